Context: an optimization exercise on an open-source flow, tuned for small area. The choices shown serve that exercise and are no tape-out recipe.
At most, simulation tests tie the RTL to the original design; equivalence was not proved.
Runs are listed by start time; runs that overlapped did not see each other's results, and the first one shown may already differ from the original design.
Not every run is shown, and edits may drop behaviour that the tests do not exercise.
For run 17, only the layout was checked, not whether the RTL still works.
In runs 6 to 18 the design's own scripts or RTL, not TritonCTS, make the clock network.
The clock port is modelled as an ideal driver, which makes a skipped or thinned clock tree look cheaper than it is; a real chip needs a root buffer or a tree.
Power and IR drop assume default switching activity.

==> design.v <==
module rand_gen(clk, rst, srand, init_srand, randi);
input clk;
input rst;
input [15:0]srand;
input init_srand;
output reg [15:0]randi;
always @(posedge clk or negedge rst)
begin
	if(rst == 1'b0)
		randi <= 16'd0;
	else
		if(init_srand == 1'b0)
			randi <= srand;
		else
			randi <= {randi[13] ^ randi[0], randi[14] ^ randi[15], randi[13:8], (randi[7] ^ randi[2] ^ randi[1]), randi[5:0], randi[6] ^ randi[7]};
end
endmodule
module seven_segment (
input [3:0]i,
output reg [6:0]o
);
always @(*)
begin
   o[0] = !((!i[2] & !i[0]) | (i[3]& !i[1] & !i[0]) | (i[3] & !i[2] & !i[1]) | (!i[3] & i[2] & i[0]) | (i[2] & i[1]) | (!i[3] & i[1]));
	o[1] = !((!i[2] & !i[0]) | (!i[3] & !i[2]) | (!i[3] & !i[1] & !i[0]) | (i[3] & !i[1] & i[0]) | (!i[3] & i[1] & i[0]));
	o[2] = !((!i[3] & !i[1]) | (!i[3] & i[0]) | (!i[3] & i[2] ) | (!i[1] & i[0]) | (i[3] & !i[2]));
	o[3] = !((!i[3] & !i[2] & !i[0] & !i[1]) | (!i[3] & !i[2] & i[1]) | (i[2] & i[1] & !i[0]) | ( i[2] & !i[1] & i[0]) | (i[3] & !i[2] & i[0]) | (i[3] & !i[1]));
	o[4] = !((!i[2] & !i[0]) | (i[1] & !i[0]) | (!i[1] & i[2] & i[3]) | (i[1] & i[0] & i[3]));
	o[5] = !((!i[1] & !i[0]) | (i[3] & !i[2]) | (!i[1] & !i[3] & i[2]) | (i[3] & i[2] & i[1]) | (i[2] & i[1] & !i[0]));
	o[6] = !((i[1] & !i[0]) | (i[3] & !i[2]) | (!i[1] & !i[3] & i[2]) | (i[0] & i[3] & i[2]) | (!i[3] & !i[2] & i[1]));
end
endmodule
module seven_segment_negative(i,ou);
input i;
output reg [6:0]ou;  
always @(*)
begin
if (i) begin
ou[6] = 0;
ou[5] = 1;
ou[4] = 1;
ou[3] = 1;
ou[2] = 1;
ou[1] = 1;
ou[0] = 1;
end
else begin
ou[6] = 1;
ou[5] = 0;
ou[4] = 0;
ou[3] = 0;
ou[2] = 0;
ou[1] = 0;
ou[0] = 0;
end
end
endmodule
module three_decimal_vals_w_neg (
input [7:0]val,
output [6:0]seg7_neg_sign,
output [6:0]seg7_lsb,
output [6:0]seg7_mmb,
output [6:0]seg7_msb
);
reg [3:0] result_hun_digit;
reg [3:0] result_one_digit;
reg [3:0] result_ten_digit;
reg result_is_negative;
reg [6:0]twos_comp;
always @(*)
begin
result_is_negative = 1'b0;
twos_comp = 1'b0;
	if(val[7] == 1'b1) begin
	result_is_negative = 1'b1;
	if(val[0] == 1'b1) begin
		twos_comp[0] = val[0];
		twos_comp[1] = !val[1];
		twos_comp[2] = !val[2];
		twos_comp[3] = !val[3];
		twos_comp[4] = !val[4];
		twos_comp[5] = !val[5];
		twos_comp[6] = !val[6];
		end
	else if(val[1] == 1'b1) begin
		twos_comp[0] = val[0];
		twos_comp[1] = val[1];
		twos_comp[2] = !val[2];
		twos_comp[3] = !val[3];
		twos_comp[4] = !val[4];
		twos_comp[5] = !val[5];
		twos_comp[6] = !val[6];
		end
	else if(val[2] == 1'b1) begin
		twos_comp[0] = val[0];
		twos_comp[1] = val[1];
		twos_comp[2] = val[2];
		twos_comp[3] = !val[3];
		twos_comp[4] = !val[4];
		twos_comp[5] = !val[5];
		twos_comp[6] = !val[6];
		end
	else if(val[3] == 1'b1) begin
		twos_comp[0] = val[0];
		twos_comp[1] = val[1];
		twos_comp[2] = val[2];
		twos_comp[3] = val[3];
		twos_comp[4] = !val[4];
		twos_comp[5] = !val[5];
		twos_comp[6] = !val[6];
		end
	else if(val[4] == 1'b1) begin
		twos_comp[0] = val[0];
		twos_comp[1] = val[1];
		twos_comp[2] = val[2];
		twos_comp[3] = val[3];
		twos_comp[4] = val[4];
		twos_comp[5] = !val[5];
		twos_comp[6] = !val[6];
		end
	else if(val[5] == 1'b1) begin
		twos_comp[0] = val[0];
		twos_comp[1] = val[1];
		twos_comp[2] = val[2];
		twos_comp[3] = val[3];
		twos_comp[4] = val[4];
		twos_comp[5] = val[5];
		twos_comp[6] = !val[6];
	end
	end
	if(val[7] == 1'b0) begin
	result_one_digit = val % 10;
	result_ten_digit = (val / 10) % 10;
	result_hun_digit = val / 100;
	result_is_negative = 0;
	end
	else begin
	result_one_digit = twos_comp % 10;
	result_ten_digit = (twos_comp / 10) % 10;
	result_hun_digit = twos_comp / 100;
	end
end
seven_segment msb(result_ten_digit, seg7_msb);
seven_segment lsb(result_one_digit, seg7_lsb);
seven_segment mmb(result_hun_digit, seg7_mmb);
seven_segment_negative neg(result_is_negative, seg7_neg_sign);
endmodule
module time_to_hit(clk, rst, en, done);
input clk;
input rst;
input en;
output reg done;
parameter one_second = 26'd50000000;
reg [25:0]counter;
always @ (posedge clk or negedge rst)
	begin 
	if (rst == 1'b0)
	begin
		counter <= 26'd0;
		done <= 1'b0;
	end
	else
		if (en == 1'b1)
			if (counter <= one_second)
			begin
				done <= 1'b0;
				counter <= counter +1'b1;
			end
			else
			begin
				done <= 1'b1;
				counter <= 26'd0;
			end
	end
endmodule
module delay(clk, rst, en, done);
input clk;
input rst;
input en;
output reg done;
parameter one_second = 26'd50000000;
reg [25:0]counter;
always @ (posedge clk or negedge rst)
	begin 
	if (rst == 1'b0)
	begin
		counter <= 26'd0;
		done <= 1'b0;
	end
	else
		if (en == 1'b1)
			if (counter <= one_second)
			begin
				done <= 1'b0;
				counter <= counter +1'b1;
			end
			else
			begin
				done <= 1'b1;
				counter <= 26'd0;
			end
	end
endmodule
module guitar(
input clk,
input rst,
input start,
input [3:0]buttons,
output [6:0]seg7_neg_sign,
output [6:0]seg7_dig0,
output [6:0]seg7_dig1,
output [6:0]seg7_dig2,
output [6:0]num_to_hit,
output reg led
);
reg [2:0]S;
reg [2:0]NS;
wire [15:0]randwire;
reg [6:0]song_dur;
reg [7:0]notes_played;
reg [15:0]random;
reg [3:0]hit_num;
reg [3:0]button_hold;
reg [7:0]score;
reg en;
reg en2;
wire deldone;
wire deldone2;
reg del_hold;
reg del_hold2;
reg randhelp;
parameter START = 3'd0,
			 CHECK = 3'd1,
			 NOTE = 3'd2,
			 DELAY = 3'd3,
			 DONE = 3'd4;
rand_gen myrand(clk, rst, 16'd62969, randhelp, randwire);
seven_segment numout(hit_num, num_to_hit);
three_decimal_vals_w_neg mynum(score, seg7_neg_sign, seg7_dig0, seg7_dig2, seg7_dig1);
time_to_hit #(.one_second(26'd500)) my(clk, rst, en, deldone);			 
delay #(.one_second(26'd500)) mydelay(clk, rst, en2, deldone2);			
always @(posedge clk or negedge rst)
begin
	if (rst == 1'b0)
	begin
		S <= START;
	end
	else
	begin
		S <= NS;
	end
end
always @(*) 
begin
	case (S)
		START:
		begin
		if (start == 1'b1)
						NS = CHECK;
				 else
						NS = START;
		end
		CHECK:
		begin
		if (notes_played <= song_dur)
						NS = NOTE;
	   else
						NS = DONE;
		end
		NOTE: 
		begin
		if (del_hold == 1'b1)
					NS = DELAY;
				 else 
					NS = NOTE;
		end
		DELAY: 
		begin
		if (del_hold2 == 1'b1)
					NS = CHECK;
				 else 
					NS = DELAY;
		end
		DONE: NS = DONE;
		default NS = START;
	endcase
end
always @(posedge clk or negedge rst)
begin
	if(rst == 1'b0)
	begin
		notes_played <= 8'd0;
		hit_num <= 4'd0;
		random <= 16'd0;
		en <= 1'b0;
		en2 <= 1'b0;
		button_hold <= 4'd0;
		song_dur <= 7'd127;
		led <= 1'b0;
		score <= 8'd0;
		randhelp <= 1'b0;
		del_hold <= 1'b0;
		del_hold2 <= 1'b0;
	end
	else
	begin
		case (S)
			CHECK:
			begin
				hit_num <= random % 4;
				notes_played <= notes_played + 1'b1;
				song_dur <= 7'd127;
				random <= randwire;
				randhelp <= 1'b1;
				del_hold <= 1'b0;
				del_hold2 <= 1'b0;
				en <= 1'b0;
				en2 <= 1'b0;
				button_hold[0] <= 1'b0;
				button_hold[1] <= 1'b0;
				button_hold[2] <= 1'b0;
				button_hold[3] <= 1'b0;
			end
			NOTE:
			begin
			 	en <= 1'b1;
				del_hold <= deldone;
				button_hold[0] <= !buttons[0];
				button_hold[1] <= !buttons[1];
				button_hold[2] <= !buttons[2];
				button_hold[3] <= !buttons[3];
				if (hit_num == 4'd0)
					if (button_hold[0] == 1'b1)
					begin
						score <= score + 2'd2;
						del_hold <= 1;
					end
				    else if (button_hold[1] == 1'b1)
						begin
						score <= score - 2'd2;
						del_hold <= 1;
					end
					else if (button_hold[2] == 1'b1)
						begin
						score <= score - 2'd2;
						del_hold <= 1;
					end
					else if (button_hold[3] == 1'b1)
						begin
						score <= score - 2'd2;
						del_hold <= 1;
					end
				if (hit_num == 4'd1)
					if (button_hold[1] == 1'b1)
						begin
						score <= score + 2'd2;
						del_hold <= 1;
					end
					else if (button_hold[0] == 1'b1)
						begin
						score <= score - 2'd2;
						del_hold <= 1;
					end
					else if (button_hold[2] == 1'b1)
						begin
						score <= score - 2'd2;
						del_hold <= 1;
					end
					else if (button_hold[3] == 1'b1)
						begin
						score <= score - 2'd2;
						del_hold <= 1;
					end
				if (hit_num == 4'd2)
					if (button_hold[2] == 1'b1)
						begin
						score <= score + 2'd2;
						del_hold <= 1;
					end
					else if (button_hold[1] == 1'b1)
						begin
						score <= score - 2'd2;
						del_hold <= 1;
					end
					else if (button_hold[0] == 1'b1)
						begin
						score <= score - 2'd2;
						del_hold <= 1;
					end
					else if (button_hold[3] == 1'b1)
						begin
						score <= score - 2'd2;
						del_hold <= 1;
					end
				if (hit_num == 4'd3)
					if (button_hold[3] == 1'b1)
						begin
						score <= score + 2'd2;
						del_hold <= 1;
					end
					else if (button_hold[1] == 1'b1)
						begin
						score <= score - 2'd2;
						del_hold <= 1;
					 end
					else if (button_hold[2] == 1'b1)
						begin
						score <= score - 2'd2;
						del_hold <= 1;
					 end
					else if (button_hold[0] == 1'b1)
						begin
						score <= score - 2'd2;
						del_hold <= 1;
					 end
			end
			DELAY: 
			begin
			en2 <= 1'b1;
			del_hold2 <= deldone2;
			end
			DONE: led <= 1'b1;
		endcase
	end
end
endmodule
==> run.sh <==
#!/bin/bash
# synth_recipe.tcl (not shown) runs the flow's synth.tcl, then flattens the netlist and writes it again
# the make line also repeats each setting of config.mk as NAME=value (left out here)
make -C /OpenROAD-flow-scripts/flow DESIGN_CONFIG=/design/flow/config.mk WORK_HOME=/design/flow/orfs CLKGATE_MAP_FILE= SYNTH_SCRIPT=/design/flow/synth_recipe.tcl finish
==> config.mk <==
export PLATFORM = sky130hd
export DESIGN_NAME = guitar
export DESIGN_NICKNAME = guitar
export VERILOG_FILES = /design/flow/design.v
export SDC_FILE = /design/flow/constraint.sdc
export NUM_CORES = 4
export LEC_CHECK = 0
export CAP_MARGIN = 20
export CORE_MARGIN = 2
export CORE_UTILIZATION = 40
export SLEW_MARGIN = 20
==> constraint.sdc <==
create_clock -name core_clock -period 10.0 [get_ports {clk}]
set_input_delay 2.0000 -clock core_clock [delete_from_list [all_inputs] [get_ports {clk}]]
set_output_delay 2.0000 -clock core_clock [all_outputs]
set_load 0.01 [all_outputs]
==> run_results.csv, run 1 <==
group,metric,value,unit
status,status,"no timing/DRC/antenna violations",
min_path,hp-class,"reg2reg",
cts,cts_root_buf,"clkbuf_16",
routing,initialDrtViolationCount,543,
global_routing,antenna_found_initial,0,
yosys,synth_seq_cells,94,
yosys,synth_edf_count,0,
cts,cts_resized,0,
worst_setup_path,crit_buf_inv,4,
global_routing,grt_max_degree,55,
timing,min_period,8060,ps
die,die_w,132,um
timing,hold_viol,0,
die,coreArea,16000,sq um
yosys,ys.flop_type,"dfrtp_1",
timing,finalCritPeriodShare,80.6,%
worst_setup_path,crit_chain,"inv_1 > ha_1 > and4bb_1 > a311o_1 > a21oi_1 > inv_1 > ha_1 > nor2b_1 > o31ai_4 > a2111oi_0 > o32a_1 > nand2_4 > inv_2 > ha_1 > nor2b_1 > and2_1 > a21o_1 > a311o_1 > clkdlybuf4s50_1",
worst_setup_path,path_class,"reg2out",
layout,num-fill-cells,1570,
worst_setup_path,cpMaxStageDelayCell,"dfrtp_1",
global_routing,grt_overflow,0,
cts,tritoncts,"yes",
timing,max_slew_margin,37.0,%
yosys,synth.avg_cell_area,8.25,sq um
global_routing,grt_usage,17.7,%
routing,avgRoutedWirePerCell,15.3,um
worst_setup_path,cp.required,8000,ps
layout,diodes,0,
layout,drive_above_1_share,7.44,%
cts,post-cts-setup-buffers,0,
worst_setup_path,max_stage_delay,660,ps
worst_setup_path,cpMostUsedCell,"ha_1",
placed_design,finalWeightedCongestion,0.898,
yosys,synthCells,798,
cts,cts.clk_slew.worst_paths,70,ps
cts,cts-htree-levels,3,
die,initial_core_util,41.1,%
timing,max_freq,124,MHz
global_routing,busiest_layer,"met2",
cts,clock-sinks,94,
layout,nets,825,
yosys,yosysWarnings,7,
global_routing,gr-usage-met1,25.2,%
global_routing,grt_pass1_vias,5488,
layout,final_common_cell,"nor2_1",
die,dieArea,17500,sq um
routing,dr.pass1.iters,5,
cts,clock_latency,340,ps
timing,fin_setup_tns,0,ps
global_routing,use_met3,2.35,%
layout,area_growth,10.7,%
cts,cts_made_buffers,9,
timing,grt_setup_unrepaired,"false",
cts,cts-hold-fix-buffers,0,
routing,vias,5869,
yosys,seq_area_frac_synth,35.7,%
routing,wirelength,15.7,mm
worst_setup_path,start_kind,"register",
job,cap_violations,0,
routing,drc,0,
global_routing,grt_first_pass_wirelength,26.5,mm
timing,finalClockSkew,7.22,ps
yosys,synth.distinct_cells,87,
yosys,synthArstFlopShare,100,%
die,io_pins,43,
timing,slew_viol_final,0,
worst_setup_path,arrival,6060,ps
worst_setup_path,crit_fanout,16,
timing,setup_violations,0,
yosys,syn_area,6580,sq um
die,placementRows,46,
worst_setup_path,cp_top_family,"compound AO/OA/AOI/OAI gates",
placed_design,portBuffers,38,
global_routing,gr-usage-met2,28.6,%
die,die_h,132,um
routing,ant_nets,0,
cts,clk_path_buf_depth,2,
routing,vias_per_cell,5.74,
worst_setup_path,crit_path_end_kind,"primary output",
layout,layout_common_cells,"nor2_1 (105), dfrtp_1 (94), nand2_1 (75)",
placed_design,dp.final_hpwl,11.2,mm
timing,tightest_slew,919,ps
## cells in the mapped netlist, drive strengths merged, types with 5 or more instances
| master | count | area share (%) |
|---|---|---|
| nor2 | 107 | 6.2 |
| dfrtp | 94 | 36 |
| nand2 | 76 | 4.4 |
| a21oi | 53 | 4.1 |
| o21ai | 51 | 4.1 |
| inv | 31 | 1.8 |
| nand3 | 30 | 2.5 |
| buf | 28 | 3.0 |
| clkbuf | 24 | 1.4 |
| nor3 | 24 | 1.8 |
| xnor2 | 23 | 3.1 |
| ha | 17 | 3.2 |
| nand2b | 17 | 1.6 |
| xor2 | 17 | 2.3 |
| nor4 | 16 | 1.7 |
| a31oi | 14 | 1.4 |
| and3 | 13 | 1.2 |
| nand4 | 12 | 1.1 |
| nor2b | 12 | 1.1 |
| a22oi | 11 | 1.3 |
| o31ai | 9 | 1.3 |
| and2 | 8 | 0.80 |
| o211ai | 8 | 0.91 |
| mux2 | 7 | 1.3 |
| a211oi | 6 | 0.76 |
| a221oi | 6 | 0.89 |
| mux2i | 6 | 0.91 |
| or2 | 6 | 0.65 |
| o22ai | 5 | 0.48 |
| or3 | 5 | 0.55 |
## state kept, by name, summed over array words and instances, names as in the netlist, 2 cells and up
name and flops:
myrand.randi 8, random 2, button_hold 4, S 3
score 7, hit_num 2, notes_played 8, my.counter 26
mydelay.counter 26
## worst paths after layout
check                                                  endpoint  slack (ps)                 startpoint  cells past startpoint
max in group asynchronous           notes_played[0]$_DFFE_PN0N_        7280                        rst                      2
worst min register to register        myrand.randi[5]$_DFF_PN0_         440  myrand.randi[4]$_DFF_PN0_                      1
min in group asynchronous       mydelay.counter[15]$_DFFE_PN0P_        1620                        rst                      1
worst max-delay path                               seg7_dig1[0]        1940       score[3]$_DFFE_PN0P_                     19
worst min-delay path                  myrand.randi[5]$_DFF_PN0_         440  myrand.randi[4]$_DFF_PN0_                      1
worst max register to register             score[6]$_DFFE_PN0P_        6980       score[3]$_DFFE_PN0P_                     10
## routing by layer
metal	up-vias	part of all wire, %
li1	2862	-
met1	2818	48
met2	174	46
met3	15	4.6
met4	0	1.4
met5	-	0
## worst reg2reg max path, stage by stage (launching register included)
cell      delay (ps)
dfrtp_1          660
inv_1            210
ha_1             220
a21boi_0         440
nand2_1          160
xor2_1           190
a222oi_1         390
a22oi_1          110
o21ai_0          200
a32oi_1           90
o31ai_1          250
## metrics by stage
stage / setup slack [ps] / utilization (%) / std cells / hold slack, ps / instance area (sq um)
CTS: 1990 / 45.6 / 1022 / 447 / 7290
detailed placement: 2410 / 43.6 / 1006 / 425 / 6980
finish: 1940 / 45.6 / 1022 / 444 / 7290
global route: 1450 / 45.6 / 1022 / 448 / 7290
floorplan: 3440 / - / 800 / 408 / 6590
global placement: 2600 / 43.6 / 1006 / 424 / 6980
## logic make-up (layout without fill, tap and decap cells)
family,Yosys count,in the layout,share of synthesized area [%]
compound gates,213,213,22.2
simple gates,335,335,24.9
buf+inv,83,89,6.16
xor+xnor,40,40,5.32
fa+ha+maj,18,18,3.40
mux,13,13,2.17
other cells,2,4,0.114
flops,94,94,35.7
## area by class of cell
cell class / instances / area, sq um / share of cell area (%)
multi-input cells: 623 / 3830 / 52.6
flip-flops and latches: 94 / 2350 / 32.3
repair buffers: 42 / 408 / 5.60
well taps: 216 / 270 / 3.71
clock buffers: 9 / 225 / 3.09
inverters: 31 / 116 / 1.60
clock inverters: 7 / 82.6 / 1.13
Power of run 1 is not shown: default switching activity piles up to over one toggle a cycle in this logic, so the estimate is an artifact.
==> run 2, diff against run 1 <==
==> design.v (replaced) <==
module rand_gen(clk, rst, load, r);
input clk;
input rst;
input load;
output reg [6:0] r;
always @(posedge clk or negedge rst)
begin
	if (rst == 1'b0)
		r <= 7'd0;
	else if (load)
		r <= 7'b0101101;
	else
		r <= {r[4] ^ r[0], r[6:1]};
end
endmodule
module seven_segment (
input [3:0]i,
output reg [6:0]o
);
always @(*)
begin
	case (i)
	4'd0: o = 7'h40;
	4'd1: o = 7'h79;
	4'd2: o = 7'h24;
	4'd3: o = 7'h30;
	4'd4: o = 7'h19;
	4'd5: o = 7'h12;
	4'd6: o = 7'h02;
	4'd7: o = 7'h78;
	4'd8: o = 7'h00;
	4'd9: o = 7'h10;
	default: o = 7'bx;
	endcase
end
endmodule
module seven_segment_negative(i,ou);
input i;
output [6:0]ou;
assign ou = i ? 7'b0111111 : 7'b1000000;
endmodule
module three_decimal_vals_w_neg (
input [6:0]s,
output [6:0]seg7_neg_sign,
output [6:0]seg7_ones,
output [6:0]seg7_tens,
output [6:0]seg7_huns
);
wire neg = s[6];
wire [6:0] ns = -s;
wire [5:0] q = neg ? ((s[4:0] == 5'd0) ? 6'd0 : ns[5:0]) : s[5:0];
wire [7:0] m = {1'b0, q, 1'b0};
wire [3:0] one = m % 10;
wire [3:0] ten = (m / 10) % 10;
wire [3:0] hun = m / 100;
seven_segment lsb(one, seg7_ones);
seven_segment msb(ten, seg7_tens);
seven_segment mmb(hun, seg7_huns);
seven_segment_negative sg(neg, seg7_neg_sign);
endmodule
module time_to_hit(clk, rst, en, done);
input clk;
input rst;
input en;
output done;
reg [8:0] counter;
wire [9:0] inc = counter + en;
assign done = &counter;
always @(posedge clk or negedge rst)
begin
	if (rst == 1'b0)
		counter <= 9'd9;
	else
		counter <= inc[8:0] | {5'd0, inc[9], 1'b0, inc[9], 1'b0};
end
endmodule
module delay(clk, rst, en, done);
input clk;
input rst;
input en;
output done;
reg [8:0] counter;
wire [9:0] inc = counter + en;
assign done = inc[9];
always @(posedge clk or negedge rst)
begin
	if (rst == 1'b0)
		counter <= 9'd7;
	else
		counter <= inc[8:0] | {5'd0, inc[9], 1'b0, inc[9], 1'b0};
end
endmodule
module guitar(
input clk,
input rst,
input start,
input [3:0]buttons,
output [6:0]seg7_neg_sign,
output [6:0]seg7_dig0,
output [6:0]seg7_dig1,
output [6:0]seg7_dig2,
output [6:0]num_to_hit,
output reg led
);
localparam START  = 3'd0,
           CHECK1 = 3'd1,    
           CHECK  = 3'd3,
           NOTE1  = 3'd2,
           NOTE   = 3'd6,
           NOTEX  = 3'd7,
           DELAY  = 3'd5,
           DONE   = 3'd4;
reg  [2:0] S;
reg  [2:0] NS;
reg  [6:0] notes;        
reg  [1:0] random;       
reg  [1:0] hit_num;      
reg        bp;           
reg        bc;           
reg  [6:0] score;        
wire [6:0] y;            
wire       win_done;     
wire       del_end;      
wire is_check = (S == CHECK1) || (S == CHECK);
wire note01   = (S == NOTE1) || (S == NOTE);
wire win_en   = (S == NOTE) || (S == NOTEX) || (S == DELAY) || (S == CHECK);
wire last     = &notes;
rand_gen myrand(clk, rst, (S == START) || (S == CHECK1), y);
time_to_hit my(clk, rst, win_en, win_done);
delay mydelay(clk, rst, S == DELAY, del_end);
seven_segment numout({2'b00, hit_num}, num_to_hit);
three_decimal_vals_w_neg mynum(score, seg7_neg_sign, seg7_dig0, seg7_dig1, seg7_dig2);
always @(*)
begin
	case (S)
	START:  NS = start ? CHECK1 : START;
	CHECK1: NS = NOTE1;
	CHECK:  NS = last ? DONE : NOTE1;
	NOTE1,
	NOTE:   NS = (bp | win_done) ? NOTEX : NOTE;
	NOTEX:  NS = DELAY;
	DELAY:  NS = del_end ? CHECK : DELAY;
	default: NS = DONE;
	endcase
end
always @(posedge clk or negedge rst)
begin
	if (rst == 1'b0)
	begin
		S <= START;
		notes <= 7'd0;
		random <= 2'd0;
		hit_num <= 2'd0;
		bp <= 1'b0;
		bc <= 1'b0;
		score <= 7'd0;
		led <= 1'b0;
	end
	else
	begin
		S <= NS;
		if (S == CHECK)
			notes <= notes + 1'b1;
		if (is_check)
		begin
			hit_num <= random;
			random <= ~{y[0], y[1]};
		end
		bp <= note01 & ~&buttons;
		bc <= ~buttons[hit_num];
		if (bp)
			score <= bc ? score + 1'b1 : score - 1'b1;
		if (S == DONE)
			led <= 1'b1;
	end
end
endmodule
==> run_results.csv, run 2 <==
group,metric,value,unit
status,status,"no timing/DRC/antenna violations",
yosys,synth_area_leaders,"dfrtp_1 (28%), ha_1 (8.4%), xnor2_1 (5.0%)",
job,cap_violations,0,
cts,clk_path_buf_depth,2,
yosys,yosysMostFrequentCell,"dfrtp_1",
worst_setup_path,crit_path_end_kind,"primary output",
routing,wl_met1,3.95,mm
routing,dr.pass1.iters,5,
timing,finalCritPeriodShare,91.1,%
layout,num-fill-cells,892,
placed_design,place_inst,565,
timing,max_freq,110,MHz
min_path,min_to,"myrand.r[5]$_DFF_PN0_",
global_routing,grt_pass1_vias,2877,
worst_setup_path,reg2reg_slack,7770,ps
layout,fin_area,4270,sq um
yosys,synth.distinct_cells,76,
layout,drive_above_1_share,10.6,%
routing,drc,0,
min_path,hold_depth,1,
layout,final_cells,573,
yosys,synth_seq_cells,49,
timing,min_period,9110,ps
global_routing,grt_max_degree,50,
routing,ant_nets,0,
global_routing,grt_usage,15.8,%
routing,avgRoutedWirePerCell,13.6,um
worst_setup_path,cp.required,8000,ps
layout,layout_common_cells,"dfrtp_1 (44), clkdlybuf4s50_1 (37), nand2_1 (35)",
cts,clock-sinks,49,
yosys,ys.flop_type,"dfrtp_1",
worst_setup_path,cpMaxStageDelayCell,"dfrtp_1",
global_routing,grt_overflow,0,
timing,finalClockSkew,6.69,ps
timing,setup_violations,0,
timing,grt_setup_unrepaired,"false",
yosys,synth_area_leader_cell,"dfrtp_1",
layout,diodes,0,
cts,cts_made_buffers,5,
cts,tritoncts,"yes",
yosys,seq_area_frac_synth,31.8,%
global_routing,antenna_found_initial,0,
yosys,synth_edf_count,0,
cts,post-cts-setup-buffers,0,
routing,topRoutingLayerUsed,"met4",
layout,final_common_cell,"dfrtp_1",
worst_setup_path,crit_fanout,12,
routing,initialDrtViolationCount,195,
yosys,synth.avg_cell_area,9.03,sq um
timing,fin_ws,894,ps
yosys,synthCells,429,
timing,hold_viol,0,
cts,clock_latency,300,ps
placed_design,portBuffers,38,
worst_setup_path,worstReg2RegEnd,"score[6]$_DFFE_PN0P_",
worst_setup_path,arrival,7110,ps
routing,wirelength,7.80,mm
layout,nets,477,
worst_setup_path,r2r_start,"score[2]$_DFFE_PN0P_",
yosys,yosysWarnings,5,
worst_setup_path,start_kind,"register",
placed_design,pre_cts_slack,1230,ps
routing,vias_per_cell,5.29,
placed_design,dp.final_hpwl,5.85,mm
layout,top_regs,"my.counter: 9 flops, mydelay.counter: 9 flops",
placed_design,finalWeightedCongestion,0.941,
cts,cts_root_buf,"clkbuf_8",
placed_design,placed_area,4190,sq um
die,die_h,102,um
timing,slew_viol_final,0,
worst_setup_path,path_class,"reg2out",
yosys,synthArstFlopShare,100,%
cts,cts.clk_slew.worst_paths,80,ps
die,die_w,102,um
min_path,hp-class,"reg2reg",
yosys,syn_area,3870,sq um
routing,dr_wl_met3,253,um
die,coreArea,9330,sq um
cts,cts_resized,0,
global_routing,grt_first_pass_wirelength,13.4,mm
die,dieArea,10500,sq um
timing,max_slew_margin,47.3,%
worst_setup_path,max_stage_delay,590,ps
routing,vias,3032,
layout,area_growth,10.2,%
cts,cts-htree-levels,2,
cts,cts-hold-fix-buffers,0,
die,placementRows,35,
yosys,synth_commonest_cells,"dfrtp_1 (44), nand2_1 (35), nor2_1 (33)",
die,io_pins,43,
timing,fin_setup_tns,0,ps
worst_setup_path,r2r_cells,8,
min_path,min_from,"myrand.r[6]$_DFF_PN0_",
timing,tightest_slew,791,ps
yosys,synth_top_area_share,28.4,%
worst_setup_path,cpMostUsedCell,"ha_1",
routing,wl_met2,3.43,mm
die,initial_core_util,41.5,%
==> run 2: cell types whose count changed in the layout (fill, tap and decap cells not counted), moves of 11 or more <==
| cell | previous run | this run |
|---|---|---|
| a21oi_1 | 52 | 19 |
| nor3_1 | 24 | 9 |
| dfrtp_1 | 94 | 44 |
| nand2b_1 | 17 | 6 |
| nor4_1 | 14 | 2 |
| inv_1 | 28 | 16 |
| nand2_1 | 75 | 35 |
| nor2_1 | 105 | 33 |
| o21ai_0 | 46 | 14 |
==> run 2: worst max path at each step <==
stage	end	slack, ps	cells past startpoint	startpoint
after global placement	seg7_dig1[3]	1420	26	score[0]$_DFFE_PN0P_
after global routing	seg7_dig1[3]	270	26	score[0]$_DFFE_PN0P_
final	seg7_dig1[3]	890	26	score[0]$_DFFE_PN0P_
after floorplan	seg7_dig1[3]	2390	29	score[1]$_DFFE_PN0P_
after detailed placement	seg7_dig1[3]	1230	26	score[0]$_DFFE_PN0P_
after CTS	seg7_dig1[3]	900	26	score[0]$_DFFE_PN0P_
==> run 2: final cells by class <==
type	instances	area, sq um	share of cell area, %
sequential	49	1230	28.9
multi-input combinational	328	2330	54.7
timing repair buffer	38	378	8.85
clock buffer	8	80.1	1.88
tap	129	161	3.78
inverter	21	83.8	1.96
==> run 2: cell families after synthesis <==
| logic type | share of synthesized area, % |
|---|---|
| AND/OR/NAND/NOR | 21.5 |
| AO/OA/AOI/OAI | 18.1 |
| buffers and inverters | 8.14 |
| flip-flops | 31.8 |
| XOR/XNOR | 7.01 |
| adder cells (fa/ha/maj) | 8.91 |
| multiplexers | 4.36 |
| other | 0.194 |
==> run 2: per-layer routing <==
metal | global-route usage (%) | up-vias
li1 | - | 1538
met1 | 22.5 | 1426
met2 | 24.3 | 53
met3 | 2.60 | 15
met4 | 5.33 | 0
met5 | 0 | -
==> run 2: stage by stage <==
| step | hold WS, ps | util (%) |
|---|---|---|
| finish | 447 | 45.8 |
| global route | 481 | 45.8 |
| CTS | 451 | 45.7 |
| detailed placement | 421 | 44.9 |
| global placement | 418 | 44.9 |
| floorplan | 413 | - |
==> run 2: critical path: cells and delay by family (launching register included) <==
kind | cells | cell delay, ps
buf+inv | 5 | 1060
compound gates | 10 | 2260
flops | 1 | 590
simple gates | 6 | 1530
fa+ha+maj | 5 | 1410
Power of run 2 is not shown: the default activity estimate is doubtful for this run.
==> run 3, diff against run 2 <==
==> design.v (replaced) <==
module rand_gen(clk, load, r);
input clk;
input load;
output reg [6:0] r;
always @(posedge clk)
begin
	if (load)
		r <= 7'b0101101;
	else
		r <= {r[4] ^ r[0], r[6:1]};
end
endmodule
module seven_segment (
input [3:0]i,
output reg [6:0]o
);
always @(*)
begin
	case (i)
	4'd0: o = 7'h40;
	4'd1: o = 7'h79;
	4'd2: o = 7'h24;
	4'd3: o = 7'h30;
	4'd4: o = 7'h19;
	4'd5: o = 7'h12;
	4'd6: o = 7'h02;
	4'd7: o = 7'h78;
	4'd8: o = 7'h00;
	4'd9: o = 7'h10;
	default: o = 7'bx;
	endcase
end
endmodule
module seven_segment_negative(i,ou);
input i;
output [6:0]ou;
assign ou = i ? 7'b0111111 : 7'b1000000;
endmodule
module three_decimal_vals_w_neg (
input clk,
input rst,
input en,         
input hit,        
output [6:0]seg7_neg_sign,
output [6:0]seg7_ones,
output [6:0]seg7_tens,
output [6:0]seg7_huns
);
reg neg;
reg [3:0] t;
reg [2:0] o;
wire z   = (t == 4'd0) && (o == 3'd0);
wire q1  = (t == 4'd0) && (o == 3'd1);
wire q63 = (t == 4'd12) && (o == 3'd3);
wire q64 = (t == 4'd12) && (o == 3'd4);
wire up  = z | ((hit ^ neg) & ~(neg & q64));
always @(posedge clk or negedge rst)
begin
	if (!rst)
	begin
		neg <= 1'b0;
		t <= 4'd0;
		o <= 3'd0;
	end
	else if (en)
	begin
		neg <= neg ? ~((q1 & hit) | (q64 & ~hit)) : ((z & ~hit) | (q63 & hit));
		if (up)
		begin
			if (o == 3'd4)
			begin
				o <= 3'd0;
				t <= t + 1'b1;
			end
			else
				o <= o + 1'b1;
		end
		else
		begin
			if (o == 3'd0)
			begin
				o <= 3'd4;
				t <= t - 1'b1;
			end
			else
				o <= o - 1'b1;
		end
	end
end
wire quirk = neg & (((t == 4'd6) && (o == 3'd2)) | q64);
wire [2:0] od = quirk ? 3'd0 : o;
wire [3:0] td = quirk ? 4'd0 : ((t >= 4'd10) ? t - 4'd10 : t);
wire h = ~quirk & (t >= 4'd10);
seven_segment lsb({od, 1'b0}, seg7_ones);
seven_segment msb(td, seg7_tens);
seven_segment mmb({3'd0, h}, seg7_huns);
seven_segment_negative sg(neg, seg7_neg_sign);
endmodule
module time_to_hit(clk, rst, en, done);
input clk;
input rst;
input en;
output done;
reg [8:0] counter;
wire [9:0] inc = counter + en;
assign done = &counter;
always @(posedge clk or negedge rst)
begin
	if (rst == 1'b0)
		counter <= 9'd9;
	else
		counter <= inc[8:0] | {5'd0, inc[9], 1'b0, inc[9], 1'b0};
end
endmodule
module delay(clk, load, first, done);
input clk;
input load;
input first;
output done;
reg [8:0] x;
assign done = (x[8:7] == 2'b10) && (x[5:0] == 6'b100100);
always @(posedge clk)
begin
	if (load)
		x <= {4'b0010, ~first, 4'b1011};
	else
		x <= {x[7:0], x[8] ^ x[4]};
end
endmodule
module guitar(
input clk,
input rst,
input start,
input [3:0]buttons,
output [6:0]seg7_neg_sign,
output [6:0]seg7_dig0,
output [6:0]seg7_dig1,
output [6:0]seg7_dig2,
output [6:0]num_to_hit,
output reg led
);
localparam START  = 3'd0,
           CHECK1 = 3'd1,    
           CHECK  = 3'd3,
           NOTE1  = 3'd2,
           NOTE   = 3'd6,
           NOTEX  = 3'd7,
           DELAY  = 3'd5,
           DONE   = 3'd4;
reg  [2:0] S;
reg  [2:0] NS;
reg  [6:0] notes;        
reg  [1:0] random;       
reg  [1:0] hit_num;      
reg        bp;           
reg        bc;           
wire [6:0] y;            
wire       win_done;     
wire       del_end;      
wire is_check = (S == CHECK1) || (S == CHECK);
wire note01   = (S == NOTE1) || (S == NOTE);
wire win_en   = (S == NOTE) || (S == NOTEX) || (S == DELAY) || (S == CHECK);
wire last     = &notes;
rand_gen myrand(clk, (S == START) || (S == CHECK1), y);
time_to_hit my(clk, rst, win_en, win_done);
delay mydelay(clk, S == NOTEX, notes == 7'd0, del_end);
seven_segment numout({2'b00, hit_num}, num_to_hit);
three_decimal_vals_w_neg mynum(clk, rst, bp, bc, seg7_neg_sign, seg7_dig0, seg7_dig1, seg7_dig2);
always @(*)
begin
	case (S)
	START:  NS = start ? CHECK1 : START;
	CHECK1: NS = NOTE1;
	CHECK:  NS = last ? DONE : NOTE1;
	NOTE1,
	NOTE:   NS = (bp | win_done) ? NOTEX : NOTE;
	NOTEX:  NS = DELAY;
	DELAY:  NS = del_end ? CHECK : DELAY;
	default: NS = DONE;
	endcase
end
always @(posedge clk)
begin
	if (is_check)
		random <= ~{y[0], y[1]};
	bc <= ~buttons[hit_num];
end
always @(posedge clk or negedge rst)
begin
	if (rst == 1'b0)
	begin
		S <= START;
		notes <= 7'd0;
		hit_num <= 2'd0;
		bp <= 1'b0;
		led <= 1'b0;
	end
	else
	begin
		S <= NS;
		if (S == CHECK)
			notes <= notes + 1'b1;
		if (is_check)
			hit_num <= random & {2{S == CHECK}};
		bp <= note01 & ~&buttons;
		if (S == DONE)
			led <= 1'b1;
	end
end
endmodule
==> run_results.csv, run 3 <==
group,metric,value,unit
yosys,synth.distinct_cells,58,
yosys,ys.flop_type,"dfrtp_1",
worst_setup_path,crit_path_end_kind,"primary output",
timing,max_slew_margin,52.2,%
min_path,hp-class,"reg2reg",
timing,hold_viol,0,
yosys,yosysWarnings,6,
yosys,synthCells,297,
yosys,syn_area,2840,sq um
layout,top_regs,"my.counter: 9 flops, mydelay.x: 9 flops",
timing,slew_viol_final,0,
worst_setup_path,cpMaxStageDelayCell,"clkdlybuf4s50_1",
cts,cts_resized,0,
worst_setup_path,path_class,"reg2out",
yosys,synthArstFlopShare,62.0,%
cts,cts-htree-levels,2,
pwr,clock_power_share,12.7,%
layout,diodes,0,
yosys,yosysMostFrequentCell,"dfrtp_1",
yosys,synth.avg_cell_area,9.55,sq um
global_routing,grt_overflow,0,
die,io_pins,43,
die,die_w,88.2,um
cts,cts_made_buffers,5,
cts,post-cts-setup-buffers,0,
job,cap_violations,0,
yosys,synth-simple-area-share,19.8,%
routing,ant_nets,0,
yosys,synth_area_leader_cell,"dfrtp_1",
timing,finalClockSkew,9.48,ps
worst_setup_path,crit_chain,"inv_1 > ha_1 > or3b_4 > nor3_1 > o21ai_0 > nand2_1 > inv_1 > ha_1 > a32oi_1 > a31oi_1 > clkdlybuf4s50_1",
die,placementRows,30,
routing,drc,0,
cts,cts.clk_slew.worst_paths,100,ps
pwr,sw_frac_of_total,38.8,%
yosys,synth_xor_area_share,5.56,%
layout,num-fill-cells,686,
layout,layout_common_cells,"clkdlybuf4s50_1 (38), dfrtp_1 (29), nor2_1 (25)",
cts,clock_latency,300,ps
placed_design,finalWeightedCongestion,0.787,
layout,area_growth,14.4,%
global_routing,antenna_found_initial,0,
yosys,synth_edf_count,2,
routing,vias,2050,
placed_design,dp.final_hpwl,3.68,mm
global_routing,grt_usage,13.8,%
pwr,intPower,575,uW
yosys,seq_area_frac_synth,41.5,%
routing,dr.pass1.iters,6,
global_routing,grt_first_pass_wirelength,8.63,mm
cts,tritoncts,"yes",
global_routing,grt_max_degree,32,
pwr,leakagePower,0.00139,uW
layout,nets,339,
die,coreArea,6830,sq um
timing,grt_setup_unrepaired,"false",
routing,vias_per_cell,4.99,
status,status,"no timing/DRC/antenna violations",
routing,avgRoutedWirePerCell,12.4,um
yosys,synthMuxAreaShare,4.19,%
timing,setup_violations,0,
layout,fin_util,47.5,%
layout,drive_above_1_share,8.57,%
worst_setup_path,cp.required,8000,ps
die,initial_core_util,41.5,%
pwr,peakVddDrop,0.143,mV
worst_setup_path,crit_fanout,10,
pwr,powerDensity,289,nW/um^2
pwr,p_comb_share,48.2,%
worst_setup_path,arrival,3660,ps
cts,cts-hold-fix-buffers,0,
yosys,synth_compound_area_share,11.3,%
routing,initialDrtViolationCount,74,
timing,fin_setup_tns,0,ps
global_routing,use_met3,2.71,%
die,dieArea,7780,sq um
global_routing,grt_pass1_vias,1865,
routing,wirelength,5.09,mm
global_routing,busiest_layer,"met2",
placed_design,portBuffers,38,
timing,fin_hold_ws,425,ps
pwr,power.switching,364,uW
global_routing,gr-usage-met2,23.0,%
global_routing,gr-usage-met1,18.4,%
yosys,synth_top_area_share,25.6,%
cts,clock-sinks,50,
yosys,synth_top_family_by_area,"simple AND/OR/NAND/NOR gates",
timing,min_period,5660,ps
timing,max_freq,177,MHz
worst_setup_path,max_stage_delay,500,ps
cts,clk_path_buf_depth,2,
timing,finalCritPeriodShare,56.6,%
cts,cts_root_buf,"clkbuf_8",
pwr,power_frac_seq,39.1,%
yosys,synth_area_leaders,"dfrtp_1 (26%), dfxtp_1 (12%), ha_1 (7.9%)",
yosys,synth_commonest_cells,"dfrtp_1 (29), nor2_1 (25), nand2_1 (20)",
timing,tightest_slew,699,ps
yosys,synth_seq_cells,50,
worst_setup_path,start_kind,"register",
layout,final_common_cell,"clkdlybuf4s50_1",
yosys,synthAdderAreaFrac,7.94,%
die,die_h,88.2,um
## run 3: cell types whose count changed after synthesis, sizes merged, moves of 8 or more
cell and delta:
a21oi -9, dfrtp -15, dfxtp +17, ha -8, nand2 -15, nand3 -17
nor2 -9, nor3 -8, xnor2 -9
## run 3: power groups by stage
stage / clock network, uW / logic [uW] / registers (uW)
final: 119 / 453 / 367
after global routing: 129 / 510 / 379
after CTS: 125 / 459 / 366
after detailed placement: 0 / 457 / 369
after global placement: 0 / 450 / 368
after floorplan: 0 / 363 / 324
## run 3: worst paths after layout
kind	startpoint	endpoint	slack [ps]	depth (start not counted)
min reg2reg	myrand.r[6]$_SDFF_PP0_	myrand.r[5]$_SDFF_PP1_	430	1
max	mynum.o[0]$_DFFE_PN0P_	seg7_dig1[6]	4340	11
max in group asynchronous	rst	my.counter[3]$_DFF_PN1_	7590	2
min in group asynchronous	rst	led$_DFFE_PN0N_	2070	2
min	myrand.r[6]$_SDFF_PP0_	myrand.r[5]$_SDFF_PP1_	430	1
max reg2reg	mynum.o[0]$_DFFE_PN0P_	mynum.t[2]$_DFFE_PN0P_	6990	10
## run 3: cells by family (layout without fill, tap and decap cells)
group / Yosys count / count (layout)
AOI/OAI and AO/OA: 45 / 45
xor gates and xnor gates: 18 / 18
adders and majority gates: 18 / 18
buffers and inverters: 49 / 65
DFF: 50 / 50
muxes: 10 / 10
other: 2 / 4
and+or+nand+nor: 105 / 105
## run 3: layout make-up
| cell class | count | area [sq um] | area share [%] |
|---|---|---|---|
| tap | 96 | 120 | 3.70 |
| sequential | 50 | 1180 | 36.3 |
| timing repair buffer | 39 | 388 | 11.9 |
| clock buffer | 5 | 68.8 | 2.12 |
| clock inverter | 3 | 25.0 | 0.771 |
| inverter | 18 | 67.6 | 2.08 |
| multi-input combinational | 200 | 1400 | 43.1 |
## run 3: layer usage
layer / part of all wire [%] / routed length [um]
met4: 1.2 / 59
met2: 47 / 2410
met3: 4.2 / 212
met5: 0 / 0
met1: 47 / 2400
## run 3: critical path: cells and delay by family (launching register included)
kind / cells / cell delay (ps)
fa+ha+maj: 2 / 600
simple gates: 3 / 1000
compound gates: 3 / 530
flops: 1 / 450
buf+inv: 3 / 780
## run 3: per-stage QoR
stage	cell area [sq um]	std cells	total power [uW]	setup slack [ps]
after floorplan	2850	299	688	5590
after global placement	3150	403	818	4800
after detailed placement	3150	403	826	4680
after CTS	3250	411	950	4330
after global routing	3250	411	1020	4170
final	3250	411	939	4340
==> run 4, diff against run 3 <==
==> flow/run.sh (new file) <==
#!/bin/bash
# Own layout flow: the standard synthesis, then its combinational logic re-mapped
# for area (registers and their names untouched), then the standard layout steps
# with the port buffers made of the smallest buffer cell.
set -euo pipefail
W=$(pwd)
R=$W/orfs/results/$FLOW_PLATFORM/guitar/base
LIB=$FLOW_HOME/platforms/$FLOW_PLATFORM/lib/sky130_fd_sc_hd__tt_025C_1v80.lib
YOSYS=$(command -v yosys || echo "$FLOW_HOME/../tools/install/yosys/bin/yosys")

bash standard.sh synth > "$W/flow_synth.log" 2>&1
cp "$R/1_2_yosys.v" "$W/standard_synth.v"

REOPT_LIB=$LIB REOPT_IN=$W/standard_synth.v REOPT_OUT=$W/reopt.v REOPT_ABC=$W/flow/area.abc \
  "$YOSYS" -c "$W/flow/reopt.tcl" > "$W/flow_reopt.log" 2>&1

cp "$W/reopt.v" "$R/1_2_yosys.v"
rm -f "$R/1_synth.odb" "$R/1_synth.sdc"
touch "$R/1_2_yosys.v"

BUFFER_PORTS_ARGS="-buffer_cell sky130_fd_sc_hd__buf_1" bash standard.sh finish > "$W/flow_layout.log" 2>&1
==> flow/area.abc (new file) <==
strash
&get -n
&deepsyn -T 10
&put
strash
&get -n
&dch -f
&nf -R 1000
&put
==> flow/reopt.tcl (new file) <==
# Re-map the combinational logic of the standard synthesis for area. Registers
# (cell type and instance name) and tie cells are kept as they are.
set lib $::env(REOPT_LIB)
set in  $::env(REOPT_IN)
set out $::env(REOPT_OUT)
set abc $::env(REOPT_ABC)
yosys read_liberty -ignore_miss_func $lib
yosys read_verilog $in
yosys hierarchy -top $::env(FLOW_TOP)
yosys setattr -mod -set keep_hierarchy 1 sky130_fd_sc_hd__df* sky130_fd_sc_hd__edf* sky130_fd_sc_hd__conb*
yosys flatten
yosys rename -hide w:*.* 
yosys opt_clean -purge
yosys tee -o $out.before.stat stat
yosys abc -liberty $lib -dont_use *lpflow* -dont_use *probe* -dont_use *_ha_* -dont_use *_fa_* -script $abc
yosys opt_clean -purge
yosys splitnets
yosys opt_clean -purge
yosys hilomap -singleton -hicell sky130_fd_sc_hd__conb_1 HI -locell sky130_fd_sc_hd__conb_1 LO
yosys insbuf -buf sky130_fd_sc_hd__buf_4 A X
yosys tee -o $out.stat stat -liberty $lib
yosys blackbox sky130_fd_sc_hd__*
yosys hierarchy -top $::env(FLOW_TOP)
yosys write_verilog -noattr -noexpr -nohex -nodec $out
==> standard.sh (new file) <==
#!/bin/bash
# synth_recipe.tcl (not shown) runs the flow's synth.tcl, then flattens the netlist and writes it again
# the make line also repeats each setting of config.mk as NAME=value (left out here)
make -C /OpenROAD-flow-scripts/flow DESIGN_CONFIG=/design/flow/config.mk WORK_HOME=/design/flow/orfs CLKGATE_MAP_FILE= SYNTH_SCRIPT=/design/flow/synth_recipe.tcl "${@:-finish}"
removed: run.sh
==> run_results.csv, run 4 <==
group,metric,value,unit
status,status,"no timing/DRC/antenna violations",
pwr,power.switching,238,uW
pwr,sw_frac_of_total,36.8,%
yosys,synthCells,225,
timing,max_slew_margin,34.2,%
worst_setup_path,path_class,"reg2out",
global_routing,grt_overflow,0,
yosys,synth.avg_cell_area,9.95,sq um
timing,min_period,3960,ps
global_routing,antenna_found_initial,0,
job,cap_violations,0,
placed_design,portBuffers,38,
yosys,syn_area,2240,sq um
timing,fin_ws,6040,ps
die,die_h,78.8,um
timing,finalCritPeriodShare,39.6,%
worst_setup_path,crit_chain,"nor2b_1 > o221ai_1 > nand2_1 > o21ai_0 > nor2b_1 > buf_1",
pwr,leakagePower,0.000994,uW
global_routing,grt_usage,13.1,%
cts,clock_latency,290,ps
die,die_w,78.8,um
worst_setup_path,cp_top_family,"compound AO/OA/AOI/OAI gates",
die,io_pins,43,
worst_setup_path,max_stage_delay,480,ps
worst_setup_path,cp.required,8000,ps
die,coreArea,5470,sq um
routing,drc,0,
placed_design,pre_cts_slack,6370,ps
pwr,intPower,409,uW
yosys,yosysWarnings,6,
layout,layout_common_cells,"buf_1 (37), dfrtp_1 (29), nand2_1 (20)",
worst_setup_path,arrival,1960,ps
pwr,clock_power_share,17.0,%
global_routing,grt_max_degree,32,
worst_setup_path,cpMaxStageDelayCell,"dfrtp_1",
die,placementRows,27,
worst_setup_path,cpMostUsedCell,"nor2b_1",
cts,clock-sinks,50,
cts,cts-htree-levels,2,
pwr,peakVddDrop,0.164,mV
routing,initialDrtViolationCount,82,
routing,dr.pass1.iters,4,
routing,avgRoutedWirePerCell,11.6,um
worst_setup_path,crit_buf_inv,1,
worst_setup_path,crit_path_end_kind,"primary output",
cts,cts_resized,0,
cts,clk_path_buf_depth,2,
cts,cts.clk_slew.worst_paths,90,ps
timing,fin_hold_ws,428,ps
global_routing,grt_pass1_vias,1467,
global_routing,grt_first_pass_wirelength,6.50,mm
cts,tritoncts,"yes",
routing,ant_nets,0,
timing,fin_setup_tns,0,ps
timing,slew_viol_final,0,
timing,grt_setup_unrepaired,"false",
cts,cts_root_buf,"clkbuf_8",
layout,final_common_cell,"buf_1",
routing,vias_per_cell,4.84,
cts,cts-hold-fix-buffers,0,
die,dieArea,6210,sq um
layout,area_growth,8.55,%
routing,vias,1584,
layout,nets,261,
cts,post-cts-setup-buffers,0,
worst_setup_path,crit_fanout,10,
timing,max_freq,252,MHz
die,initial_core_util,40.9,%
layout,fin_util,44.4,%
timing,finalClockSkew,7.66,ps
pwr,p_comb_share,30.4,%
placed_design,finalWeightedCongestion,0.855,
placed_design,dp.final_hpwl,2.81,mm
timing,setup_violations,0,
layout,diodes,0,
timing,tightest_slew,978,ps
pwr,power_frac_seq,52.6,%
routing,wirelength,3.80,mm
layout,drive_above_1_share,4.31,%
layout,num-fill-cells,563,
layout,top_regs,"my.counter: 9 flops, mydelay.x: 9 flops",
cts,cts_made_buffers,5,
timing,hold_viol,0,
pwr,powerDensity,266,nW/um^2
worst_setup_path,start_kind,"register",
min_path,hp-class,"reg2reg",
-- run 4: cell type report --
| cell class | count | area (sq um) | share of cell area [%] |
|---|---|---|---|
| flip-flops and latches | 50 | 1180 | 48.5 |
| clock inverters | 3 | 16.3 | 0.669 |
| clock buffers | 5 | 68.8 | 2.83 |
| repair buffers | 38 | 144 | 5.92 |
| well taps | 72 | 90.1 | 3.71 |
| inverters | 13 | 48.8 | 2.01 |
| multi-input cells | 146 | 885 | 36.4 |
-- run 4: final timing paths --
check,cells after the start,end,slack [ps],startpoint
max reg2reg,10,mynum.t[3]$_DFFE_PN0P_,7520,mynum.t[0]$_DFFE_PN0P_
min reg2reg,1,myrand.r[2]$_SDFF_PP1_,430,myrand.r[3]$_SDFF_PP1_
max,6,seg7_dig1[2],6040,mynum.t[1]$_DFFE_PN0P_
max in group asynchronous,1,mynum.t[3]$_DFFE_PN0P_,7760,rst
min,1,myrand.r[2]$_SDFF_PP1_,430,myrand.r[3]$_SDFF_PP1_
min in group asynchronous,1,S[0]$_DFF_PN0_,1760,rst
-- run 4: power by group through the flow --
| stage | registers [uW] | logic (uW) | clock network (uW) |
|---|---|---|---|
| 2_1_floorplan | 328 | 169 | 0 |
| 3_3_place_gp | 345 | 195 | 0 |
| 3_5_place_dp | 345 | 198 | 0 |
| 4_1_cts | 341 | 200 | 115 |
| 5_1_grt | 352 | 224 | 123 |
| 6_report | 341 | 196 | 110 |
-- run 4: per-stage QoR --
| stage | cells | area [sq um] | total power (uW) |
|---|---|---|---|
| 5_1_grt | 327 | 2430 | 699 |
| 6_report | 327 | 2430 | 647 |
| 4_1_cts | 327 | 2430 | 657 |
| 3_3_place_gp | 319 | 2350 | 540 |
| 3_5_place_dp | 319 | 2350 | 543 |
| 2_1_floorplan | 227 | 2250 | 498 |
-- run 4: metal layers --
metal  wire [um]  track usage, %  vias up
li1            -               -      801
met1        1910            17.7      731
met2        1680            21.1       48
met3         169            3.75        4
met4          36            3.10        0
met5           0               0        -
-- run 4: worst register-to-register path: stages (launching register included) --
cell,delay [ps]
dfrtp_1,490
nand2b_1,220
nor3_1,140
o221ai_1,220
o21ai_0,370
and2_0,270
nand2_1,150
nor3_1,150
a31oi_1,90
nor2_1,150
xor2_1,150
==> run 5, diff against run 4 <==
--- a/design.v
+++ b/design.v
@@ -137,7 +137,7 @@
 output [6:0]seg7_dig1,
 output [6:0]seg7_dig2,
 output [6:0]num_to_hit,
-output reg led
+output led
 );
 localparam START  = 3'd0,
            CHECK1 = 3'd1,    
@@ -161,6 +161,7 @@
 wire note01   = (S == NOTE1) || (S == NOTE);
 wire win_en   = (S == NOTE) || (S == NOTEX) || (S == DELAY) || (S == CHECK);
 wire last     = &notes;
+assign led = (S == DONE) & notes[0];
 rand_gen myrand(clk, (S == START) || (S == CHECK1), y);
 time_to_hit my(clk, rst, win_en, win_done);
 delay mydelay(clk, S == NOTEX, notes == 7'd0, del_end);
@@ -193,18 +194,17 @@
 		notes <= 7'd0;
 		hit_num <= 2'd0;
 		bp <= 1'b0;
-		led <= 1'b0;
 	end
 	else
 	begin
 		S <= NS;
 		if (S == CHECK)
 			notes <= notes + 1'b1;
+		else if (S == DONE)
+			notes[0] <= 1'b1;
 		if (is_check)
 			hit_num <= random & {2{S == CHECK}};
 		bp <= note01 & ~&buttons;
-		if (S == DONE)
-			led <= 1'b1;
-	end
-end
-endmodule
+	end
+end
+endmodule
--- a/flow/run.sh
+++ b/flow/run.sh
@@ -18,4 +18,6 @@
 rm -f "$R/1_synth.odb" "$R/1_synth.sdc"
 touch "$R/1_2_yosys.v"
 
-BUFFER_PORTS_ARGS="-buffer_cell sky130_fd_sc_hd__buf_1" bash standard.sh finish > "$W/flow_layout.log" 2>&1
+BUFFER_PORTS_ARGS="-buffer_cell sky130_fd_sc_hd__buf_1" \
+  CTS_ARGS="-sink_clustering_enable -repair_clock_nets -dont_use_dummy_load -buf_list sky130_fd_sc_hd__clkbuf_16 -root_buf sky130_fd_sc_hd__clkbuf_16 -sink_clustering_size 64 -sink_clustering_max_diameter 400" \
+  bash standard.sh finish > "$W/flow_layout.log" 2>&1
==> flow/area.abc (replaced) <==
strash
&get -n
&deepsyn -J 200 -S 1 -T 120
&put
strash
&get -n
&dch -f
&nf -R 1000
&put
==> run_results.csv, run 5 <==
group,metric,value,unit
pwr,power.switching,340,uW
cts,cts_resized,0,
routing,drc,0,
status,status,"no timing/DRC/antenna violations",
placed_design,dp.final_hpwl,2.79,mm
global_routing,grt_first_pass_wirelength,6.48,mm
global_routing,busiest_layer,"met2",
cts,tritoncts,"yes",
pwr,intPower,518,uW
cts,cts-hold-fix-buffers,0,
timing,slew_viol_final,0,
pwr,leakagePower,0.00101,uW
global_routing,gr-usage-met2,19.3,%
timing,min_period,4130,ps
routing,wirelength,3.85,mm
timing,max_slew_margin,49.5,%
routing,ant_nets,0,
timing,max_freq,242,MHz
worst_setup_path,reg2reg_slack,7010,ps
pwr,clock_power_share,17.7,%
worst_setup_path,max_stage_delay,440,ps
global_routing,grt_max_degree,31,
routing,vias_per_cell,4.85,
timing,fin_setup_tns,0,ps
timing,tightest_slew,758,ps
cts,cts-htree-levels,2,
layout,top_regs,"my.counter: 9 flops, mydelay.x: 9 flops",
global_routing,grt_usage,13.5,%
pwr,p_comb_share,38.7,%
cts,clock_latency,290,ps
die,dieArea,6190,sq um
global_routing,gr-usage-met1,18.7,%
cts,cts_root_buf,"clkbuf_16",
job,cap_violations,0,
yosys,yosysWarnings,6,
pwr,power_frac_seq,43.6,%
yosys,synth.avg_cell_area,9.78,sq um
placed_design,portBuffers,38,
global_routing,grt_pass1_vias,1398,
pwr,powerDensity,348,nW/um^2
layout,diodes,0,
timing,finalCritPeriodShare,41.3,%
worst_setup_path,cpMostUsedCell,"o21ai_0",
die,initial_core_util,41.0,%
routing,initialDrtViolationCount,65,
timing,hold_viol,0,
worst_setup_path,cpMaxStageDelayCell,"dfrtp_1",
worst_setup_path,crit_chain,"nand2b_1 > nor3_1 > o21ai_0 > nand2_1 > o21ai_0 > nor2b_1 > buf_1",
die,coreArea,5440,sq um
worst_setup_path,arrival,2130,ps
timing,finalClockSkew,19.3,ps
routing,vias,1585,
layout,nets,264,
worst_setup_path,crit_fanout,7,
timing,setup_violations,0,
placed_design,finalWeightedCongestion,0.835,
pwr,peakVddDrop,0.123,mV
yosys,syn_area,2230,sq um
routing,dr.pass1.iters,4,
cts,post-cts-setup-buffers,0,
worst_setup_path,start_kind,"register",
global_routing,grt_overflow,0,
worst_setup_path,cp.required,8000,ps
die,placementRows,27,
worst_setup_path,path_class,"reg2out",
cts,cts_made_buffers,5,
global_routing,use_met3,4.02,%
layout,layout_common_cells,"buf_1 (37), dfrtp_1 (28), nand2_1 (21)",
cts,clk_path_buf_depth,2,
min_path,hp-class,"reg2reg",
pwr,sw_frac_of_total,39.6,%
cts,clock-sinks,49,
layout,drive_above_1_share,3.53,%
timing,fin_ws,5870,ps
global_routing,antenna_found_initial,0,
die,die_h,78.7,um
die,io_pins,43,
timing,grt_setup_unrepaired,"false",
layout,area_growth,10.4,%
layout,final_common_cell,"buf_1",
yosys,synthCells,228,
die,die_w,78.7,um
cts,cts.clk_slew.worst_paths,70,ps
placed_design,pre_cts_slack,6170,ps
routing,avgRoutedWirePerCell,11.8,um
worst_setup_path,crit_path_end_kind,"primary output",
[run 5: worst max-delay path, delay by kind of cell (launching register included)]
kind | cells | cell delay, ps
flops | 1 | 440
compound gates | 2 | 630
simple gates | 4 | 630
buf+inv | 1 | 150
[run 5: layer usage]
metal / up-vias / part of all wire (%)
met5: - / 0
met4: 0 / 1.8
met3: 6 / 6.2
met2: 43 / 40
met1: 730 / 52
li1: 806 / -
[run 5: layout make-up]
class / count / area (sq um)
Multi-Input combinational cell: 153 / 911
Tap cell: 72 / 90.1
Timing Repair Buffer: 38 / 144
Fill cell: 546 / 2980
Clock buffer: 5 / 125
Sequential cell: 49 / 1150
Inverter: 10 / 37.5
[run 5: worst paths after layout]
kind | startpoint | end | cells after the start
min in group asynchronous | rst | S[1]$_DFF_PN0_ | 1
max | mynum.t[1]$_DFFE_PN0P_ | seg7_dig1[2] | 7
min | myrand.r[3]$_SDFF_PP1_ | myrand.r[2]$_SDFF_PP1_ | 1
max in group asynchronous | rst | my.counter[1]$_DFF_PN0_ | 1
max reg2reg | mynum.t[1]$_DFFE_PN0P_ | mynum.t[3]$_DFFE_PN0P_ | 13
min reg2reg | myrand.r[3]$_SDFF_PP1_ | myrand.r[2]$_SDFF_PP1_ | 1
[run 5: stage by stage]
stage	hold slack [ps]	power (uW)	instance area [sq um]	util [%]	std cells
floorplan	394	636	2240	-	230
global placement	396	705	2340	42.9	322
detailed placement	403	711	2340	42.9	322
CTS	421	868	2460	45.2	327
global route	454	932	2460	45.2	327
finish	418	857	2460	45.2	327
[run 5: power by group through the flow]
stage	clock (uW)	combinational, uW	sequential, uW
2_1_floorplan	0	280	356
3_3_place_gp	0	329	377
3_5_place_dp	0	333	378
4_1_cts	157	336	375
5_1_grt	164	377	391
6_report	151	332	374
==> run 6, diff against run 5 <==
==> flow/run.sh (replaced) <==
#!/bin/bash
# Own layout flow: the standard synthesis, then its combinational logic re-mapped
# for area (registers and their names untouched), then the standard layout steps
# with the port buffers made of the smallest buffer cell and a one-buffer clock net.
set -euo pipefail
W=$(pwd)
R=$W/orfs/results/$FLOW_PLATFORM/guitar/base
LIB=$FLOW_HOME/platforms/$FLOW_PLATFORM/lib/sky130_fd_sc_hd__tt_025C_1v80.lib
YOSYS=$(command -v yosys || echo "$FLOW_HOME/../tools/install/yosys/bin/yosys")

bash standard.sh synth > "$W/flow_synth.log" 2>&1
cp "$R/1_2_yosys.v" "$W/standard_synth.v"

REOPT_LIB=$LIB REOPT_IN=$W/standard_synth.v REOPT_OUT=$W/reopt.v REOPT_ABC=$W/flow/area.abc \
  "$YOSYS" -c "$W/flow/reopt.tcl" > "$W/flow_reopt.log" 2>&1

cp "$W/reopt.v" "$R/1_2_yosys.v"
rm -f "$R/1_synth.odb" "$R/1_synth.sdc"
touch "$R/1_2_yosys.v"

export BUFFER_PORTS_ARGS="-buffer_cell sky130_fd_sc_hd__buf_1"
bash standard.sh place > "$W/flow_place.log" 2>&1

# clock distribution: one buffer (see clock.tcl) instead of the clock tree step
PLATFORM_DIR=$FLOW_HOME/platforms/$FLOW_PLATFORM CLK_BUF_CELL=sky130_fd_sc_hd__clkbuf_8 CLK_BUF_COUNT=3 \
  FLOW_CLOCK_PORT=clk CLK_IN_ODB=$R/3_place.odb CLK_IN_SDC=$R/3_place.sdc \
  CLK_OUT_ODB=$R/4_1_cts.odb CLK_OUT_SDC=$W/clock.sdc \
  openroad -no_init -exit "$W/flow/clock.tcl" > "$W/flow_clock.log" 2>&1
cp "$R/4_1_cts.odb" "$R/4_cts.odb"
cp "$W/clock.sdc" "$R/4_cts.sdc"

bash standard.sh finish > "$W/flow_layout.log" 2>&1
==> flow/clock.tcl (new file) <==
# Clock distribution in place of ORFS's clock tree step: CLK_BUF_COUNT clock
# buffers driven straight from the clock port, each at the centre of the group
# of registers it drives (groups by k-means on position). Every register sees
# one buffer of the same type between the port and its clock pin.
set platform $::env(PLATFORM_DIR)
read_lef $platform/lef/sky130_fd_sc_hd.tlef
read_lef $platform/lef/sky130_fd_sc_hd_merged.lef
read_liberty $platform/lib/sky130_fd_sc_hd__tt_025C_1v80.lib
read_db $::env(CLK_IN_ODB)
read_sdc $::env(CLK_IN_SDC)
source $platform/setRC.tcl

set db [ord::get_db]
set block [ord::get_db_block]
set master [$db findMaster $::env(CLK_BUF_CELL)]
set clk [$block findNet $::env(FLOW_CLOCK_PORT)]
$clk setSigType CLOCK
set nbuf $::env(CLK_BUF_COUNT)

# register clock pins and their positions
set pins {}
foreach it [$clk getITerms] {
  set box [[$it getInst] getBBox]
  lappend pins [list $it [expr {([$box xMin] + [$box xMax]) / 2}] [expr {([$box yMin] + [$box yMax]) / 2}]]
}
set pins [lsort -integer -index 1 $pins]

# k-means on the pin positions, seeded from the pins sorted by x
set k 0
set centres {}
for {set k 0} {$k < $nbuf} {incr k} {
  set p [lindex $pins [expr {int(($k + 0.5) * [llength $pins] / $nbuf)}]]
  lappend centres [list [lindex $p 1] [lindex $p 2]]
}
for {set iter 0} {$iter < 50} {incr iter} {
  set assign {}
  foreach p $pins {
    set best 0
    set bd 1e30
    for {set k 0} {$k < $nbuf} {incr k} {
      set c [lindex $centres $k]
      set d [expr {abs([lindex $p 1] - [lindex $c 0]) + abs([lindex $p 2] - [lindex $c 1])}]
      if {$d < $bd} { set bd $d; set best $k }
    }
    lappend assign $best
  }
  set newc {}
  for {set k 0} {$k < $nbuf} {incr k} {
    set sx 0.0; set sy 0.0; set n 0
    foreach p $pins a $assign {
      if {$a == $k} { set sx [expr {$sx + [lindex $p 1]}]; set sy [expr {$sy + [lindex $p 2]}]; incr n }
    }
    if {$n > 0} { lappend newc [list [expr {$sx / $n}] [expr {$sy / $n}]] } else { lappend newc [lindex $centres $k] }
  }
  set centres $newc
}

for {set k 0} {$k < $nbuf} {incr k} {
  set leaf [odb::dbNet_create $block clknet_${k}_clk]
  $leaf setSigType CLOCK
  set buf [odb::dbInst_create $block $master clkbuf_${k}_clk]
  set n 0
  foreach p $pins a $assign {
    if {$a == $k} {
      set it [lindex $p 0]
      $it disconnect
      $it connect $leaf
      incr n
    }
  }
  puts "clock buffer $k drives $n pins"
  [$buf findITerm A] connect $clk
  [$buf findITerm X] connect $leaf
  set c [lindex $centres $k]
  $buf setLocation [expr {int([lindex $c 0])}] [expr {int([lindex $c 1])}]
  $buf setPlacementStatus PLACED
}

detailed_placement
check_placement -verbose
set_propagated_clock [all_clocks]
estimate_parasitics -placement
report_clock_skew
report_checks -path_delay min -format full_clock_expanded
report_check_types -max_slew -max_capacitance -max_fanout -violators
write_db $::env(CLK_OUT_ODB)
write_sdc -no_timestamp $::env(CLK_OUT_SDC)
==> run_results.csv, run 6 <==
group,metric,value,unit
global_routing,grt_usage,12.1,%
die,dieArea,6190,sq um
routing,avgRoutedWirePerCell,11.6,um
timing,fin_setup_tns,0,ps
worst_setup_path,r2r_start,"mynum.t[1]$_DFFE_PN0P_",
pwr,leakagePower,0.000974,uW
yosys,syn_area,2230,sq um
timing,hold_viol,0,
die,die_h,78.7,um
worst_setup_path,r2r_cells,13,
yosys,synthCells,228,
layout,nets,262,
die,placementRows,27,
layout,diodes,0,
job,cap_violations,0,
yosys,synth.avg_cell_area,9.78,sq um
layout,drive_above_1_share,2.77,%
die,coreArea,5440,sq um
global_routing,antenna_found_initial,0,
min_path,hp-class,"reg2reg",
pwr,peakVddDrop,0.134,mV
timing,finalClockSkew,31.6,ps
layout,final_common_cell,"buf_1",
die,initial_core_util,41.0,%
layout,layout_common_cells,"buf_1 (37), dfrtp_1 (28), nand2_1 (21)",
timing,finalCritPeriodShare,40.3,%
layout,top_regs,"my.counter: 9 flops, mydelay.x: 9 flops",
global_routing,grt_pass1_vias,1362,
routing,dr.pass1.iters,4,
timing,tightest_slew,767,ps
global_routing,grt_first_pass_wirelength,6.35,mm
timing,setup_violations,0,
die,io_pins,43,
routing,vias,1579,
placed_design,dp.final_hpwl,2.79,mm
layout,num-fill-cells,548,
routing,ant_nets,0,
min_path,min_from,"myrand.r[3]$_SDFF_PP1_",
cts,clock_latency,170,ps
worst_setup_path,startpoint,"mynum.t[1]$_DFFE_PN0P_",
routing,drc,0,
global_routing,grt_max_degree,31,
layout,area_growth,6.62,%
timing,max_freq,248,MHz
worst_setup_path,crit_fanout,7,
worst_setup_path,start_kind,"register",
die,die_w,78.7,um
worst_setup_path,path_class,"reg2out",
routing,vias_per_cell,4.86,
placed_design,finalWeightedCongestion,0.835,
worst_setup_path,arrival,2030,ps
min_path,hold_depth,1,
status,status,"no timing/DRC/antenna violations",
timing,min_period,4030,ps
worst_setup_path,crit_path_end_kind,"primary output",
routing,initialDrtViolationCount,42,
timing,max_slew_margin,48.8,%
timing,slew_viol_final,0,
pwr,powerDensity,329,nW/um^2
placed_design,portBuffers,38,
layout,fin_area,2380,sq um
global_routing,grt_overflow,0,
worst_setup_path,cp.required,8000,ps
routing,wirelength,3.77,mm
placed_design,placed_area,2340,sq um
timing,grt_setup_unrepaired,"false",
yosys,yosysWarnings,6,
cts,cts.clk_slew.worst_paths,120,ps
-- run 6: final cells by class --
| class | count | area, sq um | share of cell area [%] |
|---|---|---|---|
| Buffer | 3 | 41.3 | 1.74 |
| Inverter | 10 | 37.5 | 1.58 |
| Multi-Input combinational cell | 153 | 911 | 38.3 |
| Sequential cell | 49 | 1150 | 48.5 |
| Tap cell | 72 | 90.1 | 3.79 |
| Timing Repair Buffer | 38 | 144 | 6.05 |
-- run 6: power by group --
group,switching (uW),internal (uW)
Clock,48.5,27.9
Combinational,193,139
Sequential,83.3,290
-- run 6: layer usage --
metal / track usage [%] / up-vias / part of all wire (%)
li1: - / 797 / -
met1: 18.3 / 735 / 52
met2: 19.1 / 44 / 40
met3: 1.38 / 3 / 6.6
met4: 1.40 / 0 / 1.3
met5: 0 / - / 0
-- run 6: path summary, 6_finish.rpt --
| path | endpoint | slack [ps] |
|---|---|---|
| min in group asynchronous | S[2]$_DFF_PN0_ | 1880 |
| max in group asynchronous | mynum.neg$_DFFE_PN0P_ | 7600 |
| setup / recovery | seg7_dig1[2] | 5970 |
| setup reg to reg | mynum.t[3]$_DFFE_PN0P_ | 7000 |
| hold reg to reg | myrand.r[2]$_SDFF_PP1_ | 430 |
| hold / removal | myrand.r[2]$_SDFF_PP1_ | 430 |
-- run 6: worst max-delay path: stages (launching register included) --
cell,delay [ps]
dfrtp_1,460
nand2b_1,260
nor3_1,80
o21ai_0,400
nand2_1,130
o21ai_0,230
nor2b_1,160
buf_1,150
-- run 6: stage by stage --
stage                     cells  setup slack (ps)  hold WS [ps]  total power [uW]  util (%)
after floorplan             230              6310           394               636         -
after global placement      322              6290           396               705      42.9
after detailed placement    322              6170           403               711      42.9
after global routing        325              5760           463               853      43.7
final                       325              5970           431               781      43.7
==> run 7, diff against run 6 <==
--- a/flow/clock.tcl
+++ b/flow/clock.tcl
@@ -1,6 +1,6 @@
 # Clock distribution in place of ORFS's clock tree step: CLK_BUF_COUNT clock
 # buffers driven straight from the clock port, each at the centre of the group
-# of registers it drives (groups by k-means on position). Every register sees
+# of registers it drives (groups of equal size by k-means on position). Every register sees
 # one buffer of the same type between the port and its clock pin.
 set platform $::env(PLATFORM_DIR)
 read_lef $platform/lef/sky130_fd_sc_hd.tlef
@@ -32,17 +32,26 @@
   set p [lindex $pins [expr {int(($k + 0.5) * [llength $pins] / $nbuf)}]]
   lappend centres [list [lindex $p 1] [lindex $p 2]]
 }
+# balanced k-means: every buffer drives at most ceil(pins / buffers) pins
+set cap [expr {([llength $pins] + $nbuf - 1) / $nbuf}]
 for {set iter 0} {$iter < 50} {incr iter} {
-  set assign {}
+  set pairs {}
+  set i 0
   foreach p $pins {
-    set best 0
-    set bd 1e30
     for {set k 0} {$k < $nbuf} {incr k} {
       set c [lindex $centres $k]
-      set d [expr {abs([lindex $p 1] - [lindex $c 0]) + abs([lindex $p 2] - [lindex $c 1])}]
-      if {$d < $bd} { set bd $d; set best $k }
+      lappend pairs [list [expr {abs([lindex $p 1] - [lindex $c 0]) + abs([lindex $p 2] - [lindex $c 1])}] $i $k]
     }
-    lappend assign $best
+    incr i
+  }
+  set pairs [lsort -real -index 0 $pairs]
+  set assign [lrepeat [llength $pins] -1]
+  set load [lrepeat $nbuf 0]
+  foreach pr $pairs {
+    lassign $pr d i k
+    if {[lindex $assign $i] >= 0 || [lindex $load $k] >= $cap} { continue }
+    lset assign $i $k
+    lset load $k [expr {[lindex $load $k] + 1}]
   }
   set newc {}
   for {set k 0} {$k < $nbuf} {incr k} {
==> run_results.csv, run 7 <==
group,metric,value,unit
min_path,hp-class,"reg2reg",
yosys,synth.avg_cell_area,9.78,sq um
global_routing,grt_first_pass_wirelength,6.45,mm
routing,drc,0,
timing,tightest_slew,757,ps
worst_setup_path,cp.required,8000,ps
worst_setup_path,arrival,2000,ps
layout,drive_above_1_share,2.77,%
die,dieArea,6190,sq um
layout,top_regs,"my.counter: 9 flops, mydelay.x: 9 flops",
global_routing,grt_usage,12.3,%
timing,grt_setup_unrepaired,"false",
timing,finalCritPeriodShare,40.0,%
pwr,powerDensity,329,nW/um^2
routing,initialDrtViolationCount,62,
pwr,leakagePower,0.000974,uW
timing,max_slew_margin,49.5,%
die,die_w,78.7,um
layout,area_growth,6.62,%
routing,wirelength,3.77,mm
min_path,min_to,"myrand.r[2]$_SDFF_PP1_",
status,status,"no timing/DRC/antenna violations",
routing,vias_per_cell,4.86,
die,coreArea,5440,sq um
timing,hold_viol,0,
global_routing,grt_max_degree,31,
placed_design,portBuffers,38,
worst_setup_path,worstReg2RegEnd,"mynum.t[3]$_DFFE_PN0P_",
worst_setup_path,crit_path_end_kind,"primary output",
worst_setup_path,start_kind,"register",
cts,clock_latency,150,ps
timing,finalClockSkew,2.37,ps
layout,diodes,0,
min_path,min_from,"myrand.r[3]$_SDFF_PP1_",
worst_setup_path,r2r_cells,13,
worst_setup_path,r2r_start,"mynum.t[1]$_DFFE_PN0P_",
timing,slew_viol_final,0,
job,cap_violations,0,
yosys,synthCells,228,
die,die_h,78.7,um
die,placementRows,27,
worst_setup_path,reg2reg_slack,7010,ps
global_routing,grt_pass1_vias,1377,
min_path,hold_depth,1,
yosys,syn_area,2230,sq um
pwr,peakVddDrop,0.123,mV
routing,ant_nets,0,
routing,dr.pass1.iters,4,
die,io_pins,43,
layout,layout_common_cells,"buf_1 (37), dfrtp_1 (28), nand2_1 (21)",
die,initial_core_util,41.0,%
timing,setup_violations,0,
global_routing,antenna_found_initial,0,
layout,nets,262,
placed_design,dp.final_hpwl,2.79,mm
timing,fin_setup_tns,0,ps
cts,cts.clk_slew.worst_paths,100,ps
worst_setup_path,path_class,"reg2out",
yosys,yosysWarnings,6,
timing,fin_hold_ws,425,ps
global_routing,grt_overflow,0,
worst_setup_path,crit_fanout,7,
routing,vias,1578,
routing,avgRoutedWirePerCell,11.6,um
timing,min_period,4000,ps
timing,max_freq,250,MHz
layout,final_common_cell,"buf_1",
placed_design,finalWeightedCongestion,0.835,
## run 7: where the power goes
| group | internal [uW] | switching, uW |
|---|---|---|
| logic | 139 | 193 |
| clock network | 27.8 | 47.8 |
| registers | 290 | 83.8 |
## run 7: layout make-up
cell class                      instances  area (sq um)
Buffer                                  3          41.3
Fill cell                             547          3060
Inverter                               10          37.5
Multi-Input combinational cell        153           911
Sequential cell                        49          1150
Tap cell                               72          90.1
Timing Repair Buffer                   38           144
## run 7: critical path, stage by stage, from the launching register on
cell	delay, ps
dfrtp_1	460
nand2b_1	250
nor3_1	80
o21ai_0	390
nand2_1	130
o21ai_0	220
nor2b_1	160
buf_1	150
## run 7: per-stage QoR
stage / cell area [sq um] / util, % / setup WS (ps) / total power [uW] / cells
finish: 2380 / 43.7 / 6000 / 781 / 325
global route: 2380 / 43.7 / 5740 / 855 / 325
detailed placement: 2340 / 42.9 / 6170 / 711 / 322
global placement: 2340 / 42.9 / 6290 / 705 / 322
floorplan: 2240 / - / 6310 / 636 / 230
## run 7: worst max path at each step
stage / startpoint / end / slack [ps] / cells past startpoint
floorplan: mynum.t[0]$_DFFE_PN0P_ / seg7_dig1[2] / 6310 / 6
global placement: mynum.t[0]$_DFFE_PN0P_ / seg7_dig1[2] / 6290 / 7
detailed placement: mynum.t[0]$_DFFE_PN0P_ / seg7_dig1[2] / 6170 / 7
global route: mynum.t[1]$_DFFE_PN0P_ / seg7_dig1[2] / 5740 / 7
finish: mynum.t[1]$_DFFE_PN0P_ / seg7_dig1[2] / 6000 / 7
## run 7: routing by layer
layer  routed length, um  global-route usage (%)  vias to the layer above
li1                    -                       -                      799
met2                1550                    19.7                       43
met5                   0                       0                        -
met3                 231                    1.38                        3
met1                1940                    18.5                      733
met4                  49                    1.40                        0
==> run 8, diff against run 7 <==
--- a/design.v
+++ b/design.v
@@ -96,17 +96,17 @@
 seven_segment mmb({3'd0, h}, seg7_huns);
 seven_segment_negative sg(neg, seg7_neg_sign);
 endmodule
-module time_to_hit(clk, rst, en, done);
+module time_to_hit(clk, init, en, done);
 input clk;
-input rst;
+input init;       
 input en;
 output done;
 reg [8:0] counter;
 wire [9:0] inc = counter + en;
 assign done = &counter;
-always @(posedge clk or negedge rst)
-begin
-	if (rst == 1'b0)
+always @(posedge clk)
+begin
+	if (init)
 		counter <= 9'd9;
 	else
 		counter <= inc[8:0] | {5'd0, inc[9], 1'b0, inc[9], 1'b0};
@@ -163,7 +163,7 @@
 wire last     = &notes;
 assign led = (S == DONE) & notes[0];
 rand_gen myrand(clk, (S == START) || (S == CHECK1), y);
-time_to_hit my(clk, rst, win_en, win_done);
+time_to_hit my(clk, S == START, win_en, win_done);
 delay mydelay(clk, S == NOTEX, notes == 7'd0, del_end);
 seven_segment numout({2'b00, hit_num}, num_to_hit);
 three_decimal_vals_w_neg mynum(clk, rst, bp, bc, seg7_neg_sign, seg7_dig0, seg7_dig1, seg7_dig2);
@@ -182,6 +182,12 @@
 end
 always @(posedge clk)
 begin
+	if (S == START)
+		notes <= 7'd0;
+	else if (S == CHECK)
+		notes <= notes + 1'b1;
+	else if (S == DONE)
+		notes[0] <= 1'b1;
 	if (is_check)
 		random <= ~{y[0], y[1]};
 	bc <= ~buttons[hit_num];
@@ -191,17 +197,12 @@
 	if (rst == 1'b0)
 	begin
 		S <= START;
-		notes <= 7'd0;
 		hit_num <= 2'd0;
 		bp <= 1'b0;
 	end
 	else
 	begin
 		S <= NS;
-		if (S == CHECK)
-			notes <= notes + 1'b1;
-		else if (S == DONE)
-			notes[0] <= 1'b1;
 		if (is_check)
 			hit_num <= random & {2{S == CHECK}};
 		bp <= note01 & ~&buttons;
==> run_results.csv, run 8 <==
group,metric,value,unit
layout,diodes,0,
yosys,synth.avg_cell_area,9.18,sq um
timing,max_slew_margin,49.9,%
die,coreArea,5170,sq um
timing,setup_violations,0,
worst_setup_path,crit_path_end_kind,"primary output",
worst_setup_path,crit_buf_inv,2,
worst_setup_path,cpMostUsedCell,"a21oi_1",
layout,final_cells,332,
placed_design,dp.final_hpwl,2.79,mm
placed_design,pre_cts_slack,5960,ps
worst_setup_path,startpoint,"mynum.t[1]$_DFFE_PN0P_",
worst_setup_path,arrival,2270,ps
layout,num-fill-cells,528,
routing,wirelength,3.76,mm
worst_setup_path,crit_chain,"nor2b_1 > a21oi_1 > nor4_1 > o21ai_0 > and2_0 > a21oi_1 > clkinv_1 > buf_1",
yosys,yosysWarnings,6,
routing,initialDrtViolationCount,66,
timing,finalCritPeriodShare,42.7,%
layout,top_regs,"my.counter: 9 flops, mydelay.x: 9 flops",
die,die_h,77.7,um
timing,fin_ws,5730,ps
global_routing,antenna_found_initial,0,
timing,hold_viol,0,
layout,fin_util,44.8,%
min_path,hp-class,"reg2reg",
global_routing,grt_max_degree,18,
routing,ant_nets,0,
worst_setup_path,worstReg2RegEnd,"mynum.t[3]$_DFFE_PN0P_",
die,die_w,77.7,um
layout,fin_area,2320,sq um
pwr,leakagePower,0.000896,uW
worst_setup_path,cpMaxStageDelayCell,"dfrtp_1",
global_routing,grt_first_pass_wirelength,6.53,mm
worst_setup_path,r2r_start,"mynum.t[1]$_DFFE_PN0P_",
worst_setup_path,max_stage_delay,480,ps
worst_setup_path,path_depth,8,
placed_design,finalWeightedCongestion,0.806,
worst_setup_path,crit_fanout,8,
worst_setup_path,critPathCapture,"seg7_dig1[5]",
pwr,powerDensity,308,nW/um^2
layout,area_growth,6.62,%
min_path,min_from,"myrand.r[3]$_SDFF_PP1_",
worst_setup_path,start_kind,"register",
yosys,syn_area,2170,sq um
routing,dr.pass1.iters,4,
layout,final_common_cell,"buf_1",
timing,finalClockSkew,4.17,ps
worst_setup_path,path_class,"reg2out",
die,io_pins,43,
global_routing,grt_pass1_vias,1475,
cts,clock_latency,160,ps
timing,min_period,4270,ps
worst_setup_path,cp.required,8000,ps
die,initial_core_util,42.0,%
timing,slew_viol_final,0,
job,cap_violations,0,
status,status,"no timing/DRC/antenna violations",
layout,nets,271,
routing,drc,0,
routing,vias_per_cell,4.93,
timing,grt_setup_unrepaired,"false",
timing,fin_setup_tns,0,ps
pwr,peakVddDrop,0.165,mV
timing,max_freq,234,MHz
global_routing,grt_usage,12.4,%
routing,avgRoutedWirePerCell,11.3,um
layout,drive_above_1_share,1.53,%
placed_design,portBuffers,38,
die,placementRows,26,
die,dieArea,6040,sq um
worst_setup_path,r2r_cells,11,
placed_design,placed_area,2280,sq um
routing,vias,1638,
worst_setup_path,reg2reg_slack,6910,ps
layout,layout_common_cells,"buf_1 (38), dfxtp_1 (33), nor2_1 (17), a21oi_1 (17)",
worst_setup_path,cp_top_family,"simple AND/OR/NAND/NOR gates",
cts,cts.clk_slew.worst_paths,100,ps
placed_design,place_inst,329,
timing,tightest_slew,751,ps
global_routing,grt_overflow,0,
yosys,synthCells,237,
run 8: worst reg2reg max path, delay by kind of cell (launching register included):
| family | cells | cell delay (ps) |
|---|---|---|
| AOI/OAI and AO/OA | 6 | 1340 |
| and+or+nand+nor | 5 | 1220 |
| DFF | 1 | 480 |
run 8: routing by layer:
layer	global-route usage, %	wire length, um
met1	17.2	1870
met2	21.9	1730
met4	0.893	34
met5	0	0
met3	1.28	128
run 8: how the worst min path moves through the flow:
| stage | endpoint | cells after the start |
|---|---|---|
| 2_1_floorplan | myrand.r[2]$_SDFF_PP1_ | 1 |
| 3_3_place_gp | myrand.r[2]$_SDFF_PP1_ | 1 |
| 3_5_place_dp | myrand.r[5]$_SDFF_PP1_ | 1 |
| 5_1_grt | myrand.r[5]$_SDFF_PP1_ | 1 |
| 6_report | myrand.r[2]$_SDFF_PP1_ | 1 |
run 8: power by group:
group / leakage, uW / internal [uW] / total, uW / switching (uW)
Clock: 0.0000216 / 27.9 / 77.2 / 49.3
Combinational: 0.000406 / 121 / 281 / 160
Sequential: 0.000469 / 279 / 357 / 77.5
Total: 0.000896 / 428 / 715 / 287
run 8: layout make-up:
class	count	area (sq um)	share of cell area, %
inverter	11	41.3	1.78
buffer	3	41.3	1.78
timing repair buffer	38	143	6.15
sequential	49	1070	46.2
tap	70	87.6	3.78
multi-input combinational	161	935	40.3
run 8: through the flow:
step | hold slack, ps | total power (uW)
final | 434 | 715
after global routing | 454 | 781
after detailed placement | 417 | 645
after global placement | 397 | 640
after floorplan | 394 | 579
==> run 9, diff against run 8 <==
--- a/design.v
+++ b/design.v
@@ -203,8 +203,8 @@
 	else
 	begin
 		S <= NS;
-		if (is_check)
-			hit_num <= random & {2{S == CHECK}};
+		if (S == CHECK)
+			hit_num <= random;
 		bp <= note01 & ~&buttons;
 	end
 end
--- a/flow/run.sh
+++ b/flow/run.sh
@@ -11,8 +11,30 @@
 bash standard.sh synth > "$W/flow_synth.log" 2>&1
 cp "$R/1_2_yosys.v" "$W/standard_synth.v"
 
-REOPT_LIB=$LIB REOPT_IN=$W/standard_synth.v REOPT_OUT=$W/reopt.v REOPT_ABC=$W/flow/area.abc \
-  "$YOSYS" -c "$W/flow/reopt.tcl" > "$W/flow_reopt.log" 2>&1
+# several area re-maps (two scripts, four seeds each); the smallest is kept
+mkdir -p "$W/reopt"
+for script in area area2; do
+  for seed in 1 2 3 4; do
+    sed "s/SEED/$seed/" "$W/flow/$script.abc" > "$W/reopt/$script-$seed.abc"
+    REOPT_LIB=$LIB REOPT_IN=$W/standard_synth.v REOPT_OUT=$W/reopt/$script-$seed.v \
+      REOPT_ABC=$W/reopt/$script-$seed.abc timeout 600 \
+      "$YOSYS" -c "$W/flow/reopt.tcl" > "$W/reopt/$script-$seed.log" 2>&1 &
+  done
+  wait
+done
+best=""
+bestarea=""
+for f in "$W"/reopt/*.v; do
+  [[ -s "$f" && -s "$f.stat" ]] || continue
+  a=$(awk '/Chip area for module .\\guitar/{print $NF}' "$f.stat" | tail -1)
+  [[ -n "$a" ]] || continue
+  if [[ -z "$bestarea" ]] || awk -v a="$a" -v b="$bestarea" 'BEGIN{exit !(a < b)}'; then
+    best=$f
+    bestarea=$a
+  fi
+done
+echo "re-map kept: $best ($bestarea)" | tee "$W/flow_reopt.log"
+cp "$best" "$W/reopt.v"
 
 cp "$W/reopt.v" "$R/1_2_yosys.v"
 rm -f "$R/1_synth.odb" "$R/1_synth.sdc"
==> flow/area.abc (replaced) <==
strash
&get -n
&deepsyn -J 200 -S SEED -T 120
&put
strash
&get -n
&dch -f
&nf -R 1000
&put
==> flow/area2.abc (new file) <==
strash
&get -n
&deepsyn -J 200 -S SEED -T 120
&put
strash
dch -f
map -a
strash
&get -n
&dch -f
&nf -R 1000 -p
&put
==> run_results.csv, run 9 <==
group,metric,value,unit
status,status,"no timing/DRC/antenna violations",
die,coreArea,5170,sq um
global_routing,grt_max_degree,18,
routing,initialDrtViolationCount,56,
pwr,power.switching,237,uW
global_routing,grt_first_pass_wirelength,6.65,mm
worst_setup_path,cpMostUsedCell,"o21ai_0",
routing,vias_per_cell,4.92,
worst_setup_path,start_kind,"register",
timing,min_period,4010,ps
timing,tightest_slew,792,ps
timing,hold_viol,0,
worst_setup_path,crit_path_end_kind,"primary output",
pwr,clock_power_share,12.0,%
layout,final_common_cell,"buf_1",
layout,diodes,0,
pwr,leakagePower,0.000922,uW
die,initial_core_util,41.9,%
die,dieArea,6020,sq um
worst_setup_path,r2r_cells,8,
worst_setup_path,path_class,"reg2out",
timing,slew_viol_final,0,
die,die_w,77.6,um
placed_design,portBuffers,38,
pwr,sw_frac_of_total,37.3,%
routing,avgRoutedWirePerCell,11.3,um
die,die_h,77.6,um
layout,nets,273,
routing,wirelength,3.77,mm
worst_setup_path,cpMaxStageDelayCell,"dfrtp_1",
pwr,power_frac_seq,54.0,%
worst_setup_path,crit_chain,"nor2b_1 > o21ai_0 > nor3_1 > o21ai_0 > and2_0 > nand2_1 > o21ai_0 > nor2b_1 > buf_1",
yosys,synth.avg_cell_area,9.07,sq um
timing,grt_setup_unrepaired,"false",
pwr,p_comb_share,34.0,%
cts,cts.clk_slew.worst_paths,100,ps
global_routing,grt_usage,12.8,%
placed_design,placed_area,2270,sq um
min_path,hold_depth,1,
yosys,syn_area,2170,sq um
timing,finalCritPeriodShare,40.1,%
pwr,peakVddDrop,0.149,mV
routing,ant_nets,0,
worst_setup_path,max_stage_delay,460,ps
yosys,synthCells,239,
worst_setup_path,reg2reg_slack,7420,ps
layout,fin_area,2310,sq um
placed_design,dp.final_hpwl,2.89,mm
die,io_pins,43,
min_path,min_from,"myrand.r[3]$_SDFF_PP1_",
timing,max_freq,249,MHz
pwr,intPower,398,uW
timing,fin_setup_tns,0,ps
worst_setup_path,worstReg2RegEnd,"mynum.t[3]$_DFFE_PN0P_",
die,placementRows,26,
pwr,power,636,uW
worst_setup_path,crit_fanout,7,
placed_design,finalWeightedCongestion,0.861,
job,cap_violations,0,
yosys,yosysWarnings,6,
global_routing,antenna_found_initial,0,
layout,top_regs,"my.counter: 9 flops, mydelay.x: 9 flops",
routing,vias,1643,
timing,fin_hold_ws,428,ps
min_path,min_to,"myrand.r[2]$_SDFF_PP1_",
min_path,hp-class,"reg2reg",
global_routing,grt_overflow,0,
global_routing,grt_pass1_vias,1494,
layout,drive_above_1_share,1.52,%
layout,area_growth,6.64,%
pwr,powerDensity,275,nW/um^2
worst_setup_path,r2r_start,"mynum.t[2]$_DFFE_PN0P_",
routing,drc,0,
cts,clock_latency,160,ps
worst_setup_path,cp.required,8000,ps
worst_setup_path,arrival,2010,ps
layout,layout_common_cells,"buf_1 (38), dfxtp_1 (33), nand2_1 (22)",
timing,max_slew_margin,47.2,%
layout,fin_util,44.7,%
routing,dr.pass1.iters,4,
timing,finalClockSkew,5.10,ps
timing,setup_violations,0,
run 9: power groups by stage:
stage	Sequential [uW]	Combinational [uW]	Clock, uW
detailed placement	347	219	0
floorplan	330	191	0
global placement	347	215	0
finish	344	216	76.2
global route	357	252	86.6
run 9: how the worst max path moves through the flow:
| stage | from | endpoint | slack (ps) | cells after the start |
|---|---|---|---|---|
| after global routing | mynum.t[1]$_DFFE_PN0P_ | seg7_dig1[2] | 5740 | 9 |
| after floorplan | mynum.t[3]$_DFFE_PN0P_ | seg7_dig1[2] | 6310 | 5 |
| after global placement | mynum.t[1]$_DFFE_PN0P_ | seg7_dig1[2] | 6220 | 9 |
| after detailed placement | mynum.t[1]$_DFFE_PN0P_ | seg7_dig1[2] | 6170 | 9 |
| final | mynum.t[1]$_DFFE_PN0P_ | seg7_dig1[2] | 5990 | 9 |
run 9: area by class of cell:
type	instances	area [sq um]
Buffer	3	41.3
Fill cell	519	2860
Inverter	6	22.5
Multi-Input combinational cell	168	946
Sequential cell	49	1070
Tap cell	70	87.6
Timing Repair Buffer	38	143
run 9: critical path: cells and delay by family, from the launching register on:
kind                   cells  cell delay [ps]
and+or+nand+nor            5              900
DFF                        1              460
AOI/OAI and AO/OA          3              370
buffers and inverters      1              120
run 9: per-layer routing:
| layer | share of wire [%] | GRT usage [%] | vias up |
|---|---|---|---|
| met2 | 41 | 21.3 | 52 |
| met3 | 6.4 | 1.98 | 4 |
| li1 | - | - | 865 |
| met1 | 52 | 18.3 | 722 |
| met4 | 1.0 | 1.25 | 0 |
| met5 | 0 | 0 | - |
run 9: through the flow:
step	setup slack [ps]	std cells
global route	5740	334
global placement	6220	331
finish	5990	334
floorplan	6310	241
detailed placement	6170	331
==> run 10, diff against run 9 <==
--- a/flow/run.sh
+++ b/flow/run.sh
@@ -11,9 +11,9 @@
 bash standard.sh synth > "$W/flow_synth.log" 2>&1
 cp "$R/1_2_yosys.v" "$W/standard_synth.v"
 
-# several area re-maps (two scripts, four seeds each); the smallest is kept
+# several area re-maps (three scripts, four seeds each); the smallest is kept
 mkdir -p "$W/reopt"
-for script in area area2; do
+for script in area area2 area3; do
   for seed in 1 2 3 4; do
     sed "s/SEED/$seed/" "$W/flow/$script.abc" > "$W/reopt/$script-$seed.abc"
     REOPT_LIB=$LIB REOPT_IN=$W/standard_synth.v REOPT_OUT=$W/reopt/$script-$seed.v \
@@ -41,6 +41,8 @@
 touch "$R/1_2_yosys.v"
 
 export BUFFER_PORTS_ARGS="-buffer_cell sky130_fd_sc_hd__buf_1"
+# keep the shared tie cells of the synthesis
+export SKIP_REPAIR_TIE_FANOUT=1
 bash standard.sh place > "$W/flow_place.log" 2>&1
 
 # clock distribution: one buffer (see clock.tcl) instead of the clock tree step
==> flow/area3.abc (new file) <==
strash
&get -n
&deepsyn -J 200 -S SEED -T 120
&put
strash
dch -f
amap
strash
&get -n
&dch -f
&nf -R 1000 -p
&put
==> run_results.csv, run 10 <==
group,metric,value,unit
timing,max_freq,249,MHz
layout,diodes,0,
pwr,peakVddDrop,0.144,mV
routing,ant_nets,0,
layout,nets,271,
cts,clock_latency,160,ps
min_path,min_to,"myrand.r[2]$_SDFF_PP1_",
min_path,hold_depth,1,
worst_setup_path,crit_fanout,7,
placed_design,portBuffers,38,
timing,min_period,4020,ps
routing,vias_per_cell,4.95,
worst_setup_path,cpMostUsedCell,"o21ai_0",
timing,setup_violations,0,
yosys,yosysWarnings,6,
worst_setup_path,path_depth,9,
global_routing,grt_usage,12.4,%
die,placementRows,26,
layout,drive_above_1_share,1.53,%
pwr,intPower,399,uW
pwr,power.switching,240,uW
routing,drc,0,
timing,grt_setup_unrepaired,"false",
pwr,p_comb_share,34.1,%
layout,top_regs,"my.counter: 9 flops, mydelay.x: 9 flops",
layout,layout_common_cells,"buf_1 (38), dfxtp_1 (33), nand2_1 (22)",
routing,initialDrtViolationCount,65,
global_routing,grt_first_pass_wirelength,6.36,mm
worst_setup_path,r2r_start,"mynum.t[2]$_DFFE_PN0P_",
timing,fin_hold_ws,425,ps
global_routing,antenna_found_initial,0,
die,initial_core_util,41.9,%
timing,finalCritPeriodShare,40.2,%
routing,dr_wl_met3,191,um
worst_setup_path,r2r_cells,8,
routing,wl_met2,1.60,mm
yosys,syn_area,2170,sq um
timing,tightest_slew,753,ps
die,die_h,77.6,um
die,die_w,77.6,um
pwr,power_frac_seq,53.9,%
min_path,min_from,"myrand.r[3]$_SDFF_PP1_",
placed_design,placed_area,2260,sq um
routing,wirelength,3.87,mm
timing,slew_viol_final,0,
worst_setup_path,path_class,"reg2out",
worst_setup_path,max_stage_delay,460,ps
timing,finalClockSkew,17.5,ps
worst_setup_path,reg2reg_slack,7510,ps
timing,hold_viol,0,
min_path,hp-class,"reg2reg",
worst_setup_path,crit_chain,"nor2b_1 > o21ai_0 > nor3_1 > o21ai_0 > and2_0 > nand2_1 > o21ai_0 > nor2b_1 > buf_1",
yosys,synthCells,239,
cts,cts.clk_slew.worst_paths,100,ps
routing,wl_met1,2.03,mm
routing,avgRoutedWirePerCell,11.6,um
worst_setup_path,start_kind,"register",
pwr,leakagePower,0.000915,uW
worst_setup_path,worstReg2RegEnd,"mynum.t[3]$_DFFE_PN0P_",
worst_setup_path,arrival,2020,ps
yosys,synth.avg_cell_area,9.07,sq um
worst_setup_path,crit_path_end_kind,"primary output",
die,coreArea,5170,sq um
global_routing,grt_overflow,0,
status,status,"no timing/DRC/antenna violations",
worst_setup_path,crit_buf_inv,1,
routing,vias,1645,
timing,fin_setup_tns,0,ps
layout,final_common_cell,"buf_1",
die,io_pins,43,
placed_design,finalWeightedCongestion,0.810,
global_routing,grt_pass1_vias,1384,
pwr,powerDensity,277,nW/um^2
die,dieArea,6020,sq um
pwr,clock_power_share,11.9,%
timing,max_slew_margin,49.8,%
layout,fin_area,2300,sq um
placed_design,dp.final_hpwl,2.93,mm
pwr,sw_frac_of_total,37.6,%
worst_setup_path,cp_top_family,"simple AND/OR/NAND/NOR gates",
routing,dr.pass1.iters,4,
worst_setup_path,cp.required,8000,ps
layout,area_growth,6.29,%
worst_setup_path,cpMaxStageDelayCell,"dfrtp_1",
job,cap_violations,0,
routing,topRoutingLayerUsed,"met4",
global_routing,grt_max_degree,18,
run 10: through the flow:
step                      worst slack [ps]  instances  power, uW  utilization, %
after global routing                  5780        332        694            44.5
after detailed placement              6170        329        569            43.7
final                                 5980        332        639            44.5
after global placement                6220        329        564            43.7
after floorplan                       6310        239        521               -
run 10: metal layers:
layer	GRT usage (%)	vias to the layer above
li1	-	857
met1	18.5	740
met2	20.3	46
met3	1.16	2
met4	1.25	0
met5	0	-
run 10: cell type report:
cell class	count	area [sq um]
fill	540	2870
inverter	6	22.5
sequential	49	1070
timing repair buffer	38	143
multi-input combinational	166	938
tap	70	87.6
buffer	3	41.3
run 10: worst register-to-register path, stage by stage (launching register included):
cell and delay [ps]:
dfrtp_1 460, nor4_1 510, nand3_1 160, nand3_1 150, a21oi_1 120, or3_1 400, o31ai_1 330, nand2_1 110
xnor2_1 140
run 10: worst max-delay path by stage:
stage                   endpoint                    from
floorplan           seg7_dig1[2]  mynum.t[3]$_DFFE_PN0P_
global placement    seg7_dig1[2]  mynum.t[1]$_DFFE_PN0P_
detailed placement  seg7_dig1[2]  mynum.t[1]$_DFFE_PN0P_
global route        seg7_dig1[2]  mynum.t[1]$_DFFE_PN0P_
finish              seg7_dig1[2]  mynum.t[1]$_DFFE_PN0P_
run 10: power groups by stage:
stage | clock [uW] | combinational [uW] | sequential (uW)
6_report | 76.3 | 218 | 344
2_1_floorplan | 0 | 191 | 330
5_1_grt | 88.1 | 250 | 356
3_3_place_gp | 0 | 217 | 347
3_5_place_dp | 0 | 220 | 349
==> run 11, diff against run 10 <==
--- a/flow/run.sh
+++ b/flow/run.sh
@@ -11,9 +11,9 @@
 bash standard.sh synth > "$W/flow_synth.log" 2>&1
 cp "$R/1_2_yosys.v" "$W/standard_synth.v"
 
-# several area re-maps (three scripts, four seeds each); the smallest is kept
+# several area re-maps (two scripts, four seeds each); the smallest is kept
 mkdir -p "$W/reopt"
-for script in area area2 area3; do
+for script in area area2; do
   for seed in 1 2 3 4; do
     sed "s/SEED/$seed/" "$W/flow/$script.abc" > "$W/reopt/$script-$seed.abc"
     REOPT_LIB=$LIB REOPT_IN=$W/standard_synth.v REOPT_OUT=$W/reopt/$script-$seed.v \
removed: flow/area3.abc
==> run_results.csv, run 11 <==
group,metric,value,unit
routing,dr.pass1.iters,4,
die,initial_core_util,41.9,%
timing,grt_setup_unrepaired,"false",
timing,max_slew_margin,49.8,%
job,cap_violations,0,
pwr,leakagePower,0.000915,uW
pwr,p_comb_share,34.1,%
die,die_w,77.6,um
global_routing,antenna_found_initial,0,
layout,top_regs,"my.counter: 9 flops, mydelay.x: 9 flops",
yosys,syn_area,2170,sq um
pwr,powerDensity,277,nW/um^2
worst_setup_path,cp.required,8000,ps
timing,min_period,4020,ps
global_routing,grt_overflow,0,
worst_setup_path,crit_fanout,7,
layout,num-fill-cells,540,
die,placementRows,26,
timing,setup_violations,0,
worst_setup_path,cpMostUsedCell,"o21ai_0",
die,coreArea,5170,sq um
placed_design,finalWeightedCongestion,0.810,
worst_setup_path,cp_top_family,"simple AND/OR/NAND/NOR gates",
worst_setup_path,crit_path_end_kind,"primary output",
pwr,peakVddDrop,0.144,mV
timing,max_freq,249,MHz
worst_setup_path,arrival,2020,ps
routing,drc,0,
pwr,clock_power_share,11.9,%
timing,fin_setup_tns,0,ps
status,status,"no timing/DRC/antenna violations",
cts,clock_latency,160,ps
global_routing,grt_max_degree,18,
layout,final_common_cell,"buf_1",
worst_setup_path,cpMaxStageDelayCell,"dfrtp_1",
min_path,hp-class,"reg2reg",
routing,ant_nets,0,
die,io_pins,43,
min_path,hold_depth,1,
timing,tightest_slew,753,ps
routing,vias,1645,
layout,layout_common_cells,"buf_1 (38), dfxtp_1 (33), nand2_1 (22)",
yosys,yosysWarnings,6,
placed_design,portBuffers,38,
worst_setup_path,start_kind,"register",
pwr,intPower,399,uW
routing,avgRoutedWirePerCell,11.6,um
timing,hold_viol,0,
pwr,power_frac_seq,53.9,%
routing,initialDrtViolationCount,65,
timing,finalCritPeriodShare,40.2,%
worst_setup_path,path_class,"reg2out",
worst_setup_path,crit_buf_inv,1,
pwr,power.switching,240,uW
worst_setup_path,crit_chain,"nor2b_1 > o21ai_0 > nor3_1 > o21ai_0 > and2_0 > nand2_1 > o21ai_0 > nor2b_1 > buf_1",
die,dieArea,6020,sq um
worst_setup_path,r2r_cells,8,
global_routing,grt_usage,12.4,%
yosys,synth.avg_cell_area,9.07,sq um
layout,area_growth,6.29,%
pwr,sw_frac_of_total,37.6,%
layout,nets,271,
die,die_h,77.6,um
global_routing,grt_pass1_vias,1384,
routing,wirelength,3.87,mm
global_routing,grt_first_pass_wirelength,6.36,mm
placed_design,dp.final_hpwl,2.93,mm
yosys,synthCells,239,
worst_setup_path,max_stage_delay,460,ps
timing,finalClockSkew,17.5,ps
worst_setup_path,path_depth,9,
routing,vias_per_cell,4.95,
layout,drive_above_1_share,1.53,%
layout,fin_util,44.5,%
layout,diodes,0,
timing,slew_viol_final,0,
cts,cts.clk_slew.worst_paths,100,ps
[run 11: cell counts in the layout (fill, tap and decap cells not counted)]
Identical to the previous run, type by type.
[run 11: path summary, 6_finish.rpt]
check / startpoint / endpoint / slack, ps
setup reg to reg: mynum.t[2]$_DFFE_PN0P_ / mynum.t[3]$_DFFE_PN0P_ / 7510
setup / recovery: mynum.t[1]$_DFFE_PN0P_ / seg7_dig1[2] / 5980
hold reg to reg: myrand.r[3]$_SDFF_PP1_ / myrand.r[2]$_SDFF_PP1_ / 420
max in group asynchronous: rst / S[2]$_DFF_PN0_ / 7640
min in group asynchronous: rst / S[1]$_DFF_PN0_ / 1870
hold / removal: myrand.r[3]$_SDFF_PP1_ / myrand.r[2]$_SDFF_PP1_ / 420
[run 11: power by group through the flow]
stage | clock (uW) | sequential [uW] | combinational, uW
6_report | 76.3 | 344 | 218
5_1_grt | 88.1 | 356 | 250
3_5_place_dp | 0 | 349 | 220
3_3_place_gp | 0 | 347 | 217
2_1_floorplan | 0 | 330 | 191
[run 11: per-stage QoR]
stage	instance area (sq um)	std cells	hold slack [ps]	power, uW	worst slack, ps
5_1_grt	2300	332	437	694	5780
2_1_floorplan	2170	239	394	521	6310
3_3_place_gp	2260	329	395	564	6220
3_5_place_dp	2260	329	409	569	6170
6_report	2300	332	425	639	5980
[run 11: layer usage]
layer  up-vias  global-route usage (%)  part of all wire (%)
met2        46                    20.3                    41
met5         -                       0                     0
met3         2                    1.16                   4.9
met1       740                    18.5                    53
met4         0                    1.25                   1.1
li1        857                       -                     -
[run 11: cell type report]
class / instances / area, sq um / share of cell area (%)
inverter: 6 / 22.5 / 0.978
timing repair buffer: 38 / 143 / 6.19
tap: 70 / 87.6 / 3.80
multi-input combinational: 166 / 938 / 40.7
sequential: 49 / 1070 / 46.5
buffer: 3 / 41.3 / 1.79
==> run 12, diff against run 11 <==
==> flow/run.sh (replaced) <==
#!/bin/bash
# Own layout flow: the standard synthesis, then its combinational logic re-mapped
# for area (registers and their names untouched), then the standard layout steps
# with the port buffers made of the smallest buffer cell and a clock net of three buffers.
set -euo pipefail
W=$(pwd)
R=$W/orfs/results/$FLOW_PLATFORM/guitar/base
LIB=$FLOW_HOME/platforms/$FLOW_PLATFORM/lib/sky130_fd_sc_hd__tt_025C_1v80.lib
YOSYS=$(command -v yosys || echo "$FLOW_HOME/../tools/install/yosys/bin/yosys")

bash standard.sh synth > "$W/flow_synth.log" 2>&1
cp "$R/1_2_yosys.v" "$W/standard_synth.v"

# A second starting point for the re-map: ORFS's synthesis of the flattened
# design. It is used only if its registers (instance names and cell types) are
# exactly those of the standard synthesis.
regs() { grep -E '^ *sky130_fd_sc_hd__(df|edf|sdf|dl)' "$1" | awk '{print $1, $2}' | sort; }
starts="std"
if make -C "$FLOW_HOME" DESIGN_CONFIG="$W/config.mk" WORK_HOME="$W/orfs_flat" CLKGATE_MAP_FILE= \
     SYNTH_ARGS="-flatten -nofsm -noshare" synth > "$W/flow_synth_flat.log" 2>&1; then
  cp "$W/orfs_flat/results/$FLOW_PLATFORM/guitar/base/1_2_yosys.v" "$W/flat_synth.v"
  if [[ -n "$(regs "$W/flat_synth.v")" && "$(regs "$W/flat_synth.v")" == "$(regs "$W/standard_synth.v")" ]]; then
    starts="std flat"
  fi
fi
echo "re-map starting points: $starts" > "$W/flow_reopt.log"

# several area re-maps (two scripts, four seeds each, per starting point); the
# smallest is kept
mkdir -p "$W/reopt"
for start in $starts; do
  src=$W/standard_synth.v
  [[ $start == flat ]] && src=$W/flat_synth.v
  for script in area area2; do
    for seed in 1 2 3 4; do
      sed "s/SEED/$seed/" "$W/flow/$script.abc" > "$W/reopt/$start-$script-$seed.abc"
      REOPT_LIB=$LIB REOPT_IN=$src REOPT_OUT=$W/reopt/$start-$script-$seed.v \
        REOPT_ABC=$W/reopt/$start-$script-$seed.abc timeout 600 \
        "$YOSYS" -c "$W/flow/reopt.tcl" > "$W/reopt/$start-$script-$seed.log" 2>&1 &
    done
    wait
  done
done
best=""
bestarea=""
for f in "$W"/reopt/*.v; do
  [[ -s "$f" && -s "$f.stat" ]] || continue
  a=$(awk '/Chip area for module .\\guitar/{print $NF}' "$f.stat" | tail -1)
  [[ -n "$a" ]] || continue
  if [[ -z "$bestarea" ]] || awk -v a="$a" -v b="$bestarea" 'BEGIN{exit !(a < b)}'; then
    best=$f
    bestarea=$a
  fi
done
echo "re-map kept: $best ($bestarea)" | tee -a "$W/flow_reopt.log"
cp "$best" "$W/reopt.v"

cp "$W/reopt.v" "$R/1_2_yosys.v"
rm -f "$R/1_synth.odb" "$R/1_synth.sdc"
touch "$R/1_2_yosys.v"

export BUFFER_PORTS_ARGS="-buffer_cell sky130_fd_sc_hd__buf_1"
# keep the shared tie cells of the synthesis
export SKIP_REPAIR_TIE_FANOUT=1
bash standard.sh place > "$W/flow_place.log" 2>&1

# clock distribution: three clock buffers (see clock.tcl) instead of the clock tree step
PLATFORM_DIR=$FLOW_HOME/platforms/$FLOW_PLATFORM CLK_BUF_CELL=sky130_fd_sc_hd__clkbuf_8 CLK_BUF_COUNT=3 \
  FLOW_CLOCK_PORT=clk CLK_IN_ODB=$R/3_place.odb CLK_IN_SDC=$R/3_place.sdc \
  CLK_OUT_ODB=$R/4_1_cts.odb CLK_OUT_SDC=$W/clock.sdc \
  openroad -no_init -exit "$W/flow/clock.tcl" > "$W/flow_clock.log" 2>&1
cp "$R/4_1_cts.odb" "$R/4_cts.odb"
cp "$W/clock.sdc" "$R/4_cts.sdc"

bash standard.sh finish > "$W/flow_layout.log" 2>&1
==> run_results.csv, run 12 <==
group,metric,value,unit
timing,tightest_slew,753,ps
layout,num-fill-cells,540,
layout,diodes,0,
die,coreArea,5170,sq um
yosys,synth.avg_cell_area,9.07,sq um
timing,fin_setup_tns,0,ps
global_routing,grt_max_degree,18,
die,initial_core_util,41.9,%
timing,slew_viol_final,0,
cts,cts.clk_slew.worst_paths,100,ps
timing,fin_hold_ws,425,ps
layout,regArea,1070,sq um
global_routing,grt_usage,12.4,%
placed_design,finalWeightedCongestion,0.810,
routing,avgRoutedWirePerCell,11.6,um
pwr,sw_frac_of_total,37.6,%
routing,drc,0,
layout,layout_common_cells,"buf_1 (38), dfxtp_1 (33), nand2_1 (22)",
timing,finalCritPeriodShare,40.2,%
pwr,power_frac_seq,53.9,%
min_path,hp-class,"reg2reg",
die,die_w,77.6,um
timing,hold_viol,0,
routing,initialDrtViolationCount,65,
timing,max_freq,249,MHz
timing,min_period,4020,ps
global_routing,grt_overflow,0,
worst_setup_path,r2r_cells,8,
pwr,intPower,399,uW
worst_setup_path,worstReg2RegEnd,"mynum.t[3]$_DFFE_PN0P_",
pwr,leakagePower,0.000915,uW
die,io_pins,43,
cts,clock_latency,160,ps
worst_setup_path,path_class,"reg2out",
routing,vias,1645,
routing,vias_per_cell,4.95,
yosys,syn_area,2170,sq um
routing,dr.pass1.iters,4,
worst_setup_path,start_kind,"register",
pwr,clock_power_share,11.9,%
routing,ant_nets,0,
die,placementRows,26,
min_path,min_to,"myrand.r[2]$_SDFF_PP1_",
worst_setup_path,reg2reg_slack,7510,ps
global_routing,grt_first_pass_wirelength,6.36,mm
placed_design,dp.final_hpwl,2.93,mm
worst_setup_path,cp.required,8000,ps
min_path,hold_depth,1,
pwr,p_comb_share,34.1,%
worst_setup_path,r2r_start,"mynum.t[2]$_DFFE_PN0P_",
job,cap_violations,0,
layout,area_growth,6.29,%
placed_design,portBuffers,38,
die,dieArea,6020,sq um
yosys,synthCells,239,
global_routing,grt_pass1_vias,1384,
timing,finalClockSkew,17.5,ps
layout,nets,271,
pwr,peakVddDrop,0.144,mV
timing,max_slew_margin,49.8,%
worst_setup_path,crit_fanout,7,
layout,final_common_cell,"buf_1",
layout,multi_input_area,938,sq um
worst_setup_path,arrival,2020,ps
status,status,"no timing/DRC/antenna violations",
die,die_h,77.6,um
worst_setup_path,crit_path_end_kind,"primary output",
routing,wirelength,3.87,mm
pwr,powerDensity,277,nW/um^2
yosys,yosysWarnings,6,
timing,setup_violations,0,
timing,grt_setup_unrepaired,"false",
global_routing,antenna_found_initial,0,
layout,top_regs,"my.counter: 9 flops, mydelay.x: 9 flops",
pwr,power.switching,240,uW
min_path,min_from,"myrand.r[3]$_SDFF_PP1_",
layout,drive_above_1_share,1.53,%
-- run 12: worst max path at each step --
| stage | startpoint | end | slack [ps] | depth (start not counted) |
|---|---|---|---|---|
| after floorplan | mynum.t[3]$_DFFE_PN0P_ | seg7_dig1[2] | 6310 | 5 |
| after global placement | mynum.t[1]$_DFFE_PN0P_ | seg7_dig1[2] | 6220 | 9 |
| after detailed placement | mynum.t[1]$_DFFE_PN0P_ | seg7_dig1[2] | 6170 | 9 |
| after global routing | mynum.t[1]$_DFFE_PN0P_ | seg7_dig1[2] | 5780 | 9 |
| final | mynum.t[1]$_DFFE_PN0P_ | seg7_dig1[2] | 5980 | 9 |
-- run 12: final cells by class --
type,instances,share of cell area (%)
sequential,49,46.5
multi-input combinational,166,40.7
timing repair buffer,38,6.19
tap,70,3.80
buffer,3,1.79
inverter,6,0.978
-- run 12: stage by stage --
step / area (sq um) / worst slack, ps / util (%) / cells / power (uW)
after detailed placement: 2260 / 6170 / 43.7 / 329 / 569
after floorplan: 2170 / 6310 / - / 239 / 521
after global routing: 2300 / 5780 / 44.5 / 332 / 694
after global placement: 2260 / 6220 / 43.7 / 329 / 564
final: 2300 / 5980 / 44.5 / 332 / 639
-- run 12: worst max-delay path, cell delays in order, from the launching register on --
cell and delay (ps):
dfrtp_1 460, nor2b_1 310, o21ai_0 120, nor3_1 190, o21ai_0 160, and2_0 210
nand2_1 60, o21ai_0 90, nor2b_1 140, buf_1 120
-- run 12: layer usage --
layer | GRT usage (%) | vias up | part of all wire, % | wire length (um)
met5 | 0 | - | 0 | 0
met4 | 1.25 | 0 | 1.1 | 42
met3 | 1.16 | 2 | 4.9 | 191
met2 | 20.3 | 46 | 41 | 1600
met1 | 18.5 | 740 | 53 | 2030
li1 | - | 857 | - | -
-- run 12: power by group through the flow --
stage	clock network [uW]	logic (uW)	registers, uW
detailed placement	0	220	349
floorplan	0	191	330
finish	76.3	218	344
global route	88.1	250	356
global placement	0	217	347
==> run 13, diff against run 12 <==
==> flow/run.sh (replaced) <==
#!/bin/bash
# Own layout flow: the standard synthesis, then its combinational logic re-mapped
# for area (registers and their names untouched), then the standard layout steps
# with the port buffers made of the smallest buffer cell and a one-buffer clock net.
set -euo pipefail
W=$(pwd)
R=$W/orfs/results/$FLOW_PLATFORM/guitar/base
LIB=$FLOW_HOME/platforms/$FLOW_PLATFORM/lib/sky130_fd_sc_hd__tt_025C_1v80.lib
YOSYS=$(command -v yosys || echo "$FLOW_HOME/../tools/install/yosys/bin/yosys")

bash standard.sh synth > "$W/flow_synth.log" 2>&1
cp "$R/1_2_yosys.v" "$W/standard_synth.v"

# several area re-maps (two scripts, four seeds each); the smallest is kept
mkdir -p "$W/reopt"
for script in area area2; do
  for seed in 1 2 3 4; do
    sed "s/SEED/$seed/" "$W/flow/$script.abc" > "$W/reopt/$script-$seed.abc"
    REOPT_LIB=$LIB REOPT_IN=$W/standard_synth.v REOPT_OUT=$W/reopt/$script-$seed.v \
      REOPT_ABC=$W/reopt/$script-$seed.abc timeout 600 \
      "$YOSYS" -c "$W/flow/reopt.tcl" > "$W/reopt/$script-$seed.log" 2>&1 &
  done
  wait
done
best=""
bestarea=""
for f in "$W"/reopt/*.v; do
  [[ -s "$f" && -s "$f.stat" ]] || continue
  a=$(awk '/Chip area for module .\\guitar/{print $NF}' "$f.stat" | tail -1)
  [[ -n "$a" ]] || continue
  if [[ -z "$bestarea" ]] || awk -v a="$a" -v b="$bestarea" 'BEGIN{exit !(a < b)}'; then
    best=$f
    bestarea=$a
  fi
done
echo "re-map kept: $best ($bestarea)" | tee "$W/flow_reopt.log"
cp "$best" "$W/reopt.v"

cp "$W/reopt.v" "$R/1_2_yosys.v"
rm -f "$R/1_synth.odb" "$R/1_synth.sdc"
touch "$R/1_2_yosys.v"

export BUFFER_PORTS_ARGS="-buffer_cell sky130_fd_sc_hd__buf_1"
# keep the shared tie cells of the synthesis
export SKIP_REPAIR_TIE_FANOUT=1
bash standard.sh place > "$W/flow_place.log" 2>&1

# clock distribution: one buffer (see clock.tcl) instead of the clock tree step
PLATFORM_DIR=$FLOW_HOME/platforms/$FLOW_PLATFORM CLK_BUF_CELL=sky130_fd_sc_hd__buf_6 CLK_BUF_COUNT=3 \
  FLOW_CLOCK_PORT=clk CLK_IN_ODB=$R/3_place.odb CLK_IN_SDC=$R/3_place.sdc \
  CLK_OUT_ODB=$R/4_1_cts.odb CLK_OUT_SDC=$W/clock.sdc \
  openroad -no_init -exit "$W/flow/clock.tcl" > "$W/flow_clock.log" 2>&1
cp "$R/4_1_cts.odb" "$R/4_cts.odb"
cp "$W/clock.sdc" "$R/4_cts.sdc"

bash standard.sh finish > "$W/flow_layout.log" 2>&1
==> run_results.csv, run 13 <==
group,metric,value,unit
global_routing,grt_overflow,0,
placed_design,placed_area,2260,sq um
global_routing,grt_max_degree,18,
worst_setup_path,cp.required,8000,ps
timing,fin_ws,6000,ps
timing,hold_viol,0,
worst_setup_path,crit_path_end_kind,"primary output",
die,dieArea,6020,sq um
routing,initialDrtViolationCount,52,
timing,finalClockSkew,17.1,ps
status,status,"no timing/DRC/antenna violations",
cts,cts.clk_slew.worst_paths,110,ps
min_path,hp-class,"reg2reg",
timing,min_period,4000,ps
worst_setup_path,start_kind,"register",
job,cap_violations,0,
routing,drc,0,
cts,clock_latency,140,ps
layout,drive_above_1_share,1.53,%
pwr,peakVddDrop,0.143,mV
die,placementRows,26,
layout,top_regs,"my.counter: 9 flops, mydelay.x: 9 flops",
routing,wirelength,3.87,mm
placed_design,dp.final_hpwl,2.93,mm
worst_setup_path,startpoint,"mynum.t[1]$_DFFE_PN0P_",
worst_setup_path,worstReg2RegEnd,"mynum.t[3]$_DFFE_PN0P_",
placed_design,pre_cts_slack,6170,ps
placed_design,finalWeightedCongestion,0.810,
timing,max_slew_margin,49.8,%
yosys,synthCells,239,
yosys,syn_area,2170,sq um
global_routing,grt_first_pass_wirelength,6.36,mm
routing,vias,1641,
layout,diodes,0,
layout,nets,271,
timing,fin_setup_tns,0,ps
worst_setup_path,r2r_start,"mynum.t[2]$_DFFE_PN0P_",
die,io_pins,43,
global_routing,grt_usage,12.4,%
global_routing,grt_pass1_vias,1384,
die,coreArea,5170,sq um
layout,area_growth,5.95,%
routing,dr.pass1.iters,4,
timing,setup_violations,0,
layout,fin_area,2300,sq um
worst_setup_path,path_class,"reg2out",
routing,vias_per_cell,4.94,
timing,slew_viol_final,0,
placed_design,portBuffers,38,
die,initial_core_util,41.9,%
worst_setup_path,arrival,2000,ps
routing,avgRoutedWirePerCell,11.7,um
yosys,yosysWarnings,6,
timing,tightest_slew,753,ps
layout,layout_common_cells,"buf_1 (38), dfxtp_1 (33), nand2_1 (22)",
die,die_h,77.6,um
worst_setup_path,reg2reg_slack,7510,ps
timing,max_freq,250,MHz
routing,ant_nets,0,
pwr,powerDensity,277,nW/um^2
layout,fin_util,44.4,%
yosys,synth.avg_cell_area,9.07,sq um
timing,finalCritPeriodShare,40.0,%
layout,final_common_cell,"buf_1",
timing,fin_hold_ws,426,ps
die,die_w,77.6,um
timing,grt_setup_unrepaired,"false",
worst_setup_path,critPathCapture,"seg7_dig1[2]",
worst_setup_path,r2r_cells,8,
global_routing,antenna_found_initial,0,
worst_setup_path,crit_fanout,7,
pwr,leakagePower,0.000912,uW
run 13: worst min path at each step:
stage | start | to | slack, ps | cells after the start
floorplan | myrand.r[3]$_SDFF_PP1_ | myrand.r[2]$_SDFF_PP1_ | 390 | 1
global placement | myrand.r[3]$_SDFF_PP1_ | myrand.r[2]$_SDFF_PP1_ | 400 | 1
detailed placement | myrand.r[3]$_SDFF_PP1_ | myrand.r[2]$_SDFF_PP1_ | 410 | 1
global route | myrand.r[3]$_SDFF_PP1_ | myrand.r[2]$_SDFF_PP1_ | 440 | 1
finish | myrand.r[3]$_SDFF_PP1_ | myrand.r[2]$_SDFF_PP1_ | 430 | 1
run 13: cell type report:
class                           instances  area (sq um)
Fill cell                             541          2880
Sequential cell                        49          1070
Multi-Input combinational cell        166           938
Timing Repair Buffer                   38           143
Tap cell                               70          87.6
Buffer                                  3          33.8
Inverter                                6          22.5
run 13: report_power, final:
group	total, uW	switching, uW	internal [uW]	leakage (uW)
Clock	72.7	48.5	24.3	0.0000182
Sequential	344	69.5	275	0.000473
Combinational	218	122	95.8	0.000420
Total	635	240	395	0.000912
run 13: metal layers:
metal | up-vias | wire length [um] | part of all wire (%) | GRT usage (%)
met1 | 738 | 2040 | 53 | 18.5
met4 | 0 | 42 | 1.1 | 1.25
met3 | 2 | 187 | 4.8 | 1.16
li1 | 859 | - | - | -
met2 | 42 | 1600 | 41 | 20.3
met5 | - | 0 | 0 | 0
run 13: per-stage QoR:
stage / cells / total power (uW)
final: 332 / 635
after global routing: 332 / 691
after detailed placement: 329 / 569
after global placement: 329 / 564
after floorplan: 239 / 521
run 13: worst max-delay path: stages (launching register included):
cell and delay (ps):
dfrtp_1 470, nor2b_1 310, o21ai_0 120, nor3_1 190, o21ai_0 160, and2_0 210
nand2_1 60, o21ai_0 90, nor2b_1 140, buf_1 120
==> run 14, diff against run 13 <==
--- a/design.v
+++ b/design.v
@@ -165,7 +165,19 @@
 rand_gen myrand(clk, (S == START) || (S == CHECK1), y);
 time_to_hit my(clk, S == START, win_en, win_done);
 delay mydelay(clk, S == NOTEX, notes == 7'd0, del_end);
-seven_segment numout({2'b00, hit_num}, num_to_hit);
+assign num_to_hit = {hit_num[1], ~hit_num[1] | hit_num[0], hit_num[0],
+                     hit_num[1] & hit_num[0], ~hit_num[1] & ~hit_num[0], 1'b0,
+                     hit_num[1] & hit_num[0]};
+reg  [3:0] lane;         
+always @(*)
+begin
+	case (hit_num)
+	2'b10:   lane = 4'b0001;
+	2'b11:   lane = 4'b0010;
+	2'b00:   lane = 4'b0100;
+	default: lane = 4'b1000;
+	endcase
+end
 three_decimal_vals_w_neg mynum(clk, rst, bp, bc, seg7_neg_sign, seg7_dig0, seg7_dig1, seg7_dig2);
 always @(*)
 begin
@@ -189,15 +201,15 @@
 	else if (S == DONE)
 		notes[0] <= 1'b1;
 	if (is_check)
-		random <= ~{y[0], y[1]};
-	bc <= ~buttons[hit_num];
+		random <= {y[0], ~y[1]};    
+	bc <= ~|(buttons & lane);
 end
 always @(posedge clk or negedge rst)
 begin
 	if (rst == 1'b0)
 	begin
 		S <= START;
-		hit_num <= 2'd0;
+		hit_num <= 2'b10;
 		bp <= 1'b0;
 	end
 	else
==> run_results.csv, run 14 <==
group,metric,value,unit
die,initial_core_util,41.6,%
worst_setup_path,cp_top_family,"simple AND/OR/NAND/NOR gates",
layout,drive_above_1_share,1.98,%
routing,dr_wl_met3,217,um
worst_setup_path,max_stage_delay,450,ps
die,dieArea,5950,sq um
min_path,hp-class,"reg2reg",
pwr,sw_frac_of_total,39.3,%
routing,vias_per_cell,5.02,
pwr,peakVddDrop,0.138,mV
yosys,syn_area,2140,sq um
yosys,synth.avg_cell_area,9.38,sq um
placed_design,dp.final_hpwl,2.90,mm
timing,fin_ws,6130,ps
timing,finalClockSkew,9.40,ps
global_routing,grt_pass1_vias,1504,
placed_design,portBuffers,38,
die,die_h,77.1,um
worst_setup_path,crit_buf_inv,1,
die,coreArea,5140,sq um
worst_setup_path,crit_path_end_kind,"primary output",
die,die_w,77.1,um
layout,top_regs,"my.counter: 9 flops, mydelay.x: 9 flops",
routing,topRoutingLayerUsed,"met4",
timing,setup_violations,0,
global_routing,grt_max_degree,18,
worst_setup_path,reg2reg_slack,7160,ps
routing,ant_nets,0,
cts,clock_latency,130,ps
pwr,leakagePower,0.000870,uW
yosys,yosysWarnings,6,
routing,drc,0,
job,cap_violations,0,
pwr,intPower,420,uW
routing,initialDrtViolationCount,53,
layout,area_growth,6.37,%
placed_design,pre_cts_slack,6300,ps
timing,fin_setup_tns,0,ps
routing,wl_met1,1.92,mm
pwr,power.switching,272,uW
timing,slew_viol_final,0,
placed_design,placed_area,2240,sq um
routing,wirelength,3.85,mm
global_routing,grt_overflow,0,
timing,hold_viol,0,
worst_setup_path,path_class,"reg2out",
global_routing,antenna_found_initial,0,
global_routing,grt_usage,13.4,%
placed_design,finalWeightedCongestion,0.800,
die,io_pins,43,
worst_setup_path,cpMostUsedCell,"nand2_1",
timing,finalCritPeriodShare,38.7,%
layout,final_common_cell,"buf_1",
status,status,"no timing/DRC/antenna violations",
yosys,synthCells,228,
global_routing,grt_first_pass_wirelength,6.86,mm
worst_setup_path,arrival,1870,ps
timing,max_freq,259,MHz
worst_setup_path,crit_fanout,6,
layout,layout_common_cells,"buf_1 (38), dfxtp_1 (33), o21ai_0 (18)",
worst_setup_path,cpMaxStageDelayCell,"dfrtp_1",
worst_setup_path,crit_chain,"nor2b_1 > nand3_1 > nand2_1 > nand2_1 > and2_0 > nand2_1 > o21ai_0 > nor2b_1 > buf_1",
layout,fin_area,2280,sq um
timing,tightest_slew,713,ps
routing,wl_met2,1.65,mm
pwr,p_comb_share,37.8,%
routing,avgRoutedWirePerCell,12.0,um
pwr,power_frac_seq,51.9,%
pwr,powerDensity,304,nW/um^2
timing,max_slew_margin,52.5,%
timing,grt_setup_unrepaired,"false",
pwr,clock_power_share,10.2,%
timing,min_period,3870,ps
layout,nets,261,
routing,vias,1617,
die,placementRows,26,
cts,cts.clk_slew.worst_paths,100,ps
worst_setup_path,start_kind,"register",
worst_setup_path,cp.required,8000,ps
layout,diodes,0,
routing,dr.pass1.iters,6,
run 14: worst register-to-register path: cells and delay by family (launching register included):
family | cells | cell delay, ps
simple gates | 4 | 1170
compound gates | 4 | 1000
flops | 1 | 450
xor+xnor | 1 | 130
run 14: final timing paths:
| path | start | to | cells after the start |
|---|---|---|---|
| worst max-delay path | mynum.t[1]$_DFFE_PN0P_ | seg7_dig1[2] | 9 |
| worst min-delay path | myrand.r[3]$_SDFF_PP1_ | myrand.r[2]$_SDFF_PP1_ | 1 |
| worst max register to register | mynum.t[1]$_DFFE_PN0P_ | mynum.t[3]$_DFFE_PN0P_ | 9 |
| worst min register to register | myrand.r[3]$_SDFF_PP1_ | myrand.r[2]$_SDFF_PP1_ | 1 |
| max in group asynchronous | rst | hit_num[0]$_DFFE_PN0P_ | 1 |
| min in group asynchronous | rst | mynum.neg$_DFFE_PN0P_ | 1 |
run 14: layout make-up:
class	count	area [sq um]
timing repair buffer	38	143
buffer	3	33.8
tap	70	87.6
fill	524	2860
multi-input combinational	157	921
sequential	49	1070
inverter	5	18.8
run 14: layer usage:
metal | up-vias | track usage [%]
met2 | 46 | 21.8
li1 | 834 | -
met4 | 0 | 2.14
met5 | - | 0
met3 | 7 | 1.06
met1 | 730 | 19.7
run 14: stage by stage:
| stage | cells | total power (uW) | hold WS [ps] | utilization, % |
|---|---|---|---|---|
| after global placement | 319 | 625 | 397 | 43.6 |
| after detailed placement | 319 | 628 | 410 | 43.6 |
| after global routing | 322 | 758 | 469 | 44.3 |
| after floorplan | 228 | 564 | 394 | - |
| final | 322 | 693 | 431 | 44.3 |
run 14: power by group through the flow:
stage / Clock, uW / Sequential, uW / Combinational (uW)
final: 70.9 / 360 / 262
after global placement: 0 / 362 / 263
after floorplan: 0 / 345 / 219
after global routing: 81.4 / 378 / 299
after detailed placement: 0 / 364 / 264
==> run 15, diff against run 14 <==
--- a/flow/run.sh
+++ b/flow/run.sh
@@ -11,16 +11,19 @@
 bash standard.sh synth > "$W/flow_synth.log" 2>&1
 cp "$R/1_2_yosys.v" "$W/standard_synth.v"
 
-# several area re-maps (two scripts, four seeds each); the smallest is kept
+# several area re-maps (two scripts, eight seeds each, four at a time); the
+# smallest is kept
 mkdir -p "$W/reopt"
 for script in area area2; do
-  for seed in 1 2 3 4; do
-    sed "s/SEED/$seed/" "$W/flow/$script.abc" > "$W/reopt/$script-$seed.abc"
-    REOPT_LIB=$LIB REOPT_IN=$W/standard_synth.v REOPT_OUT=$W/reopt/$script-$seed.v \
-      REOPT_ABC=$W/reopt/$script-$seed.abc timeout 600 \
-      "$YOSYS" -c "$W/flow/reopt.tcl" > "$W/reopt/$script-$seed.log" 2>&1 &
+  for batch in "1 2 3 4" "5 6 7 8"; do
+    for seed in $batch; do
+      sed "s/SEED/$seed/" "$W/flow/$script.abc" > "$W/reopt/$script-$seed.abc"
+      REOPT_LIB=$LIB REOPT_IN=$W/standard_synth.v REOPT_OUT=$W/reopt/$script-$seed.v \
+        REOPT_ABC=$W/reopt/$script-$seed.abc timeout 600 \
+        "$YOSYS" -c "$W/flow/reopt.tcl" > "$W/reopt/$script-$seed.log" 2>&1 &
+    done
+    wait
   done
-  wait
 done
 best=""
 bestarea=""
==> run_results.csv, run 15 <==
group,metric,value,unit
timing,max_slew_margin,52.5,%
worst_setup_path,arrival,1870,ps
pwr,power,693,uW
worst_setup_path,start_kind,"register",
layout,num-fill-cells,524,
routing,ant_nets,0,
yosys,yosysWarnings,6,
global_routing,grt_first_pass_wirelength,6.86,mm
worst_setup_path,cp.required,8000,ps
layout,diodes,0,
yosys,synthCells,228,
die,coreArea,5140,sq um
worst_setup_path,crit_path_end_kind,"primary output",
routing,wirelength,3.85,mm
worst_setup_path,path_class,"reg2out",
placed_design,finalWeightedCongestion,0.800,
timing,setup_violations,0,
placed_design,pre_cts_slack,6300,ps
die,placementRows,26,
pwr,powerDensity,304,nW/um^2
timing,grt_setup_unrepaired,"false",
global_routing,gr-usage-met2,21.8,%
timing,hold_viol,0,
yosys,synth.avg_cell_area,9.38,sq um
status,status,"no timing/DRC/antenna violations",
worst_setup_path,crit_fanout,6,
layout,nets,261,
timing,min_period,3870,ps
global_routing,grt_overflow,0,
job,cap_violations,0,
global_routing,grt_max_degree,18,
timing,max_freq,259,MHz
min_path,hp-class,"reg2reg",
routing,initialDrtViolationCount,53,
layout,final_common_cell,"buf_1",
layout,area_growth,6.37,%
cts,clock_latency,130,ps
timing,finalClockSkew,9.40,ps
die,die_w,77.1,um
routing,dr.pass1.iters,6,
global_routing,use_met3,1.06,%
layout,drive_above_1_share,1.98,%
routing,vias_per_cell,5.02,
cts,cts.clk_slew.worst_paths,100,ps
routing,vias,1617,
layout,top_regs,"my.counter: 9 flops, mydelay.x: 9 flops",
placed_design,dp.final_hpwl,2.90,mm
pwr,peakVddDrop,0.138,mV
die,dieArea,5950,sq um
die,initial_core_util,41.6,%
yosys,syn_area,2140,sq um
timing,slew_viol_final,0,
timing,fin_ws,6130,ps
timing,fin_setup_tns,0,ps
die,die_h,77.1,um
global_routing,grt_usage,13.4,%
routing,avgRoutedWirePerCell,12.0,um
placed_design,portBuffers,38,
pwr,leakagePower,0.000870,uW
timing,finalCritPeriodShare,38.7,%
global_routing,antenna_found_initial,0,
timing,fin_hold_ws,431,ps
timing,tightest_slew,713,ps
global_routing,gr-usage-met1,19.7,%
die,io_pins,43,
layout,layout_common_cells,"buf_1 (38), dfxtp_1 (33), o21ai_0 (18)",
global_routing,busiest_layer,"met2",
routing,drc,0,
global_routing,grt_pass1_vias,1504,
## run 15: area by class of cell
type | count | area (sq um) | share of cell area [%]
Sequential cell | 49 | 1070 | 47.1
Buffer | 3 | 33.8 | 1.48
Tap cell | 70 | 87.6 | 3.85
Inverter | 5 | 18.8 | 0.825
Timing Repair Buffer | 38 | 143 | 6.27
Multi-Input combinational cell | 157 | 921 | 40.5
## run 15: final timing paths
path	startpoint	endpoint	slack, ps	depth (start not counted)
max	mynum.t[1]$_DFFE_PN0P_	seg7_dig1[2]	6130	9
min	myrand.r[3]$_SDFF_PP1_	myrand.r[2]$_SDFF_PP1_	430	1
max reg2reg	mynum.t[1]$_DFFE_PN0P_	mynum.t[3]$_DFFE_PN0P_	7160	9
min reg2reg	myrand.r[3]$_SDFF_PP1_	myrand.r[2]$_SDFF_PP1_	430	1
max in group asynchronous	rst	hit_num[0]$_DFFE_PN0P_	7670	1
min in group asynchronous	rst	mynum.neg$_DFFE_PN0P_	1880	1
## run 15: report_power, final
group | leakage (uW) | switching, uW | total, uW | internal, uW
Sequential | 0.000464 | 81.0 | 360 | 279
Clock | 0.0000182 | 46.7 | 70.9 | 24.2
Combinational | 0.000388 | 145 | 262 | 117
Total | 0.000870 | 272 | 693 | 420
## run 15: through the flow
| step | cell area [sq um] | utilization [%] | instances |
|---|---|---|---|
| 5_1_grt | 2280 | 44.3 | 322 |
| 3_5_place_dp | 2240 | 43.6 | 319 |
| 3_3_place_gp | 2240 | 43.6 | 319 |
| 6_report | 2280 | 44.3 | 322 |
| 2_1_floorplan | 2140 | - | 228 |
## run 15: per-layer routing
| metal | up-vias | wire length (um) |
|---|---|---|
| met5 | - | 0 |
| met4 | 0 | 65 |
| met1 | 730 | 1920 |
| met2 | 46 | 1650 |
| li1 | 834 | - |
| met3 | 7 | 217 |
## run 15: critical path: stages (launching register included)
cell     delay, ps
dfrtp_1        450
nor2b_1        350
nand3_1        150
nand2_1         90
nand2_1         90
and2_0         190
nand2_1         60
o21ai_0         90
nor2b_1        140
buf_1          120
==> run 16, diff against run 15 <==
--- a/design.v
+++ b/design.v
@@ -112,17 +112,24 @@
 		counter <= inc[8:0] | {5'd0, inc[9], 1'b0, inc[9], 1'b0};
 end
 endmodule
-module delay(clk, load, first, done);
+module delay(clk, load, first, note, pressed, on_target, done, press);
 input clk;
 input load;
 input first;
+input note;
+input pressed;
+input on_target;
 output done;
+output [1:0] press;
 reg [8:0] x;
 assign done = (x[8:7] == 2'b10) && (x[5:0] == 6'b100100);
+assign press = x[1:0];
 always @(posedge clk)
 begin
 	if (load)
 		x <= {4'b0010, ~first, 4'b1011};
+	else if (note)
+		x <= {x[7:1], on_target, pressed};
 	else
 		x <= {x[7:0], x[8] ^ x[4]};
 end
@@ -152,8 +159,8 @@
 reg  [6:0] notes;        
 reg  [1:0] random;       
 reg  [1:0] hit_num;      
-reg        bp;           
-reg        bc;           
+wire [1:0] press;        
+wire       bp;           
 wire [6:0] y;            
 wire       win_done;     
 wire       del_end;      
@@ -162,12 +169,6 @@
 wire win_en   = (S == NOTE) || (S == NOTEX) || (S == DELAY) || (S == CHECK);
 wire last     = &notes;
 assign led = (S == DONE) & notes[0];
-rand_gen myrand(clk, (S == START) || (S == CHECK1), y);
-time_to_hit my(clk, S == START, win_en, win_done);
-delay mydelay(clk, S == NOTEX, notes == 7'd0, del_end);
-assign num_to_hit = {hit_num[1], ~hit_num[1] | hit_num[0], hit_num[0],
-                     hit_num[1] & hit_num[0], ~hit_num[1] & ~hit_num[0], 1'b0,
-                     hit_num[1] & hit_num[0]};
 reg  [3:0] lane;         
 always @(*)
 begin
@@ -178,15 +179,23 @@
 	default: lane = 4'b1000;
 	endcase
 end
-three_decimal_vals_w_neg mynum(clk, rst, bp, bc, seg7_neg_sign, seg7_dig0, seg7_dig1, seg7_dig2);
+rand_gen myrand(clk, (S == START) || (S == CHECK1), y);
+time_to_hit my(clk, S == START, win_en, win_done);
+delay mydelay(clk, S == NOTEX, notes == 7'd0, note01, ~&buttons, ~|(buttons & lane),
+              del_end, press);
+assign bp = press[0] & ((S == NOTE) || (S == NOTEX));
+assign num_to_hit = {hit_num[1], ~hit_num[1] | hit_num[0], hit_num[0],
+                     hit_num[1] & hit_num[0], ~hit_num[1] & ~hit_num[0], 1'b0,
+                     hit_num[1] & hit_num[0]};
+three_decimal_vals_w_neg mynum(clk, rst, bp, press[1], seg7_neg_sign, seg7_dig0, seg7_dig1, seg7_dig2);
 always @(*)
 begin
 	case (S)
 	START:  NS = start ? CHECK1 : START;
 	CHECK1: NS = NOTE1;
 	CHECK:  NS = last ? DONE : NOTE1;
-	NOTE1,
-	NOTE:   NS = (bp | win_done) ? NOTEX : NOTE;
+	NOTE1:  NS = win_done ? NOTEX : NOTE;
+	NOTE:   NS = (press[0] | win_done) ? NOTEX : NOTE;
 	NOTEX:  NS = DELAY;
 	DELAY:  NS = del_end ? CHECK : DELAY;
 	default: NS = DONE;
@@ -202,7 +211,6 @@
 		notes[0] <= 1'b1;
 	if (is_check)
 		random <= {y[0], ~y[1]};    
-	bc <= ~|(buttons & lane);
 end
 always @(posedge clk or negedge rst)
 begin
@@ -210,14 +218,12 @@
 	begin
 		S <= START;
 		hit_num <= 2'b10;
-		bp <= 1'b0;
 	end
 	else
 	begin
 		S <= NS;
 		if (S == CHECK)
 			hit_num <= random;
-		bp <= note01 & ~&buttons;
-	end
-end
-endmodule
+	end
+end
+endmodule
--- a/flow/run.sh
+++ b/flow/run.sh
@@ -11,19 +11,16 @@
 bash standard.sh synth > "$W/flow_synth.log" 2>&1
 cp "$R/1_2_yosys.v" "$W/standard_synth.v"
 
-# several area re-maps (two scripts, eight seeds each, four at a time); the
-# smallest is kept
+# several area re-maps (two scripts, four seeds each); the smallest is kept
 mkdir -p "$W/reopt"
 for script in area area2; do
-  for batch in "1 2 3 4" "5 6 7 8"; do
-    for seed in $batch; do
-      sed "s/SEED/$seed/" "$W/flow/$script.abc" > "$W/reopt/$script-$seed.abc"
-      REOPT_LIB=$LIB REOPT_IN=$W/standard_synth.v REOPT_OUT=$W/reopt/$script-$seed.v \
-        REOPT_ABC=$W/reopt/$script-$seed.abc timeout 600 \
-        "$YOSYS" -c "$W/flow/reopt.tcl" > "$W/reopt/$script-$seed.log" 2>&1 &
-    done
-    wait
+  for seed in 1 2 3 4; do
+    sed "s/SEED/$seed/" "$W/flow/$script.abc" > "$W/reopt/$script-$seed.abc"
+    REOPT_LIB=$LIB REOPT_IN=$W/standard_synth.v REOPT_OUT=$W/reopt/$script-$seed.v \
+      REOPT_ABC=$W/reopt/$script-$seed.abc timeout 600 \
+      "$YOSYS" -c "$W/flow/reopt.tcl" > "$W/reopt/$script-$seed.log" 2>&1 &
   done
+  wait
 done
 best=""
 bestarea=""
==> run_results.csv, run 16 <==
group,metric,value,unit
routing,avgRoutedWirePerCell,11.6,um
timing,min_period,4140,ps
die,dieArea,5870,sq um
global_routing,grt_first_pass_wirelength,6.53,mm
layout,num-fill-cells,535,
min_path,hp-class,"reg2reg",
routing,vias,1628,
global_routing,grt_max_degree,17,
placed_design,dp.final_hpwl,2.78,mm
routing,vias_per_cell,5.07,
layout,layout_common_cells,"buf_1 (38), dfxtp_1 (32), a21oi_1 (19)",
worst_setup_path,start_kind,"register",
die,die_h,76.6,um
worst_setup_path,crit_fanout,7,
layout,fin_area,2240,sq um
job,cap_violations,0,
cts,clock_latency,130,ps
global_routing,grt_usage,12.5,%
worst_setup_path,crit_path_end_kind,"primary output",
timing,finalCritPeriodShare,41.4,%
placed_design,placed_area,2210,sq um
pwr,peakVddDrop,0.147,mV
timing,finalClockSkew,6.05,ps
die,placementRows,26,
timing,max_freq,241,MHz
die,coreArea,5110,sq um
placed_design,portBuffers,38,
placed_design,finalWeightedCongestion,0.748,
yosys,syn_area,2110,sq um
pwr,powerDensity,326,nW/um^2
yosys,synth.avg_cell_area,9.29,sq um
timing,setup_violations,0,
routing,initialDrtViolationCount,66,
layout,area_growth,6.47,%
layout,final_common_cell,"buf_1",
yosys,yosysWarnings,6,
cts,cts.clk_slew.worst_paths,100,ps
layout,regArea,1030,sq um
worst_setup_path,cp.required,8000,ps
layout,multi_input_area,935,sq um
global_routing,antenna_found_initial,0,
worst_setup_path,path_class,"reg2out",
timing,tightest_slew,707,ps
timing,max_slew_margin,52.9,%
layout,fin_util,43.9,%
die,initial_core_util,41.3,%
layout,top_regs,"my.counter: 9 flops, mydelay.x: 9 flops",
layout,diodes,0,
layout,drive_above_1_share,1.99,%
layout,nets,260,
worst_setup_path,arrival,2140,ps
timing,slew_viol_final,0,
routing,drc,0,
yosys,synthCells,227,
global_routing,grt_overflow,0,
timing,hold_viol,0,
die,die_w,76.6,um
die,io_pins,43,
routing,dr.pass1.iters,4,
status,status,"no timing/DRC/antenna violations",
pwr,leakagePower,0.000836,uW
timing,fin_setup_tns,0,ps
timing,grt_setup_unrepaired,"false",
routing,wirelength,3.71,mm
routing,ant_nets,0,
global_routing,grt_pass1_vias,1464,
[run 16: layout make-up]
class	instances	share of cell area, %
inverters	5	0.836
multi-input cells	158	41.6
flip-flops and latches	47	45.8
well taps	70	3.90
plain buffers	3	1.51
repair buffers	38	6.35
[run 16: routing by layer]
layer	GRT usage, %	wire (um)
met1	18.0	1860
met2	21.0	1620
met3	1.07	157
met4	2.00	68
met5	0	0
[run 16: where the power goes]
part           switching (uW)  internal [uW]  total (uW)  leakage (uW)
sequential               88.0            270         358      0.000441
clock                    45.2           24.2        69.4     0.0000182
combinational             172            132         305      0.000377
total                     305            427         732      0.000836
[run 16: through the flow]
stage	hold slack (ps)	instances	power (uW)	worst slack, ps
finish	430	321	732	5860
detailed placement	411	318	670	6040
global route	462	321	803	5630
global placement	399	318	665	6150
floorplan	394	227	597	6260
[run 16: critical path, cell delays in order, from the launching register on]
cell and delay [ps]:
dfrtp_1 470, nor2b_1 270, a21oi_1 70, nor4_1 420
o21ai_0 290, nand2_1 150, o21ai_0 100, nor2b_1 140
buf_1 120
[run 16: path summary, 6_finish.rpt]
| kind | start | depth (start not counted) | to | slack (ps) |
|---|---|---|---|---|
| hold reg to reg | myrand.r[3]$_SDFF_PP1_ | 1 | myrand.r[2]$_SDFF_PP1_ | 430 |
| setup / recovery | mynum.t[1]$_DFFE_PN0P_ | 8 | seg7_dig1[2] | 5860 |
| max in group asynchronous | rst | 1 | mynum.t[0]$_DFFE_PN0P_ | 7670 |
| min in group asynchronous | rst | 1 | hit_num[0]$_DFFE_PN0N_ | 1880 |
| setup reg to reg | S[2]$_DFF_PN0_ | 8 | S[1]$_DFF_PN0_ | 7370 |
| hold / removal | myrand.r[3]$_SDFF_PP1_ | 1 | myrand.r[2]$_SDFF_PP1_ | 430 |
==> run 17, diff against run 16 <==
--- a/design.v
+++ b/design.v
@@ -167,7 +167,8 @@
 wire is_check = (S == CHECK1) || (S == CHECK);
 wire note01   = (S == NOTE1) || (S == NOTE);
 wire win_en   = (S == NOTE) || (S == NOTEX) || (S == DELAY) || (S == CHECK);
-wire last     = &notes;
+wire first    = (notes == 7'd0);     
+wire last     = (notes == 7'h01);    
 assign led = (S == DONE) & notes[0];
 reg  [3:0] lane;         
 always @(*)
@@ -181,7 +182,7 @@
 end
 rand_gen myrand(clk, (S == START) || (S == CHECK1), y);
 time_to_hit my(clk, S == START, win_en, win_done);
-delay mydelay(clk, S == NOTEX, notes == 7'd0, note01, ~&buttons, ~|(buttons & lane),
+delay mydelay(clk, S == NOTEX, first, note01, ~&buttons, ~|(buttons & lane),
               del_end, press);
 assign bp = press[0] & ((S == NOTE) || (S == NOTEX));
 assign num_to_hit = {hit_num[1], ~hit_num[1] | hit_num[0], hit_num[0],
@@ -206,7 +207,7 @@
 	if (S == START)
 		notes <= 7'd0;
 	else if (S == CHECK)
-		notes <= notes + 1'b1;
+		notes <= {notes[5:1], notes[0] | first, notes[6] ^ notes[5]};
 	else if (S == DONE)
 		notes[0] <= 1'b1;
 	if (is_check)
--- a/flow/run.sh
+++ b/flow/run.sh
@@ -1,7 +1,8 @@
 #!/bin/bash
 # Own layout flow: the standard synthesis, then its combinational logic re-mapped
 # for area (registers and their names untouched), then the standard layout steps
-# with the port buffers made of the smallest buffer cell and a one-buffer clock net.
+# with the port buffers made of the smallest buffer cell and the clock net driven
+# by three buffers (clock.tcl) in place of the clock tree step.
 set -euo pipefail
 W=$(pwd)
 R=$W/orfs/results/$FLOW_PLATFORM/guitar/base
@@ -45,7 +46,7 @@
 export SKIP_REPAIR_TIE_FANOUT=1
 bash standard.sh place > "$W/flow_place.log" 2>&1
 
-# clock distribution: one buffer (see clock.tcl) instead of the clock tree step
+# clock distribution: three buffers (see clock.tcl) instead of the clock tree step
 PLATFORM_DIR=$FLOW_HOME/platforms/$FLOW_PLATFORM CLK_BUF_CELL=sky130_fd_sc_hd__buf_6 CLK_BUF_COUNT=3 \
   FLOW_CLOCK_PORT=clk CLK_IN_ODB=$R/3_place.odb CLK_IN_SDC=$R/3_place.sdc \
   CLK_OUT_ODB=$R/4_1_cts.odb CLK_OUT_SDC=$W/clock.sdc \
==> run_results.csv, run 17 <==
group,metric,value,unit
placed_design,placed_area,2190,sq um
routing,avgRoutedWirePerCell,11.7,um
timing,min_period,3900,ps
worst_setup_path,arrival,1900,ps
layout,nets,263,
routing,dr.pass1.iters,4,
worst_setup_path,cp.required,8000,ps
timing,grt_setup_unrepaired,"false",
layout,layout_common_cells,"buf_1 (38), dfxtp_1 (32), nor2_1 (25)",
worst_setup_path,cpMostUsedCell,"nand2_1",
layout,final_common_cell,"buf_1",
worst_setup_path,crit_fanout,5,
pwr,leakagePower,0.000868,uW
layout,fin_area,2220,sq um
job,cap_violations,0,
global_routing,antenna_found_initial,0,
placed_design,portBuffers,38,
cts,cts.clk_slew.worst_paths,100,ps
die,die_w,76.2,um
routing,vias_per_cell,4.91,
placed_design,dp.final_hpwl,2.87,mm
layout,fin_util,43.8,%
worst_setup_path,max_stage_delay,430,ps
global_routing,grt_first_pass_wirelength,6.47,mm
global_routing,grt_usage,12.8,%
layout,diodes,0,
routing,initialDrtViolationCount,57,
layout,drive_above_1_share,1.97,%
status,status,"no timing/DRC/antenna violations",
timing,slew_viol_final,0,
yosys,syn_area,2090,sq um
pwr,peakVddDrop,0.139,mV
pwr,power,785,uW
worst_setup_path,crit_buf_inv,2,
timing,finalCritPeriodShare,39.0,%
routing,drc,0,
yosys,synthCells,230,
die,die_h,76.2,um
placed_design,finalWeightedCongestion,0.835,
layout,area_growth,6.53,%
routing,ant_nets,0,
yosys,synth.avg_cell_area,9.07,sq um
die,placementRows,26,
die,dieArea,5810,sq um
global_routing,grt_overflow,0,
worst_setup_path,cp_top_family,"simple AND/OR/NAND/NOR gates",
die,initial_core_util,41.1,%
timing,hold_viol,0,
routing,vias,1592,
worst_setup_path,crit_chain,"clkinv_1 > nand2_1 > nor2_1 > nand3_1 > o21ai_0 > nand2_1 > nand2_1 > o21ai_0 > nor2b_1 > buf_1",
timing,setup_violations,0,
timing,fin_ws,6100,ps
die,io_pins,43,
yosys,yosysWarnings,6,
global_routing,grt_max_degree,17,
cts,clock_latency,130,ps
timing,max_slew_margin,48.8,%
min_path,hp-class,"reg2reg",
routing,wirelength,3.79,mm
die,coreArea,5070,sq um
worst_setup_path,cpMaxStageDelayCell,"dfrtp_1",
layout,top_regs,"my.counter: 9 flops, mydelay.x: 9 flops",
timing,max_freq,257,MHz
timing,tightest_slew,767,ps
worst_setup_path,crit_path_end_kind,"primary output",
pwr,powerDensity,353,nW/um^2
timing,fin_setup_tns,0,ps
worst_setup_path,path_class,"reg2out",
worst_setup_path,start_kind,"register",
timing,finalClockSkew,4.92,ps
placed_design,pre_cts_slack,6270,ps
global_routing,grt_pass1_vias,1412,
run 17: final cells by class:
type | instances | area, sq um
fill | 535 | 2850
tap | 70 | 87.6
timing repair buffer | 38 | 143
multi-input combinational | 161 | 913
sequential | 47 | 1030
inverter | 5 | 18.8
buffer | 3 | 33.8
run 17: per-stage QoR:
stage	hold WS, ps	std cells
finish	432	324
floorplan	394	230
global placement	402	321
global route	459	324
detailed placement	414	321
run 17: path summary, 6_finish.rpt:
| path | from | endpoint | slack (ps) | cells past startpoint |
|---|---|---|---|---|
| worst max-delay path | mynum.t[1]$_DFFE_PN0P_ | seg7_dig1[2] | 6100 | 10 |
| worst min-delay path | myrand.r[3]$_SDFF_PP1_ | myrand.r[2]$_SDFF_PP1_ | 430 | 1 |
| worst max register to register | mynum.t[1]$_DFFE_PN0P_ | mynum.o[2]$_DFFE_PN0P_ | 7220 | 17 |
| worst min register to register | myrand.r[3]$_SDFF_PP1_ | myrand.r[2]$_SDFF_PP1_ | 430 | 1 |
| max in group asynchronous | rst | mynum.neg$_DFFE_PN0P_ | 7620 | 1 |
| min in group asynchronous | rst | S[1]$_DFF_PN0_ | 1910 | 1 |
run 17: metal layers:
metal / GRT usage, % / share of wire (%)
met1: 19.3 / 52
met2: 20.4 / 43
met3: 1.18 / 3.9
met4: 1.82 / 1.6
met5: 0 / 0
run 17: power by group:
part           internal [uW]  switching (uW)  leakage [uW]
combinational            146             204      0.000413
clock                   24.2            45.5     0.0000182
sequential               279            85.6      0.000437
==> run 18, diff against run 17 <==
--- a/design.v
+++ b/design.v
@@ -102,14 +102,13 @@
 input en;
 output done;
 reg [8:0] counter;
-wire [9:0] inc = counter + en;
-assign done = &counter;
+assign done = (counter[8:1] == 8'b10001000);
 always @(posedge clk)
 begin
 	if (init)
-		counter <= 9'd9;
-	else
-		counter <= inc[8:0] | {5'd0, inc[9], 1'b0, inc[9], 1'b0};
+		counter <= 9'h001;
+	else if (en)
+		counter <= {counter[7:5], counter[4] & ~done, counter[3:0], counter[8] ^ counter[4]};
 end
 endmodule
 module delay(clk, load, first, note, pressed, on_target, done, press);
==> run_results.csv, run 18 <==
group,metric,value,unit
global_routing,grt_usage,12.5,%
pwr,clock_power_share,10.3,%
layout,final_common_cell,"buf_1",
layout,regArea,1030,sq um
pwr,sw_frac_of_total,39.7,%
layout,area_growth,7.05,%
cts,cts.clk_slew.worst_paths,110,ps
worst_setup_path,crit_fanout,7,
job,cap_violations,0,
yosys,yosysWarnings,6,
global_routing,grt_pass1_vias,1259,
timing,tightest_slew,691,ps
yosys,synthCells,217,
die,die_w,75.5,um
pwr,power.switching,269,uW
global_routing,grt_first_pass_wirelength,5.87,mm
timing,slew_viol_final,0,
global_routing,antenna_found_initial,0,
timing,max_slew_margin,53.9,%
layout,diodes,0,
yosys,synth.avg_cell_area,9.41,sq um
pwr,powerDensity,310,nW/um^2
timing,finalClockSkew,7.03,ps
routing,dr.pass1.iters,4,
timing,grt_setup_unrepaired,"false",
status,status,"no timing/DRC/antenna violations",
placed_design,portBuffers,38,
die,die_h,75.5,um
routing,vias_per_cell,5.00,
layout,drive_above_1_share,2.07,%
die,dieArea,5690,sq um
placed_design,dp.final_hpwl,2.64,mm
worst_setup_path,path_class,"reg2out",
layout,fin_util,43.6,%
layout,nets,251,
die,initial_core_util,40.8,%
pwr,leakagePower,0.000862,uW
layout,num-fill-cells,514,
yosys,syn_area,2040,sq um
cts,clock_latency,130,ps
die,placementRows,26,
routing,wirelength,3.56,mm
min_path,hp-class,"reg2reg",
timing,min_period,3980,ps
routing,initialDrtViolationCount,65,
pwr,peakVddDrop,0.122,mV
timing,hold_viol,0,
global_routing,grt_max_degree,17,
pwr,power_frac_seq,48.9,%
routing,ant_nets,0,
placed_design,finalWeightedCongestion,0.826,
layout,multi_input_area,876,sq um
global_routing,grt_overflow,0,
pwr,p_comb_share,40.8,%
worst_setup_path,cp.required,8000,ps
layout,layout_common_cells,"buf_1 (38), dfxtp_1 (32), nand2_1 (24)",
pwr,power,678,uW
die,coreArea,5010,sq um
die,io_pins,43,
timing,setup_violations,0,
pwr,intPower,409,uW
worst_setup_path,start_kind,"register",
layout,top_regs,"my.counter: 9 flops, mydelay.x: 9 flops",
routing,vias,1560,
timing,fin_setup_tns,0,ps
timing,finalCritPeriodShare,39.8,%
worst_setup_path,arrival,1980,ps
timing,max_freq,252,MHz
routing,avgRoutedWirePerCell,11.4,um
routing,drc,0,
worst_setup_path,crit_path_end_kind,"primary output",
==> run 18: final timing paths <==
path / startpoint / endpoint / slack, ps / cells after the start
max: mynum.t[2]$_DFFE_PN0P_ / seg7_dig1[5] / 6020 / 8
min: myrand.r[3]$_SDFF_PP1_ / myrand.r[2]$_SDFF_PP1_ / 430 / 1
max reg2reg: mynum.t[1]$_DFFE_PN0P_ / mynum.o[1]$_DFFE_PN0P_ / 7470 / 12
min reg2reg: myrand.r[3]$_SDFF_PP1_ / myrand.r[2]$_SDFF_PP1_ / 430 / 1
max in group asynchronous: rst / mynum.t[3]$_DFFE_PN0P_ / 7690 / 1
min in group asynchronous: rst / S[2]$_DFF_PN0_ / 1870 / 1
==> run 18: layout make-up <==
cell class / count / area share, %
Tap cell: 70 / 4.01
Sequential cell: 47 / 47.0
Inverter: 5 / 0.859
Timing Repair Buffer: 38 / 6.53
Buffer: 3 / 1.55
Multi-Input combinational cell: 149 / 40.1
==> run 18: through the flow <==
step                      cell area, sq um  hold WS [ps]  setup WS (ps)  instances
after global placement                2150           396           6280        309
after floorplan                       2040           394           6390        217
final                                 2190           428           6020        312
after detailed placement              2150           406           6210        309
after global routing                  2190           463           5760        312
==> run 18: power groups by stage <==
stage / combinational, uW / clock [uW] / sequential [uW]
floorplan: 237 / 0 / 320
global route: 324 / 79.9 / 346
detailed placement: 278 / 0 / 336
global placement: 279 / 0 / 335
finish: 277 / 70.1 / 332
==> run 18: layer usage <==
layer | global-route usage [%] | routed length [um] | vias to the layer above
li1 | - | - | 797
met1 | 19.8 | 1870 | 721
met2 | 19.5 | 1510 | 40
met3 | 0.794 | 150 | 2
met4 | 1.17 | 23 | 0
met5 | 0 | 0 | -
==> run 18: worst max-delay path, stage by stage (launching register included) <==
cell	delay (ps)
dfrtp_1	460
nor2b_1	290
nand2_1	100
nor4_1	260
a31oi_1	120
and2_0	210
a21oi_1	210
nand2_1	70
buf_1	120

afterwards: timing with drivers on the ports:
The results above use ideal ports. As a check the final layouts listed here were re-extracted and re-timed, cells and wires unchanged. Step 1, drivers: a clkbuf_16 drives clk and a buf_2 each remaining input, both assumed. Step 2, shift: input delay + t, output delay - t, t = (earliest + latest rising clock arrival at the registers) / 2. This alone moves slack from input paths to output paths. Three values: ideal ports, drivers, drivers and shift; two values: the first two.
run | t, ns | setup slack, ns | worst setup path at the end
run 1 | 0.379 | 1.936 / 1.897 / 2.276 | register to output
run 2 | 0.326 | 0.894 / 0.864 / 1.190 | register to output
run 3 | 0.327 | 4.344 / 4.317 / 4.644 | register to output
run 4 | 0.314 | 6.037 / 6.014 / 6.328 | register to output
run 5 | 0.314 | 5.869 / 5.837 / 6.151 | register to output
run 6 | 0.206 | 5.973 / 5.925 / 6.131 | register to output
run 7 | 0.200 | 6.000 / 5.953 / 6.153 | register to output
run 8 | 0.201 | 5.734 / 5.688 / 5.889 | register to output
run 9 | 0.200 | 5.985 / 5.939 / 6.139 | register to output
run 10 | 0.200 | 5.979 / 5.932 / 6.132 | register to output
run 11 | 0.200 | 5.979 / 5.932 / 6.132 | register to output
run 12 | 0.200 | 5.979 / 5.932 / 6.132 | register to output
run 13 | 0.179 | 5.998 / 5.949 / 6.128 | register to output
run 14 | 0.175 | 6.133 / 6.086 / 6.261 | register to output
run 15 | 0.175 | 6.133 / 6.086 / 6.261 | register to output
run 16 | 0.177 | 5.859 / 5.809 / 5.987 | register to output
run 17 | 0.177 | 6.104 / 6.054 / 6.232 | register to output
run 18 | 0.172 | 6.024 / 5.980 / 6.152 | register to output
After both steps setup and hold are still met in every run listed.
